Source: an optimization exercise on an open RTL-to-GDS flow (aim: small area). Production flows keep margins and buffers that such runs may drop.
RTL that was checked went through simulation tests only; none was proved equivalent to the original.
Runs are listed by start time; runs that overlapped did not see each other's results, and the first one shown may already differ from the original design.
Not every run is shown, and edits may drop behaviour that the tests do not exercise.
Only the layout flow was run in runs 2 and 11; the RTL was not checked for function there.
In runs 6 to 8, 16 and 18 to 21 the design's own scripts or RTL, not TritonCTS, make the clock network.
The clock input has no modelled driver; a real chip could not lean on it and would need a root buffer or a full tree.
Power is estimated from default activity; no workload was simulated.

==> design.v <==
`timescale 1ns / 1ps
module Reg18b(clk, rst, ena, DataIn, DataOut);
parameter n = 18;
input clk, rst, ena;
input [n-1:0] DataIn;
output reg [n-1:0] DataOut;
always @(posedge clk)
	if (rst)
		DataOut <= 0;
	else if (ena)
		DataOut <= DataIn;
endmodule
`timescale 1ns / 1ps
module DecoPrioridad(Sel, Salid);
	 input [3:0]Sel;
	 output reg [7:0] Salid;
   always @(*)
      case (Sel)
         4'b0011: Salid = 8'b00000001; 
         4'b0100: Salid = 8'b00000010; 
         4'b0101: Salid = 8'b00000100;   
         4'b0110: Salid = 8'b00001000;   
         4'b0111: Salid = 8'b00010000;   
         4'b1000: Salid = 8'b00100000;   
         4'b1001: Salid = 8'b01000000;   
         4'b1010: Salid = 8'b10000000;   
			default: Salid = 8'b0;
      endcase
endmodule
`timescale 1ns / 1ps
module Mux16x1(Sel,Dat0, Dat1, Dat2, Dat3, Dat4, Dat5, Dat6,Dat7,Dat8,Dat9,Dat10,DatSal);
	 input [17:0] Dat0, Dat1, Dat2, Dat3, Dat4, Dat5, Dat6,Dat7,Dat8,Dat9,Dat10;
	 input [3:0]Sel;
	 output reg [17:0] DatSal;
   always @(Sel,Dat0, Dat1, Dat2, Dat3, Dat4, Dat5, Dat6,Dat7,Dat8,Dat9,Dat10)
      case (Sel)
         4'b0000: DatSal = Dat0;
         4'b0001: DatSal = Dat1;
         4'b0010: DatSal = Dat2;
         4'b0011: DatSal = Dat3;
         4'b0100: DatSal = Dat4;
         4'b0101: DatSal = Dat5;
         4'b0110: DatSal = Dat6;
         4'b0111: DatSal = Dat7;
         4'b1000: DatSal = Dat8;
         4'b1001: DatSal = Dat9;
         4'b1010: DatSal = Dat10;
			default: DatSal = 18'b0;
      endcase
endmodule
`timescale 1ns / 1ps
module BancoRegistros(clk, rst,WtReg, WrDat, RtAddrs, RsAddrs, RdAddrs, REF, POT, PWM,OperaA, OperaB);
input clk, rst;
input [3:0] RtAddrs, RsAddrs, RdAddrs;  
input WtReg;
input [17:0]REF, POT, WrDat;
output [17:0] OperaA, OperaB;
output wire [17:0] PWM;
wire [17:0] wv1,wa0,wa1,wa2,wa3,wt0,wt1,wt2;
wire [7:0] Salid;
DecoPrioridad SelDecWrt(RdAddrs, Salid);   
Reg18b v1(clk,rst,WtReg && Salid[0], WrDat, wv1);  
Reg18b a0(clk,rst,WtReg && Salid[1], WrDat, wa0);  
Reg18b a1(clk,rst,WtReg && Salid[2], WrDat, wa1);  
Reg18b a2(clk,rst,WtReg && Salid[3], WrDat, wa2);  
Reg18b a3(clk,rst,WtReg && Salid[4], WrDat, wa3);  
Reg18b t0(clk,rst,WtReg && Salid[5], WrDat, wt0);  
Reg18b t1(clk,rst,WtReg && Salid[6], WrDat, wt1);  
Reg18b t2(clk,rst,WtReg && Salid[7], WrDat, wt2);  
assign PWM = wt2;
Mux16x1 MuxRs(RsAddrs,18'b0, REF, POT, wv1, wa0, wa1, wa2,wa3,wt0,wt1,wt2,OperaB);
Mux16x1 MuxRt(RtAddrs,18'b0, REF, POT, wv1, wa0, wa1, wa2,wa3,wt0,wt1,wt2,OperaA);
endmodule
`timescale 1ns / 1ps
module Conta4b(rst, clk, ena, cuenta);
parameter LARGO = 4;
input rst, clk, ena;
output reg [LARGO - 1:0]cuenta;
always @(posedge clk)
	if(rst)
		cuenta = 0;
	else if (ena)
		cuenta = cuenta + 1;
	else
		cuenta = cuenta;
endmodule
`timescale 1ns / 1ps
module ALU(OPCODE,A,B,P);
	input [1:0] OPCODE;
	input signed [17:0] A,B;
	output reg [17:0] P;
	always@(*)
		case(OPCODE)
				2'b00: P=A+B;
				2'b01: P=A-B;
				2'b10: P=A*B;
				2'b11: P=A+B;
		endcase
endmodule
`timescale 1ns / 1ps
module CONTROLCPU(OP_CODE,FUNCT,HAB,CONTROL);
	input [5:0] OP_CODE,FUNCT;
	input HAB;
	output reg [5:0] CONTROL;
   always @(HAB,OP_CODE,FUNCT)
      casex ({HAB,OP_CODE,FUNCT})
         13'b1000000100000: CONTROL=6'b010001; 
         13'b1000000100010: CONTROL=6'b010011; 
         13'b1000000011000: CONTROL=6'b010101; 
         13'b1000000000000: CONTROL=6'b000110; 
         13'b1001000xxxxxx: CONTROL=6'b111001; 
         13'b1011100000010: CONTROL=6'b010101; 
         default CONTROL=6'b000000;
      endcase
endmodule
`timescale 1ns / 1ps
module Timer5ms(clk, rst, ena, tiempo);
parameter CUENTAMAX = 16'd55554;
input clk, rst, ena;
output tiempo;
reg [15:0] cuenta;
always @(posedge clk)
	if (rst)
		cuenta <= 0;
	else if (ena)
		cuenta <= (cuenta == CUENTAMAX) ? 16'd0 : cuenta + 16'd1;
assign tiempo = (cuenta == 16'd0);
endmodule
`timescale 1ns / 1ps
module RAMReplacement_ROM(Addrs, DataOut);
input [3:0] Addrs;
output [31:0] DataOut;
reg [31:0] MemoryRom [0:15];
initial $readmemh("rom.hex", MemoryRom);
assign DataOut = MemoryRom[Addrs];
endmodule
`timescale 1ns / 1ps
module Micro_Con_ROM(clk, rst, REF, POT, PWM, Ena_ADC);
input clk, rst;
input   [17:0]REF, POT;
output  [17:0]PWM;
output Ena_ADC;
wire [3:0]AddrsRt;
wire [3:0]AddrsRs;
wire [3:0]AddrsRd;
wire [15:0]Inmediate;
wire [4:0]Shamt;
wire [5:0]funct;
wire [5:0]opcode;
wire [31:0]InstruccionOut_IR;
wire [3:0]PC;
wire [17:0]WrDat;
wire RST_PC;
wire [17:0]OperaA, OperaBBancos,OperaBALU;
wire [17:0]ExtSign;
wire [5:0]CONTROL;
wire CE_MEM,SEL_OPERAB,REG_WR,SEL_DEST;
wire [3:0]AddDestino;
wire [1:0]LU_OPCODE;
RAMReplacement_ROM InstructionRegister(PC,InstruccionOut_IR);
assign Ena_ADC = !CE_MEM;
assign opcode = InstruccionOut_IR[31:26];
assign AddrsRs = InstruccionOut_IR[24:21];
assign AddrsRt = InstruccionOut_IR[19:16];
assign AddrsRd = InstruccionOut_IR[14:11];
assign Shamt = InstruccionOut_IR[10:6];
assign funct = InstruccionOut_IR[5:0];
assign Inmediate = InstruccionOut_IR[20:0];
BancoRegistros BankReg(clk, rst,REG_WR, WrDat, AddrsRs, AddrsRt, AddDestino, REF, POT, PWM,OperaA, OperaBBancos);
Conta4b PC1(RST_PC, clk, (1'b1)&&CE_MEM, PC);
assign AddDestino = SEL_DEST ? AddrsRt : AddrsRd;
ALU  AALU(LU_OPCODE,OperaA,OperaBALU,WrDat);
assign ExtSign = {{2{Inmediate[15]}}, Inmediate};
assign  OperaBALU = SEL_OPERAB  ? ExtSign : OperaBBancos; 
assign CE_MEM=CONTROL[0];
assign LU_OPCODE=CONTROL[2:1];
assign SEL_OPERAB=CONTROL[3];
assign REG_WR=CONTROL[4];
assign SEL_DEST=CONTROL[5];
CONTROLCPU CCPU(opcode,funct,1'b1,CONTROL);
Timer5ms Time(clk,rst,1'b1,RST_PC);
endmodule
==> rom.hex <==
00221822
2007000e
70671802
00662020
00451822
2007012c
70e34002
20030024
70624802
01281820
00835022
00043020
00022820
00000000
00000000
00000000
==> run.sh <==
#!/bin/bash
# synth_recipe.tcl (not shown) runs the flow's synth.tcl, then flattens the netlist and writes it again
# the make line also repeats each setting of config.mk as NAME=value (left out here)
make -C /OpenROAD-flow-scripts/flow DESIGN_CONFIG=/design/flow/config.mk WORK_HOME=/design/flow/orfs CLKGATE_MAP_FILE= SYNTH_SCRIPT=/design/flow/synth_recipe.tcl finish
==> config.mk <==
export PLATFORM = sky130hd
export DESIGN_NAME = Micro_Con_ROM
export DESIGN_NICKNAME = Micro_Con_ROM
export VERILOG_FILES = /design/flow/design.v
export SDC_FILE = /design/flow/constraint.sdc
export NUM_CORES = 4
export LEC_CHECK = 0
export CAP_MARGIN = 20
export CORE_MARGIN = 2
export CORE_UTILIZATION = 40
export SLEW_MARGIN = 20
==> constraint.sdc <==
create_clock -name core_clock -period 15.0 [get_ports {clk}]
set_input_delay 3.0000 -clock core_clock [delete_from_list [all_inputs] [get_ports {clk}]]
set_output_delay 3.0000 -clock core_clock [all_outputs]
set_load 0.01 [all_outputs]
==> results of run 1 <==
==> sequential cells by signal (all words and copies together), names as in the netlist <==
signal	cells
BankReg.a0.DataOut	18
BankReg.a1.DataOut	18
BankReg.a2.DataOut	18
BankReg.a3.DataOut	18
BankReg.t0.DataOut	18
BankReg.t1.DataOut	18
BankReg.t2.DataOut	18
BankReg.v1.DataOut	18
InstruccionOut_IR	18
Time.cuenta	16
PC1.cuenta	4
==> metrics by stage <==
stage | util [%] | setup WS, ns | hold slack (ns) | cells
after floorplan | - | 5.28 | 0.437 | 1998
final | 44.2 | 4.28 | 0.488 | 2528
after detailed placement | 42.8 | 3.98 | 0.470 | 2496
after CTS | 44.2 | 4.41 | 0.488 | 2528
after global placement | 42.8 | 4.12 | 0.460 | 2496
after global routing | 44.2 | 3.91 | 0.511 | 2528
==> worst max-delay path, stage by stage <==
cell and delay (ns):
clkdlybuf4s50_1 0.50, mux2_2 0.30, a22oi_1 0.18, nor2_1 0.06
nor3_1 0.36, nor2_1 0.11, a21oi_1 0.86, inv_1 0.17
nand2_1 0.15, fa_1 0.43, fa_1 0.49, inv_1 0.05
fa_1 0.48, fa_1 0.55, inv_1 0.05, fa_1 0.46
fa_1 0.39, xor2_1 0.17, xnor2_1 0.19, xnor2_1 0.16
xnor2_1 0.16, xnor2_1 0.17, xnor2_1 0.15, xnor3_1 0.24
xor2_1 0.18, xor3_1 0.45, a211o_1 0.43, mux2i_1 0.18
==> layout make-up <==
cell class                      instances  area, um2  share of cell area [%]
Timing Repair Buffer                   94        843                    4.66
Clock inverter                         13        139                   0.767
Tap cell                              532        666                    3.68
Multi-Input combinational cell       1485      11600                    64.1
Clock buffer                           19        443                    2.45
Sequential cell                       182       3650                    20.2
Inverter                              203        762                    4.21
==> worst max path at each step <==
stage,end,slack [ns]
floorplan,BankReg.a0.DataOut[17],5.28
global placement,BankReg.a3.DataOut[17],4.12
detailed placement,BankReg.a0.DataOut[17],3.98
CTS,BankReg.a0.DataOut[17],4.41
global route,BankReg.a2.DataOut[17],3.91
finish,BankReg.a0.DataOut[17],4.28
==> synth_stat cells, types with 17 or more instances <==
| library cell | instances |
|---|---|
| ha_1 | 98 |
| clkbuf_1 | 79 |
| mux2i_1 | 74 |
| dfxtp_1 | 182 |
| inv_1 | 200 |
| nand3_1 | 28 |
| nor2b_1 | 37 |
| buf_2 | 17 |
| nand2b_1 | 34 |
| nor2_1 | 282 |
| fa_1 | 109 |
| o22ai_1 | 18 |
| a21oi_1 | 56 |
| mux2_2 | 20 |
| a211oi_1 | 128 |
| nand2_1 | 145 |
| o21ai_0 | 49 |
| nor3_1 | 23 |
| xnor2_1 | 59 |
| a22oi_1 | 48 |
| a32oi_1 | 19 |
| xor2_1 | 19 |
==> metal layers <==
| metal | vias up | GRT usage, % | wire, um |
|---|---|---|---|
| li1 | 6878 | - | - |
| met2 | 824 | 40.7 | 25200 |
| met1 | 7341 | 37.9 | 25300 |
| met4 | 0 | 11.0 | 2560 |
| met3 | 182 | 5.05 | 5600 |
| met5 | - | 0 | 0 |
==> kinds of logic (layout without fill, tap and decap cells) <==
group                      Yosys count  in the layout  synth area share [%]
and+or+nand+nor                    640            640                  18.0
muxes                              102            102                  6.64
xor gates and xnor gates            81             81                  4.53
AOI/OAI and AO/OA                  455            455                  19.8
DFF                                182            182                  22.0
buffers and inverters              331            329                  8.55
adders and majority gates          207            207                  20.5
==> summary.md, run 1 <==
| Metric | Value |
|---|---|
| Status | complete, no violations |
| First-pass GRT wire length | 90400 um |
| Die Area | 43100 um2 |
| CP Data Arrival Time | 11.09 ns |
| Syn Inst Count | 1998 |
| Wirelength per Cell | 23.2 um |
| Most frequent cells in the layout | 275 x nor2_1, 200 x inv_1, 175 x dfxtp_1 |
| Max clock buf depth | 2 |
| Share of layout cells above drive strength 1 | 6.96% |
| Count of different cell masters after synthesis | 92 |
| Top cell type's share of synthesized area | 22.0% |
| Worst min-delay path endpoint | Time.cuenta[0] |
| CTS HTree Levels | 4 |
| Worst slew margin | 20.1% |
| EDFF count, synth | 0 |
| Hold Violations, Final | 0 |
| Worst endpoint required time | 15.37 ns |
| TritonCTS clock tree | done |
| Total grt overflow | 0 |
| Reg2Reg Depth | 30 |
| Vias per cell | 6.02 |
| Critical Path Source | REF[8] |
| Synthesized flop and latch total | 182 |
| Most common cell after layout, fill and taps aside | nor2_1 |
| Starting Density | 40.5% |
| Die outline width | 208 um |
| Min Clock Period, post-route | 10.72 ns |
| Largest net degree at the start of global routing | 82 |
| Post-DP HPWL | 42400 um |
| Final worst path period share | 71.5% |
| Via count | 15225 |
| Most used DFF post-synth | dfxtp_1 |
| Clock sink count | 182 |
| Post-synth top area cell | dfxtp_1 |
| Sequential share of the synthesized area | 22.0% |
| Top Ports | 57 |
| Clk latency of the worst-skew pair | 0.45 ns |
| Initial antenna violation count | 1 |
| Achievable Freq | 0.0933 GHz |
| Post-DP Area | 17500 um2 |
| First drt pass iteration count | 7 |
| Avg Cell Area, Syn | 8.30 um2 |
| CTS Hold Buffers Added | 0 |
| Crit Reg-Reg Startpoint | InstruccionOut_IR[24] |
| DR iter-0 viols | 1658 |
| Total GRT Usage | 27.0% |
| # Max-Cap Violations | 0 |
| Detailed-route DRC error count | 0 |
| Row count | 74 |
| Worst-Margin Slew | 1.20 ns |
| Setup violators final | 0 |
| Largest fanout on the critical path | 11 |
| R2r endpoint | BankReg.a0.DataOut[17] |
| Hold Path Origin | Time.cuenta[0] |
| Fraction of registers with async set/reset | 0% |
| Placer Congestion | 0.937 |
| Fillcell total | 4122 |
| Sum Neg Setup Slack | 0 ns |
| CP startpoint kind | primary input |
| CTS resizes | 0 |
| DRT Wirelength | 58700 um |
| Clock Skews | 0.0124 ns |
| Core Footprint | 40900 um2 |
| Area growth syn-to-layout | 9.10% |
| Post-route antenna net violation count | 0 |
| Count of port buffers added during placement | 56 |
| Crit end category | register |
| Syn. warnings | 8 |
| Ant diodes | 0 |
| HP Class | reg -> reg |
| Worst Hold Depth | 1 |
| Post-route cell area | 18100 um2 |
| Setup Buffers After CTS | 0 |
| CP Class | in -> reg |
| Worst reg2reg setup slack | 5.66 ns |
| RSZ-0062 raised after global routing | false |
| Netlist Area Pre-Place | 16600 um2 |
| Top cells by area, synth | dfxtp_1 22%, fa_1 13%, ha_1 7.4% |
| CTS root buffer | clkbuf_16 |
| Final net count | 2228 |
| Slew Viols, Final | 0 |
| Number of global-route vias before repair | 14767 |
| Clock Pin Slew Worst Setup and Hold Paths | 0.07 ns |
| Num CTS Buffers | 17 |
| Die Y | 208 um |
Power of run 1 is left out: the tool's default activity adds up to more than one toggle a clock period on the data nets, which glitch-free logic cannot reach.
==> inputs of run 2 (changes only) <==
==> design.v (replaced) <==
`timescale 1ns / 1ps
module Micro_Con_ROM(clk, rst, REF, POT, PWM, Ena_ADC);
input clk, rst;
input [17:0] REF, POT;
output reg [17:0] PWM;
output Ena_ADC;
localparam [17:0] HSTART = 18'd206623;    
reg [5:0]  s;       
reg [17:0] H;       
reg [17:0] A;
reg [15:0] Dr;
wire [17:0] D = {Dr, 2'b00};
wire idle = s[5] & s[1];
function st; input [5:0] v; st = (s == v); endfunction
wire nr   = !rst;
wire x0   = st(1) | st(13) | st(16) | st(25) | st(33) | rst;      
wire x1   = st(10) | st(12) | st(24) | st(32) | idle;             
wire sREF = nr & (st(7) | st(8) | st(9));                        
wire sPp  = nr & (st(3) | st(5) | st(10));                       
wire sPn  = nr & (st(1) | st(13));                               
wire sA   = nr & (st(11) | st(24));                              
wire sDn  = nr & (st(12) | st(16) | st(19) | st(20) | st(21) | st(22) | st(23)
                  | st(25) | st(28) | st(30) | st(31));           
wire sK   = nr & st(33);
wire inc  = nr & idle;
wire ldP  = st(11) | rst;
wire ldA  = st(12) | st(24) | rst;
wire ldD  = st(15) | st(32) | rst;
wire [17:0] X = x0 ? 18'd0 : x1 ? H : {H[16:0], 1'b0};
wire neg = sPn | sDn;
wire [17:0] dv = ({18{sREF}} & REF) | ({18{sPp | sPn}} & POT)
              | ({18{sA}} & A) | ({18{sDn}} & D) | ({18{sK}} & HSTART);
wire [17:0] B = dv ^ {18{neg}};
wire [18:0] c;
assign c[0] = sPn | sDn | inc;
wire [17:0] S;
genvar gi;
generate for (gi = 0; gi < 18; gi = gi + 1) begin : rca
  assign S[gi] = X[gi] ^ B[gi] ^ c[gi];
  assign c[gi+1] = (X[gi] & B[gi]) | (c[gi] & (X[gi] ^ B[gi]));
end endgenerate
wire cout = c[18];
always @(posedge clk) begin
  if (rst) s <= 6'd0;
  else if (!idle) s <= s + 6'd1;
  else if (cout) s <= 6'd0;
  H <= S;
  if (ldP) PWM <= S;
  if (ldA) A <= S;
  if (ldD) Dr <= S[17:2];
end
assign Ena_ADC = !(s >= 6'd1 && s <= 6'd13);
endmodule
==> flow/run.sh (new file) <==
#!/bin/bash
# The standard layout (standard synthesis), with buf_1 port buffers and a
# clock tree of clkbuf_8 without dummy loads. make's output goes to standard.log.
set -uo pipefail
bash standard.sh \
  "BUFFER_PORTS_ARGS=-buffer_cell sky130_fd_sc_hd__buf_1" \
  "CTS_ARGS=-sink_clustering_enable -repair_clock_nets -dont_use_dummy_load -buf_list sky130_fd_sc_hd__clkbuf_8 -root_buf sky130_fd_sc_hd__clkbuf_8" \
  finish > standard.log 2>&1
rc=$?
tail -5 standard.log
exit $rc
==> standard.sh (new file) <==
#!/bin/bash
# synth_recipe.tcl (not shown) runs the flow's synth.tcl, then flattens the netlist and writes it again
# the make line also repeats each setting of config.mk as NAME=value (left out here)
make -C /OpenROAD-flow-scripts/flow DESIGN_CONFIG=/design/flow/config.mk WORK_HOME=/design/flow/orfs CLKGATE_MAP_FILE= SYNTH_SCRIPT=/design/flow/synth_recipe.tcl "${@:-finish}"
removed: rom.hex
removed: run.sh
==> summary.md, run 2 <==
| Metric | Value |
|---|---|
| Status | complete, no violations |
| Synthesized flop and latch total | 76 (-58%) |
| Fraction of registers with async set/reset | 0% (unchanged) |
| Total GRT Usage | 15.8% (-11 points) |
| Area growth syn-to-layout | 10.7% |
| # Max-Cap Violations | 0 (unchanged) |
| Worst-Margin Slew | 1.03 ns (-0.165 ns) |
| Worst endpoint required time | 15.05 ns (-0.32 ns) |
| RSZ-0062 raised after global routing | false |
| Clock share of power | 21.9% |
| CTS root buffer | clkbuf_8 |
| Hold Violations, Final | 0 (unchanged) |
| Number of global-route vias before repair | 2589 (-82%) |
| Clock sink count | 76 (-58%) |
| Sequential share of the synthesized area | 50.8% (+29 points) |
| Top Ports | 57 (unchanged) |
| Post-DP Area | 4310 um2 (-75%) |
| Sequential Power Share | 57.5% |
| Top cells by area, synth | edfxtp_1 39%, dfxtp_1 12%, fa_1 9.0% |
| Die Area | 10900 um2 (-75%) |
| Detailed-route DRC error count | 0 (unchanged) |
| Most common cell after layout, fill and taps aside | buf_1 |
| CP startpoint kind | primary input |
| Placer Congestion | 0.758 (-19%) |
| Starting Density | 41.1% (+0.58 points) |
| PnR worst setup slack | 3.23 ns (-1.05 ns) |
| Avg Cell Area, Syn | 12.8 um2 (+54%) |
| PD cells | 119 nW/um2 |
| Num CTS Buffers | 9 (-8) |
| Syn Inst Count | 314 (-84%) |
| DRT Wirelength | 8320 um (-86%) |
| Post-synth top area cell | edfxtp_1 |
| Clock Skews | 0.0329 ns (+0.0206 ns) |
| Post-route cell area | 4450 um2 (-75%) |
| Die outline width | 104 um (-50%) |
| Top cell type's share of synthesized area | 38.9% (+17 points) |
| EDFF count, synth | 52 (+52) |
| Largest fanout on the critical path | 18 (+7) |
| HP Class | reg -> reg |
| Netlist Area Pre-Place | 4020 um2 (-76%) |
| Combinational Power Share | 20.7% |
| Achievable Freq | 0.0849 GHz (-8.9%) |
| CTS Hold Buffers Added | 0 (unchanged) |
| CTS HTree Levels | 3 (-1) |
| Crit end category | register |
| Static leakage | 1.70 nW |
| TritonCTS clock tree | done |
| Most used DFF post-synth | edfxtp_1 |
| P_sw | 0.145 mW |
| Most common library cells after synthesis | 52 x edfxtp_1, 25 x inv_1, 24 x dfxtp_1, 24 x nand2_1, 22 x o21ai_0 |
| CP Data Arrival Time | 11.82 ns (+0.73 ns) |
| First-pass GRT wire length | 13400 um (-85%) |
| DR iter-0 viols | 190 (-89%) |
| Core Footprint | 9770 um2 (-76%) |
| Max clock buf depth | 2 (unchanged) |
| Wirelength per Cell | 16.7 um (-28%) |
| Share of layout cells above drive strength 1 | 12.8% (+5.9 points) |
| Vias per cell | 5.27 (-13%) |
| Die Y | 104 um (-50%) |
| Row count | 36 (-51%) |
| Worst slew margin | 30.7% (+11 points) |
| Most frequent cells in the layout | 56 x buf_1, 52 x edfxtp_1, 25 x inv_1 |
| First drt pass iteration count | 5 (-2) |
| Initial antenna violation count | 0 (-1) |
| Setup violators final | 0 (unchanged) |
| Syn. warnings | 1 (-7) |
| VDD IR-drop max | 36.0 uV |
| CTS resizes | 0 (unchanged) |
| Largest net degree at the start of global routing | 25 (-70%) |
| Net Sw Frac | 27.3% |
| Dpl cells | 489 (-80%) |
| Post-DP HPWL | 5610 um (-87%) |
| Fillcell total | 898 (-78%) |
| Post-Place Worst Slack | 2.94 ns (-1.03 ns) |
| Final net count | 429 (-81%) |
| Ant diodes | 0 (unchanged) |
| P_int | 0.386 mW |
| Final worst path period share | 78.5% (+7.0 points) |
| Layout Cells excl Fill | 499 (-80%) |
| Setup Buffers After CTS | 0 (unchanged) |
| Count of different cell masters after synthesis | 52 (-43%) |
| Sum Neg Setup Slack | 0 ns (unchanged) |
| Slew Viols, Final | 0 (unchanged) |
| Cell with the most instances after synthesis | edfxtp_1 |
| Count of port buffers added during placement | 56 (unchanged) |
| Min Clock Period, post-route | 11.77 ns (+1.05 ns) |
| Clock Pin Slew Worst Setup and Hold Paths | 0.06 ns (about the same) |
| Post-route antenna net violation count | 0 (unchanged) |
| Clk latency of the worst-skew pair | 0.35 ns (-0.10 ns) |
| Total grt overflow | 0 (unchanged) |
| Via count | 2628 (-83%) |
| CP Class | in -> reg |
| Top flop regs | A (18), H (18), PWM (18) |
-- run 2: cell count changes after synthesis, moves of 44 or more --
cell | previous run | this run
nor2_1 | 282 | 8
edfxtp_1 | 0 | 52
clkbuf_1 | 79 | 3
a21oi_1 | 56 | 12
fa_1 | 109 | 18
xnor2_1 | 59 | 3
ha_1 | 98 | 5
a211oi_1 | 128 | 1
nand2_1 | 145 | 24
inv_1 | 200 | 25
mux2i_1 | 74 | 16
dfxtp_1 | 182 | 24
a22oi_1 | 48 | 1
-- run 2: per-layer routing --
metal | share of wire, % | GRT usage, % | vias to the layer above
li1 | - | - | 1251
met1 | 44 | 20.9 | 1272
met2 | 48 | 26.1 | 95
met3 | 6.0 | 2.94 | 10
met4 | 1.7 | 5.79 | 0
met5 | 0 | 0 | -
-- run 2: per-stage QoR --
stage | hold slack, ns | power (mW) | utilization, %
2_1_floorplan | 0.532 | 0.385 | -
3_3_place_gp | 0.571 | 0.417 | 44.1
3_5_place_dp | 0.577 | 0.419 | 44.1
4_1_cts | 0.582 | 0.536 | 45.3
5_1_grt | 0.640 | 0.563 | 45.5
6_report | 0.586 | 0.531 | 45.5
-- run 2: layout make-up --
type	instances	area, um2	share of cell area, %
Tap cell	133	166	3.74
Multi-Input combinational cell	192	1750	39.3
Inverter	25	93.8	2.11
Sequential cell	76	2040	45.9
Clock buffer	9	124	2.78
Timing Repair Buffer	64	274	6.16
-- run 2: cell families (layout without fill, tap and decap cells) --
group,count (synthesis),count (layout),share of synthesized area (%)
xor+xnor,4,4,0.872
compound gates,74,74,14.3
buf+inv,46,98,6.32
flops,76,76,50.8
simple gates,57,57,7.29
mux,34,34,9.87
fa+ha+maj,23,23,10.5
-- run 2: path summary, 6_finish.rpt --
| kind | start | endpoint | slack [ns] | cells past startpoint |
|---|---|---|---|---|
| hold reg to reg | s[0] | s[0] | 0.59 | 1 |
| setup reg to reg | s[1] | Dr[15] | 5.15 | 28 |
| hold / removal | s[0] | s[0] | 0.59 | 1 |
| setup / recovery | rst | Dr[15] | 3.23 | 27 |
-- run 2: power groups by stage --
| stage | Clock, mW | Combinational [mW] | Sequential (mW) |
|---|---|---|---|
| finish | 0.116 | 0.110 | 0.305 |
| global route | 0.127 | 0.125 | 0.310 |
| CTS | 0.120 | 0.111 | 0.305 |
| detailed placement | 0 | 0.110 | 0.309 |
| global placement | 0 | 0.109 | 0.309 |
| floorplan | 0 | 0.0768 | 0.309 |
-- run 2: critical path: stages --
cell and delay (ns):
buf_1 0.28, nor3_1 0.29, o221a_1 0.75, a221o_1 0.30, a21oi_2 0.04, xnor2_1 0.14
fa_1 0.42, fa_1 0.40, fa_1 0.40, fa_1 0.39, fa_1 0.39, fa_1 0.39
fa_1 0.38, fa_1 0.38, fa_1 0.38, fa_1 0.39, fa_1 0.39, fa_1 0.39
fa_1 0.39, fa_1 0.40, fa_1 0.36, inv_1 0.07, fa_1 0.15, inv_1 0.05
fa_1 0.35, inv_1 0.08, fa_1 0.46
==> inputs of run 3 (changes only) <==
--- a/design.v
+++ b/design.v
@@ -11,6 +11,7 @@
 reg [15:0] Dr;
 wire [17:0] D = {Dr, 2'b00};
 wire idle = s[5] & s[1];
+wire neg;
 function st; input [5:0] v; st = (s == v); endfunction
 wire nr   = !rst;
 wire x0   = st(1) | st(13) | st(16) | st(25) | st(33) | rst;      
@@ -22,22 +23,22 @@
 wire sDn  = nr & (st(12) | st(16) | st(19) | st(20) | st(21) | st(22) | st(23)
                   | st(25) | st(28) | st(30) | st(31));           
 wire sK   = nr & st(33);
+assign neg = sPn | sDn;
 wire inc  = nr & idle;
 wire ldP  = st(11) | rst;
 wire ldA  = st(12) | st(24) | rst;
 wire ldD  = st(15) | st(32) | rst;
-wire [17:0] X = x0 ? 18'd0 : x1 ? H : {H[16:0], 1'b0};
-wire neg = sPn | sDn;
-wire [17:0] dv = ({18{sREF}} & REF) | ({18{sPp | sPn}} & POT)
-              | ({18{sA}} & A) | ({18{sDn}} & D) | ({18{sK}} & HSTART);
-wire [17:0] B = dv ^ {18{neg}};
+wire [17:0] S;
 wire [18:0] c;
-assign c[0] = sPn | sDn | inc;
-wire [17:0] S;
+assign c[0] = neg | inc;
+wire [17:0] H2 = {H[16:0], 1'b0};
+wire [17:0] Kv = HSTART;
 genvar gi;
-generate for (gi = 0; gi < 18; gi = gi + 1) begin : rca
-  assign S[gi] = X[gi] ^ B[gi] ^ c[gi];
-  assign c[gi+1] = (X[gi] & B[gi]) | (c[gi] & (X[gi] ^ B[gi]));
+generate for (gi = 0; gi < 18; gi = gi + 1) begin : dp
+  DpBit u (.x1(x1), .x2(!x0 && !x1), .h(H[gi]), .h2(H2[gi]),
+           .sr(sREF), .r(REF[gi]), .sp(sPp | sPn), .p(POT[gi]), .sa(sA), .a(A[gi]),
+           .sd(sDn), .d(D[gi]), .k(sK & Kv[gi]), .neg(neg),
+           .ci(c[gi]), .s(S[gi]), .co(c[gi+1]));
 end endgenerate
 wire cout = c[18];
 always @(posedge clk) begin
@@ -51,3 +52,11 @@
 end
 assign Ena_ADC = !(s >= 6'd1 && s <= 6'd13);
 endmodule
+module DpBit(x1, x2, h, h2, sr, r, sp, p, sa, a, sd, d, k, neg, ci, s, co);
+input x1, x2, h, h2, sr, r, sp, p, sa, a, sd, d, k, neg, ci;
+output s, co;
+wire x = (x1 & h) | (x2 & h2);
+wire b = ((sr & r) | (sp & p) | (sa & a) | (sd & d) | k) ^ neg;
+assign s = x ^ b ^ ci;
+assign co = (x & b) | (ci & (x ^ b));
+endmodule
==> flow/run.sh (replaced) <==
#!/bin/bash
# The standard layout (standard synthesis), with buf_1 port buffers and a
# clock tree of clkbuf_8 without dummy loads; modules synthesized separately. make's output goes to standard.log.
set -uo pipefail
bash standard.sh \
  "BUFFER_PORTS_ARGS=-buffer_cell sky130_fd_sc_hd__buf_1" \
  "CTS_ARGS=-sink_clustering_enable -repair_clock_nets -dont_use_dummy_load -buf_list sky130_fd_sc_hd__clkbuf_8 -root_buf sky130_fd_sc_hd__clkbuf_8" \
  SYNTH_HIERARCHICAL=1 \
  finish > standard.log 2>&1
rc=$?
tail -5 standard.log
exit $rc
==> summary.md, run 3 <==
| Metric | Value |
|---|---|
| Status | complete, no violations |
| HP Class | reg -> reg |
| Avg Cell Area, Syn | 11.7 um2 (-8.3%) |
| Ant diodes | 0 (unchanged) |
| Clock Skews | 0.0239 ns (-0.00896 ns) |
| Cell with the most instances after synthesis | inv_1 |
| Most common cell after layout, fill and taps aside | inv_1 |
| Core Footprint | 9240 um2 (-5.5%) |
| DR iter-0 viols | 193 (+1.6%) |
| Via count | 2678 (+1.9%) |
| Initial antenna violation count | 0 (unchanged) |
| Die Y | 102 um (-2.4%) |
| Worst-Margin Slew | 1.04 ns (+0.00618 ns) |
| Post-Place Worst Slack | 1.18 ns (-1.76 ns) |
| First-pass GRT wire length | 13300 um (-0.61%) |
| Most frequent cells in the layout | 57 x inv_1, 56 x buf_1, 52 x edfxtp_1 |
| Reg2Reg Depth | 63 (+130%) |
| Critical Path Source | rst |
| EDFF count, synth | 52 (unchanged) |
| CP startpoint kind | primary input |
| Count of different cell masters after synthesis | 44 (-15%) |
| Hold slack final | 0.589 ns (+0.00253 ns) |
| Crit Reg-Reg Startpoint | s[1] |
| # Max-Cap Violations | 0 (unchanged) |
| Achievable Freq | 0.0742 GHz (-13%) |
| Number of global-route vias before repair | 2571 (-0.70%) |
| Largest fanout on the critical path | 16 (-2) |
| Crit end category | register |
| Worst endpoint required time | 15.21 ns (+0.16 ns) |
| CP Data Arrival Time | 13.69 ns (+1.87 ns) |
| Slowest cell on the critical path | fa_1 |
| CTS Hold Buffers Added | 0 (unchanged) |
| Sum Neg Setup Slack | 0 ns (unchanged) |
| Clock Pin Slew Worst Setup and Hold Paths | 0.06 ns (about the same) |
| Most used DFF post-synth | edfxtp_1 |
| Wirelength per Cell | 15.6 um (-6.2%) |
| Hold Path Origin | s[0] |
| Count of port buffers added during placement | 56 (unchanged) |
| Worst reg2reg setup slack | 3.23 ns (-1.92 ns) |
| Post-synth top area cell | edfxtp_1 |
| Top cells by area, synth | edfxtp_1 41%, dfxtp_1 13%, fa_1 9.4% |
| Num CTS Buffers | 9 (unchanged) |
| Slew Viols, Final | 0 (unchanged) |
| PnR worst setup slack | 1.53 ns (-1.70 ns) |
| Min Clock Period, post-route | 13.47 ns (+1.70 ns) |
| Top Ports | 57 (unchanged) |
| Placer Congestion | 0.752 (-0.73%) |
| R2r endpoint | s[3] |
| Top flop regs | A (18), H (18), PWM (18) |
| Starting Density | 41.4% (+0.28 points) |
| VDD IR-drop max | 44.4 uV (+24%) |
| Total grt overflow | 0 (unchanged) |
| Slowest stage delay, CP | 0.42 ns (-0.33 ns) |
| DRT Wirelength | 8320 um (about the same) |
| Largest net degree at the start of global routing | 20 (-20%) |
| Vias per cell | 5.03 (-4.4%) |
| Syn. warnings | 7 (+6) |
| Setup violators final | 0 (unchanged) |
| Post-DP HPWL | 5440 um (-3.1%) |
| TritonCTS clock tree | done |
| Most common library cells after synthesis | 57 x inv_1, 52 x edfxtp_1, 27 x a21oi_1 |
| RSZ-0062 raised after global routing | false |
| Synthesized flop and latch total | 76 (unchanged) |
| Top cell type's share of synthesized area | 40.8% (+2.0 points) |
| Fraction of registers with async set/reset | 0% (unchanged) |
| First drt pass iteration count | 4 (-1) |
| Final design utilization | 47.7% (+2.1 points) |
| Final worst path period share | 89.8% (+11 points) |
| Setup Buffers After CTS | 0 (unchanged) |
| Die outline width | 102 um (-2.4%) |
| PD cells | 138 nW/um2 (+15%) |
| Detailed-route DRC error count | 0 (unchanged) |
| Sequential share of the synthesized area | 53.4% (+2.6 points) |
| Syn Inst Count | 326 (+3.8%) |
| CTS HTree Levels | 3 (unchanged) |
| Clock sink count | 76 (unchanged) |
| Area growth syn-to-layout | 15.1% |
| Max clock buf depth | 2 (unchanged) |
| CP Class | in -> reg |
| Clk latency of the worst-skew pair | 0.34 ns (about the same) |
| CTS resizes | 0 (unchanged) |
| Final net count | 466 (+8.6%) |
| Share of layout cells above drive strength 1 | 7.44% (-5.4 points) |
| CTS root buffer | clkbuf_8 |
| Cell mode on critical path | inv_1 |
| Post-route antenna net violation count | 0 (unchanged) |
| Static leakage | 1.72 nW (+0.80%) |
| Total GRT Usage | 17.3% (+1.5 points) |
| Row count | 35 (-2.8%) |
| Crit path capture | s[3] |
| Die Area | 10400 um2 (-4.6%) |
| Netlist Area Pre-Place | 3820 um2 (-4.8%) |
| Hold Violations, Final | 0 (unchanged) |
| Worst slew margin | 30.7% (about the same) |
==> run 3: modules after synthesis, one instance, submodules excluded <==
module         cell area [um2]  cells  copies in the design  flops+latches
DpBit                     66.3      9                    18              0
Micro_Con_ROM             2630    164                     1             76
==> run 3: metal layers <==
metal  share of wire, %  GRT usage, %
met1                 47          23.9
met5                  0             0
met3                5.1          3.31
met2                 47          27.1
met4                1.5          6.55
==> run 3: worst min-delay path by stage <==
| stage | slack [ns] | depth (start not counted) | to |
|---|---|---|---|
| floorplan | 0.52 | 2 | s[5] |
| detailed placement | 0.58 | 2 | s[5] |
| global route | 0.64 | 2 | s[5] |
| CTS | 0.60 | 2 | s[5] |
| finish | 0.59 | 2 | s[5] |
| global placement | 0.58 | 2 | s[5] |
==> run 3: kinds of logic after synthesis <==
| group | after synthesis | synth area share (%) |
|---|---|---|
| fa+ha+maj | 23 | 11.1 |
| mux | 3 | 0.785 |
| simple gates | 59 | 7.95 |
| flops | 76 | 53.4 |
| other cells | 1 | 0.0980 |
| buf+inv | 64 | 6.71 |
| compound gates | 80 | 15.4 |
| xor+xnor | 20 | 4.58 |
==> run 3: per-stage QoR <==
stage               area [um2]  cells  total power [mW]
finish                    4400    532             0.606
global route              4400    532             0.653
CTS                       4400    532             0.613
detailed placement        4280    523             0.497
global placement          4280    523             0.491
floorplan                 3860    335             0.444
==> run 3: report_power, final <==
part           internal [mW]  switching (mW)
Combinational         0.0461          0.0924
Sequential             0.324          0.0277
Clock                 0.0536          0.0618
Total                  0.424           0.182
==> run 3: worst max-delay path: cells and delay by family <==
family	cells	cell delay, ns
AND/OR/NAND/NOR	3	0.24
buffers and inverters	37	2.28
XOR/XNOR	1	0.15
adder cells (fa/ha/maj)	18	7.26
AO/OA/AOI/OAI	4	0.78
==> run 3: area by class of cell <==
type                    count  area, um2
inverters                  57        214
multi-input cells         195       1580
flip-flops and latches     76       2040
repair buffers             66        285
clock buffers               9        124
fillers                   852       4840
well taps                 129        161
==> inputs of run 4 (changes only) <==
==> flow/run.sh (replaced) <==
#!/bin/bash
# The standard layout (standard synthesis), with buf_1 port buffers and a
# clock tree of clkbuf_8 without dummy loads. make's output goes to standard.log.
set -uo pipefail
bash standard.sh \
  "BUFFER_PORTS_ARGS=-buffer_cell sky130_fd_sc_hd__buf_1" \
  "CTS_ARGS=-sink_clustering_enable -repair_clock_nets -dont_use_dummy_load -buf_list sky130_fd_sc_hd__clkbuf_8 -root_buf sky130_fd_sc_hd__clkbuf_8" \
  finish > standard.log 2>&1
rc=$?
tail -5 standard.log
exit $rc
==> summary.md, run 4 <==
| Metric | Value |
|---|---|
| Top Ports | 57 (unchanged) |
| Largest fanout on the critical path | 16 (unchanged) |
| Vias per cell | 5.50 (+9.3%) |
| Min Clock Period, post-route | 11.81 ns (-1.66 ns) |
| Synthesized flop and latch total | 76 (unchanged) |
| Critical Path Source | rst |
| Netlist Area Pre-Place | 3880 um2 (+1.5%) |
| R2r endpoint | s[2] |
| CTS resizes | 0 (unchanged) |
| Ant diodes | 0 (unchanged) |
| Slowest cell on the critical path | buf_1 |
| Largest net degree at the start of global routing | 19 (-5.0%) |
| First drt pass iteration count | 5 (+1) |
| Clock share of power | 23.5% (+4.5 points) |
| Wirelength per Cell | 18.6 um (+19%) |
| Hold Violations, Final | 0 (unchanged) |
| Top cells by area, synth | edfxtp_1 40%, dfxtp_1 12%, fa_1 9.3% |
| Core Footprint | 9330 um2 (+0.95%) |
| Crit end category | register |
| Hold slack final | 0.603 ns (+0.0144 ns) |
| Num CTS Buffers | 9 (unchanged) |
| # Max-Cap Violations | 0 (unchanged) |
| Status | complete, no violations |
| Sequential Power Share | 58.9% (+0.8 points) |
| Top flop regs | A (18), H (18), PWM (18) |
| Static leakage | 1.52 nW (-11%) |
| Combinational Power Share | 17.5% (-5.4 points) |
| Via count | 2723 (+1.7%) |
| Clock Pin Slew Worst Setup and Hold Paths | 0.07 ns (about the same) |
| Slowest stage delay, CP | 0.61 ns (+0.19 ns) |
| Most used DFF post-synth | edfxtp_1 |
| Avg Cell Area, Syn | 12.3 um2 (+4.4%) |
| Most common library cells after synthesis | 52 x edfxtp_1, 42 x a21oi_1, 24 x dfxtp_1, 24 x inv_1, 18 x fa_1 |
| Worst reg2reg setup slack | 5.24 ns (+2.01 ns) |
| RSZ-0062 raised after global routing | false |
| Critical path depth in cells | 31 (-51%) |
| Sequential share of the synthesized area | 52.6% (-0.81 points) |
| Die Y | 103 um (+0.74%) |
| Sum Neg Setup Slack | 0 ns (unchanged) |
| Cell with the most instances after synthesis | edfxtp_1 |
| Die outline width | 103 um (+0.74%) |
| Dpl cells | 486 (-7.1%) |
| Reg2Reg Depth | 31 (-51%) |
| Delay-heaviest family, CP | adder cells |
| CP Data Arrival Time | 11.99 ns (-1.70 ns) |
| Post-route antenna net violation count | 0 (unchanged) |
| EDFF count, synth | 52 (unchanged) |
| Clk latency of the worst-skew pair | 0.35 ns (about the same) |
| Post-synth top area cell | edfxtp_1 |
| Layout Cells excl Fill | 495 (-7.0%) |
| Final design utilization | 45.9% (-1.7 points) |
| Worst slew margin | 29.2% (-1.5 points) |
| Cell mode on critical path | fa_1 |
| P_int | 0.366 mW (-14%) |
| Worst-Margin Slew | 1.06 ns (+0.0163 ns) |
| Most common cell after layout, fill and taps aside | buf_1 |
| Final net count | 429 (-7.9%) |
| PD cells | 119 nW/um2 (-14%) |
| Count of different cell masters after synthesis | 55 (+25%) |
| Post-Place Worst Slack | 2.83 ns (+1.64 ns) |
| Crit path buffers/inverters | 5 (-86%) |
| DR iter-0 viols | 139 (-28%) |
| Setup Buffers After CTS | 0 (unchanged) |
| Clock Skews | 0.0224 ns (-0.00153 ns) |
| TritonCTS clock tree | done |
| VDD IR-drop max | 58.2 uV (+31%) |
| Crit Reg-Reg Startpoint | s[1] |
| Total grt overflow | 0 (unchanged) |
| Die Area | 10500 um2 (+1.5%) |
| Worst endpoint required time | 15.18 ns (-0.03 ns) |
| Area growth syn-to-layout | 10.2% |
| Initial antenna violation count | 0 (unchanged) |
| CP Class | in -> reg |
| CTS root buffer | clkbuf_8 |
| Crit path capture | s[2] |
| Count of port buffers added during placement | 56 (unchanged) |
| Top cell type's share of synthesized area | 40.2% (-0.62 points) |
| Detailed-route DRC error count | 0 (unchanged) |
| P_sw | 0.144 mW (-21%) |
| Syn. warnings | 1 (-6) |
| CP startpoint kind | primary input |
| DRT Wirelength | 9210 um (+11%) |
| Final worst path period share | 78.7% (-11 points) |
| Row count | 35 (unchanged) |
| Post-route cell area | 4280 um2 (-2.8%) |
| Net Sw Frac | 28.2% (-1.8 points) |
| Clock sink count | 76 (unchanged) |
| Power Total | 0.509 mW (-16%) |
| Share of layout cells above drive strength 1 | 6.83% (-0.61 points) |
| Syn Inst Count | 317 (-2.8%) |
| CTS Hold Buffers Added | 0 (unchanged) |
| Most frequent cells in the layout | 56 x buf_1, 52 x edfxtp_1, 42 x a21oi_1 |
| Total GRT Usage | 19.0% (+1.7 points) |
| HP Class | reg -> reg |
| CTS HTree Levels | 3 (unchanged) |
| Number of global-route vias before repair | 2742 (+6.7%) |
| Fraction of registers with async set/reset | 0% (unchanged) |
| Setup violators final | 0 (unchanged) |
| Placer Congestion | 0.811 (+7.8%) |
| PnR worst setup slack | 3.19 ns (+1.66 ns) |
| Fillcell total | 864 (+1.4%) |
| Max clock buf depth | 2 (unchanged) |
| Slew Viols, Final | 0 (unchanged) |
| Achievable Freq | 0.0847 GHz (+14%) |
| Post-DP HPWL | 6150 um (+13%) |
| Starting Density | 41.6% (+0.24 points) |
| Post-DP Area | 4160 um2 (-2.8%) |
| First-pass GRT wire length | 14700 um (+11%) |
[run 4: worst min path at each step]
stage | start | to | slack, ns | depth (start not counted)
after detailed placement | s[1] | s[5] | 0.60 | 1
after floorplan | s[1] | s[5] | 0.54 | 1
after global placement | s[0] | s[0] | 0.60 | 2
after global routing | s[1] | s[5] | 0.64 | 1
final | s[1] | s[5] | 0.60 | 1
after CTS | s[1] | s[5] | 0.61 | 1
[run 4: final cells by class]
| cell class | instances | area (um2) | share of cell area, % |
|---|---|---|---|
| clock buffer | 9 | 124 | 2.89 |
| inverter | 24 | 90.1 | 2.10 |
| timing repair buffer | 61 | 248 | 5.79 |
| sequential | 76 | 2040 | 47.7 |
| multi-input combinational | 196 | 1620 | 37.8 |
| tap | 129 | 161 | 3.77 |
[run 4: worst reg2reg max path: cells and delay by family, from the launching register on]
kind	cells	cell delay, ns
adders and majority gates	19	7.02
AOI/OAI and AO/OA	4	0.96
and+or+nand+nor	3	0.72
DFF	1	0.37
buffers and inverters	4	0.37
xor gates and xnor gates	1	0.17
[run 4: logic make-up after synthesis]
group / count (synthesis) / share of synthesized area [%]
adders and majority gates: 23 / 10.9
buffers and inverters: 45 / 5.93
DFF: 76 / 52.6
muxes: 9 / 2.35
AOI/OAI and AO/OA: 104 / 19.3
xor gates and xnor gates: 4 / 0.902
and+or+nand+nor: 56 / 8.02
[run 4: power groups by stage]
stage | clock [mW] | sequential [mW] | combinational, mW
5_1_grt | 0.130 | 0.305 | 0.103
3_3_place_gp | 0 | 0.304 | 0.0890
4_1_cts | 0.123 | 0.300 | 0.0902
2_1_floorplan | 0 | 0.304 | 0.0572
6_report | 0.120 | 0.300 | 0.0894
3_5_place_dp | 0 | 0.304 | 0.0895
[run 4: routing by layer]
layer  share of wire, %  vias up  wire length [um]  track usage [%]
li1                   -     1286                 -                -
met4                1.7        0               156             8.92
met2                 46       97              4210             28.2
met3                6.1       12               563             3.46
met1                 47     1328              4290             27.1
met5                  0        -                 0                0
==> inputs of run 5 (changes only) <==
==> flow/run.sh (replaced) <==
#!/bin/bash
# The standard layout (standard synthesis), with buf_1 port buffers; before
# CTS all clock sinks are put behind one clkbuf_16 (flow/pre_cts.tcl).
# make's output goes to standard.log.
set -uo pipefail
bash standard.sh \
  "BUFFER_PORTS_ARGS=-buffer_cell sky130_fd_sc_hd__buf_1" \
  "PRE_CTS_TCL=$(pwd)/flow/pre_cts.tcl" \
  "CTS_ARGS=-repair_clock_nets -dont_use_dummy_load -buf_list sky130_fd_sc_hd__clkbuf_16 -root_buf sky130_fd_sc_hd__clkbuf_16" \
  finish > standard.log 2>&1
rc=$?
tail -5 standard.log
exit $rc
==> flow/pre_cts.tcl (new file) <==
# Drive all clock sinks from a single clkbuf_16 placed at their centroid,
# so the clock port feeds one buffer input.
set block [ord::get_db_block]
set db [ord::get_db]
set master [$db findMaster sky130_fd_sc_hd__clkbuf_16]
set clknet [$block findNet clk]
set sinks [$clknet getITerms]
set newnet [odb::dbNet_create $block clk_root]
$newnet setSigType CLOCK
set inst [odb::dbInst_create $block $master clk_root_buf]
set sx 0; set sy 0; set n 0
foreach it $sinks {
  set bb [[$it getInst] getBBox]
  set sx [expr {$sx + [$bb xMin]}]; set sy [expr {$sy + [$bb yMin]}]; incr n
  $it disconnect
  $it connect $newnet
}
[$inst findITerm A] connect $clknet
[$inst findITerm X] connect $newnet
$inst setLocation [expr {$sx / $n}] [expr {$sy / $n}]
$inst setPlacementStatus PLACED
puts "pre_cts: moved $n clock sinks behind clk_root_buf"
==> summary.md, run 5 <==
| Metric | Value |
|---|---|
| Status | complete, no violations |
| Final net count | 430 (+0.23%) |
| Dpl cells | 486 (unchanged) |
| Cell mode on critical path | fa_1 |
| Number of global-route vias before repair | 2746 (+0.15%) |
| Combinational Power Share | 15.4% (-2.1 points) |
| Power Total | 0.581 mW (+14%) |
| Hold Violations, Final | 0 (unchanged) |
| Worst Hold Depth | 1 (unchanged) |
| Worst slew margin | 28.1% (-1.1 points) |
| Hold slack final | 0.614 ns (+0.0113 ns) |
| Fillcell total | 854 (-1.2%) |
| # Max-Cap Violations | 0 (unchanged) |
| TritonCTS clock tree | done |
| Count of port buffers added during placement | 56 (unchanged) |
| Crit end category | register |
| Reg2Reg Depth | 30 (-3.2%) |
| Share of layout cells above drive strength 1 | 7.08% (+0.25 points) |
| Sum Neg Setup Slack | 0 ns (unchanged) |
| R2r endpoint | s[2] |
| CTS resizes | 0 (unchanged) |
| P_int | 0.429 mW (+17%) |
| Fraction of registers with async set/reset | 0% (unchanged) |
| CP startpoint kind | primary input |
| Via count | 2702 (-0.77%) |
| Top flop regs | A (18), H (18), PWM (18) |
| DRT Wirelength | 9270 um (+0.56%) |
| Setup violators final | 0 (unchanged) |
| Most frequent cells in the layout | 56 x buf_1, 52 x edfxtp_1, 42 x a21oi_1 |
| Worst-Margin Slew | 1.07 ns (+0.0162 ns) |
| Top Ports | 57 (unchanged) |
| Worst reg2reg setup slack | 5.18 ns (-0.06 ns) |
| Post-route antenna net violation count | 0 (unchanged) |
| Vias per cell | 5.45 (-0.97%) |
| Wirelength per Cell | 18.7 um (+0.36%) |
| Setup Buffers After CTS | 0 (unchanged) |
| Initial antenna violation count | 0 (unchanged) |
| P_sw | 0.152 mW (+6.0%) |
| Clock share of power | 32.9% (+9.4 points) |
| Post-synth top area cell | edfxtp_1 |
| Layout Cells excl Fill | 496 (+0.20%) |
| Die Y | 103 um (unchanged) |
| Most common cell after layout, fill and taps aside | buf_1 |
| First-pass GRT wire length | 14800 um (+0.75%) |
| Slowest stage delay, CP | 0.60 ns (about the same) |
| Num CTS Buffers | 9 (unchanged) |
| Area growth syn-to-layout | 13.5% |
| Avg Cell Area, Syn | 12.3 um2 (unchanged) |
| CP Class | in -> reg |
| First drt pass iteration count | 4 (-1) |
| Sequential Power Share | 51.8% (-7.1 points) |
| Ant diodes | 0 (unchanged) |
| Row count | 35 (unchanged) |
| Worst min-delay path endpoint | s[5] |
| Total GRT Usage | 18.9% (-0.13 points) |
| Clock Pin Slew Worst Setup and Hold Paths | 0.05 ns (-0.02 ns) |
| Achievable Freq | 0.0852 GHz (+0.66%) |
| Most common library cells after synthesis | 52 x edfxtp_1, 42 x a21oi_1, 24 x dfxtp_1, 24 x inv_1, 18 x fa_1 |
| Crit Reg-Reg Startpoint | s[1] |
| Cell with the most instances after synthesis | edfxtp_1 |
| PD cells | 132 nW/um2 (+11%) |
| Synthesized flop and latch total | 76 (unchanged) |
| Critical Path Source | rst |
| Top cell type's share of synthesized area | 40.2% (unchanged) |
| Hold Path Origin | s[1] |
| Net Sw Frac | 26.2% (-2.0 points) |
| Count of different cell masters after synthesis | 55 (unchanged) |
| Sequential share of the synthesized area | 52.6% (unchanged) |
| VDD IR-drop max | 64.7 uV (+11%) |
| Syn. warnings | 1 (unchanged) |
| EDFF count, synth | 52 (unchanged) |
| Largest net degree at the start of global routing | 19 (unchanged) |
| Post-Place Worst Slack | 2.83 ns (unchanged) |
| Min Clock Period, post-route | 11.73 ns (-0.0770 ns) |
| Netlist Area Pre-Place | 3880 um2 (unchanged) |
| Post-DP HPWL | 6150 um (unchanged) |
| DR iter-0 viols | 158 (+14%) |
| Most used DFF post-synth | edfxtp_1 |
| Placer Congestion | 0.811 (unchanged) |
| Die Area | 10500 um2 (unchanged) |
| Total grt overflow | 0 (unchanged) |
| Top cells by area, synth | edfxtp_1 40%, dfxtp_1 12%, fa_1 9.3% |
| Delay-heaviest family, CP | adder cells |
| Final worst path period share | 78.2% (-0.51 points) |
| Worst endpoint required time | 15.28 ns (+0.10 ns) |
| Syn Inst Count | 317 (unchanged) |
| Slew Viols, Final | 0 (unchanged) |
| RSZ-0062 raised after global routing | false |
| PnR worst setup slack | 3.27 ns (+0.0770 ns) |
| Clk latency of the worst-skew pair | 0.45 ns (+0.10 ns) |
| Starting Density | 41.6% (unchanged) |
| CTS Hold Buffers Added | 0 (unchanged) |
| Crit path buffers/inverters | 5 (unchanged) |
| Clock Skews | 0.0153 ns (-0.00713 ns) |
| Detailed-route DRC error count | 0 (unchanged) |
| Slowest cell on the critical path | buf_1 |
| HP Class | reg -> reg |
| Die outline width | 103 um (unchanged) |
| Static leakage | 1.58 nW (+3.8%) |
| Largest fanout on the critical path | 16 (unchanged) |
| CP Data Arrival Time | 12.01 ns (+0.02 ns) |
| Core Footprint | 9330 um2 (unchanged) |
| Clock sink count | 76 (unchanged) |
## run 5: cell counts after synthesis
No cell type changed its count.
## run 5: worst max-delay path by stage
stage	cells after the start	endpoint	slack, ns
floorplan	28	A[17]	3.86
global placement	31	s[2]	3.05
detailed placement	31	s[2]	2.83
CTS	31	s[2]	3.26
global route	31	s[2]	2.68
finish	31	s[2]	3.27
## run 5: layout make-up, without the clock buffers
| cell class | instances | area, um2 | share of cell area (%) |
|---|---|---|---|
| buffer | 1 | 25.0 | 0.568 |
| multi-input combinational | 196 | 1620 | 36.7 |
| inverter | 24 | 90.1 | 2.04 |
| sequential | 76 | 2040 | 46.3 |
| timing repair buffer | 61 | 248 | 5.62 |
| tap | 129 | 161 | 3.66 |
## run 5: kinds of logic (layout without fill, tap and decap cells)
group / count (synthesis) / after routing / synth area share, %
AO/OA/AOI/OAI: 104 / 104 / 19.3
flip-flops: 76 / 76 / 52.6
AND/OR/NAND/NOR: 56 / 56 / 8.02
buffers and inverters: 45 / 95 / 5.93
adder cells (fa/ha/maj): 23 / 23 / 10.9
multiplexers: 9 / 9 / 2.35
XOR/XNOR: 4 / 4 / 0.902
## run 5: per-stage QoR
step | utilization, % | instance area (um2)
6_report | 47.3 | 4410
5_1_grt | 47.3 | 4410
4_1_cts | 47.3 | 4410
3_5_place_dp | 44.6 | 4160
3_3_place_gp | 44.6 | 4160
2_1_floorplan | - | 3880
## run 5: layer usage
| metal | vias up | share of wire (%) | track usage (%) |
|---|---|---|---|
| li1 | 1284 | - | - |
| met1 | 1323 | 47 | 27.5 |
| met2 | 83 | 46 | 28.5 |
| met3 | 12 | 5.5 | 2.78 |
| met4 | 0 | 1.4 | 7.38 |
| met5 | - | 0 | 0 |
## run 5: power by group through the flow
| stage | Combinational [mW] | Clock, mW | Sequential, mW |
|---|---|---|---|
| 2_1_floorplan | 0.0572 | 0 | 0.304 |
| 3_3_place_gp | 0.0890 | 0 | 0.304 |
| 3_5_place_dp | 0.0895 | 0 | 0.304 |
| 4_1_cts | 0.0904 | 0.194 | 0.301 |
| 5_1_grt | 0.103 | 0.203 | 0.305 |
| 6_report | 0.0895 | 0.191 | 0.301 |
==> inputs of run 6 (changes only) <==
==> flow/run.sh (replaced) <==
#!/bin/bash
# The standard layout (standard synthesis) with buf_1 port buffers and the
# clock tree of flow/pre_cts.tcl: four clock buffers, one per quadrant of the
# clock sinks, driven by the clock port. make's output goes to standard.log.
set -uo pipefail
export FLOW_CLK_BUF=sky130_fd_sc_hd__clkbuf_8
bash standard.sh \
  "BUFFER_PORTS_ARGS=-buffer_cell sky130_fd_sc_hd__buf_1" \
  "PRE_CTS_TCL=$(pwd)/flow/pre_cts.tcl" \
  finish > standard.log 2>&1
rc=$?
tail -5 standard.log
exit $rc
==> flow/pre_cts.tcl (replaced) <==
# Clock tree made here instead of by TritonCTS: the clock sinks are split into
# four groups by placement (around the median x and y) and each group is driven
# by its own clkbuf_8 at the group's centroid. The clock port drives the four
# buffer inputs. clock_tree_synthesis then only marks the clock as propagated.
set block [ord::get_db_block]
set db [ord::get_db]
set master [$db findMaster $::env(FLOW_CLK_BUF)]
set clknet [$block findNet clk]
set sinks [$clknet getITerms]
set xs {}; set ys {}
foreach it $sinks {
  set bb [[$it getInst] getBBox]
  lappend xs [expr {([$bb xMin] + [$bb xMax]) / 2}]
  lappend ys [expr {([$bb yMin] + [$bb yMax]) / 2}]
}
set n [llength $sinks]
set mx [lindex [lsort -integer $xs] [expr {$n / 2}]]
set my [lindex [lsort -integer $ys] [expr {$n / 2}]]
for {set g 0} {$g < 4} {incr g} { set grp($g) {}; set gx($g) 0; set gy($g) 0 }
for {set i 0} {$i < $n} {incr i} {
  set x [lindex $xs $i]; set y [lindex $ys $i]
  set g [expr {($x >= $mx ? 1 : 0) + ($y >= $my ? 2 : 0)}]
  lappend grp($g) [lindex $sinks $i]
  set gx($g) [expr {$gx($g) + $x}]; set gy($g) [expr {$gy($g) + $y}]
}
for {set g 0} {$g < 4} {incr g} {
  set m [llength $grp($g)]
  if { $m == 0 } { continue }
  set net [odb::dbNet_create $block clk_leaf_$g]
  $net setSigType CLOCK
  set inst [odb::dbInst_create $block $master clk_leaf_buf_$g]
  foreach it $grp($g) { $it disconnect; $it connect $net }
  [$inst findITerm A] connect $clknet
  [$inst findITerm X] connect $net
  $inst setLocation [expr {$gx($g) / $m}] [expr {$gy($g) / $m}]
  $inst setPlacementStatus PLACED
  puts "pre_cts: group $g: $m sinks on clk_leaf_buf_$g"
}

rename clock_tree_synthesis tritoncts_unused
proc clock_tree_synthesis { args } {
  puts "clock_tree_synthesis replaced by flow/pre_cts.tcl"
  set_propagated_clock [all_clocks]
}
==> summary.md, run 6 <==
| Metric | Value |
|---|---|
| Most frequent cells in the layout | 56 x buf_1, 52 x edfxtp_1, 42 x a21oi_1 |
| RSZ-0062 raised after global routing | false |
| Setup Buffers After CTS | 0 (unchanged) |
| Cell with the most instances after synthesis | edfxtp_1 |
| CTS resizes | 0 (unchanged) |
| Post-synth top area cell | edfxtp_1 |
| Slowest cell on the critical path | buf_1 |
| Avg Cell Area, Syn | 12.3 um2 (unchanged) |
| Final net count | 424 (-1.4%) |
| Via count | 2693 (-0.33%) |
| Die Area | 10500 um2 (unchanged) |
| PD cells | 111 nW/um2 (-16%) |
| Top cells by area, synth | edfxtp_1 40%, dfxtp_1 12%, fa_1 9.3% |
| Most common library cells after synthesis | 52 x edfxtp_1, 42 x a21oi_1, 24 x dfxtp_1, 24 x inv_1, 18 x fa_1 |
| Top flop regs | A (18), H (18), PWM (18) |
| CP Data Arrival Time | 12.00 ns (about the same) |
| Largest fanout on the critical path | 16 (unchanged) |
| Die outline width | 103 um (unchanged) |
| Placer Congestion | 0.811 (unchanged) |
| Starting Density | 41.6% (unchanged) |
| CTS Hold Buffers Added | 0 (unchanged) |
| HP Class | reg -> reg |
| # Max-Cap Violations | 0 (unchanged) |
| Detailed-route DRC error count | 0 (unchanged) |
| Static leakage | 1.48 nW (-6.0%) |
| Sum Neg Setup Slack | 0 ns (unchanged) |
| Clk latency of the worst-skew pair | 0.17 ns (-0.28 ns) |
| Top Ports | 57 (unchanged) |
| Crit end category | register |
| EDFF count, synth | 52 (unchanged) |
| Area growth syn-to-layout | 8.47% |
| DR iter-0 viols | 137 (-13%) |
| Core Footprint | 9330 um2 (unchanged) |
| Worst-Margin Slew | 1.08 ns (+0.00589 ns) |
| Layout Cells excl Fill | 490 (-1.2%) |
| Cell mode on critical path | fa_1 |
| Most common cell after layout, fill and taps aside | buf_1 |
| Share of layout cells above drive strength 1 | 5.54% (-1.5 points) |
| Syn. warnings | 1 (unchanged) |
| Worst endpoint required time | 15.03 ns (-0.25 ns) |
| Count of port buffers added during placement | 56 (unchanged) |
| VDD IR-drop max | 71.5 uV (+11%) |
| Hold Violations, Final | 0 (unchanged) |
| Most used DFF post-synth | edfxtp_1 |
| First-pass GRT wire length | 14500 um (-2.2%) |
| Setup violators final | 0 (unchanged) |
| Final design utilization | 45.2% (-2.1 points) |
| Status | complete, no violations |
| CP Class | in -> reg |
| Clock Skews | 0.0142 ns (-0.00106 ns) |
| Total grt overflow | 0 (unchanged) |
| Min Clock Period, post-route | 11.97 ns (+0.239 ns) |
| Synthesized flop and latch total | 76 (unchanged) |
| Hold slack final | 0.613 ns (-0.00118 ns) |
| Achievable Freq | 0.0835 GHz (-2.0%) |
| CP startpoint kind | primary input |
| Largest net degree at the start of global routing | 21 (+2) |
| Sequential share of the synthesized area | 52.6% (unchanged) |
| Post-route antenna net violation count | 0 (unchanged) |
| Dpl cells | 486 (unchanged) |
| Final worst path period share | 79.8% (+1.6 points) |
| Top cell type's share of synthesized area | 40.2% (unchanged) |
| DRT Wirelength | 9090 um (-1.9%) |
| Number of global-route vias before repair | 2694 (-1.9%) |
| Total GRT Usage | 17.7% (-1.2 points) |
| Slowest stage delay, CP | 0.60 ns (about the same) |
| Fraction of registers with async set/reset | 0% (unchanged) |
| Netlist Area Pre-Place | 3880 um2 (unchanged) |
| Ant diodes | 0 (unchanged) |
| First drt pass iteration count | 5 (+1) |
| Syn Inst Count | 317 (unchanged) |
| Slew Viols, Final | 0 (unchanged) |
| Initial antenna violation count | 0 (unchanged) |
| Vias per cell | 5.50 (+0.89%) |
| Count of different cell masters after synthesis | 55 (unchanged) |
| Worst slew margin | 27.7% (-0.40 points) |
| Wirelength per Cell | 18.6 um (-0.68%) |
| Row count | 35 (unchanged) |
| Post-DP HPWL | 6150 um (unchanged) |
| Die Y | 103 um (unchanged) |
| Clock Pin Slew Worst Setup and Hold Paths | 0.12 ns (+0.07 ns) |
run 6: cell types whose count changed in the layout (fill, tap and decap cells not counted):
cell       previous run  this run
clkbuf_8              0         4
clkbuf_16            10         0
run 6: kinds of logic after synthesis:
kind of cell               count (synthesis)  synth area share, %
DFF                                       76                 52.6
AOI/OAI and AO/OA                        104                 19.3
muxes                                      9                 2.35
xor gates and xnor gates                   4                0.902
buffers and inverters                     45                 5.93
adders and majority gates                 23                 10.9
and+or+nand+nor                           56                 8.02
run 6: worst max-delay path: cells and delay by family:
kind	cells	cell delay [ns]
buffers and inverters	5	1.05
AOI/OAI and AO/OA	5	0.96
and+or+nand+nor	2	0.18
xor gates and xnor gates	1	0.11
adders and majority gates	18	6.65
run 6: cell type report:
class                           count  area [um2]
Fill cell                         866        5110
Sequential cell                    76        2040
Multi-Input combinational cell    196        1620
Timing Repair Buffer               61         248
Tap cell                          129         161
Inverter                           24        90.1
Buffer                              4        55.1
run 6: layer usage:
metal	wire [um]	up-vias	global-route usage, %
li1	-	1272	-
met1	4270	1332	26.9
met2	4210	86	28.6
met3	564	3	1.76
met4	48	0	1.74
met5	0	-	0
run 6: where the power goes:
group | internal [mW] | switching [mW] | total, mW
clock | 0.0250 | 0.0520 | 0.0770
combinational | 0.0304 | 0.0590 | 0.0894
sequential | 0.281 | 0.0186 | 0.300
run 6: path summary, 6_finish.rpt:
path,start,end,slack (ns),cells after the start
max reg2reg,s[0],s[2],5.21,30
max,rst,s[2],3.03,31
min,s[1],s[5],0.61,1
min reg2reg,s[1],s[5],0.61,1
run 6: through the flow:
stage               power (mW)  worst slack, ns  instance area (um2)
finish                   0.466             3.03                 4210
floorplan                0.361             3.86                 3880
CTS                      0.469             3.01                 4210
detailed placement       0.394             2.83                 4160
global placement         0.393             3.05                 4160
global route             0.492             2.43                 4210
==> inputs of run 7 (changes only) <==
==> flow/run.sh (replaced) <==
#!/bin/bash
# The standard layout (standard synthesis) with buf_1 port buffers and the
# clock tree of flow/pre_cts.tcl: a root buffer at the clock port driving one
# leaf buffer per quadrant of the clock sinks. make's output goes to standard.log.
set -uo pipefail
export FLOW_CLK_ROOT=sky130_fd_sc_hd__clkbuf_8
export FLOW_CLK_LEAF=sky130_fd_sc_hd__clkbuf_8
bash standard.sh \
  "BUFFER_PORTS_ARGS=-buffer_cell sky130_fd_sc_hd__buf_1" \
  "PRE_CTS_TCL=$(pwd)/flow/pre_cts.tcl" \
  finish > standard.log 2>&1
rc=$?
tail -5 standard.log
exit $rc
--- a/flow/pre_cts.tcl
+++ b/flow/pre_cts.tcl
@@ -1,10 +1,11 @@
-# Clock tree made here instead of by TritonCTS: the clock sinks are split into
-# four groups by placement (around the median x and y) and each group is driven
-# by its own clkbuf_8 at the group's centroid. The clock port drives the four
-# buffer inputs. clock_tree_synthesis then only marks the clock as propagated.
+# Clock tree made here instead of by TritonCTS. The clock port drives one root
+# buffer placed next to it; the root drives one leaf buffer per quadrant of the
+# clock sinks (split around their median x and y), each placed at the centroid
+# of its sinks. clock_tree_synthesis then only marks the clock as propagated.
 set block [ord::get_db_block]
 set db [ord::get_db]
-set master [$db findMaster $::env(FLOW_CLK_BUF)]
+set root_master [$db findMaster $::env(FLOW_CLK_ROOT)]
+set leaf_master [$db findMaster $::env(FLOW_CLK_LEAF)]
 set clknet [$block findNet clk]
 set sinks [$clknet getITerms]
 set xs {}; set ys {}
@@ -23,14 +24,29 @@
   lappend grp($g) [lindex $sinks $i]
   set gx($g) [expr {$gx($g) + $x}]; set gy($g) [expr {$gy($g) + $y}]
 }
+# root buffer next to the clock pin, pulled slightly towards the core
+set bt [$block findBTerm clk]
+set pbb [[lindex [$bt getBPins] 0] getBBox]
+set px [expr {([$pbb xMin] + [$pbb xMax]) / 2}]
+set py [expr {([$pbb yMin] + [$pbb yMax]) / 2}]
+set core [$block getCoreArea]
+set rx [expr {min(max($px, [$core xMin]), [$core xMax] - 10000)}]
+set ry [expr {min(max($py, [$core yMin]), [$core yMax] - 10000)}]
+set rnet [odb::dbNet_create $block clk_root]
+$rnet setSigType CLOCK
+set root [odb::dbInst_create $block $root_master clk_root_buf]
+[$root findITerm A] connect $clknet
+[$root findITerm X] connect $rnet
+$root setLocation $rx $ry
+$root setPlacementStatus PLACED
 for {set g 0} {$g < 4} {incr g} {
   set m [llength $grp($g)]
   if { $m == 0 } { continue }
   set net [odb::dbNet_create $block clk_leaf_$g]
   $net setSigType CLOCK
-  set inst [odb::dbInst_create $block $master clk_leaf_buf_$g]
+  set inst [odb::dbInst_create $block $leaf_master clk_leaf_buf_$g]
   foreach it $grp($g) { $it disconnect; $it connect $net }
-  [$inst findITerm A] connect $clknet
+  [$inst findITerm A] connect $rnet
   [$inst findITerm X] connect $net
   $inst setLocation [expr {$gx($g) / $m}] [expr {$gy($g) / $m}]
   $inst setPlacementStatus PLACED
==> summary.md, run 7 <==
| Metric | Value |
|---|---|
| Status | complete, no violations |
| Placer Congestion | 0.811 (unchanged) |
| First drt pass iteration count | 4 (-1) |
| DRT Wirelength | 9090 um (unchanged) |
| Mux contribution to synthesized area | 2.35% (unchanged) |
| Simple-gate area share of the yosys netlist | 8.02% (unchanged) |
| Most common cell after layout, fill and taps aside | buf_1 |
| HP Class | reg -> reg |
| Clk latency of the worst-skew pair | 0.35 ns (+0.18 ns) |
| Top flop regs | A (18), H (18), PWM (18) |
| Wirelength per Cell | 18.5 um (-0.20%) |
| Count of different cell masters after synthesis | 55 (unchanged) |
| # Max-Cap Violations | 0 (unchanged) |
| Post-DP Area | 4160 um2 (unchanged) |
| PD cells | 114 nW/um2 (+2.7%) |
| CP Class | in -> reg |
| Share of layout cells above drive strength 1 | 5.80% (+0.26 points) |
| Slowest cell on the critical path | buf_1 |
| Static leakage | 1.49 nW (+0.48%) |
| Adder-cell share of the synthesized area | 10.9% (unchanged) |
| Min Clock Period, post-route | 11.77 ns (-0.199 ns) |
| RSZ-0062 raised after global routing | false |
| Largest net degree at the start of global routing | 21 (unchanged) |
| Initial antenna violation count | 0 (unchanged) |
| Setup violators final | 0 (unchanged) |
| Post-Place Worst Slack | 2.83 ns (unchanged) |
| Compound-cell area share of the yosys netlist | 19.3% (unchanged) |
| Number of global-route vias before repair | 2701 (+0.26%) |
| Cell with the most instances after synthesis | edfxtp_1 |
| Top cell type's share of synthesized area | 40.2% (unchanged) |
| Synthesized flop and latch total | 76 (unchanged) |
| Most used DFF post-synth | edfxtp_1 |
| Worst-Margin Slew | 1.07 ns (-0.0117 ns) |
| Cell mode on critical path | fa_1 |
| Most frequent cells in the layout | 56 x buf_1, 52 x edfxtp_1, 42 x a21oi_1 |
| Syn Inst Count | 317 (unchanged) |
| Worst endpoint required time | 15.20 ns (+0.17 ns) |
| CP startpoint kind | primary input |
| CP Data Arrival Time | 11.97 ns (-0.03 ns) |
| Die Area | 10500 um2 (unchanged) |
| CTS resizes | 0 (unchanged) |
| Slowest stage delay, CP | 0.59 ns (about the same) |
| First-pass GRT wire length | 14500 um (unchanged) |
| Die outline width | 103 um (unchanged) |
| Area growth syn-to-layout | 8.83% |
| Row count | 35 (unchanged) |
| Achievable Freq | 0.0850 GHz (+1.7%) |
| Post-synth top area cell | edfxtp_1 |
| Avg Cell Area, Syn | 12.3 um2 (unchanged) |
| VDD IR-drop max | 132 uV (+85%) |
| Post-DP HPWL | 6150 um (unchanged) |
| Fraction of registers with async set/reset | 0% (unchanged) |
| Sum Neg Setup Slack | 0 ns (unchanged) |
| Vias per cell | 5.51 (+0.17%) |
| Clock Pin Slew Worst Setup and Hold Paths | 0.11 ns (about the same) |
| Total grt overflow | 0 (unchanged) |
| XOR/XNOR Fraction of Synth Area | 0.902% (unchanged) |
| Worst slew margin | 28.5% (+0.79 points) |
| Syn. warnings | 1 (unchanged) |
| Final worst path period share | 78.5% (-1.3 points) |
| Setup Buffers After CTS | 0 (unchanged) |
| Largest family of logic cells by synthesized area | compound AO/OA/AOI/OAI gates |
| Final net count | 425 (+0.24%) |
| CTS Hold Buffers Added | 0 (unchanged) |
| Ant diodes | 0 (unchanged) |
| Total GRT Usage | 17.7% (unchanged) |
| Post-route antenna net violation count | 0 (unchanged) |
| Top Ports | 57 (unchanged) |
| Sequential share of the synthesized area | 52.6% (unchanged) |
| Starting Density | 41.6% (unchanged) |
| Top cells by area, synth | edfxtp_1 40%, dfxtp_1 12%, fa_1 9.3% |
| EDFF count, synth | 52 (unchanged) |
| Count of port buffers added during placement | 56 (unchanged) |
| DR iter-0 viols | 169 (+23%) |
| Hold Violations, Final | 0 (unchanged) |
| Via count | 2703 (+0.37%) |
| Slew Viols, Final | 0 (unchanged) |
| Clock Skews | 0.0157 ns (+0.00146 ns) |
| Largest fanout on the critical path | 16 (unchanged) |
| Crit path buffers/inverters | 5 (unchanged) |
| Post-route cell area | 4230 um2 (+0.33%) |
| Detailed-route DRC error count | 0 (unchanged) |
| Delay-heaviest family, CP | adder cells |
| Most common library cells after synthesis | 52 x edfxtp_1, 42 x a21oi_1, 24 x dfxtp_1, 24 x inv_1, 18 x fa_1 |
| Die Y | 103 um (unchanged) |
| Netlist Area Pre-Place | 3880 um2 (unchanged) |
| PnR worst setup slack | 3.23 ns (+0.199 ns) |
| Crit end category | register |
| Core Footprint | 9330 um2 (unchanged) |
## run 7: cell counts after synthesis
Identical to the previous run, type by type.
## run 7: layout make-up
type                            instances  area [um2]
Fill cell                             863        5100
Sequential cell                        76        2040
Multi-Input combinational cell        196        1620
Timing Repair Buffer                   61         248
Tap cell                              129         161
Inverter                               24        90.1
Buffer                                  5        68.8
## run 7: power by group
| part | internal [mW] | total, mW | switching (mW) |
|---|---|---|---|
| sequential | 0.281 | 0.300 | 0.0185 |
| combinational | 0.0304 | 0.0894 | 0.0590 |
| clock | 0.0307 | 0.0912 | 0.0606 |
## run 7: final timing paths
check	from	endpoint	slack, ns	depth (start not counted)
max	rst	s[2]	3.23	31
max reg2reg	s[0]	s[2]	5.23	30
min	s[1]	s[5]	0.61	1
min reg2reg	s[1]	s[5]	0.61	1
## run 7: per-layer routing
metal / track usage, % / part of all wire [%] / vias to the layer above
met4: 1.74 / 1.4 / 0
li1: - / - / 1274
met2: 28.6 / 45 / 86
met1: 26.9 / 48 / 1336
met3: 1.76 / 5.1 / 7
met5: 0 / 0 / -
## run 7: cell families after synthesis
group | after synthesis
compound gates | 104
flops | 76
simple gates | 56
buf+inv | 45
fa+ha+maj | 23
mux | 9
xor+xnor | 4
## run 7: worst register-to-register path, delay by kind of cell, from the launching register on
kind,cells,cell delay (ns)
adder cells (fa/ha/maj),19,7.06
AO/OA/AOI/OAI,4,0.99
AND/OR/NAND/NOR,2,0.62
flip-flops,1,0.46
buffers and inverters,4,0.32
XOR/XNOR,1,0.17
## run 7: stage by stage
stage | power [mW] | instances | util, % | hold WS (ns)
final | 0.480 | 491 | 45.3 | 0.615
after global routing | 0.508 | 491 | 45.3 | 0.644
after CTS | 0.485 | 491 | 45.3 | 0.616
after detailed placement | 0.394 | 486 | 44.6 | 0.596
after global placement | 0.393 | 486 | 44.6 | 0.603
after floorplan | 0.361 | 317 | - | 0.536
==> inputs of run 8 (changes only) <==
==> flow/run.sh (replaced) <==
#!/bin/bash
# The standard layout (standard synthesis) with buf_1 port buffers and the
# clock tree of flow/pre_cts.tcl (a root buffer driving one leaf buffer per
# k-means group of clock sinks). make's output goes to standard.log.
set -uo pipefail
export FLOW_CLK_ROOT=sky130_fd_sc_hd__clkbuf_8
export FLOW_CLK_LEAF=sky130_fd_sc_hd__clkbuf_4
export FLOW_CLK_GROUPS=8
bash standard.sh \
  "BUFFER_PORTS_ARGS=-buffer_cell sky130_fd_sc_hd__buf_1" \
  "PRE_CTS_TCL=$(pwd)/flow/pre_cts.tcl" \
  finish > standard.log 2>&1
rc=$?
tail -5 standard.log
exit $rc
==> flow/pre_cts.tcl (replaced) <==
# Clock tree made here instead of by TritonCTS. The clock sinks are split into
# FLOW_CLK_GROUPS groups by k-means on their placed positions; each group is
# driven by a FLOW_CLK_LEAF buffer at the group's centroid, and all leaf
# buffers by one FLOW_CLK_ROOT buffer at the centroid of the leaves, which the
# clock port drives. clock_tree_synthesis then only marks the clock as
# propagated.
set block [ord::get_db_block]
set db [ord::get_db]
set root_master [$db findMaster $::env(FLOW_CLK_ROOT)]
set leaf_master [$db findMaster $::env(FLOW_CLK_LEAF)]
set k $::env(FLOW_CLK_GROUPS)
set clknet [$block findNet clk]
set sinks [$clknet getITerms]
set n [llength $sinks]
set xs {}; set ys {}
foreach it $sinks {
  set bb [[$it getInst] getBBox]
  lappend xs [expr {([$bb xMin] + [$bb xMax]) / 2.0}]
  lappend ys [expr {([$bb yMin] + [$bb yMax]) / 2.0}]
}
# initial centres: sinks spread along the sorted order of x + y
set order [lsort -real -indices [lmap x $xs y $ys {expr {$x + 0.5 * $y}}]]
for {set g 0} {$g < $k} {incr g} {
  set i [lindex $order [expr {int(($g + 0.5) * $n / $k)}]]
  set cx($g) [lindex $xs $i]; set cy($g) [lindex $ys $i]
}
for {set iter 0} {$iter < 50} {incr iter} {
  for {set g 0} {$g < $k} {incr g} { set sx($g) 0.0; set sy($g) 0.0; set cnt($g) 0 }
  set asg {}
  for {set i 0} {$i < $n} {incr i} {
    set x [lindex $xs $i]; set y [lindex $ys $i]
    set best 0; set bd 1e30
    for {set g 0} {$g < $k} {incr g} {
      set d [expr {abs($x - $cx($g)) + abs($y - $cy($g))}]
      if { $d < $bd } { set bd $d; set best $g }
    }
    lappend asg $best
    set sx($best) [expr {$sx($best) + $x}]; set sy($best) [expr {$sy($best) + $y}]
    incr cnt($best)
  }
  for {set g 0} {$g < $k} {incr g} {
    if { $cnt($g) > 0 } {
      set cx($g) [expr {$sx($g) / $cnt($g)}]; set cy($g) [expr {$sy($g) / $cnt($g)}]
    }
  }
}
set rnet [odb::dbNet_create $block clk_root]
$rnet setSigType CLOCK
set root [odb::dbInst_create $block $root_master clk_root_buf]
[$root findITerm A] connect $clknet
set rx 0.0; set ry 0.0; set used 0
for {set g 0} {$g < $k} {incr g} {
  if { $cnt($g) == 0 } { continue }
  set net [odb::dbNet_create $block clk_leaf_$g]
  $net setSigType CLOCK
  set inst [odb::dbInst_create $block $leaf_master clk_leaf_buf_$g]
  for {set i 0} {$i < $n} {incr i} {
    if { [lindex $asg $i] == $g } {
      set it [lindex $sinks $i]
      $it disconnect
      $it connect $net
    }
  }
  [$inst findITerm A] connect $rnet
  [$inst findITerm X] connect $net
  $inst setLocation [expr {int($cx($g))}] [expr {int($cy($g))}]
  $inst setPlacementStatus PLACED
  set rx [expr {$rx + $cx($g)}]; set ry [expr {$ry + $cy($g)}]; incr used
  puts "pre_cts: group $g: $cnt($g) sinks on clk_leaf_buf_$g"
}
[$root findITerm X] connect $rnet
$root setLocation [expr {int($rx / $used)}] [expr {int($ry / $used)}]
$root setPlacementStatus PLACED

rename clock_tree_synthesis tritoncts_unused
proc clock_tree_synthesis { args } {
  puts "clock_tree_synthesis replaced by flow/pre_cts.tcl"
  set_propagated_clock [all_clocks]
}
==> summary.md, run 8 <==
| Metric | Value |
|---|---|
| Sequential share of the synthesized area | 52.6% (unchanged) |
| Clock Skews | 0.0189 ns (+0.00318 ns) |
| Largest net degree at the start of global routing | 19 (-9.5%) |
| Crit end category | register |
| CP Data Arrival Time | 11.99 ns (+0.02 ns) |
| Die Area | 10500 um2 (unchanged) |
| Status | complete, no violations |
| Power Total | 0.481 mW (+0.16%) |
| Post-route antenna net violation count | 0 (unchanged) |
| Initial antenna violation count | 0 (unchanged) |
| HP Class | reg -> reg |
| Clk latency of the worst-skew pair | 0.36 ns (about the same) |
| CTS Hold Buffers Added | 0 (unchanged) |
| Die outline width | 103 um (unchanged) |
| Most common cell after layout, fill and taps aside | buf_1 |
| # Max-Cap Violations | 0 (unchanged) |
| Post-DP HPWL | 6150 um (unchanged) |
| Total grt overflow | 0 (unchanged) |
| Setup violators final | 0 (unchanged) |
| Dpl cells | 486 (unchanged) |
| EDFF count, synth | 52 (unchanged) |
| Most frequent cells in the layout | 56 x buf_1, 52 x edfxtp_1, 42 x a21oi_1 |
| Top flop regs | A (18), H (18), PWM (18) |
| Cell with the most instances after synthesis | edfxtp_1 |
| First drt pass iteration count | 5 (+1) |
| Slowest stage delay, CP | 0.60 ns (about the same) |
| Worst slew margin | 27.2% (-1.3 points) |
| Placer Congestion | 0.811 (unchanged) |
| Total GRT Usage | 17.8% (+0.16 points) |
| Worst-Margin Slew | 1.09 ns (+0.0197 ns) |
| Syn Inst Count | 317 (unchanged) |
| Final worst path period share | 78.6% (+0.13 points) |
| Die Y | 103 um (unchanged) |
| Fraction of registers with async set/reset | 0% (unchanged) |
| Number of global-route vias before repair | 2742 (+1.5%) |
| PnR worst setup slack | 3.21 ns (-0.0194 ns) |
| Min Clock Period, post-route | 11.79 ns (+0.0194 ns) |
| Sum Neg Setup Slack | 0 ns (unchanged) |
| Slowest cell on the critical path | buf_1 |
| Starting Density | 41.6% (unchanged) |
| Row count | 35 (unchanged) |
| Vias per cell | 5.53 (+0.44%) |
| Final design utilization | 45.4% (+0.054 points) |
| Ant diodes | 0 (unchanged) |
| Netlist Area Pre-Place | 3880 um2 (unchanged) |
| VDD IR-drop max | 57.9 uV (-56%) |
| Avg Cell Area, Syn | 12.3 um2 (unchanged) |
| Syn. warnings | 1 (unchanged) |
| Slew Viols, Final | 0 (unchanged) |
| CTS resizes | 0 (unchanged) |
| Post-synth top area cell | edfxtp_1 |
| Post-DP Area | 4160 um2 (unchanged) |
| Count of port buffers added during placement | 56 (unchanged) |
| DRT Wirelength | 9150 um (+0.60%) |
| Layout Cells excl Fill | 495 (+0.81%) |
| Fillcell total | 877 (+1.6%) |
| Synthesized flop and latch total | 76 (unchanged) |
| Top cell type's share of synthesized area | 40.2% (unchanged) |
| Worst endpoint required time | 15.20 ns (about the same) |
| Core Footprint | 9330 um2 (unchanged) |
| Post-Place Worst Slack | 2.83 ns (unchanged) |
| Wirelength per Cell | 18.5 um (-0.21%) |
| Detailed-route DRC error count | 0 (unchanged) |
| Hold Violations, Final | 0 (unchanged) |
| First-pass GRT wire length | 14600 um (+0.57%) |
| Hold slack final | 0.619 ns (+0.00409 ns) |
| Share of layout cells above drive strength 1 | 6.83% (+1.0 points) |
| Cell mode on critical path | fa_1 |
| CP Class | in -> reg |
| Via count | 2737 (+1.3%) |
| Largest fanout on the critical path | 16 (unchanged) |
| RSZ-0062 raised after global routing | false |
| PD cells | 114 nW/um2 (about the same) |
| DR iter-0 viols | 149 (-12%) |
| Final net count | 429 (+0.94%) |
| Achievable Freq | 0.0848 GHz (-0.16%) |
| Top cells by area, synth | edfxtp_1 40%, dfxtp_1 12%, fa_1 9.3% |
| Area growth syn-to-layout | 8.96% |
| Count of different cell masters after synthesis | 55 (unchanged) |
| Post-route cell area | 4230 um2 (+0.12%) |
| Clock Pin Slew Worst Setup and Hold Paths | 0.09 ns (-0.02 ns) |
| Static leakage | 1.50 nW (+0.54%) |
| Most used DFF post-synth | edfxtp_1 |
| Top Ports | 57 (unchanged) |
| CP startpoint kind | primary input |
| Setup Buffers After CTS | 0 (unchanged) |
| Most common library cells after synthesis | 52 x edfxtp_1, 42 x a21oi_1, 24 x dfxtp_1, 24 x inv_1, 18 x fa_1 |
## run 8: worst paths after layout
kind,startpoint,to,slack [ns],cells after the start
min,s[1],s[5],0.62,1
min reg2reg,s[1],s[5],0.62,1
max reg2reg,s[1],s[2],5.22,30
max,rst,s[2],3.21,31
## run 8: cell families (layout without fill, tap and decap cells)
kind of cell / Yosys count / count (layout) / share of synthesized area, %
adder cells (fa/ha/maj): 23 / 23 / 10.9
AND/OR/NAND/NOR: 56 / 56 / 8.02
flip-flops: 76 / 76 / 52.6
AO/OA/AOI/OAI: 104 / 104 / 19.3
XOR/XNOR: 4 / 4 / 0.902
multiplexers: 9 / 9 / 2.35
buffers and inverters: 45 / 94 / 5.93
## run 8: final cells by class
type	count	area, um2	area share, %
Sequential cell	76	2040	48.3
Multi-Input combinational cell	196	1620	38.2
Inverter	24	90.1	2.13
Tap cell	129	161	3.81
Buffer	9	73.8	1.74
Timing Repair Buffer	61	248	5.85
## run 8: worst max-delay path: cells and delay by family
family,cells,cell delay [ns]
adder cells (fa/ha/maj),18,6.67
buffers and inverters,5,1.05
AO/OA/AOI/OAI,5,0.95
AND/OR/NAND/NOR,2,0.19
XOR/XNOR,1,0.11
## run 8: metal layers
| layer | track usage [%] | share of wire, % | up-vias |
|---|---|---|---|
| met3 | 2.44 | 6.4 | 8 |
| li1 | - | - | 1284 |
| met1 | 26.6 | 46 | 1357 |
| met4 | 2.46 | 1.2 | 0 |
| met5 | 0 | 0 | - |
| met2 | 28.6 | 46 | 88 |
## run 8: power breakdown
part	switching, mW	internal, mW	total, mW
combinational	0.0587	0.0304	0.0891
sequential	0.0186	0.281	0.300
clock	0.0611	0.0311	0.0922
total	0.138	0.343	0.481
==> inputs of run 9 (changes only) <==
==> design.v (replaced) <==
`timescale 1ns / 1ps
module Micro_Con_ROM(clk, rst, REF, POT, PWM, Ena_ADC);
input clk, rst;
input [17:0] REF, POT;
output reg [17:0] PWM;
output Ena_ADC;
localparam [17:0] HSTART = 18'd206621;    
reg [5:0]  s;       
reg [17:0] H;       
reg [17:0] A;
reg [15:0] Dr;
wire [17:0] D = {Dr, 2'b00};
wire idle = s[5];
wire x0, x1, sREF, sPOT, sA, sD, sK, neg, inc, ldP, ldA, ldD;
Ctrl ctrl (.s(s), .rst(rst), .x0(x0), .x1(x1), .sREF(sREF), .sPOT(sPOT), .sA(sA),
           .sD(sD), .sK(sK), .neg(neg), .inc(inc), .ldP(ldP), .ldA(ldA), .ldD(ldD));
wire [17:0] S;
wire [18:0] cn;            
assign cn[0] = !(neg | inc);
wire [17:0] H2 = {H[16:0], 1'b0};
genvar gi;
generate for (gi = 0; gi < 18; gi = gi + 1) begin : dp
  DpBit #(.KB(HSTART[gi]), .DB(gi >= 2)) u (.x1(x1), .x2(!x0 && !x1), .h(H[gi]), .h2(H2[gi]),
           .sr(sREF), .r(REF[gi]), .sp(sPOT), .p(POT[gi]), .sa(sA), .a(A[gi]),
           .sd(sD), .d(D[gi]), .sk(sK), .neg(neg),
           .cin(cn[gi]), .s(S[gi]), .con(cn[gi+1]));
end endgenerate
wire cout = !cn[18];
always @(posedge clk) begin
  if (rst) s <= 6'd0;
  else if (!idle) s <= s + 6'd1;
  else if (cout) s <= 6'd0;
  H <= S;
  if (ldP) PWM <= S;
  if (ldA) A <= S;
  if (ldD) Dr <= S[17:2];
end
assign Ena_ADC = !(s >= 6'd1 && s <= 6'd13);
endmodule
module DpBit(x1, x2, h, h2, sr, r, sp, p, sa, a, sd, d, sk, neg, cin, s, con);
parameter KB = 0;
parameter DB = 1;
input x1, x2, h, h2, sr, r, sp, p, sa, a, sd, d, sk, neg, cin;
output s, con;
wire ci = !cin;
wire x = (x1 & h) | (x2 & h2);
wire m = (sr & r) | (sp & p) | (sa & a) | (DB ? (sd & d) : 1'b0) | (KB ? sk : 1'b0);
wire b = m ^ neg;
assign s = x ^ b ^ ci;
assign con = !((x & b) | (ci & (x ^ b)));
endmodule
module Ctrl(s, rst, x0, x1, sREF, sPOT, sA, sD, sK, neg, inc, ldP, ldA, ldD);
input [5:0] s;
input rst;
output x0, x1, sREF, sPOT, sA, sD, sK, neg, inc, ldP, ldA, ldD;
function st; input [5:0] v; st = (s == v); endfunction
wire idle = s[5];
wire nr   = !rst;
assign x0   = st(1) | st(13) | st(24) | st(31) | rst;              
assign x1   = st(10) | st(12) | st(23) | idle;                     
assign sREF = nr & (st(6) | st(9));
assign sPOT = nr & (st(1) | st(3) | st(5) | st(10) | st(13));
assign sA   = nr & (st(11) | st(23));
assign sD   = nr & (st(12) | st(18) | st(19) | st(20) | st(21) | st(22)
                    | st(24) | st(26) | st(28) | st(30));
assign sK   = nr & st(31);
assign neg  = nr & (st(1) | st(9) | st(24) | st(26));
assign inc  = nr & idle;
assign ldP  = st(11) | rst;
assign ldA  = st(12) | st(23) | rst;
assign ldD  = st(15) | st(30) | rst;
endmodule
==> flow/run.sh (replaced) <==
#!/bin/bash
# The standard layout (standard synthesis), with buf_1 port buffers and a
# clock tree of clkbuf_8 without dummy loads. make's output goes to standard.log.
set -uo pipefail
bash standard.sh \
  "BUFFER_PORTS_ARGS=-buffer_cell sky130_fd_sc_hd__buf_1" \
  "CTS_ARGS=-sink_clustering_enable -repair_clock_nets -dont_use_dummy_load -buf_list sky130_fd_sc_hd__clkbuf_8 -root_buf sky130_fd_sc_hd__clkbuf_8" \
  RECOVER_POWER=100 \
  finish > standard.log 2>&1
rc=$?
tail -5 standard.log
exit $rc
--- a/config.mk
+++ b/config.mk
@@ -9,3 +9,4 @@
 export CORE_MARGIN = 2
 export CORE_UTILIZATION = 40
 export SLEW_MARGIN = 20
+export SYNTH_HIERARCHICAL = 1
removed: flow/pre_cts.tcl
==> summary.md, run 9 <==
| Metric | Value |
|---|---|
| Register area | 2040 um2 (unchanged) |
| Ant diodes | 0 (unchanged) |
| Slowest cell on the critical path | nor3_1 |
| CTS resizes | 0 (unchanged) |
| Initial antenna violation count | 0 (unchanged) |
| Worst-Margin Slew | 1.57 ns (+0.483 ns) |
| Row count | 35 (unchanged) |
| RSZ-0062 raised after global routing | false |
| Starting Density | 40.6% (-1.0 points) |
| Most common cell after layout, fill and taps aside | buf_1 |
| Largest fanout on the critical path | 13 (-3) |
| First-pass GRT wire length | 13300 um (-8.6%) |
| Die Area | 10000 um2 (-4.6%) |
| Post-route antenna net violation count | 0 (unchanged) |
| Placer Congestion | 0.763 (-5.8%) |
| PD cells | 122 nW/um2 (+7.0%) |
| Adder-cell share of the synthesized area | 10.8% (-0.13 points) |
| Most frequent cells in the layout | 55 x buf_1, 52 x edfxtp_1, 24 x dfxtp_1 |
| Cell mode on critical path | fa_1 |
| Compound-cell area share of the yosys netlist | 18.0% (-1.3 points) |
| Layout Cells excl Fill | 456 (-7.9%) |
| VDD IR-drop max | 47.1 uV (-19%) |
| Top cells by area, synth | edfxtp_1 42%, dfxtp_1 13%, fa_1 9.7% |
| Sequential share of the synthesized area | 55.2% (+2.6 points) |
| Multi-input gate area | 1540 um2 (-5.0%) |
| Status | failed layout checks |
| Clk latency of the worst-skew pair | 0.36 ns (about the same) |
| EDFF count, synth | 52 (unchanged) |
| TritonCTS clock tree | done |
| Via count | 2520 (-7.9%) |
| Cell with the most instances after synthesis | edfxtp_1 |
| Most used DFF post-synth | edfxtp_1 |
| Number of global-route vias before repair | 2578 (-6.0%) |
| Largest family of logic cells by synthesized area | compound AO/OA/AOI/OAI gates |
| Final worst path period share | 92.2% (+14 points) |
| Fraction of registers with async set/reset | 0% (unchanged) |
| Post-route cell area | 4190 um2 (-0.89%) |
| Slew Viols, Final | 10 (+10) |
| Slowest stage delay, CP | 1.28 ns (+0.68 ns) |
| PnR worst setup slack | 1.18 ns (-2.03 ns) |
| Clock Skews | 0.0244 ns (+0.00553 ns) |
| Count of port buffers added during placement | 56 (unchanged) |
| Dpl cells | 447 (-8.0%) |
| Post-DP Area | 4080 um2 (-2.0%) |
| Worst reg2reg setup slack | 3.53 ns (-1.69 ns) |
| Crit end category | register |
| Max clock buf depth | 2 |
| Fillcell total | 875 (-0.23%) |
| First drt pass iteration count | 4 (-1) |
| Post-DP HPWL | 5530 um (-10%) |
| CTS root buffer | clkbuf_8 |
| Most common library cells after synthesis | 52 x edfxtp_1, 24 x dfxtp_1, 22 x inv_1 |
| Setup violators final | 0 (unchanged) |
| # Max-Cap Violations | 1 (+1) |
| CP startpoint kind | primary input |
| Wirelength per Cell | 18.6 um (+0.68%) |
| Post-Place Worst Slack | 1.37 ns (-1.46 ns) |
| CTS HTree Levels | 3 |
| Total grt overflow | 0 (unchanged) |
| Mux contribution to synthesized area | 0% (-2.4 points) |
| Achievable Freq | 0.0723 GHz (-15%) |
| Final net count | 406 (-5.4%) |
| CP Data Arrival Time | 14.02 ns (+2.03 ns) |
| Die Y | 100 um (-2.3%) |
| Area growth syn-to-layout | 13.4% |
| Share of layout cells above drive strength 1 | 9.28% (+2.4 points) |
| Clock sink count | 76 |
| Static leakage | 1.48 nW (-1.4%) |
| Sum Neg Setup Slack | 0 ns (unchanged) |
| Avg Cell Area, Syn | 13.3 um2 (+8.2%) |
| Syn Inst Count | 279 (-12%) |
| Detailed-route DRC error count | 0 (unchanged) |
| Vias per cell | 5.53 (about the same) |
| XOR/XNOR Fraction of Synth Area | 4.97% (+4.1 points) |
| Layout Check Fails | max-capacitance violations, max-slew violations |
| Top cell type's share of synthesized area | 42.2% (+2.0 points) |
| Total GRT Usage | 17.8% (-0.018 points) |
| Netlist Area Pre-Place | 3700 um2 (-4.8%) |
| DR iter-0 viols | 198 (+33%) |
| HP Class | reg -> reg |
| Final design utilization | 46.0% (+0.68 points) |
| CTS Hold Buffers Added | 0 (unchanged) |
| Top Ports | 57 (unchanged) |
| Hold Violations, Final | 0 (unchanged) |
| Largest net degree at the start of global routing | 24 (+5) |
| Synthesized flop and latch total | 76 (unchanged) |
| Syn. warnings | 8 (+7) |
| Simple-gate area share of the yosys netlist | 7.24% (-0.78 points) |
| Min Clock Period, post-route | 13.82 ns (+2.03 ns) |
| Worst endpoint required time | 15.20 ns (about the same) |
| DRT Wirelength | 8480 um (-7.2%) |
| Worst slew margin | -5.35% (-33 points) |
| Count of different cell masters after synthesis | 47 (-15%) |
| Post-synth top area cell | edfxtp_1 |
| Clock Pin Slew Worst Setup and Hold Paths | 0.06 ns (-0.03 ns) |
| Num CTS Buffers | 9 |
| Core Footprint | 9110 um2 (-2.3%) |
| Top flop regs | A (18), H (18), PWM (18) |
| Die outline width | 100 um (-2.3%) |
| CP Class | in -> reg |
| Setup Buffers After CTS | 0 (unchanged) |
==> run 9: cell count changes after synthesis, sizes merged, moves of 5 or more <==
cell | before | now
a22oi | 15 | 20
mux2i | 8 | 0
xnor2 | 4 | 10
a21oi | 43 | 18
a22o | 2 | 7
buf | 18 | 7
and3 | 8 | 0
xor2 | 0 | 11
a32oi | 8 | 0
a221oi | 0 | 7
==> run 9: cell families (layout without fill, tap and decap cells) <==
logic type,Yosys count,after routing
AOI/OAI and AO/OA,80,80
DFF,76,76
and+or+nand+nor,51,51
buffers and inverters,29,95
adders and majority gates,21,21
xor gates and xnor gates,21,21
other,1,1
==> run 9: cell type report <==
type / instances / area share [%]
Sequential cell: 76 / 48.7
Multi-Input combinational cell: 174 / 36.6
Timing Repair Buffer: 64 / 6.44
Tap cell: 111 / 3.31
Clock buffer: 9 / 2.95
Inverter: 22 / 1.97
==> run 9: metal layers <==
layer / vias up / track usage [%] / part of all wire [%]
met5: - / 0 / 0
met4: 0 / 5.80 / 1.2
met3: 7 / 4.53 / 5.5
met2: 85 / 28.6 / 48
met1: 1242 / 23.8 / 46
li1: 1186 / - / -
==> run 9: metrics by stage <==
step	power (mW)	hold WS (ns)
finish	0.510	0.750
global placement	0.391	0.726
CTS	0.514	0.744
floorplan	0.359	0.501
detailed placement	0.394	0.735
global route	0.540	0.817
==> run 9: worst paths after layout <==
check | start | endpoint | cells after the start
worst min-delay path | s[4] | s[5] | 2
worst max-delay path | rst | s[4] | 25
worst min register to register | s[4] | s[5] | 2
worst max register to register | s[3] | s[4] | 25
==> run 9: where the power goes <==
group / internal (mW) / leakage [nW] / switching [mW]
combinational: 0.0289 / 0.686 / 0.0554
sequential: 0.285 / 0.727 / 0.0206
clock: 0.0536 / 0.0647 / 0.0670
==> run 9: per-module statistics from Yosys, one instance, submodules excluded, a selection <==
| module | cells inside | copies in the design |
|---|---|---|
| Micro_Con_ROM | 112 | 1 |
| Ctrl | 50 | 1 |
==> run 9: worst max-delay path: cells and delay by family <==
family                     cells  cell delay [ns]
AOI/OAI and AO/OA              2             0.26
adders and majority gates     18             8.40
buffers and inverters          1             0.25
and+or+nand+nor                4             2.10
==> inputs of run 10 (changes only) <==
--- a/flow/run.sh
+++ b/flow/run.sh
@@ -5,7 +5,6 @@
 bash standard.sh \
   "BUFFER_PORTS_ARGS=-buffer_cell sky130_fd_sc_hd__buf_1" \
   "CTS_ARGS=-sink_clustering_enable -repair_clock_nets -dont_use_dummy_load -buf_list sky130_fd_sc_hd__clkbuf_8 -root_buf sky130_fd_sc_hd__clkbuf_8" \
-  RECOVER_POWER=100 \
   finish > standard.log 2>&1
 rc=$?
 tail -5 standard.log
==> summary.md, run 10 <==
| Metric | Value |
|---|---|
| Total grt overflow | 0 (unchanged) |
| Total GRT Usage | 17.8% (unchanged) |
| VDD IR-drop max | 47.1 uV (about the same) |
| Clock Pin Slew Worst Setup and Hold Paths | 0.06 ns (about the same) |
| Achievable Freq | 0.0757 GHz (+4.6%) |
| Top cell type's share of synthesized area | 42.2% (unchanged) |
| Sum Neg Setup Slack | 0 ns (unchanged) |
| DR iter-0 viols | 212 (+7.1%) |
| Max clock buf depth | 2 (unchanged) |
| Worst endpoint required time | 15.20 ns (about the same) |
| Via count | 2511 (-0.36%) |
| Most frequent cells in the layout | 56 x buf_1, 52 x edfxtp_1, 24 x dfxtp_1 |
| Count of different cell masters after synthesis | 47 (unchanged) |
| Detailed-route DRC error count | 0 (unchanged) |
| CP Data Arrival Time | 13.41 ns (-0.61 ns) |
| First drt pass iteration count | 4 (unchanged) |
| Crit path buffers/inverters | 1 (unchanged) |
| Count of port buffers added during placement | 56 (unchanged) |
| Ant diodes | 0 (unchanged) |
| Top Ports | 57 (unchanged) |
| Fillcell total | 874 (-0.11%) |
| CTS resizes | 0 (unchanged) |
| EDFF count, synth | 52 (unchanged) |
| Cell mode on critical path | fa_1 |
| Worst reg2reg setup slack | 3.97 ns (+0.44 ns) |
| Slowest stage delay, CP | 0.72 ns (-0.56 ns) |
| CP Class | in -> reg |
| CTS Hold Buffers Added | 0 (unchanged) |
| Worst-Margin Slew | 1.01 ns (-0.553 ns) |
| Row count | 35 (unchanged) |
| Area growth syn-to-layout | 13.5% |
| CTS HTree Levels | 3 (unchanged) |
| Share of layout cells above drive strength 1 | 9.86% (+0.58 points) |
| Initial antenna violation count | 0 (unchanged) |
| Top cells by area, synth | edfxtp_1 42%, dfxtp_1 13%, fa_1 9.7% |
| Most common cell after layout, fill and taps aside | buf_1 |
| Most used DFF post-synth | edfxtp_1 |
| PD cells | 122 nW/um2 (about the same) |
| Register area | 2040 um2 (unchanged) |
| Min Clock Period, post-route | 13.22 ns (-0.609 ns) |
| Starting Density | 40.6% (unchanged) |
| Placer Congestion | 0.763 (unchanged) |
| Post-DP Area | 4080 um2 (unchanged) |
| Cell with the most instances after synthesis | edfxtp_1 |
| Hold Violations, Final | 0 (unchanged) |
| Die outline width | 100 um (unchanged) |
| Post-synth top area cell | edfxtp_1 |
| # Max-Cap Violations | 0 (-1) |
| Clock sink count | 76 (unchanged) |
| Fraction of registers with async set/reset | 0% (unchanged) |
| Sequential share of the synthesized area | 55.2% (unchanged) |
| Static leakage | 1.48 nW (+0.34%) |
| Syn Inst Count | 279 (unchanged) |
| Wirelength per Cell | 18.4 um (-0.84%) |
| Clock Skews | 0.0244 ns (-0.0000135 ns) |
| Largest net degree at the start of global routing | 24 (unchanged) |
| Post-route cell area | 4200 um2 (+0.12%) |
| Final worst path period share | 88.1% (-4.1 points) |
| Die Y | 100 um (unchanged) |
| Crit end category | register |
| RSZ-0062 raised after global routing | false |
| Number of global-route vias before repair | 2578 (unchanged) |
| Post-Place Worst Slack | 1.37 ns (unchanged) |
| Power Total | 0.510 mW (about the same) |
| Final net count | 406 (unchanged) |
| DRT Wirelength | 8410 um (-0.84%) |
| Post-route antenna net violation count | 0 (unchanged) |
| Setup Buffers After CTS | 0 (unchanged) |
| Top flop regs | A (18), H (18), PWM (18) |
| Die Area | 10000 um2 (unchanged) |
| Multi-input gate area | 1540 um2 (+0.33%) |
| Largest fanout on the critical path | 13 (unchanged) |
| HP Class | reg -> reg |
| Clk latency of the worst-skew pair | 0.36 ns (about the same) |
| Avg Cell Area, Syn | 13.3 um2 (unchanged) |
| Num CTS Buffers | 9 (unchanged) |
| Core Footprint | 9110 um2 (unchanged) |
| Syn. warnings | 8 (unchanged) |
| First-pass GRT wire length | 13300 um (unchanged) |
| PnR worst setup slack | 1.78 ns (+0.609 ns) |
| Post-DP HPWL | 5530 um (unchanged) |
| CP startpoint kind | primary input |
| Delay-heaviest family, CP | adder cells |
| Worst slew margin | 32.4% (+38 points) |
| Vias per cell | 5.51 (-0.36%) |
| TritonCTS clock tree | done |
| Synthesized flop and latch total | 76 (unchanged) |
| Slowest cell on the critical path | nor3_2 |
| Netlist Area Pre-Place | 3700 um2 (unchanged) |
| Most common library cells after synthesis | 52 x edfxtp_1, 24 x dfxtp_1, 22 x inv_1 |
| Setup violators final | 0 (unchanged) |
| Slew Viols, Final | 0 (-10) |
| CTS root buffer | clkbuf_8 |
| Status | complete, no violations |
-- run 10: cell counts after synthesis --
No cell type changed its count.
-- run 10: routing by layer --
metal | vias to the layer above | global-route usage (%) | share of wire, %
li1 | 1185 | - | -
met1 | 1235 | 23.8 | 45
met2 | 80 | 28.6 | 48
met3 | 11 | 4.53 | 5.2
met4 | 0 | 5.80 | 1.6
met5 | - | 0 | 0
-- run 10: path summary, 6_finish.rpt --
check,endpoint,startpoint,cells past startpoint
max,s[4],rst,25
min,s[5],s[4],2
max reg2reg,s[4],s[0],28
min reg2reg,s[5],s[4],2
-- run 10: final cells by class --
cell class	instances	area share, %
sequential	76	48.6
multi-input combinational	174	36.7
timing repair buffer	64	6.44
tap	111	3.31
clock buffer	9	2.95
inverter	22	1.97
-- run 10: worst reg2reg max path: cells and delay by family, from the launching register on --
kind                       cells  cell delay (ns)
AOI/OAI and AO/OA              5             0.86
and+or+nand+nor                3             0.59
DFF                            1             0.70
xor gates and xnor gates       1             0.14
buffers and inverters          1             0.28
adders and majority gates     18             8.32
-- run 10: cell families (layout without fill, tap and decap cells) --
group	after synthesis	in the layout	share of synthesized area [%]
AOI/OAI and AO/OA	80	80	18.0
DFF	76	76	55.2
other	1	1	0.101
and+or+nand+nor	51	51	7.24
adders and majority gates	21	21	10.8
buffers and inverters	29	95	3.72
xor gates and xnor gates	21	21	4.97
-- run 10: report_power, final --
group	total, mW	internal [mW]	switching (mW)
registers	0.305	0.285	0.0204
logic	0.0841	0.0289	0.0552
clock network	0.121	0.0537	0.0678
total	0.510	0.367	0.143
-- run 10: Yosys stat by module (local to each module, per instance), a selection --
module,flops+latches,times used
Ctrl,0,1
Micro_Con_ROM,76,1
-- run 10: through the flow --
| step | instances | hold WS, ns | util, % |
|---|---|---|---|
| final | 456 | 0.741 | 46.1 |
| after global routing | 456 | 0.816 | 46.1 |
| after CTS | 456 | 0.744 | 46.1 |
| after detailed placement | 447 | 0.735 | 44.7 |
| after global placement | 447 | 0.726 | 44.7 |
| after floorplan | 279 | 0.501 | - |
==> inputs of run 11 (changes only) <==
==> design.v (replaced) <==
`timescale 1ns / 1ps
module Micro_Con_ROM(clk, rst, REF, POT, PWM, Ena_ADC);
input clk, rst;
input [17:0] REF, POT;
output reg [17:0] PWM;
output Ena_ADC;
localparam [17:0] HSTART = 18'd206621;    
reg [5:0]  s;       
reg [17:0] H;       
reg [17:0] A;
reg [15:0] Dr;
wire [17:0] D = {Dr, 2'b00};
wire idle = s[5];
wire x0, x1, sREF, sPOT, sA, sD, sK, neg, inc, ldP, ldA, ldD;
Ctrl ctrl (.s(s), .rst(rst), .x0(x0), .x1(x1), .sREF(sREF), .sPOT(sPOT), .sA(sA),
           .sD(sD), .sK(sK), .neg(neg), .inc(inc), .ldP(ldP), .ldA(ldA), .ldD(ldD));
wire [17:0] S;
wire [17:0] H2 = {H[16:0], 1'b0};
wire [18:0] c;
assign c[0] = neg | inc;
wire x2 = !x0 && !x1;
genvar gi;
generate for (gi = 0; gi < 18; gi = gi + 1) begin : dp
  wire xb, bb;
  XMux xm (.x1(x1), .x2(x2), .h(H[gi]), .h2(H2[gi]), .x(xb));
  BMux #(.KB(HSTART[gi]), .DB(gi >= 2)) bm (.sr(sREF), .r(REF[gi]), .sp(sPOT), .p(POT[gi]),
           .sa(sA), .a(A[gi]), .sd(sD), .d(D[gi]), .sk(sK), .neg(neg), .b(bb));
  FullAdd fa (.a(xb), .b(bb), .ci(c[gi]), .s(S[gi]), .co(c[gi+1]));
end endgenerate
wire cout = c[18];
wire [5:0] s_inc = {1'b0, s[4:0]} + 6'd1;
always @(posedge clk) begin
  s[4:0] <= (rst || (idle && cout)) ? 5'd0 : s_inc[4:0];
  s[5]   <= !rst && (idle ? !cout : s_inc[5]);
  H <= S;
  if (ldP) PWM <= S;
  if (ldA) A <= S;
  if (ldD) Dr <= S[17:2];
end
assign Ena_ADC = !(s >= 6'd1 && s <= 6'd13);
endmodule
module XMux(x1, x2, h, h2, x);
input x1, x2, h, h2;
output x;
assign x = (x1 & h) | (x2 & h2);
endmodule
module BMux(sr, r, sp, p, sa, a, sd, d, sk, neg, b);
parameter KB = 0;
parameter DB = 1;
input sr, r, sp, p, sa, a, sd, d, sk, neg;
output b;
wire m = (sr & r) | (sp & p) | (sa & a) | (DB ? (sd & d) : 1'b0) | (KB ? sk : 1'b0);
assign b = m ^ neg;
endmodule
module FullAdd(a, b, ci, s, co);
input a, b, ci;
output s, co;
assign s = a ^ b ^ ci;
assign co = (a & b) | (ci & (a ^ b));
endmodule
module Ctrl(s, rst, x0, x1, sREF, sPOT, sA, sD, sK, neg, inc, ldP, ldA, ldD);
input [5:0] s;
input rst;
output x0, x1, sREF, sPOT, sA, sD, sK, neg, inc, ldP, ldA, ldD;
function st; input [5:0] v; st = (s == v); endfunction
wire idle = s[5];
assign x0   = st(1) | st(13) | st(24) | st(31) | st(0);              
assign x1   = st(10) | st(12) | st(23) | idle;                     
assign sREF = (st(6) | st(9));
assign sPOT = (st(1) | st(3) | st(5) | st(10) | st(13));
assign sA   = (st(11) | st(23));
assign sD   = (st(12) | st(18) | st(19) | st(20) | st(21) | st(22)
                    | st(24) | st(26) | st(28) | st(30));
assign sK   = st(31);
assign neg  = (st(1) | st(9) | st(24) | st(26));
assign inc  = idle;
assign ldP  = st(11) | rst;
assign ldA  = st(12) | st(23) | rst;
assign ldD  = st(15) | st(30) | rst;
endmodule
==> summary.md, run 11 <==
| Metric | Value |
|---|---|
| Status | complete, no violations |
| Top cells by area, synth | edfxtp_1 43%, dfxtp_1 13%, fa_1 10% |
| Clk latency of the worst-skew pair | 0.34 ns (-0.02 ns) |
| Most common library cells after synthesis | 52 x edfxtp_1, 25 x a22o_1, 24 x dfxtp_1 |
| Clock share of power | 20.3% (-3.5 points) |
| Fraction of registers with async set/reset | 0% (unchanged) |
| Worst reg2reg setup slack | 5.46 ns (+1.49 ns) |
| HP Class | reg -> reg |
| CTS Hold Buffers Added | 0 (unchanged) |
| EDFF count, synth | 52 (unchanged) |
| CP startpoint kind | primary input |
| CP Data Arrival Time | 10.70 ns (-2.71 ns) |
| XOR/XNOR Fraction of Synth Area | 5.35% (+0.38 points) |
| Worst endpoint required time | 15.06 ns (-0.14 ns) |
| Adder-cell share of the synthesized area | 11.0% (+0.29 points) |
| Synthesized flop and latch total | 76 (unchanged) |
| First-pass GRT wire length | 12500 um (-6.1%) |
| Count of different cell masters after synthesis | 42 (-11%) |
| Slowest stage delay, CP | 0.51 ns (-0.21 ns) |
| Worst Hold Depth | 2 (unchanged) |
| CTS HTree Levels | 3 (unchanged) |
| Avg Cell Area, Syn | 14.1 um2 (+6.6%) |
| Clock Skews | 0.0159 ns (-0.00851 ns) |
| Cell mode on critical path | fa_1 |
| Largest family of logic cells by synthesized area | compound AO/OA/AOI/OAI gates |
| CP Class | in -> reg |
| Combinational Power Share | 20.4% (+3.9 points) |
| Die Area | 9780 um2 (-2.5%) |
| Via count | 2331 (-7.2%) |
| CTS resizes | 0 (unchanged) |
| CTS root buffer | clkbuf_8 |
| Most frequent cells in the layout | 56 x buf_1, 52 x edfxtp_1, 25 x a22o_1 |
| P_sw | 0.161 mW (+12%) |
| P_int | 0.416 mW (+13%) |
| Most common cell after layout, fill and taps aside | buf_1 |
| Vias per cell | 5.43 (-1.3%) |
| VDD IR-drop max | 41.3 uV (-12%) |
| Starting Density | 41.3% (+0.70 points) |
| Net Sw Frac | 27.9% (-0.21 points) |
| Initial antenna violation count | 0 (unchanged) |
| Share of layout cells above drive strength 1 | 10.6% (+0.74 points) |
| Static leakage | 1.58 nW (+6.3%) |
| Clock sink count | 76 (unchanged) |
| Slew Viols, Final | 0 (unchanged) |
| Mux contribution to synthesized area | 0.556% (+0.56 points) |
| Syn Inst Count | 255 (-8.6%) |
| Setup Buffers After CTS | 0 (unchanged) |
| PD cells | 141 nW/um2 (+16%) |
| Ant diodes | 0 (unchanged) |
| Sequential share of the synthesized area | 56.7% (+1.5 points) |
| RSZ-0062 raised after global routing | false |
| Total GRT Usage | 16.8% (-1.0 points) |
| Power Total | 0.577 mW (+13%) |
| Reg2Reg Depth | 25 (-11%) |
| Top Ports | 57 (unchanged) |
| First drt pass iteration count | 5 (+1) |
| Core Footprint | 8720 um2 (-4.3%) |
| Delay-heaviest family, CP | adder cells |
| Largest net degree at the start of global routing | 24 (unchanged) |
| TritonCTS clock tree | done |
| Slowest cell on the critical path | fa_1 |
| Post-DP HPWL | 4860 um (-12%) |
| Worst slew margin | 34.2% (+1.8 points) |
| Metal-1 WL | 3480 um (-9.0%) |
| Largest fanout on the critical path | 4 (-9) |
| Netlist Area Pre-Place | 3600 um2 (-2.6%) |
| Worst-path cell chain | buf_1, a22oi_1, nand2_1, xor2_1, fa_1, fa_1, fa_1, fa_1, fa_1, fa_1, fa_1, fa_1, fa_1, fa_1, fa_1, fa_1, fa_1, fa_1, fa_1, fa_1, fa_1, fa_1 |
| Num CTS Buffers | 9 (unchanged) |
| Final worst path period share | 70.9% (-17 points) |
| Syn. warnings | 8 (unchanged) |
| Top cell type's share of synthesized area | 43.3% (+1.1 points) |
| WL met3 | 553 um (+27%) |
| Simple-gate area share of the yosys netlist | 8.02% (+0.78 points) |
| Count of port buffers added during placement | 56 (unchanged) |
| Die Y | 98.9 um (-1.3%) |
| Min Clock Period, post-route | 10.64 ns (-2.58 ns) |
| Total grt overflow | 0 (unchanged) |
| Critical path depth in cells | 22 (-12%) |
| Hold slack final | 0.751 ns (+0.0106 ns) |
| Worst-Margin Slew | 0.988 ns (-0.0271 ns) |
| Achievable Freq | 0.0940 GHz (+24%) |
| Max clock buf depth | 2 (unchanged) |
| Final net count | 382 (-5.9%) |
| Post-route antenna net violation count | 0 (unchanged) |
| Highest Signal Layer | met4 |
| # Max-Cap Violations | 0 (unchanged) |
| Detailed-route DRC error count | 0 (unchanged) |
| Placer Congestion | 0.759 (-0.54%) |
| Hold Violations, Final | 0 (unchanged) |
| Wirelength per Cell | 17.7 um (-4.2%) |
| Row count | 34 (-2.9%) |
| Crit end category | register |
| Die outline width | 98.9 um (-1.3%) |
| Post-synth top area cell | edfxtp_1 |
| Top flop regs | A (18), H (18), PWM (18) |
| Cell with the most instances after synthesis | edfxtp_1 |
| Crit path buffers/inverters | 1 (unchanged) |
| Most used DFF post-synth | edfxtp_1 |
| DRT Wirelength | 7580 um (-9.9%) |
| DR iter-0 viols | 177 (-17%) |
| Sequential Power Share | 59.3% (-0.4 points) |
| Sum Neg Setup Slack | 0 ns (unchanged) |
| Area growth syn-to-layout | 14.0% |
| Metal2 WL | 3450 um (-14%) |
| Compound-cell area share of the yosys netlist | 16.4% (-1.6 points) |
| Number of global-route vias before repair | 2338 (-9.3%) |
| Setup violators final | 0 (unchanged) |
| Clock Pin Slew Worst Setup and Hold Paths | 0.06 ns (about the same) |
-- run 11: per-stage QoR --
step | setup WS, ns | instance area, um2 | util, % | instances
final | 4.36 | 4110 | 47.1 | 429
after global placement | 4.14 | 3980 | 45.7 | 420
after CTS | 4.39 | 4110 | 47.1 | 429
after floorplan | 4.33 | 3600 | - | 255
after detailed placement | 4.02 | 3980 | 45.7 | 420
after global routing | 4.07 | 4110 | 47.1 | 429
-- run 11: kinds of logic (layout without fill, tap and decap cells) --
kind of cell,after synthesis,in the layout
multiplexers,2,2
other,1,1
AO/OA/AOI/OAI,69,69
XOR/XNOR,22,22
buffers and inverters,11,77
AND/OR/NAND/NOR,53,53
adder cells (fa/ha/maj),21,21
flip-flops,76,76
-- run 11: power groups by stage --
stage	Clock (mW)	Combinational [mW]	Sequential [mW]
final	0.117	0.118	0.342
after global routing	0.128	0.132	0.350
after CTS	0.121	0.121	0.342
after detailed placement	0	0.120	0.346
after global placement	0	0.118	0.345
after floorplan	0	0.0729	0.346
-- run 11: path summary, 6_finish.rpt --
| check | startpoint | end |
|---|---|---|
| hold reg to reg | H[17] | H[17] |
| setup / recovery | POT[0] | A[17] |
| setup reg to reg | s[2] | A[17] |
| hold / removal | H[17] | H[17] |
-- run 11: worst register-to-register path: stages, from the launching register on --
cell	delay, ns
dfxtp_1	0.76
and2b_1	0.31
a22oi_1	0.23
nor3_2	0.05
buf_4	0.25
a21oi_1	0.18
nand2_1	0.07
xor2_1	0.16
fa_1	0.42
fa_1	0.40
fa_1	0.41
fa_1	0.39
fa_1	0.40
fa_1	0.40
fa_1	0.39
fa_1	0.39
fa_1	0.39
fa_1	0.39
fa_1	0.40
fa_1	0.41
fa_1	0.39
fa_1	0.39
fa_1	0.39
fa_1	0.39
fa_1	0.41
fa_1	0.51
-- run 11: layer usage --
layer / up-vias / GRT usage [%]
li1: 1130 / -
met3: 10 / 5.04
met2: 86 / 24.1
met4: 0 / 6.22
met5: - / 0
met1: 1105 / 24.2
-- run 11: per-module statistics from Yosys (local to each module, per instance), a selection --
module | times used | cells inside
Ctrl | 1 | 52
Micro_Con_ROM | 1 | 104
FullAdd | 18 | 1
XMux | 18 | 1
-- run 11: final cells by class --
| class | count | area [um2] |
|---|---|---|
| multi-input cells | 168 | 1520 |
| inverters | 4 | 15.0 |
| clock buffers | 9 | 124 |
| repair buffers | 64 | 270 |
| flip-flops and latches | 76 | 2040 |
| well taps | 108 | 135 |
| fillers | 786 | 4610 |
==> inputs of run 12 (changes only) <==
--- a/design.v
+++ b/design.v
@@ -49,7 +49,21 @@
 parameter DB = 1;
 input sr, r, sp, p, sa, a, sd, d, sk, neg;
 output b;
-wire m = (sr & r) | (sp & p) | (sa & a) | (DB ? (sd & d) : 1'b0) | (KB ? sk : 1'b0);
+wire m;
+BSel #(.KB(KB), .DB(DB)) sel (.sr(sr), .r(r), .sp(sp), .p(p), .sa(sa), .a(a), .sd(sd), .d(d),
+                              .sk(sk), .m(m));
+BInv inv (.m(m), .neg(neg), .b(b));
+endmodule
+module BSel(sr, r, sp, p, sa, a, sd, d, sk, m);
+parameter KB = 0;
+parameter DB = 1;
+input sr, r, sp, p, sa, a, sd, d, sk;
+output m;
+assign m = (sr & r) | (sp & p) | (sa & a) | (DB ? (sd & d) : 1'b0) | (KB ? sk : 1'b0);
+endmodule
+module BInv(m, neg, b);
+input m, neg;
+output b;
 assign b = m ^ neg;
 endmodule
 module FullAdd(a, b, ci, s, co);
@@ -62,17 +76,35 @@
 input [5:0] s;
 input rst;
 output x0, x1, sREF, sPOT, sA, sD, sK, neg, inc, ldP, ldA, ldD;
-function st; input [5:0] v; st = (s == v); endfunction
-wire idle = s[5];
-assign x0   = st(1) | st(13) | st(24) | st(31) | st(0);              
-assign x1   = st(10) | st(12) | st(23) | idle;                     
-assign sREF = (st(6) | st(9));
-assign sPOT = (st(1) | st(3) | st(5) | st(10) | st(13));
-assign sA   = (st(11) | st(23));
-assign sD   = (st(12) | st(18) | st(19) | st(20) | st(21) | st(22)
-                    | st(24) | st(26) | st(28) | st(30));
+wire [7:0] lo;       
+wire [3:0] hi;       
+CtrlPre pre (.s(s), .lo(lo), .hi(hi));
+CtrlOut out (.lo(lo), .hi(hi), .idle(s[5]), .rst(rst), .x0(x0), .x1(x1), .sREF(sREF),
+             .sPOT(sPOT), .sA(sA), .sD(sD), .sK(sK), .neg(neg), .inc(inc),
+             .ldP(ldP), .ldA(ldA), .ldD(ldD));
+endmodule
+module CtrlPre(s, lo, hi);
+input [5:0] s;
+output [7:0] lo;
+output [3:0] hi;
+assign lo = 8'd1 << s[2:0];
+assign hi = s[5] ? 4'd0 : (4'd1 << s[4:3]);
+endmodule
+module CtrlOut(lo, hi, idle, rst, x0, x1, sREF, sPOT, sA, sD, sK, neg, inc, ldP, ldA, ldD);
+input [7:0] lo;
+input [3:0] hi;
+input idle, rst;
+output x0, x1, sREF, sPOT, sA, sD, sK, neg, inc, ldP, ldA, ldD;
+function st; input [4:0] v; st = hi[v[4:3]] & lo[v[2:0]]; endfunction
+assign x0   = st(0) | st(1) | st(13) | st(24) | st(31);              
+assign x1   = st(10) | st(12) | st(23) | idle;                       
+assign sREF = st(6) | st(9);
+assign sPOT = st(1) | st(3) | st(5) | st(10) | st(13);
+assign sA   = st(11) | st(23);
+assign sD   = st(12) | st(18) | st(19) | st(20) | st(21) | st(22)
+            | st(24) | st(26) | st(28) | st(30);
 assign sK   = st(31);
-assign neg  = (st(1) | st(9) | st(24) | st(26));
+assign neg  = st(1) | st(9) | st(24) | st(26);
 assign inc  = idle;
 assign ldP  = st(11) | rst;
 assign ldA  = st(12) | st(23) | rst;
==> summary.md, run 12 <==
| Metric | Value |
|---|---|
| Status | complete, no violations |
| Min Clock Period, post-route | 10.70 ns (+0.0559 ns) |
| Vias per cell | 5.36 (-1.4%) |
| Achievable Freq | 0.0935 GHz (-0.52%) |
| Syn. warnings | 8 (unchanged) |
| Clock Pin Slew Worst Setup and Hold Paths | 0.07 ns (about the same) |
| First drt pass iteration count | 4 (-1) |
| Crit end category | register |
| EDFF count, synth | 52 (unchanged) |
| Total grt overflow | 0 (unchanged) |
| Fraction of registers with async set/reset | 0% (unchanged) |
| Die Y | 97.2 um (-1.7%) |
| Compound-cell area share of the yosys netlist | 15.4% (-0.96 points) |
| Top cell type's share of synthesized area | 44.9% (+1.6 points) |
| DRT Wirelength | 7370 um (-2.7%) |
| Most common library cells after synthesis | 52 x edfxtp_1, 24 x dfxtp_1, 21 x nand2_1 |
| Most used DFF post-synth | edfxtp_1 |
| PnR worst setup slack | 4.31 ns (-0.0559 ns) |
| CP Class | in -> reg |
| Post-synth top area cell | edfxtp_1 |
| Post-Place Worst Slack | 4.02 ns (+0.000990 ns) |
| XOR/XNOR Fraction of Synth Area | 5.29% (-0.059 points) |
| TritonCTS clock tree | done |
| Area growth syn-to-layout | 13.8% |
| Share of layout cells above drive strength 1 | 6.33% (-4.3 points) |
| Starting Density | 40.5% (-0.84 points) |
| Die Area | 9450 um2 (-3.3%) |
| Most frequent cells in the layout | 56 x buf_1, 52 x edfxtp_1, 24 x dfxtp_1 |
| P_int | 0.447 mW (+7.5%) |
| Cell with the most instances after synthesis | edfxtp_1 |
| Count of port buffers added during placement | 56 (unchanged) |
| RSZ-0062 raised after global routing | false |
| # Max-Cap Violations | 0 (unchanged) |
| Worst-path cell chain | buf_1, a22oi_1, nand2_1, xor2_1, fa_1, fa_1, fa_1, fa_1, fa_1, fa_1, fa_1, fa_1, fa_1, fa_1, fa_1, fa_1, fa_1, fa_1, fa_1, fa_1, fa_1, fa_1 |
| Largest net degree at the start of global routing | 20 (-17%) |
| Top Ports | 57 (unchanged) |
| Slowest stage delay, CP | 0.50 ns (about the same) |
| Adder-cell share of the synthesized area | 11.4% (+0.40 points) |
| DR iter-0 viols | 96 (-46%) |
| CP startpoint kind | primary input |
| CTS resizes | 0 (unchanged) |
| Num CTS Buffers | 9 (unchanged) |
| Net Sw Frac | 28.5% (+0.60 points) |
| P_sw | 0.178 mW (+11%) |
| Post-DP HPWL | 4700 um (-3.3%) |
| Sum Neg Setup Slack | 0 ns (unchanged) |
| Power Total | 0.626 mW (+8.4%) |
| CTS root buffer | clkbuf_8 |
| Mux contribution to synthesized area | 0% (-0.56 points) |
| Count of different cell masters after synthesis | 35 (-17%) |
| Slowest cell on the critical path | fa_1 |
| Simple-gate area share of the yosys netlist | 8.02% (about the same) |
| Ant diodes | 0 (unchanged) |
| Worst endpoint required time | 15.05 ns (about the same) |
| Setup violators final | 0 (unchanged) |
| CTS Hold Buffers Added | 0 (unchanged) |
| Largest family of logic cells by synthesized area | compound AO/OA/AOI/OAI gates |
| Clk latency of the worst-skew pair | 0.34 ns (about the same) |
| Final worst path period share | 71.3% (+0.37 points) |
| Slew Viols, Final | 0 (unchanged) |
| Synthesized flop and latch total | 76 (unchanged) |
| VDD IR-drop max | 41.4 uV (+0.12%) |
| Max clock buf depth | 2 (unchanged) |
| CP Data Arrival Time | 10.75 ns (+0.05 ns) |
| Top cells by area, synth | edfxtp_1 45%, dfxtp_1 14%, fa_1 10% |
| Initial antenna violation count | 0 (unchanged) |
| Clock share of power | 18.4% (-1.9 points) |
| Clock Skews | 0.0228 ns (+0.00696 ns) |
| PD cells | 158 nW/um2 (+12%) |
| Hold Violations, Final | 0 (unchanged) |
| Post-route antenna net violation count | 0 (unchanged) |
| Detailed-route DRC error count | 0 (unchanged) |
| Final net count | 377 (-1.3%) |
| Placer Congestion | 0.793 (+4.5%) |
| Setup Buffers After CTS | 0 (unchanged) |
| Number of global-route vias before repair | 2371 (+1.4%) |
| Largest fanout on the critical path | 4 (unchanged) |
| Via count | 2272 (-2.5%) |
| Sequential Power Share | 58.2% (-1.1 points) |
| First-pass GRT wire length | 12100 um (-3.1%) |
| Static leakage | 1.59 nW (+0.91%) |
| Worst slew margin | 30.5% (-3.7 points) |
| Most common cell after layout, fill and taps aside | buf_1 |
| Die outline width | 97.2 um (-1.7%) |
| Worst-Margin Slew | 1.04 ns (+0.0526 ns) |
| Sequential share of the synthesized area | 58.7% (+2.0 points) |
| Avg Cell Area, Syn | 14.0 um2 (-1.1%) |
| Top flop regs | A (18), H (18), PWM (18) |
| Row count | 34 (unchanged) |
| Hold slack final | 0.613 ns (-0.139 ns) |
| Core Footprint | 8590 um2 (-1.5%) |
| Clock sink count | 76 (unchanged) |
| Wirelength per Cell | 17.4 um (-1.6%) |
| HP Class | reg -> reg |
| Combinational Power Share | 23.4% (+3.0 points) |
| Netlist Area Pre-Place | 3480 um2 (-3.5%) |
| Total GRT Usage | 16.5% (-0.28 points) |
| CTS HTree Levels | 3 (unchanged) |
| Syn Inst Count | 249 (-2.4%) |
| Cell mode on critical path | fa_1 |
run 12: cell count changes after synthesis, sizes merged, moves of 4 or more:
cell	before	now
a22o	25	20
xnor2	9	1
nor2	10	6
nand2	14	22
a22oi	4	15
buf	6	2
nor3b	1	5
and3b	0	4
a221oi	7	0
o21ai	3	8
xor2	13	20
run 12: layout make-up:
cell class / instances / area, um2
sequential: 76 / 2040
multi-input combinational: 167 / 1400
clock buffer: 9 / 124
timing repair buffer: 60 / 240
inverter: 4 / 15.0
tap: 108 / 135
fill: 804 / 4640
run 12: worst paths after layout:
kind / to / cells after the start / start / slack (ns)
hold / removal: s[5] / 2 / s[5] / 0.61
setup / recovery: PWM[17] / 22 / POT[0] / 4.31
setup reg to reg: PWM[17] / 24 / s[3] / 4.80
hold reg to reg: s[5] / 2 / s[5] / 0.61
run 12: critical path: cells and delay by family:
kind                       cells  cell delay (ns)
and+or+nand+nor                1             0.10
adders and majority gates     18             7.27
buffers and inverters          1             0.07
xor gates and xnor gates       1             0.17
AOI/OAI and AO/OA              1             0.13
run 12: power by group through the flow:
stage,combinational [mW],sequential [mW],clock [mW]
floorplan,0.0883,0.371,0
global placement,0.144,0.367,0
detailed placement,0.147,0.368,0
CTS,0.149,0.364,0.119
global route,0.167,0.372,0.129
finish,0.146,0.364,0.115
run 12: cell families (layout without fill, tap and decap cells):
group / count (synthesis) / after routing
flops: 76 / 76
compound gates: 71 / 71
simple gates: 53 / 53
fa+ha+maj: 21 / 21
xor+xnor: 21 / 21
buf+inv: 6 / 73
other cells: 1 / 1
run 12: metrics by stage:
step           util, %  instances  instance area [um2]
2_1_floorplan        -        249                 3480
3_3_place_gp      44.6        415                 3830
3_5_place_dp      44.6        415                 3830
4_1_cts           46.1        424                 3960
5_1_grt           46.1        424                 3960
6_report          46.1        424                 3960
run 12: layer usage:
| layer | global-route usage (%) | vias to the layer above | share of wire [%] |
|---|---|---|---|
| li1 | - | 1095 | - |
| met1 | 22.2 | 1099 | 45 |
| met2 | 25.6 | 65 | 48 |
| met3 | 4.10 | 13 | 5.6 |
| met4 | 7.16 | 0 | 2.0 |
| met5 | 0 | - | 0 |
run 12: Yosys stat by module, one instance, submodules excluded, excerpt:
module	copies in the design	flops+latches	cell area (um2)	cells inside
FullAdd	18	0	20.0	1
XMux	18	0	8.76	1
BInv	18	0	8.76	1
Micro_Con_ROM	1	76	2220	104
CtrlPre	1	0	93.8	12
CtrlOut	1	0	160	26
==> inputs of run 13 (changes only) <==
==> flow/run.sh (replaced) <==
#!/bin/bash
# The standard layout (standard synthesis), with buf_1 port buffers and a
# clock tree of clkbuf_4 leaves under a clkbuf_8 root without dummy loads. make's output goes to standard.log.
set -uo pipefail
bash standard.sh \
  "BUFFER_PORTS_ARGS=-buffer_cell sky130_fd_sc_hd__buf_1" \
  "CTS_ARGS=-sink_clustering_enable -repair_clock_nets -dont_use_dummy_load -buf_list sky130_fd_sc_hd__clkbuf_4 -root_buf sky130_fd_sc_hd__clkbuf_8" \
  finish > standard.log 2>&1
rc=$?
tail -5 standard.log
exit $rc
--- a/config.mk
+++ b/config.mk
@@ -8,5 +8,6 @@
 export CAP_MARGIN = 20
 export CORE_MARGIN = 2
 export CORE_UTILIZATION = 40
+export PLACE_DENSITY = 0.85
 export SLEW_MARGIN = 20
 export SYNTH_HIERARCHICAL = 1
==> summary.md, run 13 <==
| Metric | Value |
|---|---|
| Most used DFF post-synth | edfxtp_1 |
| Detailed-route DRC error count | 0 (unchanged) |
| Crit end category | register |
| Delay-heaviest family, CP | adder cells |
| CP startpoint kind | primary input |
| Synthesized flop and latch total | 76 (unchanged) |
| Vias per cell | 5.67 (+5.7%) |
| Placer Congestion | 0.759 (-4.3%) |
| Largest fanout on the critical path | 4 (unchanged) |
| DR iter-0 viols | 186 (+94%) |
| Critical path depth in cells | 22 (unchanged) |
| Post-DP HPWL | 5170 um (+10%) |
| R2r endpoint | A[17] |
| Core Footprint | 8590 um2 (unchanged) |
| Setup Buffers After CTS | 0 (unchanged) |
| Total GRT Usage | 17.0% (+0.52 points) |
| First-pass GRT wire length | 12600 um (+3.6%) |
| Crit path buffers/inverters | 1 (unchanged) |
| Post-route antenna net violation count | 0 (unchanged) |
| Final net count | 378 (+0.27%) |
| Most frequent cells in the layout | 56 x buf_1, 52 x edfxtp_1, 24 x dfxtp_1 |
| Min Clock Period, post-route | 10.77 ns (+0.0712 ns) |
| EDFF count, synth | 52 (unchanged) |
| CTS HTree Levels | 3 (unchanged) |
| Syn Inst Count | 249 (unchanged) |
| Most common library cells after synthesis | 52 x edfxtp_1, 24 x dfxtp_1, 21 x nand2_1 |
| Avg Cell Area, Syn | 14.0 um2 (unchanged) |
| Met2 Use GR | 28.9% (+3.3 points) |
| Largest net degree at the start of global routing | 20 (unchanged) |
| Final worst path period share | 71.8% (+0.47 points) |
| First drt pass iteration count | 4 (unchanged) |
| Layer with the highest usage | met2 |
| Hold slack final | 0.606 ns (-0.00723 ns) |
| PD cells | 160 nW/um2 (+1.2%) |
| Worst-path cell chain | buf_1, a22oi_1, nand2_1, xor2_1, fa_1, fa_1, fa_1, fa_1, fa_1, fa_1, fa_1, fa_1, fa_1, fa_1, fa_1, fa_1, fa_1, fa_1, fa_1, fa_1, fa_1, fa_1 |
| Die Y | 97.2 um (unchanged) |
| Syn. warnings | 8 (unchanged) |
| Clock sink count | 76 (unchanged) |
| VDD IR-drop max | 52.4 uV (+27%) |
| Reg2Reg Depth | 23 (-4.2%) |
| Max clock buf depth | 2 (unchanged) |
| Num CTS Buffers | 9 (unchanged) |
| Met3 Resource Use GR | 4.39% (+0.29 points) |
| Wirelength per Cell | 18.4 um (+5.9%) |
| Count of port buffers added during placement | 56 (unchanged) |
| Via count | 2408 (+6.0%) |
| Dpl cells | 416 (+0.24%) |
| Worst endpoint required time | 15.06 ns (about the same) |
| CTS Hold Buffers Added | 0 (unchanged) |
| # Max-Cap Violations | 0 (unchanged) |
| Netlist Area Pre-Place | 3480 um2 (unchanged) |
| Die outline width | 97.2 um (unchanged) |
| Sum Neg Setup Slack | 0 ns (unchanged) |
| Worst-Margin Slew | 1.03 ns (-0.00551 ns) |
| Area growth syn-to-layout | 14.0% |
| RSZ-0062 raised after global routing | false |
| Cell mode on critical path | fa_1 |
| Most common cell after layout, fill and taps aside | buf_1 |
| Top flop regs | A (18), H (18), PWM (18) |
| Hold Path Origin | s[0] |
| Post-synth top area cell | edfxtp_1 |
| Clk latency of the worst-skew pair | 0.35 ns (about the same) |
| Routing usage on met1 | 20.0% (-2.2 points) |
| Row count | 34 (unchanged) |
| Worst slew margin | 30.9% (+0.37 points) |
| Layout Cells excl Fill | 425 (+0.24%) |
| TritonCTS clock tree | done |
| Worst min-delay path endpoint | s[0] |
| Static leakage | 1.60 nW (+0.32%) |
| DRT Wirelength | 7830 um (+6.2%) |
| Top cells by area, synth | edfxtp_1 45%, dfxtp_1 14%, fa_1 10% |
| CTS resizes | 0 (unchanged) |
| Top Ports | 57 (unchanged) |
| Cell with the most instances after synthesis | edfxtp_1 |
| Worst Hold Depth | 1 (-1) |
| Crit Reg-Reg Startpoint | s[3] |
| Power Total | 0.634 mW (+1.4%) |
| Die Area | 9450 um2 (unchanged) |
| Setup violators final | 0 (unchanged) |
| CP Class | in -> reg |
| Ant diodes | 0 (unchanged) |
| Top cell type's share of synthesized area | 44.9% (unchanged) |
| Share of layout cells above drive strength 1 | 6.62% (+0.30 points) |
| Slowest cell on the critical path | fa_1 |
| CTS root buffer | clkbuf_8 |
| Number of global-route vias before repair | 2548 (+7.5%) |
| Sequential share of the synthesized area | 58.7% (unchanged) |
| HP Class | reg -> reg |
| Slew Viols, Final | 0 (unchanged) |
| Achievable Freq | 0.0929 GHz (-0.66%) |
| CP Data Arrival Time | 10.83 ns (+0.08 ns) |
| Total grt overflow | 0 (unchanged) |
| Count of different cell masters after synthesis | 35 (unchanged) |
| Hold Violations, Final | 0 (unchanged) |
| Fraction of registers with async set/reset | 0% (unchanged) |
| Clock Pin Slew Worst Setup and Hold Paths | 0.06 ns (about the same) |
| Worst reg2reg setup slack | 4.77 ns (-0.03 ns) |
| Fillcell total | 765 (-4.9%) |
| Status | complete, no violations |
| Slowest stage delay, CP | 0.50 ns (about the same) |
| Clock Skews | 0.0173 ns (-0.00551 ns) |
| Starting Density | 40.5% (unchanged) |
| Initial antenna violation count | 0 (unchanged) |
## run 13: kinds of logic after synthesis
kind of cell	count (synthesis)	synth area share, %
compound gates	71	15.4
flops	76	58.7
other cells	1	0.108
buf+inv	6	0.972
simple gates	53	8.03
fa+ha+maj	21	11.4
xor+xnor	21	5.29
## run 13: final cells by class
| cell class | instances | area, um2 | area share (%) |
|---|---|---|---|
| Tap cell | 108 | 135 | 3.41 |
| Clock buffer | 9 | 124 | 3.12 |
| Sequential cell | 76 | 2040 | 51.5 |
| Multi-Input combinational cell | 167 | 1400 | 35.3 |
| Timing Repair Buffer | 61 | 248 | 6.25 |
| Inverter | 4 | 15.0 | 0.379 |
## run 13: modules after synthesis (local to each module, per instance), excerpt
module         cells inside  area (um2)  copies in the design  flip-flops and latches
Micro_Con_ROM           104        2220                     1                      76
CtrlOut                  26         160                     1                       0
CtrlPre                  12        93.8                     1                       0
FullAdd                   1        20.0                    18                       0
BInv                      1        8.76                    18                       0
XMux                      1        8.76                    18                       0
## run 13: layer usage
layer	share of wire, %	up-vias
met3	8.9	22
met1	38	1172
li1	-	1098
met5	0	-
met2	51	116
met4	2.4	0
## run 13: worst reg2reg max path, delay by kind of cell, from the launching register on
kind	cells	cell delay [ns]
adder cells (fa/ha/maj)	18	7.36
AO/OA/AOI/OAI	2	1.01
AND/OR/NAND/NOR	2	1.00
flip-flops	1	0.50
XOR/XNOR	1	0.09
## run 13: power breakdown
part / leakage [nW] / switching, mW / internal, mW
Clock: 0.0647 / 0.0627 / 0.0535
Combinational: 0.813 / 0.0924 / 0.0603
Sequential: 0.720 / 0.0302 / 0.335
## run 13: through the flow
step | worst slack [ns] | utilization, % | area (um2)
2_1_floorplan | 4.40 | - | 3480
3_3_place_gp | 4.15 | 44.7 | 3840
3_5_place_dp | 3.94 | 44.7 | 3840
4_1_cts | 4.28 | 46.1 | 3970
5_1_grt | 4.04 | 46.1 | 3970
6_report | 4.23 | 46.1 | 3970
## run 13: how the worst max path moves through the flow
stage	from	end	slack (ns)
after floorplan	POT[0]	A[17]	4.40
after global placement	POT[0]	A[17]	4.15
after detailed placement	POT[0]	PWM[17]	3.94
after CTS	POT[0]	A[17]	4.28
after global routing	POT[0]	s[1]	4.04
final	POT[0]	A[17]	4.23
==> inputs of run 14 (changes only) <==
--- a/design.v
+++ b/design.v
@@ -5,15 +5,20 @@
 output reg [17:0] PWM;
 output Ena_ADC;
 localparam [17:0] HSTART = 18'd206621;    
-reg [5:0]  s;       
+reg [3:0]  sj;      
+reg [1:0]  sh;      
+reg        idle;    
 reg [17:0] H;       
 reg [17:0] A;
 reg [15:0] Dr;
 wire [17:0] D = {Dr, 2'b00};
-wire idle = s[5];
 wire x0, x1, sREF, sPOT, sA, sD, sK, neg, inc, ldP, ldA, ldD;
-Ctrl ctrl (.s(s), .rst(rst), .x0(x0), .x1(x1), .sREF(sREF), .sPOT(sPOT), .sA(sA),
-           .sD(sD), .sK(sK), .neg(neg), .inc(inc), .ldP(ldP), .ldA(ldA), .ldD(ldD));
+wire [7:0] lo;       
+wire [3:0] hi;       
+CtrlPre pre (.sj(sj), .sh(sh), .idle(idle), .lo(lo), .hi(hi));
+CtrlOut out (.lo(lo), .hi(hi), .idle(idle), .rst(rst), .x0(x0), .x1(x1), .sREF(sREF),
+             .sPOT(sPOT), .sA(sA), .sD(sD), .sK(sK), .neg(neg), .inc(inc),
+             .ldP(ldP), .ldA(ldA), .ldD(ldD));
 wire [17:0] S;
 wire [17:0] H2 = {H[16:0], 1'b0};
 wire [18:0] c;
@@ -22,27 +27,51 @@
 genvar gi;
 generate for (gi = 0; gi < 18; gi = gi + 1) begin : dp
   wire xb, bb;
-  XMux xm (.x1(x1), .x2(x2), .h(H[gi]), .h2(H2[gi]), .x(xb));
+  XMux #(.B0(gi == 0)) xm (.x1(x1), .x2(x2), .h(H[gi]), .h2(H2[gi]), .x(xb));
   BMux #(.KB(HSTART[gi]), .DB(gi >= 2)) bm (.sr(sREF), .r(REF[gi]), .sp(sPOT), .p(POT[gi]),
            .sa(sA), .a(A[gi]), .sd(sD), .d(D[gi]), .sk(sK), .neg(neg), .b(bb));
   FullAdd fa (.a(xb), .b(bb), .ci(c[gi]), .s(S[gi]), .co(c[gi+1]));
 end endgenerate
 wire cout = c[18];
-wire [5:0] s_inc = {1'b0, s[4:0]} + 6'd1;
 always @(posedge clk) begin
-  s[4:0] <= (rst || (idle && cout)) ? 5'd0 : s_inc[4:0];
-  s[5]   <= !rst && (idle ? !cout : s_inc[5]);
   H <= S;
   if (ldP) PWM <= S;
   if (ldA) A <= S;
   if (ldD) Dr <= S[17:2];
 end
-assign Ena_ADC = !(s >= 6'd1 && s <= 6'd13);
+wire [3:0] sj_next;
+wire [1:0] sh_next;
+wire idle_next;
+StepNext stn (.sj(sj), .sh(sh), .idle(idle), .lo(lo), .hi(hi), .rst(rst), .cout(cout),
+              .sjn(sj_next), .shn(sh_next), .idlen(idle_next), .ena(Ena_ADC));
+always @(posedge clk) begin
+  sj <= sj_next;
+  sh <= sh_next;
+  idle <= idle_next;
+end
 endmodule
 module XMux(x1, x2, h, h2, x);
+parameter B0 = 0;
 input x1, x2, h, h2;
 output x;
-assign x = (x1 & h) | (x2 & h2);
+assign x = (x1 & h) | (B0 ? 1'b0 : (x2 & h2));
+endmodule
+module StepNext(sj, sh, idle, lo, hi, rst, cout, sjn, shn, idlen, ena);
+input [3:0] sj;
+input [1:0] sh;
+input idle, rst, cout;
+input [7:0] lo;
+input [3:0] hi;
+output [3:0] sjn;
+output [1:0] shn;
+output idlen, ena;
+wire clr = rst | (idle & cout);
+wire w = sj[3] & !sj[2];                  
+assign sjn = clr ? 4'd0 : {sj[2:0], !sj[3]};
+assign shn[0] = !clr & (sh[0] ^ w);
+assign shn[1] = !clr & (sh[1] ^ (sh[0] & w));
+assign idlen = !rst & (idle ? !cout : (sh[1] & sh[0] & w));
+assign ena = !((hi[0] & !lo[0]) | (hi[1] & !lo[6] & !lo[7]));
 endmodule
 module BMux(sr, r, sp, p, sa, a, sd, d, sk, neg, b);
 parameter KB = 0;
@@ -72,23 +101,21 @@
 assign s = a ^ b ^ ci;
 assign co = (a & b) | (ci & (a ^ b));
 endmodule
-module Ctrl(s, rst, x0, x1, sREF, sPOT, sA, sD, sK, neg, inc, ldP, ldA, ldD);
-input [5:0] s;
-input rst;
-output x0, x1, sREF, sPOT, sA, sD, sK, neg, inc, ldP, ldA, ldD;
-wire [7:0] lo;       
-wire [3:0] hi;       
-CtrlPre pre (.s(s), .lo(lo), .hi(hi));
-CtrlOut out (.lo(lo), .hi(hi), .idle(s[5]), .rst(rst), .x0(x0), .x1(x1), .sREF(sREF),
-             .sPOT(sPOT), .sA(sA), .sD(sD), .sK(sK), .neg(neg), .inc(inc),
-             .ldP(ldP), .ldA(ldA), .ldD(ldD));
-endmodule
-module CtrlPre(s, lo, hi);
-input [5:0] s;
+module CtrlPre(sj, sh, idle, lo, hi);
+input [3:0] sj;
+input [1:0] sh;
+input idle;
 output [7:0] lo;
 output [3:0] hi;
-assign lo = 8'd1 << s[2:0];
-assign hi = s[5] ? 4'd0 : (4'd1 << s[4:3]);
+assign lo[0] = !sj[0] & !sj[3];
+assign lo[1] =  sj[0] & !sj[1];
+assign lo[2] =  sj[1] & !sj[2];
+assign lo[3] =  sj[2] & !sj[3];
+assign lo[4] =  sj[3] &  sj[0];
+assign lo[5] =  sj[1] & !sj[0];
+assign lo[6] =  sj[2] & !sj[1];
+assign lo[7] =  sj[3] & !sj[2];
+assign hi = idle ? 4'd0 : (4'd1 << sh);
 endmodule
 module CtrlOut(lo, hi, idle, rst, x0, x1, sREF, sPOT, sA, sD, sK, neg, inc, ldP, ldA, ldD);
 input [7:0] lo;
==> flow/run.sh (replaced) <==
#!/bin/bash
# The standard layout (standard synthesis), with buf_1 port buffers and a
# clock tree of clkbuf_8 without dummy loads. make's output goes to standard.log.
set -uo pipefail
bash standard.sh \
  "BUFFER_PORTS_ARGS=-buffer_cell sky130_fd_sc_hd__buf_1" \
  "CTS_ARGS=-sink_clustering_enable -repair_clock_nets -dont_use_dummy_load -buf_list sky130_fd_sc_hd__clkbuf_8 -root_buf sky130_fd_sc_hd__clkbuf_8" \
  finish > standard.log 2>&1
rc=$?
tail -5 standard.log
exit $rc
--- a/config.mk
+++ b/config.mk
@@ -8,6 +8,5 @@
 export CAP_MARGIN = 20
 export CORE_MARGIN = 2
 export CORE_UTILIZATION = 40
-export PLACE_DENSITY = 0.85
 export SLEW_MARGIN = 20
 export SYNTH_HIERARCHICAL = 1
==> summary.md, run 14 <==
| Metric | Value |
|---|---|
| Detailed-route DRC error count | 0 (unchanged) |
| Final worst path period share | 71.3% (-0.43 points) |
| CTS root buffer | clkbuf_8 |
| CP startpoint kind | primary input |
| Total GRT Usage | 16.9% (-0.090 points) |
| VDD IR-drop max | 54.5 uV (+4.0%) |
| Power Total | 0.618 mW (-2.6%) |
| CTS Hold Buffers Added | 0 (unchanged) |
| Crit path buffers/inverters | 1 (unchanged) |
| Sum Neg Setup Slack | 0 ns (unchanged) |
| Post-DP HPWL | 4660 um (-9.9%) |
| Critical Path Source | POT[0] |
| # Max-Cap Violations | 0 (unchanged) |
| HP Class | reg -> reg |
| Worst-Margin Slew | 1.08 ns (+0.0432 ns) |
| Via count | 2157 (-10%) |
| Crit end category | register |
| Setup violators final | 0 (unchanged) |
| Vias per cell | 5.25 (-7.4%) |
| Worst endpoint required time | 15.26 ns (+0.20 ns) |
| Most common cell after layout, fill and taps aside | buf_1 |
| Largest net degree at the start of global routing | 20 (unchanged) |
| Placer Congestion | 0.778 (+2.4%) |
| Most frequent cells in the layout | 56 x buf_1, 52 x edfxtp_1, 25 x dfxtp_1 |
| P_sw | 0.173 mW (-6.7%) |
| Syn. warnings | 8 (unchanged) |
| Combinational Power Share | 22.5% (-1.6 points) |
| Share of layout cells above drive strength 1 | 5.23% (-1.4 points) |
| CP Data Arrival Time | 10.96 ns (+0.13 ns) |
| Die Area | 9310 um2 (-1.5%) |
| P_int | 0.445 mW (-0.94%) |
| Clock sink count | 77 (+1.3%) |
| Count of port buffers added during placement | 56 (unchanged) |
| Status | complete, no violations |
| Clock share of power | 18.8% (+0.5 points) |
| Top flop regs | A (18), H (18), PWM (18) |
| Worst-path cell chain | buf_1, a22oi_1, nand2_1, xor2_1, fa_1, fa_1, fa_1, fa_1, fa_1, fa_1, fa_1, fa_1, fa_1, fa_1, fa_1, fa_1, fa_1, fa_1, fa_1, fa_1, fa_1, fa_1, a21oi_4, and2_1 |
| Net Sw Frac | 28.0% (-1.2 points) |
| Starting Density | 41.5% (+0.99 points) |
| Top Ports | 57 (unchanged) |
| DRT Wirelength | 7330 um (-6.3%) |
| Critical path depth in cells | 24 (+9.1%) |
| TritonCTS clock tree | done |
| Slew Viols, Final | 0 (unchanged) |
| RSZ-0062 raised after global routing | false |
| CTS HTree Levels | 3 (unchanged) |
| Num CTS Buffers | 9 (unchanged) |
| Total grt overflow | 0 (unchanged) |
| R2r endpoint | sj[1] |
| Static leakage | 1.54 nW (-3.7%) |
| Delay-heaviest family, CP | adder cells |
| Cell mode on critical path | fa_1 |
| Area growth syn-to-layout | 14.1% (about the same) |
| Final design utilization | 47.3% (+1.2 points) |
| CTS resizes | 0 (unchanged) |
| Avg Cell Area, Syn | 14.3 um2 (+2.6%) |
| Post-route antenna net violation count | 0 (unchanged) |
| Hold Violations, Final | 0 (unchanged) |
| Clock Skews | 0.0224 ns (+0.00506 ns) |
| Die Y | 96.5 um (-0.75%) |
| Initial antenna violation count | 0 (unchanged) |
| Syn Inst Count | 239 (-4.0%) |
| Slowest stage delay, CP | 0.43 ns (-0.07 ns) |
| Wirelength per Cell | 17.8 um (-3.2%) |
| Clk latency of the worst-skew pair | 0.34 ns (about the same) |
| First drt pass iteration count | 4 (unchanged) |
| Final net count | 365 (-3.4%) |
| Min Clock Period, post-route | 10.70 ns (-0.0650 ns) |
| Worst slew margin | 28.1% (-2.8 points) |
| Setup Buffers After CTS | 0 (unchanged) |
| Fillcell total | 759 (-0.78%) |
| Max clock buf depth | 2 (unchanged) |
| Crit path capture | sj[1] |
| First-pass GRT wire length | 11300 um (-10%) |
| Sequential Power Share | 58.7% (+1.1 points) |
| Crit Reg-Reg Startpoint | sh[0] |
| Die outline width | 96.5 um (-0.75%) |
| Clock Pin Slew Worst Setup and Hold Paths | 0.06 ns (about the same) |
| Slowest cell on the critical path | fa_1 |
| Hold slack final | 0.506 ns (-0.100 ns) |
| Row count | 33 (-2.9%) |
| Largest fanout on the critical path | 7 (+3) |
| DR iter-0 viols | 121 (-35%) |
| Worst reg2reg setup slack | 4.98 ns (+0.21 ns) |
| Reg2Reg Depth | 26 (+13%) |
| Ant diodes | 0 (unchanged) |
| Number of global-route vias before repair | 2148 (-16%) |
| Achievable Freq | 0.0934 GHz (+0.61%) |
| PD cells | 158 nW/um2 (-1.1%) |
| Core Footprint | 8260 um2 (-3.9%) |
| Netlist Area Pre-Place | 3420 um2 (-1.5%) |
| CP Class | in -> reg |
## run 14: worst min-delay path by stage
stage,from,cells after the start,to
CTS,sj[1],1,sj[2]
floorplan,sj[1],1,sj[2]
global route,sj[1],1,sj[2]
detailed placement,sj[0],1,sj[1]
global placement,sj[1],1,sj[2]
finish,sj[1],1,sj[2]
## run 14: cell type report
type                            instances  area [um2]  share of cell area, %
Sequential cell                        77        2060                   52.8
Inverter                                1        3.75                 0.0961
Clock buffer                            9         124                   3.17
Tap cell                              105         131                   3.36
Timing Repair Buffer                   60         240                   6.15
Multi-Input combinational cell        159        1350                   34.4
## run 14: metal layers
layer / part of all wire, % / vias to the layer above / GRT usage [%]
li1: - / 1056 / -
met1: 46 / 1026 / 22.6
met2: 46 / 67 / 26.1
met3: 5.9 / 8 / 5.20
met4: 1.2 / 0 / 6.34
met5: 0 / - / 0
## run 14: stage by stage
stage	cells	setup WS [ns]	area, um2
2_1_floorplan	239	4.38	3420
3_3_place_gp	402	4.06	3780
3_5_place_dp	402	4.01	3780
4_1_cts	411	4.33	3910
5_1_grt	411	4.00	3910
6_report	411	4.30	3910
## run 14: power by group through the flow
| stage | clock network, mW | logic, mW | registers, mW |
|---|---|---|---|
| after detailed placement | 0 | 0.141 | 0.367 |
| after floorplan | 0 | 0.0839 | 0.370 |
| after global routing | 0.128 | 0.160 | 0.370 |
| final | 0.116 | 0.139 | 0.363 |
| after global placement | 0 | 0.138 | 0.365 |
| after CTS | 0.121 | 0.142 | 0.363 |
==> inputs of run 15 (changes only) <==
==> flow/run.sh (replaced) <==
#!/bin/bash
# The standard layout (standard synthesis), with buf_1 port buffers and a
# clock tree of clkbuf_8 without dummy loads. make's output goes to standard.log.
set -uo pipefail
bash standard.sh \
  "BUFFER_PORTS_ARGS=-buffer_cell sky130_fd_sc_hd__buf_1" \
  "CTS_ARGS=-sink_clustering_enable -sink_clustering_size 25 -sink_clustering_max_diameter 80 -sink_clustering_levels 1 -repair_clock_nets -dont_use_dummy_load -buf_list sky130_fd_sc_hd__clkbuf_8 -root_buf sky130_fd_sc_hd__clkbuf_8" \
  finish > standard.log 2>&1
rc=$?
tail -5 standard.log
exit $rc
==> summary.md, run 15 <==
| Metric | Value |
|---|---|
| CP Data Arrival Time | 10.96 ns (about the same) |
| Crit end category | register |
| CP startpoint kind | primary input |
| Top flop regs | A (18), H (18), PWM (18) |
| DR iter-0 viols | 121 (unchanged) |
| Worst-path cell chain | buf_1, a22oi_1, nand2_1, xor2_1, fa_1, fa_1, fa_1, fa_1, fa_1, fa_1, fa_1, fa_1, fa_1, fa_1, fa_1, fa_1, fa_1, fa_1, fa_1, fa_1, fa_1, fa_1, a21oi_4, and2_1 |
| Sum Neg Setup Slack | 0 ns (unchanged) |
| Cell mode on critical path | fa_1 |
| Reg2Reg Depth | 26 (unchanged) |
| Static leakage | 1.54 nW (unchanged) |
| Clk latency of the worst-skew pair | 0.34 ns (about the same) |
| Worst endpoint required time | 15.26 ns (about the same) |
| Most frequent cells in the layout | 56 x buf_1, 52 x edfxtp_1, 25 x dfxtp_1 |
| Max clock buf depth | 2 (unchanged) |
| CP Class | in -> reg |
| Worst reg2reg setup slack | 4.98 ns (about the same) |
| Total grt overflow | 0 (unchanged) |
| Min Clock Period, post-route | 10.70 ns (unchanged) |
| Final net count | 365 (unchanged) |
| Setup Buffers After CTS | 0 (unchanged) |
| Fillcell total | 759 (unchanged) |
| Clock sink count | 77 (unchanged) |
| Starting Density | 41.5% (unchanged) |
| Total GRT Usage | 16.9% (unchanged) |
| Die outline width | 96.5 um (unchanged) |
| # Max-Cap Violations | 0 (unchanged) |
| CTS HTree Levels | 3 (unchanged) |
| Detailed-route DRC error count | 0 (unchanged) |
| Top Ports | 57 (unchanged) |
| Met2 Use GR | 26.1% (unchanged) |
| Post-route antenna net violation count | 0 (unchanged) |
| Worst min-delay path endpoint | sj[2] |
| Die Y | 96.5 um (unchanged) |
| Hold slack final | 0.506 ns (unchanged) |
| TritonCTS clock tree | done |
| Status | complete, no violations |
| Row count | 33 (unchanged) |
| Placer Congestion | 0.778 (unchanged) |
| Largest fanout on the critical path | 7 (unchanged) |
| Critical Path Source | POT[0] |
| CTS Hold Buffers Added | 0 (unchanged) |
| Share of layout cells above drive strength 1 | 5.23% (unchanged) |
| Routing usage on met1 | 22.6% (unchanged) |
| Layer with the highest usage | met2 |
| Netlist Area Pre-Place | 3420 um2 (unchanged) |
| Via count | 2157 (unchanged) |
| Slew Viols, Final | 0 (unchanged) |
| Final worst path period share | 71.3% (unchanged) |
| R2r endpoint | sj[1] |
| Setup violators final | 0 (unchanged) |
| Worst slew margin | 28.1% (unchanged) |
| Num CTS Buffers | 9 (unchanged) |
| Number of global-route vias before repair | 2148 (unchanged) |
| Slowest cell on the critical path | fa_1 |
| Achievable Freq | 0.0934 GHz (unchanged) |
| First drt pass iteration count | 4 (unchanged) |
| Die Area | 9310 um2 (unchanged) |
| DRT Wirelength | 7330 um (unchanged) |
| VDD IR-drop max | 54.5 uV (unchanged) |
| Crit Reg-Reg Startpoint | sh[0] |
| CTS resizes | 0 (unchanged) |
| Area growth syn-to-layout | 14.1% (unchanged) |
| Slowest stage delay, CP | 0.43 ns (about the same) |
| Avg Cell Area, Syn | 14.3 um2 (unchanged) |
| Wirelength per Cell | 17.8 um (unchanged) |
| Syn Inst Count | 239 (unchanged) |
| PD cells | 158 nW/um2 (unchanged) |
| Syn. warnings | 8 (unchanged) |
| Count of port buffers added during placement | 56 (unchanged) |
| Ant diodes | 0 (unchanged) |
| HP Class | reg -> reg |
| Most common cell after layout, fill and taps aside | buf_1 |
| Hold Path Origin | sj[1] |
| Post-DP HPWL | 4660 um (unchanged) |
| CTS root buffer | clkbuf_8 |
| Clock Skews | 0.0224 ns (unchanged) |
| Core Footprint | 8260 um2 (unchanged) |
| Met3 Resource Use GR | 5.20% (unchanged) |
| Vias per cell | 5.25 (unchanged) |
| Worst Hold Depth | 1 (unchanged) |
| RSZ-0062 raised after global routing | false |
| First-pass GRT wire length | 11300 um (unchanged) |
| Clock Pin Slew Worst Setup and Hold Paths | 0.06 ns (about the same) |
| Largest net degree at the start of global routing | 20 (unchanged) |
| Initial antenna violation count | 0 (unchanged) |
| Hold Violations, Final | 0 (unchanged) |
| Worst-Margin Slew | 1.08 ns (unchanged) |
-- run 15: worst max-delay path: cells and delay by family --
family / cells / cell delay [ns]
AND/OR/NAND/NOR: 2 / 0.24
XOR/XNOR: 1 / 0.16
adder cells (fa/ha/maj): 18 / 7.13
buffers and inverters: 1 / 0.07
AO/OA/AOI/OAI: 2 / 0.34
-- run 15: routing by layer --
layer	vias up	routed length (um)
li1	1056	-
met1	1026	3410
met2	67	3400
met3	8	433
met4	0	89
met5	-	0
-- run 15: worst max-delay path by stage --
| stage | end | slack, ns | cells after the start |
|---|---|---|---|
| 3_5_place_dp | sj[2] | 4.01 | 24 |
| 2_1_floorplan | sh[0] | 4.38 | 23 |
| 3_3_place_gp | sj[1] | 4.06 | 24 |
| 5_1_grt | idle | 4.00 | 24 |
| 4_1_cts | sj[1] | 4.33 | 24 |
| 6_report | sj[1] | 4.30 | 24 |
-- run 15: through the flow --
stage	instances	setup slack, ns	power [mW]	utilization, %	instance area [um2]
finish	411	4.30	0.618	47.3	3910
global placement	402	4.06	0.504	45.8	3780
floorplan	239	4.38	0.454	-	3420
global route	411	4.00	0.659	47.3	3910
detailed placement	402	4.01	0.508	45.8	3780
CTS	411	4.33	0.626	47.3	3910
-- run 15: layout make-up --
| class | count | area [um2] | share of cell area [%] |
|---|---|---|---|
| tap | 105 | 131 | 3.36 |
| multi-input combinational | 159 | 1350 | 34.4 |
| clock buffer | 9 | 124 | 3.17 |
| timing repair buffer | 60 | 240 | 6.15 |
| sequential | 77 | 2060 | 52.8 |
| inverter | 1 | 3.75 | 0.0961 |
-- run 15: power breakdown --
part / switching, mW / leakage (nW) / internal (mW)
registers: 0.0272 / 0.722 / 0.336
clock network: 0.0627 / 0.0647 / 0.0536
logic: 0.0831 / 0.751 / 0.0558
total: 0.173 / 1.54 / 0.445
==> inputs of run 16 (changes only) <==
==> flow/run.sh (replaced) <==
#!/bin/bash
# The standard layout (standard synthesis) with buf_1 port buffers and the
# clock tree of flow/pre_cts.tcl (a root buffer driving one leaf buffer per
# k-means group of clock sinks). make's output goes to standard.log.
set -uo pipefail
export FLOW_CLK_ROOT=sky130_fd_sc_hd__clkbuf_8
export FLOW_CLK_LEAF=sky130_fd_sc_hd__clkbuf_8
export FLOW_CLK_GROUPS=6
bash standard.sh \
  "BUFFER_PORTS_ARGS=-buffer_cell sky130_fd_sc_hd__buf_1" \
  "PRE_CTS_TCL=$(pwd)/flow/pre_cts.tcl" \
  finish > standard.log 2>&1
rc=$?
tail -5 standard.log
exit $rc
==> flow/pre_cts.tcl: back to that of run 8 <==
==> summary.md, run 16 <==
| Metric | Value |
|---|---|
| Status | complete, no violations |
| Post-DP HPWL | 4660 um (unchanged) |
| Ant diodes | 0 (unchanged) |
| Avg Cell Area, Syn | 14.3 um2 (unchanged) |
| Detailed-route DRC error count | 0 (unchanged) |
| Sequential Power Share | 60.1% (+1.4 points) |
| Sum Neg Setup Slack | 0 ns (unchanged) |
| Most common cell after layout, fill and taps aside | buf_1 |
| Post-route antenna net violation count | 0 (unchanged) |
| Clock share of power | 16.9% (-1.9 points) |
| Vias per cell | 5.31 (+1.1%) |
| Syn. warnings | 8 (unchanged) |
| Critical path depth in cells | 24 (unchanged) |
| VDD IR-drop max | 62.1 uV (+14%) |
| Power Total | 0.604 mW (-2.3%) |
| Min Clock Period, post-route | 10.69 ns (-0.0103 ns) |
| DRT Wirelength | 7250 um (-1.2%) |
| PnR worst setup slack | 4.31 ns (+0.0103 ns) |
| Die outline width | 96.5 um (unchanged) |
| Wirelength per Cell | 17.7 um (-0.68%) |
| CP startpoint kind | primary input |
| Count of port buffers added during placement | 56 (unchanged) |
| RSZ-0062 raised after global routing | false |
| HP Class | reg -> reg |
| Clock Skews | 0.0391 ns (+0.0167 ns) |
| CTS Hold Buffers Added | 0 (unchanged) |
| Fillcell total | 768 (+1.2%) |
| Initial antenna violation count | 0 (unchanged) |
| P_int | 0.433 mW (-2.6%) |
| Die Y | 96.5 um (unchanged) |
| # Max-Cap Violations | 0 (unchanged) |
| DR iter-0 viols | 152 (+26%) |
| Static leakage | 1.52 nW (-0.93%) |
| Total grt overflow | 0 (unchanged) |
| Worst-Margin Slew | 1.08 ns (-0.000720 ns) |
| Largest fanout on the critical path | 7 (unchanged) |
| Crit path buffers/inverters | 1 (unchanged) |
| Hold Violations, Final | 0 (unchanged) |
| Crit Reg-Reg Startpoint | idle |
| CTS resizes | 0 (unchanged) |
| Die Area | 9310 um2 (unchanged) |
| Starting Density | 41.5% (unchanged) |
| Crit path capture | sj[3] |
| Worst reg2reg setup slack | 4.98 ns (about the same) |
| Setup Buffers After CTS | 0 (unchanged) |
| Slowest cell on the critical path | fa_1 |
| Setup violators final | 0 (unchanged) |
| First drt pass iteration count | 4 (unchanged) |
| Slowest stage delay, CP | 0.43 ns (about the same) |
| Clock Pin Slew Worst Setup and Hold Paths | 0.07 ns (about the same) |
| Combinational Power Share | 23.1% (+0.6 points) |
| First-pass GRT wire length | 11200 um (-0.42%) |
| Net Sw Frac | 28.2% (+0.22 points) |
| Largest net degree at the start of global routing | 21 (+5.0%) |
| Worst-path cell chain | buf_1, a22oi_1, nand2_1, xor2_1, fa_1, fa_1, fa_1, fa_1, fa_1, fa_1, fa_1, fa_1, fa_1, fa_1, fa_1, fa_1, fa_1, fa_1, fa_1, fa_1, fa_1, fa_1, a21oi_4, and2_1 |
| Achievable Freq | 0.0935 GHz (about the same) |
| R2r endpoint | sj[3] |
| Top Ports | 57 (unchanged) |
| Syn Inst Count | 239 (unchanged) |
| Delay-heaviest family, CP | adder cells |
| Clk latency of the worst-skew pair | 0.36 ns (+0.02 ns) |
| Slew Viols, Final | 0 (unchanged) |
| Placer Congestion | 0.778 (unchanged) |
| PD cells | 156 nW/um2 (-1.6%) |
| Row count | 33 (unchanged) |
| Crit end category | register |
| Worst endpoint required time | 15.28 ns (+0.02 ns) |
| Core Footprint | 8260 um2 (unchanged) |
| Cell mode on critical path | fa_1 |
| P_sw | 0.170 mW (-1.6%) |
| Final design utilization | 47.0% (-0.33 points) |
| Critical Path Source | POT[0] |
| Most frequent cells in the layout | 56 x buf_1, 52 x edfxtp_1, 25 x dfxtp_1 |
| CP Class | in -> reg |
| Number of global-route vias before repair | 2159 (+0.51%) |
| Netlist Area Pre-Place | 3420 um2 (unchanged) |
| Via count | 2171 (+0.65%) |
| Reg2Reg Depth | 26 (unchanged) |
| Area growth syn-to-layout | 13.3% |
| Final net count | 363 (-0.55%) |
| Top flop regs | A (18), H (18), PWM (18) |
| Share of layout cells above drive strength 1 | 4.61% (-0.62 points) |
| Post-Place Worst Slack | 4.01 ns (unchanged) |
| CP Data Arrival Time | 10.97 ns (about the same) |
| Total GRT Usage | 15.7% (-1.2 points) |
| Worst slew margin | 28.2% (+0.048 points) |
| Final worst path period share | 71.3% (about the same) |
run 16: worst register-to-register path, stage by stage, from the launching register on:
cell	delay (ns)
dfxtp_1	0.40
nor3b_1	0.84
o21ai_0	0.20
nand2_1	0.67
a22oi_1	0.15
nand2_1	0.11
xor2_1	0.08
fa_1	0.43
fa_1	0.41
fa_1	0.41
fa_1	0.41
fa_1	0.40
fa_1	0.39
fa_1	0.40
fa_1	0.40
fa_1	0.39
fa_1	0.39
fa_1	0.39
fa_1	0.39
fa_1	0.38
fa_1	0.38
fa_1	0.38
fa_1	0.39
fa_1	0.39
fa_1	0.42
a21oi_4	0.20
and2_1	0.15
run 16: layout make-up:
class,count,area (um2),area share [%]
tap,105,131,3.39
multi-input combinational,159,1350,34.7
timing repair buffer,60,240,6.19
inverter,1,3.75,0.0968
buffer,7,96.3,2.48
sequential,77,2060,53.2
run 16: routing by layer:
layer,routed length (um),vias up,share of wire (%),track usage [%]
li1,-,1050,-,-
met1,3290,1037,45,22.2
met2,3350,73,46,26.2
met3,479,11,6.6,2.17
met4,124,0,1.7,3.17
met5,0,-,0,0
run 16: worst min-delay path by stage:
stage | from | to | cells after the start
2_1_floorplan | sj[1] | sj[2] | 1
3_3_place_gp | sj[1] | sj[2] | 1
3_5_place_dp | sj[0] | sj[1] | 1
4_1_cts | sj[0] | sj[1] | 1
5_1_grt | sj[1] | sj[2] | 1
6_report | sj[1] | sj[2] | 1
run 16: through the flow:
stage	instances	area [um2]	hold slack, ns
2_1_floorplan	239	3420	0.484
3_3_place_gp	402	3780	0.504
3_5_place_dp	402	3780	0.520
4_1_cts	409	3880	0.531
5_1_grt	409	3880	0.546
6_report	409	3880	0.522
run 16: power by group through the flow:
stage | Sequential, mW | Clock [mW] | Combinational, mW
after floorplan | 0.370 | 0 | 0.0839
after global placement | 0.365 | 0 | 0.138
after detailed placement | 0.367 | 0 | 0.141
after CTS | 0.363 | 0.106 | 0.142
after global routing | 0.370 | 0.112 | 0.160
final | 0.362 | 0.102 | 0.139
==> inputs of run 17 (changes only) <==
==> flow/run.sh (replaced) <==
#!/bin/bash
# The standard layout (standard synthesis), with buf_1 port buffers and a
# clock tree of clkbuf_8 without dummy loads. make's output goes to standard.log.
set -uo pipefail
bash standard.sh \
  "BUFFER_PORTS_ARGS=-buffer_cell sky130_fd_sc_hd__buf_1" \
  "CTS_ARGS=-sink_clustering_enable -repair_clock_nets -dont_use_dummy_load -buf_list sky130_fd_sc_hd__clkbuf_8 -root_buf sky130_fd_sc_hd__clkbuf_8" \
  finish > standard.log 2>&1
rc=$?
tail -5 standard.log
exit $rc
--- a/config.mk
+++ b/config.mk
@@ -5,8 +5,8 @@
 export SDC_FILE = /design/flow/constraint.sdc
 export NUM_CORES = 4
 export LEC_CHECK = 0
-export CAP_MARGIN = 20
+export CAP_MARGIN = 0
 export CORE_MARGIN = 2
 export CORE_UTILIZATION = 40
-export SLEW_MARGIN = 20
+export SLEW_MARGIN = 0
 export SYNTH_HIERARCHICAL = 1
removed: flow/pre_cts.tcl
==> summary.md, run 17 <==
| Metric | Value |
|---|---|
| Clk latency of the worst-skew pair | 0.34 ns (-0.02 ns) |
| Top flop regs | A (18), H (18), PWM (18) |
| Setup Buffers After CTS | 0 (unchanged) |
| Delay-heaviest family, CP | adder cells |
| Reg2Reg Depth | 26 (unchanged) |
| Worst Hold Depth | 1 (unchanged) |
| Post-DP HPWL | 4660 um (unchanged) |
| Die Area | 9310 um2 (unchanged) |
| CTS resizes | 0 (unchanged) |
| Syn. warnings | 8 (unchanged) |
| R2r endpoint | sj[1] |
| RSZ-0062 raised after global routing | false |
| Die Y | 96.5 um (unchanged) |
| Crit Reg-Reg Startpoint | sh[0] |
| CP Class | in -> reg |
| Final worst path period share | 71.3% (about the same) |
| DR iter-0 viols | 121 (-20%) |
| P_int | 0.445 mW (+2.7%) |
| Combinational Power Share | 22.5% (-0.6 points) |
| Hold Path Origin | sj[1] |
| Row count | 33 (unchanged) |
| Fillcell total | 759 (-1.2%) |
| Sum Neg Setup Slack | 0 ns (unchanged) |
| Status | complete, no violations |
| Clock Skews | 0.0224 ns (-0.0167 ns) |
| First drt pass iteration count | 4 (unchanged) |
| Ant diodes | 0 (unchanged) |
| Starting Density | 41.5% (unchanged) |
| Register area | 2060 um2 (unchanged) |
| Slew Viols, Final | 0 (unchanged) |
| Count of port buffers added during placement | 56 (unchanged) |
| Share of layout cells above drive strength 1 | 5.23% (+0.62 points) |
| Crit path buffers/inverters | 1 (unchanged) |
| Number of global-route vias before repair | 2148 (-0.51%) |
| CTS HTree Levels | 3 |
| Area growth syn-to-layout | 14.1% |
| Min Clock Period, post-route | 10.70 ns (+0.0103 ns) |
| Power Total | 0.618 mW (+2.4%) |
| First-pass GRT wire length | 11300 um (+0.43%) |
| Crit end category | register |
| Core Footprint | 8260 um2 (unchanged) |
| Clock share of power | 18.8% (+1.9 points) |
| Netlist Area Pre-Place | 3420 um2 (unchanged) |
| Worst reg2reg setup slack | 4.98 ns (about the same) |
| Static leakage | 1.54 nW (+0.94%) |
| Wirelength per Cell | 17.8 um (+0.68%) |
| PD cells | 158 nW/um2 (+1.7%) |
| # Max-Cap Violations | 0 (unchanged) |
| Post-route antenna net violation count | 0 (unchanged) |
| Top Ports | 57 (unchanged) |
| Detailed-route DRC error count | 0 (unchanged) |
| Clock Pin Slew Worst Setup and Hold Paths | 0.06 ns (about the same) |
| P_sw | 0.173 mW (+1.6%) |
| Hold Violations, Final | 0 (unchanged) |
| Worst endpoint required time | 15.26 ns (-0.02 ns) |
| Achievable Freq | 0.0934 GHz (about the same) |
| CTS Hold Buffers Added | 0 (unchanged) |
| TritonCTS clock tree | done |
| CTS root buffer | clkbuf_8 |
| Final net count | 365 (+0.55%) |
| HP Class | reg -> reg |
| Total grt overflow | 0 (unchanged) |
| Worst-path cell chain | buf_1, a22oi_1, nand2_1, xor2_1, fa_1, fa_1, fa_1, fa_1, fa_1, fa_1, fa_1, fa_1, fa_1, fa_1, fa_1, fa_1, fa_1, fa_1, fa_1, fa_1, fa_1, fa_1, a21oi_4, and2_1 |
| Die outline width | 96.5 um (unchanged) |
| Largest net degree at the start of global routing | 20 (-4.8%) |
| Setup violators final | 0 (unchanged) |
| Clock sink count | 77 |
| Most common cell after layout, fill and taps aside | buf_1 |
| DRT Wirelength | 7330 um (+1.2%) |
| Total GRT Usage | 16.9% (+1.2 points) |
| Placer Congestion | 0.778 (unchanged) |
| Slowest stage delay, CP | 0.43 ns (about the same) |
| Worst min-delay path endpoint | sj[2] |
| Sequential Power Share | 58.7% (-1.4 points) |
| Avg Cell Area, Syn | 14.3 um2 (unchanged) |
| Multi-input gate area | 1350 um2 (unchanged) |
| Syn Inst Count | 239 (unchanged) |
| Most frequent cells in the layout | 56 x buf_1, 52 x edfxtp_1, 25 x dfxtp_1 |
| Net Sw Frac | 28.0% (-0.22 points) |
| Num CTS Buffers | 9 |
| Max clock buf depth | 2 |
| CP Data Arrival Time | 10.96 ns (about the same) |
| Worst-Margin Slew | 1.08 ns (+0.000720 ns) |
| Cell mode on critical path | fa_1 |
| Initial antenna violation count | 0 (unchanged) |
| Largest fanout on the critical path | 7 (unchanged) |
| Via count | 2157 (-0.64%) |
| CP startpoint kind | primary input |
| Worst slew margin | 28.1% (-0.048 points) |
| Slowest cell on the critical path | fa_1 |
| Vias per cell | 5.25 (-1.1%) |
| VDD IR-drop max | 54.5 uV (-12%) |
[run 17: final cells by class]
type / instances / area share (%)
sequential: 77 / 52.8
clock buffer: 9 / 3.17
timing repair buffer: 60 / 6.15
inverter: 1 / 0.0961
tap: 105 / 3.36
multi-input combinational: 159 / 34.4
[run 17: per-layer routing]
metal	up-vias	routed length [um]	track usage [%]
met5	-	0	0
met4	0	89	6.34
met3	8	433	5.20
met2	67	3400	26.1
met1	1026	3410	22.6
li1	1056	-	-
[run 17: metrics by stage]
step                      area [um2]  hold slack (ns)  util (%)  setup slack (ns)  cells
after floorplan                 3420            0.484         -              4.38    239
after global placement          3780            0.504      45.8              4.06    402
after detailed placement        3780            0.520      45.8              4.01    402
after CTS                       3910            0.514      47.3              4.33    411
after global routing            3910            0.528      47.3              4.00    411
final                           3910            0.506      47.3              4.30    411
[run 17: worst max-delay path by stage]
stage | from | endpoint | slack (ns) | cells past startpoint
after floorplan | POT[0] | sh[0] | 4.38 | 23
after global placement | POT[0] | sj[1] | 4.06 | 24
after detailed placement | POT[0] | sj[2] | 4.01 | 24
after CTS | POT[0] | sj[1] | 4.33 | 24
after global routing | POT[0] | idle | 4.00 | 24
final | POT[0] | sj[1] | 4.30 | 24
[run 17: power groups by stage]
| stage | Clock, mW | Combinational, mW | Sequential, mW |
|---|---|---|---|
| finish | 0.116 | 0.139 | 0.363 |
| detailed placement | 0 | 0.141 | 0.367 |
| CTS | 0.121 | 0.142 | 0.363 |
| global route | 0.128 | 0.160 | 0.370 |
| floorplan | 0 | 0.0839 | 0.370 |
| global placement | 0 | 0.138 | 0.365 |
==> inputs of run 18 (changes only) <==
==> flow/run.sh (replaced) <==
#!/bin/bash
# The standard layout (standard synthesis) with buf_1 port buffers and the
# clock tree of flow/pre_cts.tcl (a root buffer driving one leaf buffer per
# size-limited k-means group of clock sinks). make's output goes to standard.log.
set -uo pipefail
export FLOW_CLK_ROOT=sky130_fd_sc_hd__clkbuf_8
export FLOW_CLK_LEAF=sky130_fd_sc_hd__clkbuf_8
export FLOW_CLK_GROUPS=6
bash standard.sh \
  "BUFFER_PORTS_ARGS=-buffer_cell sky130_fd_sc_hd__buf_1" \
  "PRE_CTS_TCL=$(pwd)/flow/pre_cts.tcl" \
  finish > standard.log 2>&1
rc=$?
tail -5 standard.log
exit $rc
==> flow/pre_cts.tcl (new file) <==
# Clock tree made here instead of by TritonCTS. The clock sinks are split into
# FLOW_CLK_GROUPS groups of at most ceil(n/groups)+1 sinks by k-means on their
# placed positions followed by a nearest-first assignment under that size
# limit; each group is
# driven by a FLOW_CLK_LEAF buffer at the group's centroid, and all leaf
# buffers by one FLOW_CLK_ROOT buffer at the centroid of the leaves, which the
# clock port drives. clock_tree_synthesis then only marks the clock as
# propagated.
set block [ord::get_db_block]
set db [ord::get_db]
set root_master [$db findMaster $::env(FLOW_CLK_ROOT)]
set leaf_master [$db findMaster $::env(FLOW_CLK_LEAF)]
set k $::env(FLOW_CLK_GROUPS)
set clknet [$block findNet clk]
set sinks [$clknet getITerms]
set n [llength $sinks]
set xs {}; set ys {}
foreach it $sinks {
  set bb [[$it getInst] getBBox]
  lappend xs [expr {([$bb xMin] + [$bb xMax]) / 2.0}]
  lappend ys [expr {([$bb yMin] + [$bb yMax]) / 2.0}]
}
# initial centres: sinks spread along the sorted order of x + y
set order [lsort -real -indices [lmap x $xs y $ys {expr {$x + 0.5 * $y}}]]
for {set g 0} {$g < $k} {incr g} {
  set i [lindex $order [expr {int(($g + 0.5) * $n / $k)}]]
  set cx($g) [lindex $xs $i]; set cy($g) [lindex $ys $i]
}
for {set iter 0} {$iter < 50} {incr iter} {
  for {set g 0} {$g < $k} {incr g} { set sx($g) 0.0; set sy($g) 0.0; set cnt($g) 0 }
  set asg {}
  for {set i 0} {$i < $n} {incr i} {
    set x [lindex $xs $i]; set y [lindex $ys $i]
    set best 0; set bd 1e30
    for {set g 0} {$g < $k} {incr g} {
      set d [expr {abs($x - $cx($g)) + abs($y - $cy($g))}]
      if { $d < $bd } { set bd $d; set best $g }
    }
    lappend asg $best
    set sx($best) [expr {$sx($best) + $x}]; set sy($best) [expr {$sy($best) + $y}]
    incr cnt($best)
  }
  for {set g 0} {$g < $k} {incr g} {
    if { $cnt($g) > 0 } {
      set cx($g) [expr {$sx($g) / $cnt($g)}]; set cy($g) [expr {$sy($g) / $cnt($g)}]
    }
  }
}
# balanced assignment: take (sink, centre) pairs nearest first, keep a group
# from growing past the limit
set cap [expr {($n + $k - 1) / $k + 1}]
set pairs {}
for {set i 0} {$i < $n} {incr i} {
  set x [lindex $xs $i]; set y [lindex $ys $i]
  for {set g 0} {$g < $k} {incr g} {
    lappend pairs [list [expr {abs($x - $cx($g)) + abs($y - $cy($g))}] $i $g]
  }
}
set pairs [lsort -real -index 0 $pairs]
for {set g 0} {$g < $k} {incr g} { set cnt($g) 0; set sx($g) 0.0; set sy($g) 0.0 }
set asg [lrepeat $n -1]
foreach pr $pairs {
  lassign $pr d i g
  if { [lindex $asg $i] >= 0 || $cnt($g) >= $cap } { continue }
  lset asg $i $g
  incr cnt($g)
  set sx($g) [expr {$sx($g) + [lindex $xs $i]}]; set sy($g) [expr {$sy($g) + [lindex $ys $i]}]
}
for {set g 0} {$g < $k} {incr g} {
  if { $cnt($g) > 0 } {
    set cx($g) [expr {$sx($g) / $cnt($g)}]; set cy($g) [expr {$sy($g) / $cnt($g)}]
  }
}
set rnet [odb::dbNet_create $block clk_root]
$rnet setSigType CLOCK
set root [odb::dbInst_create $block $root_master clk_root_buf]
[$root findITerm A] connect $clknet
set rx 0.0; set ry 0.0; set used 0
for {set g 0} {$g < $k} {incr g} {
  if { $cnt($g) == 0 } { continue }
  set net [odb::dbNet_create $block clk_leaf_$g]
  $net setSigType CLOCK
  set inst [odb::dbInst_create $block $leaf_master clk_leaf_buf_$g]
  for {set i 0} {$i < $n} {incr i} {
    if { [lindex $asg $i] == $g } {
      set it [lindex $sinks $i]
      $it disconnect
      $it connect $net
    }
  }
  [$inst findITerm A] connect $rnet
  [$inst findITerm X] connect $net
  $inst setLocation [expr {int($cx($g))}] [expr {int($cy($g))}]
  $inst setPlacementStatus PLACED
  set rx [expr {$rx + $cx($g)}]; set ry [expr {$ry + $cy($g)}]; incr used
  puts "pre_cts: group $g: $cnt($g) sinks on clk_leaf_buf_$g"
}
[$root findITerm X] connect $rnet
$root setLocation [expr {int($rx / $used)}] [expr {int($ry / $used)}]
$root setPlacementStatus PLACED

rename clock_tree_synthesis tritoncts_unused
proc clock_tree_synthesis { args } {
  puts "clock_tree_synthesis replaced by flow/pre_cts.tcl"
  set_propagated_clock [all_clocks]
}
--- a/config.mk
+++ b/config.mk
@@ -5,8 +5,8 @@
 export SDC_FILE = /design/flow/constraint.sdc
 export NUM_CORES = 4
 export LEC_CHECK = 0
-export CAP_MARGIN = 0
+export CAP_MARGIN = 20
 export CORE_MARGIN = 2
 export CORE_UTILIZATION = 40
-export SLEW_MARGIN = 0
+export SLEW_MARGIN = 20
 export SYNTH_HIERARCHICAL = 1
==> summary.md, run 18 <==
| Metric | Value |
|---|---|
| Status | complete, no violations |
| CTS resizes | 0 (unchanged) |
| # Max-Cap Violations | 0 (unchanged) |
| Clock Pin Slew Worst Setup and Hold Paths | 0.07 ns (about the same) |
| CP Data Arrival Time | 10.97 ns (about the same) |
| Worst slew margin | 29.2% (+1.1 points) |
| Static leakage | 1.52 nW (-0.93%) |
| Post-route cell area | 3880 um2 (-0.70%) |
| Final worst path period share | 71.3% (-0.082 points) |
| Combinational Power Share | 22.9% (+0.4 points) |
| PD cells | 156 nW/um2 (-1.6%) |
| Total GRT Usage | 15.8% (-1.2 points) |
| CP Class | in -> reg |
| Syn Inst Count | 239 (unchanged) |
| Top flop regs | A (18), H (18), PWM (18) |
| Final net count | 363 (-0.55%) |
| HP Class | reg -> reg |
| Share of layout cells above drive strength 1 | 4.61% (-0.62 points) |
| Detailed-route DRC error count | 0 (unchanged) |
| Avg Cell Area, Syn | 14.3 um2 (unchanged) |
| Starting Density | 41.5% (unchanged) |
| P_sw | 0.170 mW (-1.5%) |
| CTS Hold Buffers Added | 0 (unchanged) |
| Worst-Margin Slew | 1.06 ns (-0.0168 ns) |
| Slowest cell on the critical path | fa_1 |
| Setup violators final | 0 (unchanged) |
| Worst-path cell chain | buf_1, a22oi_1, nand2_1, xor2_1, fa_1, fa_1, fa_1, fa_1, fa_1, fa_1, fa_1, fa_1, fa_1, fa_1, fa_1, fa_1, fa_1, fa_1, fa_1, fa_1, fa_1, fa_1, a21oi_4, and2_1 |
| Wirelength per Cell | 17.7 um (-0.66%) |
| Most frequent cells in the layout | 56 x buf_1, 52 x edfxtp_1, 25 x dfxtp_1 |
| Count of port buffers added during placement | 56 (unchanged) |
| Fillcell total | 769 (+1.3%) |
| Most common cell after layout, fill and taps aside | buf_1 |
| Post-Place Worst Slack | 4.01 ns (unchanged) |
| Clock share of power | 17.0% (-1.8 points) |
| Top Ports | 57 (unchanged) |
| Achievable Freq | 0.0936 GHz (+0.12%) |
| Row count | 33 (unchanged) |
| Syn. warnings | 8 (unchanged) |
| Clk latency of the worst-skew pair | 0.34 ns (about the same) |
| Via count | 2161 (+0.19%) |
| Crit path buffers/inverters | 1 (unchanged) |
| Total grt overflow | 0 (unchanged) |
| First drt pass iteration count | 4 (unchanged) |
| Min Clock Period, post-route | 10.69 ns (-0.0123 ns) |
| Netlist Area Pre-Place | 3420 um2 (unchanged) |
| Post-route antenna net violation count | 0 (unchanged) |
| Hold Violations, Final | 0 (unchanged) |
| Cell mode on critical path | fa_1 |
| RSZ-0062 raised after global routing | false |
| Vias per cell | 5.28 (+0.68%) |
| Number of global-route vias before repair | 2129 (-0.88%) |
| Sum Neg Setup Slack | 0 ns (unchanged) |
| Crit end category | register |
| Hold slack final | 0.522 ns (+0.0167 ns) |
| Core Footprint | 8260 um2 (unchanged) |
| Largest net degree at the start of global routing | 20 (unchanged) |
| Slowest stage delay, CP | 0.43 ns (about the same) |
| Area growth syn-to-layout | 13.3% |
| DRT Wirelength | 7250 um (-1.1%) |
| CP startpoint kind | primary input |
| Placer Congestion | 0.778 (unchanged) |
| Sequential Power Share | 60.0% (+1.3 points) |
| Die Y | 96.5 um (unchanged) |
| Power Total | 0.603 mW (-2.3%) |
| Worst endpoint required time | 15.28 ns (+0.02 ns) |
| Setup Buffers After CTS | 0 (unchanged) |
| DR iter-0 viols | 157 (+30%) |
| Largest fanout on the critical path | 7 (unchanged) |
| Initial antenna violation count | 0 (unchanged) |
| First-pass GRT wire length | 11200 um (-0.55%) |
| VDD IR-drop max | 62.4 uV (+14%) |
| Post-DP Area | 3780 um2 (unchanged) |
| PnR worst setup slack | 4.31 ns (+0.0123 ns) |
| Clock Skews | 0.0148 ns (-0.00761 ns) |
| Slew Viols, Final | 0 (unchanged) |
| Post-DP HPWL | 4660 um (unchanged) |
| Die outline width | 96.5 um (unchanged) |
| Ant diodes | 0 (unchanged) |
| Delay-heaviest family, CP | adder cells |
| P_int | 0.433 mW (-2.7%) |
| Die Area | 9310 um2 (unchanged) |
| Net Sw Frac | 28.3% (+0.25 points) |
-- run 18: worst paths after layout --
kind / start / endpoint / slack, ns / cells past startpoint
hold reg to reg: sj[1] / sj[2] / 0.52 / 1
hold / removal: sj[1] / sj[2] / 0.52 / 1
setup / recovery: POT[0] / sj[3] / 4.31 / 24
setup reg to reg: idle / sj[3] / 4.97 / 26
-- run 18: final cells by class --
cell class / count / area [um2] / share of cell area (%)
sequential: 77 / 2060 / 53.2
multi-input combinational: 159 / 1350 / 34.7
tap: 105 / 131 / 3.39
inverter: 1 / 3.75 / 0.0968
buffer: 7 / 96.3 / 2.48
timing repair buffer: 60 / 240 / 6.19
-- run 18: layer usage --
metal | global-route usage (%) | part of all wire, % | vias to the layer above
met1 | 22.7 | 46 | 1033
met3 | 2.17 | 6.4 | 12
li1 | - | - | 1051
met2 | 25.7 | 46 | 65
met4 | 3.29 | 1.8 | 0
met5 | 0 | 0 | -
-- run 18: power by group through the flow --
stage | Clock, mW | Sequential [mW] | Combinational, mW
finish | 0.103 | 0.362 | 0.138
detailed placement | 0 | 0.367 | 0.141
global route | 0.114 | 0.370 | 0.160
global placement | 0 | 0.365 | 0.138
CTS | 0.107 | 0.363 | 0.142
floorplan | 0 | 0.370 | 0.0839
-- run 18: per-stage QoR --
stage | util (%) | cells
2_1_floorplan | - | 239
3_3_place_gp | 45.8 | 402
3_5_place_dp | 45.8 | 402
4_1_cts | 47.0 | 409
5_1_grt | 47.0 | 409
6_report | 47.0 | 409
==> inputs of run 19 (changes only) <==
--- a/flow/run.sh
+++ b/flow/run.sh
@@ -5,7 +5,7 @@
 set -uo pipefail
 export FLOW_CLK_ROOT=sky130_fd_sc_hd__clkbuf_8
 export FLOW_CLK_LEAF=sky130_fd_sc_hd__clkbuf_8
-export FLOW_CLK_GROUPS=6
+export FLOW_CLK_GROUPS=5
 bash standard.sh \
   "BUFFER_PORTS_ARGS=-buffer_cell sky130_fd_sc_hd__buf_1" \
   "PRE_CTS_TCL=$(pwd)/flow/pre_cts.tcl" \
==> summary.md, run 19 <==
| Metric | Value |
|---|---|
| First drt pass iteration count | 4 (unchanged) |
| Sum Neg Setup Slack | 0 ns (unchanged) |
| HP Class | reg -> reg |
| Dpl cells | 402 (unchanged) |
| Crit end category | register |
| Share of layout cells above drive strength 1 | 4.29% (-0.31 points) |
| Wirelength per Cell | 17.8 um (+0.16%) |
| # Max-Cap Violations | 0 (unchanged) |
| Slowest cell on the critical path | fa_1 |
| Setup Buffers After CTS | 0 (unchanged) |
| Crit Reg-Reg Startpoint | idle |
| Reg2Reg Depth | 26 (unchanged) |
| CP startpoint kind | primary input |
| Worst reg2reg setup slack | 4.97 ns (about the same) |
| Clock Skews | 0.0249 ns (+0.0101 ns) |
| RSZ-0062 raised after global routing | false |
| Crit path capture | sj[2] |
| DRT Wirelength | 7240 um (about the same) |
| Starting Density | 41.5% (unchanged) |
| Power Total | 0.596 mW (-1.2%) |
| Worst slew margin | 26.4% (-2.8 points) |
| Setup violators final | 0 (unchanged) |
| Status | complete, no violations |
| Placer Congestion | 0.778 (unchanged) |
| Critical Path Source | POT[0] |
| Static leakage | 1.52 nW (-0.47%) |
| Final worst path period share | 71.4% (+0.11 points) |
| Die Y | 96.5 um (unchanged) |
| Slew Viols, Final | 0 (unchanged) |
| First-pass GRT wire length | 11200 um (about the same) |
| Ant diodes | 0 (unchanged) |
| CP Class | in -> reg |
| Syn Inst Count | 239 (unchanged) |
| Clock Pin Slew Worst Setup and Hold Paths | 0.07 ns (about the same) |
| Detailed-route DRC error count | 0 (unchanged) |
| Layout Cells excl Fill | 408 (-0.24%) |
| Area growth syn-to-layout | 12.9% |
| Achievable Freq | 0.0934 GHz (-0.16%) |
| Clk latency of the worst-skew pair | 0.33 ns (about the same) |
| Worst-path cell chain | buf_1, a22oi_1, nand2_1, xor2_1, fa_1, fa_1, fa_1, fa_1, fa_1, fa_1, fa_1, fa_1, fa_1, fa_1, fa_1, fa_1, fa_1, fa_1, fa_1, fa_1, fa_1, fa_1, a21oi_4, and2_1 |
| Total grt overflow | 0 (unchanged) |
| Top flop regs | A (18), H (18), PWM (18) |
| Worst-Margin Slew | 1.10 ns (+0.0426 ns) |
| Worst endpoint required time | 15.26 ns (-0.02 ns) |
| PD cells | 154 nW/um2 (-0.86%) |
| DR iter-0 viols | 149 (-5.1%) |
| Row count | 33 (unchanged) |
| Initial antenna violation count | 0 (unchanged) |
| Cell mode on critical path | fa_1 |
| Die outline width | 96.5 um (unchanged) |
| Hold Violations, Final | 0 (unchanged) |
| CTS resizes | 0 (unchanged) |
| Via count | 2162 (+0.046%) |
| Syn. warnings | 8 (unchanged) |
| Most common cell after layout, fill and taps aside | buf_1 |
| VDD IR-drop max | 43.4 uV (-30%) |
| Largest fanout on the critical path | 7 (unchanged) |
| Core Footprint | 8260 um2 (unchanged) |
| R2r endpoint | sj[2] |
| Post-Place Worst Slack | 4.01 ns (unchanged) |
| Number of global-route vias before repair | 2135 (+0.28%) |
| Avg Cell Area, Syn | 14.3 um2 (unchanged) |
| Total GRT Usage | 15.8% (+0.017 points) |
| Die Area | 9310 um2 (unchanged) |
| Top Ports | 57 (unchanged) |
| Final net count | 362 (-0.28%) |
| Most frequent cells in the layout | 56 x buf_1, 52 x edfxtp_1, 25 x dfxtp_1 |
| Netlist Area Pre-Place | 3420 um2 (unchanged) |
| Post-route antenna net violation count | 0 (unchanged) |
| Slowest stage delay, CP | 0.43 ns (about the same) |
| CP Data Arrival Time | 10.96 ns (about the same) |
| Count of port buffers added during placement | 56 (unchanged) |
| CTS Hold Buffers Added | 0 (unchanged) |
| Vias per cell | 5.30 (+0.29%) |
| Post-DP HPWL | 4660 um (unchanged) |
| Min Clock Period, post-route | 10.71 ns (+0.0171 ns) |
| PnR worst setup slack | 4.29 ns (-0.0171 ns) |
| Largest net degree at the start of global routing | 20 (unchanged) |
## run 19: cell count changes in the layout (fill, tap and decap cells not counted)
cell      previous run  this run
clkbuf_8             7         6
## run 19: per-layer routing
metal | routed length (um) | up-vias | part of all wire (%) | track usage (%)
li1 | - | 1047 | - | -
met1 | 3240 | 1021 | 45 | 22.6
met2 | 3380 | 79 | 47 | 26.0
met3 | 460 | 15 | 6.4 | 1.86
met4 | 168 | 0 | 2.3 | 3.29
met5 | 0 | - | 0 | 0
## run 19: worst max-delay path, delay by kind of cell
kind            cells  cell delay, ns
fa+ha+maj          18            7.13
compound gates      2            0.33
simple gates        2            0.25
xor+xnor            1            0.16
buf+inv             1            0.07
## run 19: worst min path at each step
stage                     start    end  depth (start not counted)
after floorplan           sj[1]  sj[2]                          1
after global placement    sj[1]  sj[2]                          1
after detailed placement  sj[0]  sj[1]                          1
after CTS                 sj[0]  sj[1]                          1
after global routing      sj[1]  sj[2]                          1
final                     sj[1]  sj[2]                          1
## run 19: final cells by class
cell class | instances | area (um2)
Buffer | 6 | 82.6
Fill cell | 766 | 4390
Inverter | 1 | 3.75
Multi-Input combinational cell | 159 | 1350
Sequential cell | 77 | 2060
Tap cell | 105 | 131
Timing Repair Buffer | 60 | 240
## run 19: per-stage QoR
stage | hold slack [ns] | instance area (um2) | utilization (%)
global placement | 0.504 | 3780 | 45.8
finish | 0.522 | 3860 | 46.8
floorplan | 0.484 | 3420 | -
detailed placement | 0.520 | 3780 | 45.8
CTS | 0.530 | 3860 | 46.8
global route | 0.546 | 3860 | 46.8
## run 19: report_power, final
part | switching (mW) | leakage (nW) | internal (mW)
Clock | 0.0589 | 0.0431 | 0.0364
Sequential | 0.0272 | 0.722 | 0.335
Combinational | 0.0828 | 0.751 | 0.0558
Total | 0.169 | 1.52 | 0.427
==> inputs of run 20 (changes only) <==
--- a/flow/run.sh
+++ b/flow/run.sh
@@ -3,7 +3,7 @@
 # clock tree of flow/pre_cts.tcl (a root buffer driving one leaf buffer per
 # size-limited k-means group of clock sinks). make's output goes to standard.log.
 set -uo pipefail
-export FLOW_CLK_ROOT=sky130_fd_sc_hd__clkbuf_8
+export FLOW_CLK_ROOT=sky130_fd_sc_hd__clkbuf_4
 export FLOW_CLK_LEAF=sky130_fd_sc_hd__clkbuf_8
 export FLOW_CLK_GROUPS=5
 bash standard.sh \
==> summary.md, run 20 <==
| Metric | Value |
|---|---|
| Status | complete, no violations |
| Count of port buffers added during placement | 56 (unchanged) |
| CTS resizes | 0 (unchanged) |
| Post-route cell area | 3860 um2 (-0.16%) |
| Largest fanout on the critical path | 7 (unchanged) |
| Post-route antenna net violation count | 0 (unchanged) |
| Top Ports | 57 (unchanged) |
| Row count | 33 (unchanged) |
| Cell mode on critical path | fa_1 |
| Static leakage | 1.51 nW (-0.17%) |
| Worst-Margin Slew | 1.11 ns (+0.00971 ns) |
| Min Clock Period, post-route | 10.65 ns (-0.0583 ns) |
| Via count | 2157 (-0.23%) |
| Fillcell total | 772 (+0.78%) |
| Slew Viols, Final | 0 (unchanged) |
| Worst-path cell chain | buf_1, a22oi_1, nand2_1, xor2_1, fa_1, fa_1, fa_1, fa_1, fa_1, fa_1, fa_1, fa_1, fa_1, fa_1, fa_1, fa_1, fa_1, fa_1, fa_1, fa_1, fa_1, fa_1, a21oi_4, and2_1 |
| Syn. warnings | 8 (unchanged) |
| Top flop regs | A (18), H (18), PWM (18) |
| Final worst path period share | 71.0% (-0.39 points) |
| Final net count | 362 (unchanged) |
| Avg Cell Area, Syn | 14.3 um2 (unchanged) |
| PnR worst setup slack | 4.35 ns (+0.0583 ns) |
| Ant diodes | 0 (unchanged) |
| Crit path capture | sj[2] |
| Worst slew margin | 25.8% (-0.65 points) |
| Initial antenna violation count | 0 (unchanged) |
| WL met3 | 444 um (-3.5%) |
| Worst Hold Depth | 1 (unchanged) |
| CP Class | in -> reg |
| Hold Violations, Final | 0 (unchanged) |
| Die Area | 9310 um2 (unchanged) |
| Worst endpoint required time | 15.32 ns (+0.06 ns) |
| Post-Place Worst Slack | 4.01 ns (unchanged) |
| Critical Path Source | POT[0] |
| Largest net degree at the start of global routing | 20 (unchanged) |
| Post-DP HPWL | 4660 um (unchanged) |
| Syn Inst Count | 239 (unchanged) |
| Slowest cell on the critical path | fa_1 |
| Post-DP Area | 3780 um2 (unchanged) |
| Worst reg2reg setup slack | 5.00 ns (+0.03 ns) |
| Metal2 WL | 3330 um (-1.3%) |
| PD cells | 154 nW/um2 (-0.44%) |
| Achievable Freq | 0.0939 GHz (+0.55%) |
| Multi-input gate area | 1350 um2 (unchanged) |
| CP Data Arrival Time | 10.96 ns (about the same) |
| Most frequent cells in the layout | 56 x buf_1, 52 x edfxtp_1, 25 x dfxtp_1 |
| Placer Congestion | 0.778 (unchanged) |
| Clock Pin Slew Worst Setup and Hold Paths | 0.07 ns (about the same) |
| DRT Wirelength | 7210 um (-0.44%) |
| Clock Skews | 0.0249 ns (+0.0000155 ns) |
| Starting Density | 41.5% (unchanged) |
| Area growth syn-to-layout | 12.7% |
| Power Total | 0.593 mW (-0.60%) |
| CP startpoint kind | primary input |
| Total GRT Usage | 15.8% (-0.017 points) |
| R2r endpoint | sj[2] |
| Final design utilization | 46.7% (-0.076 points) |
| Crit Reg-Reg Startpoint | idle |
| Register area | 2060 um2 (unchanged) |
| Die Y | 96.5 um (unchanged) |
| Wirelength per Cell | 17.7 um (-0.44%) |
| Slowest stage delay, CP | 0.43 ns (about the same) |
| Setup violators final | 0 (unchanged) |
| Setup Buffers After CTS | 0 (unchanged) |
| First drt pass iteration count | 4 (unchanged) |
| Netlist Area Pre-Place | 3420 um2 (unchanged) |
| CTS Hold Buffers Added | 0 (unchanged) |
| Clk latency of the worst-skew pair | 0.39 ns (+0.06 ns) |
| Core Footprint | 8260 um2 (unchanged) |
| Vias per cell | 5.29 (-0.23%) |
| Metal-1 WL | 3270 um (+0.93%) |
| Sum Neg Setup Slack | 0 ns (unchanged) |
| Reg2Reg Depth | 26 (unchanged) |
| Share of layout cells above drive strength 1 | 4.29% (unchanged) |
| Die outline width | 96.5 um (unchanged) |
| RSZ-0062 raised after global routing | false |
| DR iter-0 viols | 141 (-5.4%) |
| Number of global-route vias before repair | 2130 (-0.23%) |
| HP Class | reg -> reg |
| Detailed-route DRC error count | 0 (unchanged) |
| VDD IR-drop max | 42.2 uV (-2.7%) |
| Highest Signal Layer | met4 |
| Total grt overflow | 0 (unchanged) |
| # Max-Cap Violations | 0 (unchanged) |
| Most common cell after layout, fill and taps aside | buf_1 |
| Crit end category | register |
| First-pass GRT wire length | 11200 um (-0.19%) |
[run 20: cell types whose count changed in the layout (fill, tap and decap cells not counted)]
cell      previous run  this run
clkbuf_8             6         5
clkbuf_4             0         1
[run 20: critical path, delay by kind of cell]
family | cells | cell delay (ns)
compound gates | 2 | 0.33
xor+xnor | 1 | 0.16
fa+ha+maj | 18 | 7.14
buf+inv | 1 | 0.07
simple gates | 2 | 0.25
[run 20: how the worst min path moves through the flow]
| stage | slack, ns | startpoint | endpoint |
|---|---|---|---|
| finish | 0.52 | sj[1] | sj[2] |
| global route | 0.55 | sj[1] | sj[2] |
| CTS | 0.53 | sj[0] | sj[1] |
| detailed placement | 0.52 | sj[0] | sj[1] |
| global placement | 0.50 | sj[1] | sj[2] |
| floorplan | 0.48 | sj[1] | sj[2] |
[run 20: area by class of cell]
cell class                 instances  area share [%]
multi-input combinational        159            34.9
buffer                             6            1.98
sequential                        77            53.4
inverter                           1          0.0973
timing repair buffer              60            6.23
tap                              105            3.40
[run 20: where the power goes]
group | switching [mW] | internal, mW
Sequential | 0.0271 | 0.335
Clock | 0.0589 | 0.0332
Combinational | 0.0827 | 0.0557
[run 20: metrics by stage]
| step | hold slack (ns) | instances |
|---|---|---|
| after floorplan | 0.484 | 239 |
| after global placement | 0.504 | 402 |
| after detailed placement | 0.520 | 402 |
| after CTS | 0.531 | 408 |
| after global routing | 0.546 | 408 |
| final | 0.521 | 408 |
[run 20: routing by layer]
metal,track usage [%],up-vias
li1,-,1048
met1,22.6,1024
met2,26.0,70
met3,1.86,15
met4,3.17,0
met5,0,-
==> inputs of run 21 (changes only) <==
==> flow/run.sh (replaced) <==
#!/bin/bash
# The standard layout (standard synthesis, with config.mk's settings) with
# buf_1 port buffers and the clock tree of flow/pre_cts.tcl: a root buffer
# driving one leaf buffer per size-limited k-means group of clock sinks.
# make's output goes to standard.log; ORFS's own logs stay under orfs/logs.
set -uo pipefail
export FLOW_CLK_ROOT=sky130_fd_sc_hd__clkbuf_4
export FLOW_CLK_LEAF=sky130_fd_sc_hd__clkbuf_8
export FLOW_CLK_GROUPS=5
bash standard.sh \
  "BUFFER_PORTS_ARGS=-buffer_cell sky130_fd_sc_hd__buf_1" \
  "PRE_CTS_TCL=$(pwd)/flow/pre_cts.tcl" \
  finish > standard.log 2>&1
rc=$?
tail -5 standard.log
exit $rc
--- a/flow/pre_cts.tcl
+++ b/flow/pre_cts.tcl
@@ -1,8 +1,7 @@
-# Clock tree made here instead of by TritonCTS. The clock sinks are split into
-# FLOW_CLK_GROUPS groups of at most ceil(n/groups)+1 sinks by k-means on their
-# placed positions followed by a nearest-first assignment under that size
-# limit; each group is
-# driven by a FLOW_CLK_LEAF buffer at the group's centroid, and all leaf
+# Clock tree made here instead of by TritonCTS. The clock sinks are split
+# into FLOW_CLK_GROUPS groups of at most ceil(n/groups)+1 sinks: k-means on
+# their placed positions, then a nearest-first assignment under that limit.
+# Each group is driven by a FLOW_CLK_LEAF buffer at its centroid, and all leaf
 # buffers by one FLOW_CLK_ROOT buffer at the centroid of the leaves, which the
 # clock port drives. clock_tree_synthesis then only marks the clock as
 # propagated.
==> summary.md, run 21 <==
| Metric | Value |
|---|---|
| Detailed-route DRC error count | 0 (unchanged) |
| Post-DP HPWL | 4660 um (unchanged) |
| DR iter-0 viols | 141 (unchanged) |
| Die outline width | 96.5 um (unchanged) |
| # Max-Cap Violations | 0 (unchanged) |
| Avg Cell Area, Syn | 14.3 um2 (unchanged) |
| Post-route cell area | 3860 um2 (unchanged) |
| Top Ports | 57 (unchanged) |
| Clk latency of the worst-skew pair | 0.39 ns (about the same) |
| Hold Path Origin | sj[1] |
| Sum Neg Setup Slack | 0 ns (unchanged) |
| PnR worst setup slack | 4.35 ns (unchanged) |
| Setup Buffers After CTS | 0 (unchanged) |
| Most common cell after layout, fill and taps aside | buf_1 |
| Worst slew margin | 25.8% (unchanged) |
| Worst min-delay path endpoint | sj[2] |
| CP Data Arrival Time | 10.96 ns (about the same) |
| Hold Violations, Final | 0 (unchanged) |
| Core Footprint | 8260 um2 (unchanged) |
| Worst Hold Depth | 1 (unchanged) |
| First drt pass iteration count | 4 (unchanged) |
| Ant diodes | 0 (unchanged) |
| Post-Place Worst Slack | 4.01 ns (unchanged) |
| Largest fanout on the critical path | 7 (unchanged) |
| Final design utilization | 46.7% (unchanged) |
| Setup violators final | 0 (unchanged) |
| PD cells | 154 nW/um2 (unchanged) |
| Post-route antenna net violation count | 0 (unchanged) |
| Netlist Area Pre-Place | 3420 um2 (unchanged) |
| Via count | 2157 (unchanged) |
| Fillcell total | 772 (unchanged) |
| Slew Viols, Final | 0 (unchanged) |
| Total GRT Usage | 15.8% (unchanged) |
| Wirelength per Cell | 17.7 um (unchanged) |
| Final worst path period share | 71.0% (unchanged) |
| Count of port buffers added during placement | 56 (unchanged) |
| First-pass GRT wire length | 11200 um (unchanged) |
| Achievable Freq | 0.0939 GHz (unchanged) |
| VDD IR-drop max | 42.2 uV (unchanged) |
| Syn Inst Count | 239 (unchanged) |
| Top flop regs | A (18), H (18), PWM (18) |
| Min Clock Period, post-route | 10.65 ns (unchanged) |
| Starting Density | 41.5% (unchanged) |
| CP startpoint kind | primary input |
| Static leakage | 1.51 nW (unchanged) |
| Row count | 33 (unchanged) |
| HP Class | reg -> reg |
| Hold slack final | 0.521 ns (unchanged) |
| R2r endpoint | sj[2] |
| CP Class | in -> reg |
| Share of layout cells above drive strength 1 | 4.29% (unchanged) |
| Worst endpoint required time | 15.32 ns (about the same) |
| Worst-Margin Slew | 1.11 ns (unchanged) |
| Number of global-route vias before repair | 2130 (unchanged) |
| Clock Skews | 0.0249 ns (unchanged) |
| Clock Pin Slew Worst Setup and Hold Paths | 0.07 ns (about the same) |
| Status | complete, no violations |
| Crit Reg-Reg Startpoint | idle |
| Area growth syn-to-layout | 12.7% (unchanged) |
| Vias per cell | 5.29 (unchanged) |
| Die Y | 96.5 um (unchanged) |
| Largest net degree at the start of global routing | 20 (unchanged) |
| Initial antenna violation count | 0 (unchanged) |
| Placer Congestion | 0.778 (unchanged) |
| Final net count | 362 (unchanged) |
| Worst reg2reg setup slack | 5.00 ns (about the same) |
| DRT Wirelength | 7210 um (unchanged) |
| Total grt overflow | 0 (unchanged) |
| Reg2Reg Depth | 26 (unchanged) |
| Crit end category | register |
| Post-DP Area | 3780 um2 (unchanged) |
| Syn. warnings | 8 (unchanged) |
| Die Area | 9310 um2 (unchanged) |
| RSZ-0062 raised after global routing | false |
| Most frequent cells in the layout | 56 x buf_1, 52 x edfxtp_1, 25 x dfxtp_1 |
| CTS Hold Buffers Added | 0 (unchanged) |
| CTS resizes | 0 (unchanged) |
[run 21: layout make-up]
type	count	area (um2)	share of cell area, %
buffer	6	76.3	1.98
inverter	1	3.75	0.0973
timing repair buffer	60	240	6.23
tap	105	131	3.40
multi-input combinational	159	1350	34.9
sequential	77	2060	53.4
[run 21: power breakdown]
group	internal [mW]	total, mW	switching (mW)
combinational	0.0557	0.138	0.0827
clock	0.0332	0.0920	0.0589
sequential	0.335	0.362	0.0271
total	0.424	0.593	0.169
[run 21: metrics by stage]
step,total power [mW],std cells
3_3_place_gp,0.504,402
3_5_place_dp,0.508,402
4_1_cts,0.600,408
2_1_floorplan,0.454,239
6_report,0.593,408
5_1_grt,0.633,408
[run 21: worst max-delay path: stages]
cell	delay, ns
buf_1	0.07
a22oi_1	0.13
nand2_1	0.10
xor2_1	0.16
fa_1	0.43
fa_1	0.41
fa_1	0.41
fa_1	0.41
fa_1	0.39
fa_1	0.39
fa_1	0.40
fa_1	0.40
fa_1	0.39
fa_1	0.39
fa_1	0.39
fa_1	0.39
fa_1	0.38
fa_1	0.38
fa_1	0.38
fa_1	0.39
fa_1	0.39
fa_1	0.42
a21oi_4	0.20
and2_1	0.15
[run 21: worst max-delay path by stage]
stage / cells after the start / slack, ns / end / start
after floorplan: 23 / 4.38 / sh[0] / POT[0]
after global placement: 24 / 4.06 / sj[1] / POT[0]
after detailed placement: 24 / 4.01 / sj[2] / POT[0]
after CTS: 24 / 4.38 / sj[3] / POT[0]
after global routing: 24 / 4.05 / sh[0] / POT[0]
final: 24 / 4.35 / sj[2] / POT[0]
[run 21: layer usage]
metal  up-vias  global-route usage (%)  part of all wire, %
met1      1024                    22.6                   45
met2        70                    26.0                   46
li1       1048                       -                    -
met3        15                    1.86                  6.2
met5         -                       0                    0
met4         0                    3.17                  2.3

port drivers added, routing unchanged:
How much do the figures lean on ideal ports? The routed layouts below were timed once more, with nothing changed but the port constraints.
Step 1 assumes that a clkbuf_16 drives the clock port and a buf_2 every other input.
Step 2 moves the port delays by t, midway between the first and last clock arrival at a register: inputs arrive t later, outputs are due t later. That takes back most of the time a late clock gives input paths.
Three values: ideal ports, drivers, drivers and shift; two values: the first two.
run	t (ns)	setup slack, ns	worst register clock-pin slew, ns	worst slew at a driven data input, ns	pins driven straight from the clock port
run 1	0.497	4.280 / 4.307 / 3.810	0.08 / 0.08	0.05	1
run 2	0.370	3.228 / 3.239 / 2.868	0.09 / 0.09	0.03	1
run 3	0.362	1.528 / 1.536 / 1.174	0.08 / 0.08	0.03	1
run 4	0.368	3.192 / 3.194 / 2.825	0.08 / 0.08	0.04	1
run 5	0.470	3.269 / 3.271 / 2.801	0.06 / 0.06	0.04	1
run 6	0.227	3.030 / 3.062 / 2.835	0.12 / 0.12	0.04	4
run 7	0.355	3.229 / 3.217 / 2.862	0.12 / 0.12	0.04	1
run 8	0.385	3.209 / 3.212 / 2.827	0.11 / 0.11	0.04	1
run 9	0.375	1.176 / 1.187 / 0.812	0.09 / 0.09	0.03	1
run 10	0.376	1.785 / 1.796 / 1.420	0.09 / 0.09	0.03	1
run 11	0.365	4.361 / 4.369 / 4.003	0.07 / 0.07	0.04	1
run 12	0.357	4.305 / 4.315 / 3.958	0.08 / 0.08	0.03	1
run 13	0.372	4.234 / 4.242 / 3.870	0.08 / 0.08	0.04	1
run 14	0.356	4.299 / 4.307 / 3.950	0.08 / 0.08	0.04	1
run 15	0.356	4.299 / 4.307 / 3.950	0.08 / 0.08	0.04	1
run 16	0.369	4.309 / 4.317 / 3.948	0.11 / 0.11	0.04	1
run 17	0.356	4.299 / 4.307 / 3.950	0.08 / 0.08	0.04	1
run 18	0.366	4.311 / 4.320 / 3.953	0.09 / 0.09	0.04	1
run 19	0.350	4.294 / 4.301 / 3.951	0.10 / 0.10	0.04	1
run 20	0.405	4.352 / 4.356 / 3.951	0.10 / 0.10	0.04	1
run 21	0.405	4.352 / 4.356 / 3.951	0.10 / 0.10	0.04	1
The setup slack of run 1, which loses most, moves by +0.027 ns with the drivers and by -0.470 ns with both steps.
